This is an optimization exercise on Yosys and OpenROAD, whose aim is small area, a short achievable clock period and few clock cycles, not a production implementation.
RTL that was checked went through simulation tests only; none was proved equivalent to the original.
The runs stand in the order in which they began. Some may have run side by side, so a run need not build on the results above it, and the first need not be the original design.
Some runs may be left out. An edit can pass the tests and still lose a function that they never use.
For run 1, only the layout was checked, not whether the RTL still works.
Power is estimated from default activity; no workload was simulated.

**flow/config.mk**
```make
export PLATFORM = sky130hd
export DESIGN_NAME = ysyx_24090012
export DESIGN_NICKNAME = ysyx_24090012
export VERILOG_FILES = /design/flow/design.v
export SDC_FILE = /design/flow/constraint.sdc
export NUM_CORES = 4
export LEC_CHECK = 0
export CAP_MARGIN = 20
export CORE_MARGIN = 2
export CORE_UTILIZATION = 30
export SLEW_MARGIN = 20
```
**flow/constraint.sdc**
```tcl
create_clock -name core_clock -period 16.0 [get_ports {clk}]
set_input_delay 3.2000 -clock core_clock [delete_from_list [all_inputs] [get_ports {clk}]]
set_output_delay 3.2000 -clock core_clock [all_outputs]
set_load 0.01 [all_outputs]
```
**flow/design.v**
```verilog
module ysyx_24090012(
    input         clk,          
    input         reset,          
    input         io_interrupt,   
    input         io_master_awready,
    output        io_master_awvalid,
    output [31:0] io_master_awaddr,
    output [3:0]  io_master_awid,
    output [7:0]  io_master_awlen,
    output [2:0]  io_master_awsize,
    output [1:0]  io_master_awburst,
    input         io_master_wready,
    output        io_master_wvalid,
    output [31:0] io_master_wdata,
    output [3:0]  io_master_wstrb,
    output        io_master_wlast,
    output        io_master_bready,
    input         io_master_bvalid,
    input  [1:0]  io_master_bresp,
    input  [3:0]  io_master_bid,
    input         io_master_arready,
    output        io_master_arvalid,
    output [31:0] io_master_araddr,
    output [3:0]  io_master_arid,
    output [7:0]  io_master_arlen,
    output [2:0]  io_master_arsize,
    output [1:0]  io_master_arburst,
    output        io_master_rready,
    input         io_master_rvalid,
    input  [1:0]  io_master_rresp,
    input  [31:0] io_master_rdata,
    input         io_master_rlast,
    input  [3:0]  io_master_rid
);
localparam NL = 4;               
localparam LB = 2;               
localparam NW = 4;               
localparam WB = 2;               
localparam TB = 32 - LB - WB - 2;
reg  [31:0] pcf;
reg  [31:0] cdata [0:NL*NW-1];
reg  [TB-1:0] ctag [0:NL-1];
reg  [NL-1:0] cval;
reg  [31:0] rf [1:15];
reg         x_valid;
reg  [31:0] x_pc, x_inst, x_a, x_b;
reg         x_pred, x_tz;
reg  [1:0]  bstate;              
localparam B_IDLE = 2'd0, B_WR = 2'd1, B_LD = 2'd2, B_IF = 2'd3;
reg         ar_v, aw_v, w_v;
reg  [31:0] ar_addr;
reg  [7:0]  ar_len;
reg  [2:0]  ar_size;
reg  [31:0] st_addr, st_data;
reg  [3:0]  st_strb;
reg  [2:0]  st_size;
reg         st_pend;
reg  [LB-1:0] fill_idx;
reg  [TB-1:0] fill_tag;
reg  [WB-1:0] fill_beat;
reg         ld_issued;
reg         ld_clint;
reg  [31:0] clint_q;
reg         r_v;
reg  [31:0] r_pc;
reg  [31:0] mstatus, mtvec, mepc, mcause;
reg         pend_v;
reg  [1:0]  pend_sel;
reg  [31:0] pend_data;
reg  [11:0] tpre;
reg  [57:0] tcnt;
wire [LB-1:0] f_idx = pcf[LB+WB+1:WB+2];
wire [TB-1:0] f_tag = pcf[31:LB+WB+2];
wire        f_hit = cval[f_idx] && (ctag[f_idx] == f_tag);
wire [31:0] f_inst = cdata[{f_idx, pcf[WB+1:2]}];
wire [6:0]  f_op  = f_inst[6:0];
wire [3:0]  f_rs1 = f_inst[18:15];
wire [3:0]  f_rs2 = f_inst[23:20];
wire        f_use1 = !(f_op == 7'b0110111 || f_op == 7'b0010111 || f_op == 7'b1101111);
wire        f_use2 = (f_op == 7'b0110011 || f_op == 7'b1100011 || f_op == 7'b0100011);
wire        f_is_br  = (f_op == 7'b1100011);
wire        f_is_jal = (f_op == 7'b1101111);
wire [31:0] f_bimm = {{20{f_inst[31]}}, f_inst[7], f_inst[30:25], f_inst[11:8], 1'b0};
wire [31:0] f_jimm = {{12{f_inst[31]}}, f_inst[19:12], f_inst[20], f_inst[30:21], 1'b0};
wire [31:0] f_tgt  = pcf + (f_is_jal ? f_jimm : f_bimm);
wire        f_tz   = (f_tgt == 32'h0);
wire        f_pred = (f_is_jal || (f_is_br && f_inst[31])) && !f_tz;
wire [31:0] f_pc4  = pcf + 32'd4;
wire [6:0]  op = x_inst[6:0];
wire [2:0]  f3 = x_inst[14:12];
wire [6:0]  f7 = x_inst[31:25];
wire [3:0]  x_rd = x_inst[10:7];
wire        is_lui   = (op == 7'b0110111);
wire        is_auipc = (op == 7'b0010111);
wire        is_jal   = (op == 7'b1101111);
wire        is_jalr  = (op == 7'b1100111);
wire        is_br    = (op == 7'b1100011);
wire        is_ld    = (op == 7'b0000011);
wire        is_st    = (op == 7'b0100011);
wire        is_opi   = (op == 7'b0010011);
wire        is_op    = (op == 7'b0110011);
wire        is_sys   = (op == 7'b1110011);
wire        x_wen_op = is_opi | is_lui | is_auipc | is_sys | is_jal | is_jalr | is_op | is_ld;
wire [11:0] x_csr = x_inst[31:20];
wire        is_ecall = is_sys && f3 == 3'b000 && x_csr == 12'h000;
wire        is_mret  = is_sys && f3 == 3'b000 && x_csr == 12'h302;
wire        is_ebrk  = is_sys && f3 == 3'b000 && x_csr == 12'h001;
wire [31:0] imm_i = {{20{x_inst[31]}}, x_inst[31:20]};
wire [31:0] imm_s = {{20{x_inst[31]}}, x_inst[31:25], x_inst[11:7]};
wire [31:0] imm_b = {{20{x_inst[31]}}, x_inst[7], x_inst[30:25], x_inst[11:8], 1'b0};
wire [31:0] imm_u = {x_inst[31:12], 12'b0};
wire        f7_0  = (f7 == 7'b0000000);
wire        f7_20 = (f7 == 7'b0100000);
wire        op_ok = f7_0 || (f7_20 && (f3 == 3'b000 || f3 == 3'b101));
wire        opi_ok = !((f3 == 3'b001 && !f7_0) || (f3 == 3'b101 && !f7_0 && !f7_20));
wire [31:0] opb = (is_op || is_br) ? x_b : (is_st ? imm_s : imm_i);
wire        do_sub = is_op && f7[5];
wire [31:0] sum = x_a + (do_sub ? ~opb : opb) + {31'b0, do_sub};
wire        ltu = (x_a < opb);
wire        lts = ($signed(x_a) < $signed(opb));
wire        eq  = (x_a == opb);
wire [4:0]  shamt = opb[4:0];
wire [31:0] sll = x_a << shamt;
wire [31:0] shr = $signed({f7[5] & x_a[31], x_a}) >>> shamt;
reg  [31:0] alu;
always @(*) begin
    case (f3)
        3'd0: alu = sum;
        3'd1: alu = sll;
        3'd2: alu = {31'b0, lts};
        3'd3: alu = is_op ? {31'b0, ltu} : {31'b0, (x_a == 32'h0)};
        3'd4: alu = x_a ^ opb;
        3'd5: alu = shr[31:0];
        3'd6: alu = x_a | opb;
        default: alu = x_a & opb;
    endcase
end
wire        c_mstatus = (x_csr == 12'h300);
wire        c_mtvec   = (x_csr == 12'h305);
wire        c_mepc    = (x_csr == 12'h341);
wire        c_mcause  = (x_csr == 12'h342);
wire [31:0] csr_rd = (c_mstatus ? mstatus : 32'h0) | (c_mtvec ? mtvec : 32'h0) |
                     (c_mepc ? mepc : 32'h0) | (c_mcause ? mcause : 32'h0) |
                     ((x_csr == 12'hF11) ? 32'h79737978 : 32'h0) |
                     ((x_csr == 12'hF12) ? 32'h016F959E : 32'h0);
wire        is_csrw = is_sys && (f3 == 3'b001 || f3 == 3'b010);
wire        csr_wr  = is_csrw && (c_mstatus || c_mtvec || c_mepc || c_mcause);
wire [31:0] pc4 = x_pc + 32'd4;
wire [31:0] zext8 = {24'b0, x_a[7:0]};
reg  [31:0] res;
always @(*) begin
    if (is_op)            res = op_ok ? alu : zext8;
    else if (is_opi)      res = opi_ok ? alu : zext8;
    else if (is_lui)      res = imm_u;
    else if (is_auipc)    res = x_pc + imm_u;
    else if (is_jal || is_jalr) res = pc4;
    else if (is_sys)      res = is_csrw ? csr_rd : ((f3 == 3'b000 && (is_ecall || is_mret || is_ebrk)) ? 32'h0 : zext8);
    else                  res = 32'h0;
end
reg br_cond;
always @(*) begin
    case (f3)
        3'b000: br_cond = eq;
        3'b001: br_cond = !eq;
        3'b100: br_cond = lts;
        3'b101: br_cond = !lts;
        3'b110: br_cond = ltu;
        3'b111: br_cond = !ltu;
        default: br_cond = 1'b0;
    endcase
end
wire        br_eff  = (is_jal || (is_br && br_cond)) && !x_tz;
wire        mispred = x_valid && (is_br || is_jal) && (br_eff != x_pred);
wire [31:0] br_pc   = br_eff ? (x_pc + imm_b) : pc4;
wire        x_redir_op = is_jalr || is_ecall || is_mret;
wire [31:0] redir_raw = is_jalr ? {sum[31:1], 1'b0} : (is_ecall ? mtvec : mepc);
wire [1:0]  lo = sum[1:0];
wire [2:0]  ld_size = (f3 == 3'b001 || f3 == 3'b101) ? 3'd1 : (f3 == 3'b010) ? 3'd2 : 3'd0;
wire [2:0]  sd_size = (f3 == 3'b001) ? 3'd1 : (f3 == 3'b010) ? 3'd2 : 3'd0;
reg  [3:0]  sd_strb;
always @(*) begin
    case (sd_size)
        3'd0: sd_strb = 4'b0001 << lo;
        3'd1: sd_strb = (lo == 2'b00) ? 4'b0011 : (lo == 2'b10) ? 4'b1100 : 4'b0000;
        default: sd_strb = (lo == 2'b00) ? 4'b1111 : 4'b0000;
    endcase
end
wire [31:0] sd_data = (sd_size == 3'd0) ? {4{x_b[7:0]}} : (sd_size == 3'd1) ? {2{x_b[15:0]}} : x_b;
wire        is_clint = (sum[31:16] == 16'h0200);
wire [31:0] tword = (sum[3:0] == 4'hC) ? {6'b0, tcnt[57:32]} : tcnt[31:0];
wire        bus_free = (bstate == B_IDLE) ||
                       (bstate == B_WR && io_master_bvalid) ||
                       ((bstate == B_LD || bstate == B_IF) && io_master_rvalid && io_master_rlast);
wire        st_can  = !st_pend || (w_v && io_master_wready);
wire        x_st_go = x_valid && is_st && st_can;
wire        ld_req  = x_valid && is_ld && !ld_issued && !st_pend && !x_st_go;
wire        ld_done_axi = ld_issued && !ld_clint && (bstate == B_LD) && io_master_rvalid;
wire        ld_done = ld_done_axi || (ld_issued && ld_clint);
wire [31:0] ld_word = ld_clint ? clint_q : io_master_rdata;
wire [1:0]  ld_lo = lo;
wire        ld_uns = (f3 == 3'b100 || f3 == 3'b101);
reg  [31:0] ld_val;
always @(*) begin
    case (ld_size)
        3'd0: begin
            case (ld_lo)
                2'd0: ld_val = {{24{!ld_uns & ld_word[7]}},  ld_word[7:0]};
                2'd1: ld_val = {{24{!ld_uns & ld_word[15]}}, ld_word[15:8]};
                2'd2: ld_val = {{24{!ld_uns & ld_word[23]}}, ld_word[23:16]};
                default: ld_val = {{24{!ld_uns & ld_word[31]}}, ld_word[31:24]};
            endcase
        end
        3'd1: ld_val = (ld_lo == 2'd0) ? {{16{!ld_uns & ld_word[15]}}, ld_word[15:0]} :
                       (ld_lo == 2'd2) ? {{16{!ld_uns & ld_word[31]}}, ld_word[31:16]} : 32'h0;
        default: ld_val = (ld_lo == 2'd0) ? ld_word : 32'h0;
    endcase
end
wire        x_done  = !x_valid || (is_st ? st_can : (is_ld ? ld_done : 1'b1));
wire        x_stall = !x_done;
wire        x_ret   = x_valid && x_done;
wire [31:0] wb_data = is_ld ? ld_val : res;
wire        x_wr    = x_ret && x_wen_op && (x_rd != 4'd0);
wire        fwd_ok = x_valid && x_wen_op && !is_ld && (x_rd != 4'd0);
wire [31:0] rf1 = (f_rs1 == 4'd0) ? 32'h0 : rf[f_rs1];
wire [31:0] rf2 = (f_rs2 == 4'd0) ? 32'h0 : rf[f_rs2];
wire [31:0] f_a = (fwd_ok && x_rd == f_rs1) ? res : rf1;
wire [31:0] f_b = (fwd_ok && x_rd == f_rs2) ? res : rf2;
wire        f_haz = x_valid && is_ld && (x_rd != 4'd0) &&
                    ((f_use1 && f_rs1 == x_rd) || (f_use2 && f_rs2 == x_rd));
wire        f_block = r_v || (x_valid && x_redir_op) || mispred;
wire        f_adv = f_hit && !x_stall && !f_haz && !f_block;
wire        if_req = !f_hit && !f_block && (bstate != B_IF);
integer i;
always @(posedge clk) begin
    if (reset) begin
        pcf <= 32'h3000_0000;
        cval <= {NL{1'b0}};
        x_valid <= 1'b0;
        bstate <= B_IDLE;
        ar_v <= 1'b0; aw_v <= 1'b0; w_v <= 1'b0;
        st_pend <= 1'b0;
        ld_issued <= 1'b0; ld_clint <= 1'b0;
        r_v <= 1'b0;
        mstatus <= 32'h0; mtvec <= 32'h0; mepc <= 32'h0; mcause <= 32'h0;
        pend_v <= 1'b0;
        tpre <= 12'h0; tcnt <= 58'h0;
    end else begin
        tpre <= tpre + 12'h1;
        if (tpre == 12'hFFF) tcnt <= tcnt + 58'h1;
        if (r_v) pcf <= r_pc;
        else if (mispred) pcf <= br_pc;
        else if (f_adv) pcf <= f_pred ? f_tgt : f_pc4;
        r_v <= 1'b0;
        if (x_ret && x_redir_op) begin
            r_v <= 1'b1;
            r_pc <= (redir_raw == 32'h0) ? pc4 : redir_raw;
        end
        if (!x_stall) begin
            x_valid <= f_adv;
            x_pc <= pcf; x_inst <= f_inst; x_a <= f_a; x_b <= f_b;
            x_pred <= f_pred; x_tz <= f_tz;
        end
        if (x_wr) rf[x_rd] <= wb_data;
        if (x_ret) begin
            if (pend_v) begin
                case (pend_sel)
                    2'd0: mstatus <= pend_data;
                    2'd1: mtvec <= pend_data;
                    2'd2: mepc <= pend_data;
                    default: mcause <= pend_data;
                endcase
            end
            pend_v <= csr_wr;
            pend_sel <= c_mstatus ? 2'd0 : c_mtvec ? 2'd1 : c_mepc ? 2'd2 : 2'd3;
            pend_data <= (f3 == 3'b001) ? x_a : (csr_rd | x_a);
            if (is_ecall) begin
                mepc <= x_pc;
                mcause <= 32'h0000000b;
            end
        end
        if (w_v && io_master_wready) st_pend <= 1'b0;
        if (x_st_go) begin
            st_pend <= 1'b1;
            st_addr <= sum; st_data <= sd_data; st_strb <= sd_strb; st_size <= sd_size;
        end
        if (ld_done) begin ld_issued <= 1'b0; ld_clint <= 1'b0; end
        if (ld_req && is_clint) begin
            ld_issued <= 1'b1; ld_clint <= 1'b1; clint_q <= tword;
        end
        if (ar_v && io_master_arready) ar_v <= 1'b0;
        if (aw_v && io_master_awready) aw_v <= 1'b0;
        if (w_v && io_master_wready) w_v <= 1'b0;
        if (bstate == B_IF && io_master_rvalid) begin
            cdata[{fill_idx, fill_beat}] <= io_master_rdata;
            fill_beat <= fill_beat + 1'b1;
            if (io_master_rlast) begin
                ctag[fill_idx] <= fill_tag;
                cval[fill_idx] <= 1'b1;
            end
        end
        if (bus_free) begin
            bstate <= B_IDLE;
            if (st_pend || x_st_go) begin
                bstate <= B_WR;
                aw_v <= 1'b1; w_v <= 1'b1;
            end else if (ld_req && !is_clint) begin
                bstate <= B_LD;
                ar_v <= 1'b1; ar_addr <= sum; ar_len <= 8'd0; ar_size <= ld_size;
                ld_issued <= 1'b1;
            end else if (if_req) begin
                bstate <= B_IF;
                ar_v <= 1'b1; ar_addr <= {pcf[31:WB+2], {(WB+2){1'b0}}};
                ar_len <= NW - 1; ar_size <= 3'd2;
                fill_idx <= f_idx; fill_tag <= f_tag; fill_beat <= {WB{1'b0}};
                cval[f_idx] <= 1'b0;
            end
        end
    end
end
assign io_master_awvalid = aw_v;
assign io_master_awaddr  = st_addr;
assign io_master_awid    = 4'h0;
assign io_master_awlen   = 8'd0;
assign io_master_awsize  = st_size;
assign io_master_awburst = 2'b01;
assign io_master_wvalid  = w_v;
assign io_master_wdata   = st_data;
assign io_master_wstrb   = st_strb;
assign io_master_wlast   = 1'b1;
assign io_master_bready  = 1'b1;
assign io_master_arvalid = ar_v;
assign io_master_araddr  = ar_addr;
assign io_master_arid    = 4'h0;
assign io_master_arlen   = ar_len;
assign io_master_arsize  = ar_size;
assign io_master_arburst = 2'b01;
assign io_master_rready  = 1'b1;
endmodule
```
**flow/run.sh**
```bash
#!/bin/bash
# synth_recipe.tcl (not shown) runs the flow's synth.tcl, then flattens the netlist and writes it again
# the make line also repeats each setting of config.mk as NAME=value (left out here)
make -C /OpenROAD-flow-scripts/flow DESIGN_CONFIG=/design/flow/config.mk WORK_HOME=/design/flow/orfs CLKGATE_MAP_FILE= SYNTH_SCRIPT=/design/flow/synth_recipe.tcl finish
```
==> run summary, run 1 <==
- The run finished with no timing, DRC or antenna violations.
- The worst setup path is launched from a flop.
- The max-slew violation count is 0.
- The cell sitting at the root of the clock tree is a sky130_fd_sc_hd__clkbuf_16.
- Setup slack on the worst reg-to-reg path comes out at 6460 ps.
- Headroom to the max-slew limit came out at 0.170.
- The post-synthesis cell area is 88600 um^2.
- In the final routed layout, each cell accounts on average for 29.2 um.
- 193 I/O pins were placed.
- The cell family contributing the most delay on the critical path is simple AND/OR/NAND/NOR gates.
- The number of optimization iterations in the first detailed-route pass is 24.
- The number of H-tree levels is 4.
- The count of yosys warnings during synthesis is 1.
- The total setup buffers inserted after CTS is 0.
- In the synthesized netlist, the cells that appear most often are sky130_fd_sc_hd__edfxtp_1, sky130_fd_sc_hd__nand2_1, sky130_fd_sc_hd__nor2_1, sky130_fd_sc_hd__a21oi_1, sky130_fd_sc_hd__mux4_2.
- The via count of the routed design is 65104.
- The count of port buffers added during placement is 148.
- The global router's overall resource usage is 0.213.
- The worst hold slack is 445 ps.
- In this run the static leakage power is 33.4 nW.
- The primary flip-flop cell chosen by synthesis mapping is sky130_fd_sc_hd__edfxtp_1.
- Setup violations remaining at the end of the flow were counted as 0.
- The global-route wire length before repair is 464000 um.
- The number of cell rows is 199.
- Adding up every negative setup slack in the final design gives 0 ps.
- Setup repair after global routing left no endpoint under its margin.
- The count of state elements after synthesis is 1708.
- After detailed placement, the total cell area comes to 95100 um^2.
- A synthesized cell averages 12.4 um^2.
- The count of endpoints failing hold in the final timing report is 0.
- The worst min-delay path class is reg -> reg.
- The most numerous cell in the Yosys netlist is sky130_fd_sc_hd__edfxtp_1.
- Measured on the finished design, the core utilization comes to 0.344.
- The sequential-to-total area share from yosys stat is 0.551.
- The post-route cell area is 101000 um^2.
- The count of flip-flops with a built-in enable after synthesis is 1459.
- The horizontal die dimension is 547 um.
- The die area is 300000 um^2.
- Using the TritonRoute via totals, the vias-per-cell ratio works out to 5.77.
- The startpoint-to-endpoint class of the critical path is reg -> reg.
- Clock skew on the completed layout was measured at 90.7 ps.
- The wire-length estimate of the detail-placed layout is 221000 um.
- The data required time of the critical path is 16430 ps.
- Measured along the y axis, the die boundary spans 547 um.
- The ratio of cells with drive above 1 in the final layout is 0.162.
- Of all flip-flops after synthesis, the portion carrying an async set or reset was 0.
- The area growth from synthesis to layout is 14.2%.
- The clock transition at the register clock pins on the worst setup and hold paths after CTS is 60 ps.
- The number of fillers in the final layout is 28597.
- The worst-case setup margin in the final layout is 6460 ps.
- The number of gates resized after CTS was 0.
- The tool flagged a number of max-cap violations equal to 0.
- For this run, the post-layout net count is 7461.
- The post-layout minimum cycle time is 9540 ps.
- Prior to clock tree synthesis, the placed netlist has a worst setup slack of 6750 ps.
- Among the stages of the critical path, the cell type that occurs most often is sky130_fd_sc_hd__buf_4.
- Sorting the synthesized cells by area gives the leading types as sky130_fd_sc_hd__edfxtp_1, sky130_fd_sc_hd__mux4_2, sky130_fd_sc_hd__dfxtp_1.
- VDD sags by at most 91.2 uV.
- The cell with the largest stage delay on the worst path is sky130_fd_sc_hd__and2_2.
- For this configuration, the core starts out at a cell density of 0.302.
- The period utilization is 0.596.
- In this run the worst path has a maximum fanout of 53.
- The total of hold buffers inserted after clock tree synthesis is 0.
- The region available for standard cell placement spans 294000 um^2.
- For this run, the slowest stage of the critical path takes 760 ps.
- The number of distinct standard cells referenced by the synthesized netlist is 116.
- After detailed routing, the total wire length is 330000 um.
- Global routing finished with a remaining overflow of 0.
- STA classifies the critical path endpoint as a flop.
- The actual slew at the worst max-slew pin is 1240 ps.
- The number of remaining DRC errors is 0.
- The number of nets with antenna violations after routing is 0.
- Traced cell by cell, the critical path runs through nand2b_1 > o41ai_1 > a211o_2 > buf_4 > inv_2 > buf_4 > xnor2_1 > inv_1 > fa_1 > nor2b_1 > o31a_1 > o211ai_1 > a21oi_1 > o22ai_1 > xnor2_1 > or4_1 > or3_1 > nor3_1 > a31oi_4 > buf_4 > inv_2 > buf_4 > and3_1 > and2_2.
- The final instance count without filler cells is 11291.
- Data on the critical path arrives at its endpoint at 9970 ps.
- The count of buffering cells on the critical path with inverters included is 7.
- After layout, the design draws a total of 9.75 mW.
- The number of buffers on the longest clock path is 4.
- Summed over all instances, the cell type with the most area after synthesis is sky130_fd_sc_hd__edfxtp_1.
- TritonCTS built the clock tree.
- The largest net degree at the start of global routing is 162.
- The initial antenna violation count is 27.
- In this run, CTS created clock tree buffers numbering 183.
- The DRC violation total after the first TritonRoute iteration is 8984.
- The share of the synthesized area in the top cell type is 0.494.
- The number of global-route vias before repair is 62576.
- The global placement routability congestion is 0.969.
- The clock latency at the later pin of the worst-skew pair is 890 ps.
- The total power density per cell area is 96.4 nW/um^2.
- Timing would allow up to 105 MHz.
- Once placement completed, the tool counted placed cells totaling 10941.
- The number of cells produced by synthesis is 7130.
- Clock tree synthesis found a total of 1708 sinks.
[where the power goes]
group	switching, mW	internal, mW
Clock	1.81	2.45
Sequential	0.0444	4.85
Combinational	0.419	0.181
[cell families after synthesis]
| family | Yosys count | synth area share |
|---|---|---|
| AND/OR/NAND/NOR | 1962 | 0.0979 |
| XOR/XNOR | 270 | 0.0271 |
| other | 2 | 0.0000848 |
| adder cells (fa/ha/maj) | 192 | 0.0274 |
| flip-flops | 1708 | 0.551 |
| multiplexers | 770 | 0.150 |
| AO/OA/AOI/OAI | 1574 | 0.116 |
| buffers and inverters | 652 | 0.0307 |
[cell usage in the layout, fill, tap and decap left out, types with 26 or more instances in the layout]
cell type,instances
sky130_fd_sc_hd__a211oi_1,52
sky130_fd_sc_hd__a311oi_1,44
sky130_fd_sc_hd__edfxtp_1,1459
sky130_fd_sc_hd__mux2_2,100
sky130_fd_sc_hd__and3_1,49
sky130_fd_sc_hd__o21ai_0,297
sky130_fd_sc_hd__o21a_1,38
sky130_fd_sc_hd__a21oi_1,460
sky130_fd_sc_hd__nor2b_1,34
sky130_fd_sc_hd__a22oi_1,81
sky130_fd_sc_hd__a21o_1,59
sky130_fd_sc_hd__a22o_1,27
sky130_fd_sc_hd__xnor2_1,167
sky130_fd_sc_hd__and2_1,31
sky130_fd_sc_hd__nand2_1,850
sky130_fd_sc_hd__nor2_1,491
sky130_fd_sc_hd__nor3_1,95
sky130_fd_sc_hd__ha_1,188
sky130_fd_sc_hd__o22ai_1,31
sky130_fd_sc_hd__mux4_2,435
sky130_fd_sc_hd__buf_4,222
sky130_fd_sc_hd__mux2i_1,219
sky130_fd_sc_hd__o21ai_1,29
sky130_fd_sc_hd__clkdlybuf4s50_1,147
sky130_fd_sc_hd__clkinv_1,39
sky130_fd_sc_hd__o211ai_1,61
sky130_fd_sc_hd__dfxtp_1,244
sky130_fd_sc_hd__clkbuf_1,35
sky130_fd_sc_hd__nor2_4,26
sky130_fd_sc_hd__nand3_1,139
sky130_fd_sc_hd__nand4_1,50
sky130_fd_sc_hd__or3_1,39
sky130_fd_sc_hd__clkinv_2,30
sky130_fd_sc_hd__inv_1,132
sky130_fd_sc_hd__nand2b_1,29
sky130_fd_sc_hd__o221ai_1,27
sky130_fd_sc_hd__a31oi_1,82
sky130_fd_sc_hd__xor2_1,96
sky130_fd_sc_hd__conb_1,31
sky130_fd_sc_hd__clkbuf_16,188
[metal layers]
| metal | track usage | routed length (um) | vias to the layer above |
|---|---|---|---|
| li1 | - | - | 27569 |
| met1 | 0.280 | 130000 | 32798 |
| met2 | 0.329 | 148000 | 3866 |
| met3 | 0.0442 | 32100 | 851 |
| met4 | 0.113 | 19500 | 20 |
| met5 | 0 | 115 | - |
[cell type report]
| type | instances | area [um^2] | share of cell area |
|---|---|---|---|
| timing repair buffer | 382 | 3310 | 0.0327 |
| clock buffer | 227 | 4890 | 0.0483 |
| tap | 3919 | 4900 | 0.0484 |
| inverter | 142 | 533 | 0.00527 |
| clock inverter | 103 | 990 | 0.00978 |
| sequential | 1708 | 48800 | 0.482 |
| multi-input combinational | 4799 | 37700 | 0.373 |
| antenna | 11 | 27.5 | 0.000272 |
[worst paths after layout]
kind | from | endpoint | cells after the start
setup / recovery | x_inst[2] | fill_tag[16] | 24
hold / removal | tpre[0] | tpre[0] | 1
setup reg to reg | x_inst[2] | fill_tag[16] | 24
hold reg to reg | tpre[0] | tpre[0] | 1
[state kept, by name, indices dropped and copies added, names as in the netlist, 12 cells and up, named ones only]
register / count
clint_q: 32
tcnt: 58
x_inst: 32
st_data: 32
x_pc: 32
st_addr: 32
tpre: 12
r_pc: 32
ar_addr: 32
mcause: 32
x_b: 32
pcf: 32
mepc: 32
mtvec: 32
pend_data: 32
fill_tag: 26
rf: 480
ctag: 104
x_a: 32
mstatus: 32
cdata: 512
==> inputs of run 2 (changes only) <==
==> flow/design.v (replaced) <==
module ysyx_24090012(
    input         clk,          
    input         reset,          
    input         io_interrupt,   
    input         io_master_awready,
    output        io_master_awvalid,
    output [31:0] io_master_awaddr,
    output [3:0]  io_master_awid,
    output [7:0]  io_master_awlen,
    output [2:0]  io_master_awsize,
    output [1:0]  io_master_awburst,
    input         io_master_wready,
    output        io_master_wvalid,
    output [31:0] io_master_wdata,
    output [3:0]  io_master_wstrb,
    output        io_master_wlast,
    output        io_master_bready,
    input         io_master_bvalid,
    input  [1:0]  io_master_bresp,
    input  [3:0]  io_master_bid,
    input         io_master_arready,
    output        io_master_arvalid,
    output [31:0] io_master_araddr,
    output [3:0]  io_master_arid,
    output [7:0]  io_master_arlen,
    output [2:0]  io_master_arsize,
    output [1:0]  io_master_arburst,
    output        io_master_rready,
    input         io_master_rvalid,
    input  [1:0]  io_master_rresp,
    input  [31:0] io_master_rdata,
    input         io_master_rlast,
    input  [3:0]  io_master_rid
);
localparam NL = 4;               
localparam LB = 2;               
localparam NW = 4;               
localparam WB = 2;               
localparam TB = 32 - LB - WB - 2;
reg  [31:0] pcf;
reg  [31:0] cdata [0:NL*NW-1];
reg  [TB-1:0] ctag [0:NL-1];
reg  [NL*NW-1:0] wv;             
reg  [31:0] rf [1:15];
reg         x_valid;
reg  [31:0] x_pc, x_inst, x_a, x_ob, x_b, x_tgt;
reg         x_pred;
reg         xk_op, xk_opi, xk_ld, xk_st, xk_br, xk_jal, xk_jalr, xk_sys, xk_redir, xk_ecall;
reg         xs_alu, xs_imm, xs_tgt, xs_pc4, xs_csr, xs_zext;    
reg         x_wen;               
reg  [1:0]  bstate;
localparam B_IDLE = 2'd0, B_WR = 2'd1, B_LD = 2'd2, B_IF = 2'd3;
reg         ar_v, aw_v, w_v;
reg  [31:0] ar_addr;
reg  [7:0]  ar_len;
reg  [2:0]  ar_size;
reg  [31:0] st_addr, st_data;
reg  [3:0]  st_strb;
reg  [2:0]  st_size;
reg         st_pend;
reg  [WB-1:0] fill_word;
reg         ld_issued;
reg         ld_clint;
reg         r_v, r_tz;
reg  [31:0] mstatus, mtvec, mepc, mcause;
reg         pend_v;
reg  [1:0]  pend_sel;
reg  [31:0] pend_data;
reg  [11:0] tpre;
reg  [57:0] tcnt;
wire [LB-1:0] f_idx  = pcf[LB+WB+1:WB+2];
wire [WB-1:0] f_word = pcf[WB+1:2];
wire [TB-1:0] f_tag  = pcf[31:LB+WB+2];
wire        f_hit  = wv[{f_idx, f_word}] && (ctag[f_idx] == f_tag);
wire [31:0] f_inst = cdata[{f_idx, f_word}];
wire [6:0]  f_op  = f_inst[6:0];
wire [2:0]  f_f3  = f_inst[14:12];
wire [6:0]  f_f7  = f_inst[31:25];
wire [3:0]  f_rs1 = f_inst[18:15];
wire [3:0]  f_rs2 = f_inst[23:20];
wire [3:0]  f_rd  = f_inst[10:7];
wire        k_lui   = (f_op == 7'b0110111);
wire        k_auipc = (f_op == 7'b0010111);
wire        k_jal   = (f_op == 7'b1101111);
wire        k_jalr  = (f_op == 7'b1100111);
wire        k_br    = (f_op == 7'b1100011);
wire        k_ld    = (f_op == 7'b0000011);
wire        k_st    = (f_op == 7'b0100011);
wire        k_opi   = (f_op == 7'b0010011);
wire        k_op    = (f_op == 7'b0110011);
wire        k_sys   = (f_op == 7'b1110011);
wire [11:0] f_csr   = f_inst[31:20];
wire        k_ecall = k_sys && f_f3 == 3'b000 && f_csr == 12'h000;
wire        k_mret  = k_sys && f_f3 == 3'b000 && f_csr == 12'h302;
wire        k_ebrk  = k_sys && f_f3 == 3'b000 && f_csr == 12'h001;
wire        k_csrw  = k_sys && (f_f3 == 3'b001 || f_f3 == 3'b010);
wire        f_use1 = !(k_lui || k_auipc || k_jal);
wire        f_use2 = k_op || k_br || k_st;
wire        f7_0  = (f_f7 == 7'b0000000);
wire        f7_20 = (f_f7 == 7'b0100000);
wire        op_ok  = f7_0 || (f7_20 && (f_f3 == 3'b000 || f_f3 == 3'b101));
wire        opi_ok = !((f_f3 == 3'b001 && !f7_0) || (f_f3 == 3'b101 && !f7_0 && !f7_20));
wire        s_alu  = (k_op && op_ok) || (k_opi && opi_ok);
wire        s_zext = (k_op && !op_ok) || (k_opi && !opi_ok) || (k_sys && !k_csrw && !k_ecall && !k_mret && !k_ebrk);
wire        f_wen  = (k_opi || k_lui || k_auipc || k_sys || k_jal || k_jalr || k_op || k_ld) && (f_rd != 4'd0);
wire [31:0] f_iimm = {{20{f_inst[31]}}, f_inst[31:20]};
wire [31:0] f_simm = {{20{f_inst[31]}}, f_inst[31:25], f_inst[11:7]};
wire [31:0] f_bimm = {{20{f_inst[31]}}, f_inst[7], f_inst[30:25], f_inst[11:8], 1'b0};
wire [31:0] f_jimm = {{12{f_inst[31]}}, f_inst[19:12], f_inst[20], f_inst[30:21], 1'b0};
wire [31:0] f_uimm = {f_inst[31:12], 12'b0};
wire [31:0] f_tgt  = pcf + (k_jal ? f_jimm : (k_auipc ? f_uimm : f_bimm));
wire        f_pred = k_jal || (k_br && f_inst[31]);
wire [31:0] f_pc4  = pcf + 32'd4;
wire [31:0] f_imm  = k_lui ? f_uimm : (k_st ? f_simm : f_iimm);
wire [2:0]  f3 = x_inst[14:12];
wire [3:0]  x_rd = x_inst[10:7];
wire [11:0] x_csr = x_inst[31:20];
wire        sub_op = xk_op && x_inst[30];
wire [31:0] sum = x_a + (sub_op ? ~x_ob : x_ob) + {31'b0, sub_op};
wire        ltu = (x_a < x_ob);
wire        lts = ($signed(x_a) < $signed(x_ob));
wire        eq  = (x_a == x_ob);
wire [4:0]  shamt = x_ob[4:0];
wire [31:0] sll = x_a << shamt;
wire [31:0] shr = $signed({x_inst[30] & x_a[31], x_a}) >>> shamt;
reg  [31:0] alu;
always @(*) begin
    case (f3)
        3'd0: alu = sum;
        3'd1: alu = sll;
        3'd2: alu = {31'b0, lts};
        3'd3: alu = xk_op ? {31'b0, ltu} : {31'b0, (x_a == 32'h0)};
        3'd4: alu = x_a ^ x_ob;
        3'd5: alu = shr[31:0];
        3'd6: alu = x_a | x_ob;
        default: alu = x_a & x_ob;
    endcase
end
wire        c_mstatus = (x_csr == 12'h300);
wire        c_mtvec   = (x_csr == 12'h305);
wire        c_mepc    = (x_csr == 12'h341);
wire        c_mcause  = (x_csr == 12'h342);
wire [31:0] csr_rd = (c_mstatus ? mstatus : 32'h0) | (c_mtvec ? mtvec : 32'h0) |
                     (c_mepc ? mepc : 32'h0) | (c_mcause ? mcause : 32'h0) |
                     ((x_csr == 12'hF11) ? 32'h79737978 : 32'h0) |
                     ((x_csr == 12'hF12) ? 32'h016F959E : 32'h0);
wire        csr_wr  = xs_csr && (c_mstatus || c_mtvec || c_mepc || c_mcause);
wire [31:0] pc4 = x_pc + 32'd4;
wire [31:0] res = ({32{xs_alu}} & alu) | ({32{xs_imm}} & x_ob) | ({32{xs_tgt}} & x_tgt) |
                  ({32{xs_pc4}} & pc4) | ({32{xs_csr}} & csr_rd) | ({32{xs_zext}} & {24'b0, x_a[7:0]});
reg br_cond;
always @(*) begin
    case (f3)
        3'b000: br_cond = eq;
        3'b001: br_cond = !eq;
        3'b100: br_cond = lts;
        3'b101: br_cond = !lts;
        3'b110: br_cond = ltu;
        3'b111: br_cond = !ltu;
        default: br_cond = 1'b0;
    endcase
end
wire        x_tz    = (x_tgt == 32'h0);
wire        br_eff  = (xk_jal || (xk_br && br_cond)) && !x_tz;
wire        mispred = x_valid && (xk_br || xk_jal) && (br_eff != x_pred);
wire [31:0] br_pc   = br_eff ? x_tgt : pc4;
wire [31:0] redir_raw = xk_jalr ? {sum[31:1], 1'b0} : (xk_ecall ? mtvec : mepc);
wire [1:0]  lo = sum[1:0];
wire [2:0]  ld_size = (f3 == 3'b001 || f3 == 3'b101) ? 3'd1 : (f3 == 3'b010) ? 3'd2 : 3'd0;
wire [2:0]  sd_size = (f3 == 3'b001) ? 3'd1 : (f3 == 3'b010) ? 3'd2 : 3'd0;
reg  [3:0]  sd_strb;
always @(*) begin
    case (sd_size)
        3'd0: sd_strb = 4'b0001 << lo;
        3'd1: sd_strb = (lo == 2'b00) ? 4'b0011 : (lo == 2'b10) ? 4'b1100 : 4'b0000;
        default: sd_strb = (lo == 2'b00) ? 4'b1111 : 4'b0000;
    endcase
end
wire [31:0] sd_data = (sd_size == 3'd0) ? {4{x_b[7:0]}} : (sd_size == 3'd1) ? {2{x_b[15:0]}} : x_b;
wire        is_clint = (sum[31:16] == 16'h0200);
wire [31:0] tword = (sum[3:0] == 4'hC) ? {6'b0, tcnt[57:32]} : tcnt[31:0];
wire [LB-1:0] fill_idx = ar_addr[LB+WB+1:WB+2];
wire        bus_free = (bstate == B_IDLE) ||
                       (bstate == B_WR && io_master_bvalid) ||
                       (bstate == B_LD && ld_clint) ||
                       ((bstate == B_LD || bstate == B_IF) && io_master_rvalid && io_master_rlast);
wire        x_st_go = x_valid && xk_st && !st_pend;
wire        ld_req  = x_valid && xk_ld && !ld_issued && !st_pend;
wire        ld_done = ld_issued && (ld_clint || ((bstate == B_LD) && io_master_rvalid));
wire [31:0] ld_word = ld_clint ? tword : io_master_rdata;
wire        ld_uns = (f3 == 3'b100 || f3 == 3'b101);
reg  [31:0] ld_val;
always @(*) begin
    case (ld_size)
        3'd0: begin
            case (lo)
                2'd0: ld_val = {{24{!ld_uns & ld_word[7]}},  ld_word[7:0]};
                2'd1: ld_val = {{24{!ld_uns & ld_word[15]}}, ld_word[15:8]};
                2'd2: ld_val = {{24{!ld_uns & ld_word[23]}}, ld_word[23:16]};
                default: ld_val = {{24{!ld_uns & ld_word[31]}}, ld_word[31:24]};
            endcase
        end
        3'd1: ld_val = (lo == 2'd0) ? {{16{!ld_uns & ld_word[15]}}, ld_word[15:0]} :
                       (lo == 2'd2) ? {{16{!ld_uns & ld_word[31]}}, ld_word[31:16]} : 32'h0;
        default: ld_val = (lo == 2'd0) ? ld_word : 32'h0;
    endcase
end
wire        x_done  = !x_valid || (xk_st ? !st_pend : (xk_ld ? ld_done : (xk_redir ? r_v : 1'b1)));
wire        x_stall = !x_done;
wire        x_ret   = x_valid && x_done;
wire        x_wr    = x_ret && x_wen;
wire        fwd_ok = x_valid && x_wen && !xk_ld;
wire [31:0] rf1 = (f_rs1 == 4'd0) ? 32'h0 : rf[f_rs1];
wire [31:0] rf2 = (f_rs2 == 4'd0) ? 32'h0 : rf[f_rs2];
wire [31:0] f_a = (fwd_ok && x_rd == f_rs1) ? res : rf1;
wire [31:0] f_b = (fwd_ok && x_rd == f_rs2) ? res : rf2;
wire        f_haz = x_valid && xk_ld && x_wen &&
                    ((f_use1 && f_rs1 == x_rd) || (f_use2 && f_rs2 == x_rd));
wire        f_block = (x_valid && xk_redir) || mispred;
wire        f_adv = f_hit && !x_stall && !f_haz && !f_block;
wire        if_req = !f_hit && !f_block && (bstate != B_IF) && !(x_valid && xk_ld && !ld_issued);
always @(posedge clk) begin
    if (reset) begin
        pcf <= 32'h3000_0000;
        wv <= {(NL*NW){1'b0}};
        x_valid <= 1'b0;
        bstate <= B_IDLE;
        ar_v <= 1'b0; aw_v <= 1'b0; w_v <= 1'b0;
        st_pend <= 1'b0;
        ld_issued <= 1'b0; ld_clint <= 1'b0;
        r_v <= 1'b0;
        mstatus <= 32'h0; mtvec <= 32'h0; mepc <= 32'h0; mcause <= 32'h0;
        pend_v <= 1'b0;
        tpre <= 12'h0; tcnt <= 58'h0;
    end else begin
        tpre <= tpre + 12'h1;
        if (tpre == 12'hFFF) tcnt <= tcnt + 58'h1;
        if (r_v) pcf <= r_tz ? pc4 : redir_raw;
        else if (mispred) pcf <= br_pc;
        else if (f_adv) pcf <= f_pred ? f_tgt : f_pc4;
        r_v <= x_valid && xk_redir && !r_v;
        r_tz <= (redir_raw == 32'h0);
        if (!x_stall) begin
            x_valid <= f_adv;
            x_pc <= pcf; x_inst <= f_inst; x_tgt <= f_tgt;
            x_a <= f_a; x_b <= f_b; x_ob <= (k_op || k_br) ? f_b : f_imm;
            x_pred <= f_pred;
            xk_op <= k_op; xk_opi <= k_opi; xk_ld <= k_ld; xk_st <= k_st; xk_br <= k_br;
            xk_jal <= k_jal; xk_jalr <= k_jalr; xk_sys <= k_sys;
            xk_redir <= k_jalr || k_ecall || k_mret; xk_ecall <= k_ecall;
            xs_alu <= s_alu; xs_imm <= k_lui; xs_tgt <= k_auipc; xs_pc4 <= k_jal || k_jalr;
            xs_csr <= k_csrw; xs_zext <= s_zext;
            x_wen <= f_wen;
        end
        if (x_wr) rf[x_rd] <= xk_ld ? ld_val : res;
        if (x_ret) begin
            if (pend_v) begin
                case (pend_sel)
                    2'd0: mstatus <= pend_data;
                    2'd1: mtvec <= pend_data;
                    2'd2: mepc <= pend_data;
                    default: mcause <= pend_data;
                endcase
            end
            pend_v <= csr_wr;
            pend_sel <= c_mstatus ? 2'd0 : c_mtvec ? 2'd1 : c_mepc ? 2'd2 : 2'd3;
            pend_data <= (f3 == 3'b001) ? x_a : (csr_rd | x_a);
            if (xk_ecall) begin
                mepc <= x_pc;
                mcause <= 32'h0000000b;
            end
        end
        if (w_v && io_master_wready) st_pend <= 1'b0;
        if (x_st_go) begin
            st_pend <= 1'b1;
            st_addr <= sum; st_data <= sd_data; st_strb <= sd_strb; st_size <= sd_size;
        end
        if (ld_done) begin ld_issued <= 1'b0; ld_clint <= 1'b0; end
        if (ar_v && io_master_arready) ar_v <= 1'b0;
        if (aw_v && io_master_awready) aw_v <= 1'b0;
        if (w_v && io_master_wready) w_v <= 1'b0;
        if (bstate == B_IF && io_master_rvalid) begin
            cdata[{fill_idx, fill_word}] <= io_master_rdata;
            wv[{fill_idx, fill_word}] <= 1'b1;
            fill_word <= fill_word + 1'b1;
        end
        if (bus_free) begin
            bstate <= B_IDLE;
            if (st_pend || x_st_go) begin
                bstate <= B_WR;
                aw_v <= 1'b1; w_v <= 1'b1;
            end else if (ld_req) begin
                bstate <= B_LD;
                ar_v <= !is_clint; ar_addr <= sum; ar_len <= 8'd0; ar_size <= ld_size;
                ld_issued <= 1'b1; ld_clint <= is_clint;
            end else if (if_req) begin
                bstate <= B_IF;
                ar_v <= 1'b1; ar_addr <= {pcf[31:2], 2'b00};
                ar_len <= {{(8-WB){1'b0}}, ~f_word}; ar_size <= 3'd2;
                fill_word <= f_word;
                ctag[f_idx] <= f_tag;
                if (ctag[f_idx] != f_tag) wv[f_idx*NW +: NW] <= {NW{1'b0}};
            end
        end
    end
end
assign io_master_awvalid = aw_v;
assign io_master_awaddr  = st_addr;
assign io_master_awid    = 4'h0;
assign io_master_awlen   = 8'd0;
assign io_master_awsize  = st_size;
assign io_master_awburst = 2'b01;
assign io_master_wvalid  = w_v;
assign io_master_wdata   = st_data;
assign io_master_wstrb   = st_strb;
assign io_master_wlast   = 1'b1;
assign io_master_bready  = 1'b1;
assign io_master_arvalid = ar_v;
assign io_master_araddr  = ar_addr;
assign io_master_arid    = 4'h0;
assign io_master_arlen   = ar_len;
assign io_master_arsize  = ar_size;
assign io_master_arburst = 2'b01;
assign io_master_rready  = 1'b1;
endmodule
==> flow/flow/run.sh (new file) <==
#!/bin/bash
# The standard layout (standard.sh), with the setup repair aimed at 10 ns of slack
# at the design's 16 ns clock, so that repair_timing keeps shortening the critical paths.
set -euo pipefail
bash standard.sh SETUP_SLACK_MARGIN=10 finish > standard_flow.log 2>&1
==> flow/standard.sh (new file) <==
#!/bin/bash
# synth_recipe.tcl (not shown) runs the flow's synth.tcl, then flattens the netlist and writes it again
# the make line also repeats each setting of config.mk as NAME=value (left out here)
make -C /OpenROAD-flow-scripts/flow DESIGN_CONFIG=/design/flow/config.mk WORK_HOME=/design/flow/orfs CLKGATE_MAP_FILE= SYNTH_SCRIPT=/design/flow/synth_recipe.tcl "${@:-finish}"
removed: flow/run.sh
==> run 2 against run 1 <==
Hold slack gained 8.3 ps. Clock-buffer cell count shrank 3. Cell area shrank 1.5%. Sequential power is essentially flat. Maximum frequency grew 57%. Still clean on timing, DRC and antenna. Clock power is essentially flat. Largest power group unchanged. Largest cell class unchanged. Global-route usage grew 0.23 points. Total power grew 0.52%. Clock skew grew 6.5 ps.
==> run summary, run 2 <==
- The leakage power summed over all cells was 33.1 nW (-0.83%).
- In this run the top signal layer used is met5.
- The clock tree root buffer cell is sky130_fd_sc_hd__clkbuf_16.
- The initial core utilization is 0.302 (about the same).
- The peak ir drop on the vdd network is 74.2 uV (-19%).
- The synthesized-area fraction occupied by xor and xnor cells came to 0.0224 (-0.00466).
- The sequential-to-total area share from yosys stat came to 0.561 (+0.0105).
- TritonCTS built the clock tree.
- The worst-case setup slack after placement came to 8050 ps (+1290 ps).
- The signal on the critical path passes through clkinvlp_4 > ha_1 > or4_1 > or4_1 > o41a_1 > a311o_1 > a22o_1 > o21ai_4 > a21oi_4 > buf_12 > nor4_4 > and2_1 > and3_4.
- The number of clock sinks is 1694 (-0.82%).
- The number of placed instances with taps included is 10317 (-5.7%).
- The final instance count without filler cells came to 10705 (-5.2%).
- The count of endpoints failing hold in the final timing report is 0 (unchanged).
- The initial antenna violation count is 32 (+19%).
- The number of global-route vias before repair came to 59768 (-4.5%).
- The core outline area is 285000 um^2 (-2.9%).
- The total power density per cell area came to 98.4 nW/um^2 (+2.1%).
- The final setup violation count came to 0 (unchanged).
- The count of yosys warnings during synthesis came to 1 (unchanged).
- The post-route cell area was 99700 um^2 (-1.5%).
- The number of nets in the layout was 7008 (-6.1%).
- The total wire length came to 324000 um (-1.8%).
- The most used flip-flop cell after synthesis is sky130_fd_sc_hd__edfxtp_1.
- The worst min-delay path class is reg -> reg.
- The worst-case headroom to the max-slew limit is 0.193 (+0.0230).
- The sequential cell area was 48300 um^2 (-1.1%).
- The die area is 291000 um^2 (-2.9%).
- The post-layout minimum cycle time was 6070 ps (-3470 ps).
- The setup clock skew after layout was 97.2 ps (+6.52 ps).
- The largest net degree at the start of global routing was 197 (+22%).
- The clock latency at the later pin of the worst-skew pair is 890 ps (about the same).
- The data arrival time at the worst-slack endpoint came to 6550 ps (-3420 ps).
- The actual slew at the worst max-slew pin is 1210 ps (-32.3 ps).
- The routed wire length per instance was 30.3 um (+3.6%).
- The number of flip-flops under the largest register name was 512 (unchanged).
- The global router's overall resource usage is 0.215 (+0.00231).
- The number of cells produced by synthesis was 6640 (-6.9%).
- The global placement routability congestion was 0.995 (+2.6%).
- The final core utilization was 0.349 (+0.00498).
- The ratio of cells with drive above 1 in the final layout is 0.177 (+0.0150).
- The HPWL reported at the end of detailed placement is 217000 um (-1.7%).
- STA classifies the critical path startpoint as a flop.
- The worst hold slack is 454 ps (+8.32 ps).
- The overall power after layout was 9.80 mW (+0.52%).
- The largest family of logic cells by synthesized area is multiplexers.
- The clock transition at the register clock pins on the worst setup and hold paths after CTS was 60 ps (about the same).
- The period utilization was 0.379 (-0.217).
- The share of the synthesized area in the top cell type is 0.500 (+0.00595).
- The library cell appearing most often on the critical path is sky130_fd_sc_hd__or4_1.
- The number of cell rows is 196 (-1.5%).
- The number of primary I/O pins is 193 (unchanged).
- The horizontal die dimension is 539 um (-1.5%).
- The multiplexer area fraction after synthesis is 0.156 (+0.00593).
- The count of port buffers added during placement is 148 (unchanged).
- The number of fillers in the final layout is 27461 (-4.0%).
- Setup repair after global routing could not meet its margin everywhere.
- The largest registers in the layout are cdata x512, rf x480, ctag x104.
- The layout-stage area growth over the synthesis result is 15.9%.
- The total negative slack for setup checks came to 0 ps (unchanged).
- The maximum clock frequency is 165 MHz (+57%).
- The largest register by flop count is cdata.
- The cell family contributing the most delay on the critical path is simple AND/OR/NAND/NOR gates.
- The total congestion overflow is 0 (unchanged).
- The worst-case setup margin in the final layout was 9930 ps (+3470 ps).
- The total met2 wirelength after detailed routing was 144000 um (-2.8%).
- The count of buffering cells on the critical path with inverters included is 2 (-5).
- The max-slew violation count was 0 (unchanged).
- The library cell with the largest summed area after synthesis is sky130_fd_sc_hd__edfxtp_1.
- The fraction of the mapped netlist area in compound gates is 0.108 (-0.00785).
- The startpoint-to-endpoint class of the critical path is reg -> reg.
- The most common cell after layout, fill and taps aside is sky130_fd_sc_hd__edfxtp_1.
- The data required time of the critical path was 16480 ps (+50 ps).
- The number of buffers created by CTS is 173 (-5.5%).
- The number of nets with antenna violations after routing is 0 (unchanged).
- The cell area after placement came to 92200 um^2 (-3.1%).
- The run finished with no timing, DRC or antenna violations.
- The simple-gate share of the synthesized area came to 0.0948 (-0.00306).
- The per-instance average area after synthesis came to 13.0 um^2 (+4.2%).
- The number of distinct standard cells referenced by the synthesized netlist came to 99 (-15%).
- The global-route wire length before repair was 452000 um (-2.7%).
- The fraction of registers with async set or reset after synthesis is 0 (unchanged).
- The number of remaining DRC errors is 0 (unchanged).
- The via count of the routed design is 62228 (-4.4%).
- Leaving out fill and tap cells, the most frequent cells in the layout are sky130_fd_sc_hd__edfxtp_1, sky130_fd_sc_hd__nand2_1, sky130_fd_sc_hd__nor2_1, sky130_fd_sc_hd__mux4_2, sky130_fd_sc_hd__a21oi_1.
- After synthesis, the most frequently instantiated cells are sky130_fd_sc_hd__edfxtp_1, sky130_fd_sc_hd__nand2_1, sky130_fd_sc_hd__nor2_1, sky130_fd_sc_hd__mux4_2, sky130_fd_sc_hd__a21oi_1.
- The count of state elements after synthesis is 1694 (-0.82%).
- The highest net fanout along the worst path is 26 (-51%).
- The number of buffers on the longest clock path came to 3 (-1).
- The detailed-routing wirelength on met1 is 125000 um (-3.5%).
- The number of H-tree levels came to 4 (unchanged).
- The DRC violation total after the first TritonRoute iteration was 8491 (-5.5%).
- The kind of end point of the critical path is a flop.
- The die span in y came to 539 um (-1.5%).
- The adder and majority cell fraction of the synthesized area is 0.0248 (-0.00269).
- The highest cell delay on the worst timing path is 660 ps (-100 ps).
- The cell with the largest stage delay on the worst path is sky130_fd_sc_hd__edfxtp_1.
- Ranked by total cell area, the synthesized netlist is headed by sky130_fd_sc_hd__edfxtp_1, sky130_fd_sc_hd__mux4_2, sky130_fd_sc_hd__dfxtp_1.
- The number of optimization iterations in the first detailed-route pass is 9 (-63%).
- The sum of met3 wire segment lengths after detailed routing is 33000 um (+2.5%).
- The area used by multi-input combinational logic came to 36100 um^2 (-4.4%).
- The max-capacitance violation count is 0 (unchanged).
- The post-detailed-route via-to-cell ratio is 5.81 (+0.81%).
- The most numerous cell in the Yosys netlist is sky130_fd_sc_hd__edfxtp_1.
- The count of flip-flops with a built-in enable after synthesis came to 1433 (-1.8%).
- The post-synthesis cell area is 86000 um^2 (-2.9%).
run 2: cell count changes after synthesis, sizes merged, moves of 46 or more:
cell   delta
nand2   -111
a21oi    -65
mux2     -62
mux2i    -46
o21ai    -47
mux4     +52
run 2: cells by family (layout without fill, tap and decap cells):
| family | count (synthesis) | count (layout) |
|---|---|---|
| AND/OR/NAND/NOR | 1815 | 1817 |
| flip-flops | 1694 | 1694 |
| AO/OA/AOI/OAI | 1392 | 1393 |
| multiplexers | 714 | 714 |
| buffers and inverters | 634 | 898 |
| XOR/XNOR | 220 | 220 |
| adder cells (fa/ha/maj) | 169 | 169 |
| other | 2 | 38 |
run 2: power by group:
| part | internal [mW] | leakage (nW) | switching, mW |
|---|---|---|---|
| clock network | 2.42 | 2.91 | 1.84 |
| registers | 4.83 | 15.2 | 0.0368 |
| logic | 0.192 | 15.0 | 0.484 |
run 2: timing repair:
action	in CTS	in global routing
pin swaps	5	17
setup endpoints to repair	1292	918
cloned	1	6
resized for setup	103	65
hold buffers	0	0
buffers inserted	19	30
run 2: worst paths after layout:
path / cells past startpoint / start / slack (ps) / end
max: 13 / x_ob[4] / 9930 / ctag[0][2]
min: 0 / pcf[0] / 450 / x_pc[0]
max reg2reg: 13 / x_ob[4] / 9930 / ctag[0][2]
min reg2reg: 0 / pcf[0] / 450 / x_pc[0]
run 2: layout make-up:
cell class                 count  area share
sequential                  1694       0.484
clock inverter               101      0.0132
clock buffer                 224      0.0474
timing repair buffer         401      0.0389
multi-input combinational   4344       0.362
tap                         3762      0.0472
inverter                     171     0.00672
timing repair inverter         1   0.0000502
antenna                        7    0.000176
run 2: worst reg2reg max path: stages, from the launching register on:
cell                         delay, ps
sky130_fd_sc_hd__edfxtp_1          660
sky130_fd_sc_hd__clkinvlp_4        450
sky130_fd_sc_hd__ha_1              410
sky130_fd_sc_hd__or4_1             540
sky130_fd_sc_hd__or4_1             550
sky130_fd_sc_hd__o41a_1            350
sky130_fd_sc_hd__a311o_1           370
sky130_fd_sc_hd__a22o_1            390
sky130_fd_sc_hd__o21ai_4           400
sky130_fd_sc_hd__a21oi_4           110
sky130_fd_sc_hd__buf_12            180
sky130_fd_sc_hd__nor4_4            350
sky130_fd_sc_hd__and2_1            390
sky130_fd_sc_hd__and3_4            550
run 2: metal layers:
layer  global-route usage  vias up
met5                    0        -
met4                0.122       34
met3               0.0517      817
met2                0.330     3668
met1                0.277    31694
li1                     -    26015
Testbench counts for the RTL of run 2, summed over its fixed seeds: cycles 1,376,372.
==> inputs of run 3 (changes only) <==
--- a/flow/design.v
+++ b/flow/design.v
@@ -37,5 +37,5 @@
 localparam NW = 4;               
 localparam WB = 2;               
-localparam TB = 32 - LB - WB - 2;
+localparam TB = 1 + 16 - LB - WB - 2;
 reg  [31:0] pcf;
 reg  [31:0] cdata [0:NL*NW-1];
@@ -43,17 +43,21 @@
 reg  [NL*NW-1:0] wv;             
 reg  [31:0] rf [1:15];
+reg         w_en;                
+reg  [3:0]  w_rd;
+reg  [31:0] w_data;
 reg         x_valid;
-reg  [31:0] x_pc, x_inst, x_a, x_ob, x_b, x_tgt;
+reg  [31:0] x_pc, x_inst, x_a, x_ob;
 reg         x_pred;
 reg         xk_op, xk_opi, xk_ld, xk_st, xk_br, xk_jal, xk_jalr, xk_sys, xk_redir, xk_ecall;
-reg         xs_alu, xs_imm, xs_tgt, xs_pc4, xs_csr, xs_zext;    
+reg         xs_alu, xs_imm, xs_auipc, xs_pc4, xs_csr, xs_zext;    
 reg         x_wen;               
 reg  [1:0]  bstate;
 localparam B_IDLE = 2'd0, B_WR = 2'd1, B_LD = 2'd2, B_IF = 2'd3;
 reg         ar_v, aw_v, w_v;
-reg  [31:0] ar_addr;
+reg  [31:0] addr_q;              
+reg  [LB-1:0] fill_idx;
 reg  [7:0]  ar_len;
 reg  [2:0]  ar_size;
-reg  [31:0] st_addr, st_data;
+reg  [31:0] st_data;
 reg  [3:0]  st_strb;
 reg  [2:0]  st_size;
@@ -71,5 +75,5 @@
 wire [LB-1:0] f_idx  = pcf[LB+WB+1:WB+2];
 wire [WB-1:0] f_word = pcf[WB+1:2];
-wire [TB-1:0] f_tag  = pcf[31:LB+WB+2];
+wire [TB-1:0] f_tag  = {pcf[28], pcf[15:LB+WB+2]};
 wire        f_hit  = wv[{f_idx, f_word}] && (ctag[f_idx] == f_tag);
 wire [31:0] f_inst = cdata[{f_idx, f_word}];
@@ -105,12 +109,13 @@
 wire        f_wen  = (k_opi || k_lui || k_auipc || k_sys || k_jal || k_jalr || k_op || k_ld) && (f_rd != 4'd0);
 wire [31:0] f_iimm = {{20{f_inst[31]}}, f_inst[31:20]};
-wire [31:0] f_simm = {{20{f_inst[31]}}, f_inst[31:25], f_inst[11:7]};
 wire [31:0] f_bimm = {{20{f_inst[31]}}, f_inst[7], f_inst[30:25], f_inst[11:8], 1'b0};
 wire [31:0] f_jimm = {{12{f_inst[31]}}, f_inst[19:12], f_inst[20], f_inst[30:21], 1'b0};
 wire [31:0] f_uimm = {f_inst[31:12], 12'b0};
-wire [31:0] f_tgt  = pcf + (k_jal ? f_jimm : (k_auipc ? f_uimm : f_bimm));
+wire [31:0] f_tgt_b = pcf + f_bimm;
+wire [31:0] f_tgt_j = pcf + f_jimm;
+wire [31:0] f_tgt  = k_jal ? f_tgt_j : f_tgt_b;
 wire        f_pred = k_jal || (k_br && f_inst[31]);
 wire [31:0] f_pc4  = pcf + 32'd4;
-wire [31:0] f_imm  = k_lui ? f_uimm : (k_st ? f_simm : f_iimm);
+wire [31:0] f_imm  = k_lui ? f_uimm : f_iimm;
 wire [2:0]  f3 = x_inst[14:12];
 wire [3:0]  x_rd = x_inst[10:7];
@@ -147,5 +152,5 @@
 wire        csr_wr  = xs_csr && (c_mstatus || c_mtvec || c_mepc || c_mcause);
 wire [31:0] pc4 = x_pc + 32'd4;
-wire [31:0] res = ({32{xs_alu}} & alu) | ({32{xs_imm}} & x_ob) | ({32{xs_tgt}} & x_tgt) |
+wire [31:0] res = ({32{xs_alu}} & alu) | ({32{xs_imm}} & x_ob) | ({32{xs_auipc}} & {x_pc[31:12] + x_inst[31:12], x_pc[11:0]}) |
                   ({32{xs_pc4}} & pc4) | ({32{xs_csr}} & csr_rd) | ({32{xs_zext}} & {24'b0, x_a[7:0]});
 reg br_cond;
@@ -161,10 +166,13 @@
     endcase
 end
-wire        x_tz    = (x_tgt == 32'h0);
-wire        br_eff  = (xk_jal || (xk_br && br_cond)) && !x_tz;
-wire        mispred = x_valid && (xk_br || xk_jal) && (br_eff != x_pred);
-wire [31:0] br_pc   = br_eff ? x_tgt : pc4;
+wire        br_eff  = xk_jal || (xk_br && br_cond);
+wire        mispred = (xk_br || xk_jal) && (br_eff != x_pred);
+wire [31:0] x_bimm  = {{20{x_inst[31]}}, x_inst[7], x_inst[30:25], x_inst[11:8], 1'b0};
+wire [31:0] br_pc   = br_eff ? (x_pc + x_bimm) : pc4;
 wire [31:0] redir_raw = xk_jalr ? {sum[31:1], 1'b0} : (xk_ecall ? mtvec : mepc);
 wire [1:0]  lo = sum[1:0];
+wire [31:0] x_simm = {{20{x_inst[31]}}, x_inst[31:25], x_inst[11:7]};
+wire [31:0] st_sum = x_a + x_simm;
+wire [1:0]  slo = st_sum[1:0];
 wire [2:0]  ld_size = (f3 == 3'b001 || f3 == 3'b101) ? 3'd1 : (f3 == 3'b010) ? 3'd2 : 3'd0;
 wire [2:0]  sd_size = (f3 == 3'b001) ? 3'd1 : (f3 == 3'b010) ? 3'd2 : 3'd0;
@@ -172,19 +180,18 @@
 always @(*) begin
     case (sd_size)
-        3'd0: sd_strb = 4'b0001 << lo;
-        3'd1: sd_strb = (lo == 2'b00) ? 4'b0011 : (lo == 2'b10) ? 4'b1100 : 4'b0000;
-        default: sd_strb = (lo == 2'b00) ? 4'b1111 : 4'b0000;
+        3'd0: sd_strb = 4'b0001 << slo;
+        3'd1: sd_strb = (slo == 2'b00) ? 4'b0011 : (slo == 2'b10) ? 4'b1100 : 4'b0000;
+        default: sd_strb = (slo == 2'b00) ? 4'b1111 : 4'b0000;
     endcase
 end
-wire [31:0] sd_data = (sd_size == 3'd0) ? {4{x_b[7:0]}} : (sd_size == 3'd1) ? {2{x_b[15:0]}} : x_b;
+wire [31:0] sd_data = (sd_size == 3'd0) ? {4{x_ob[7:0]}} : (sd_size == 3'd1) ? {2{x_ob[15:0]}} : x_ob;
 wire        is_clint = (sum[31:16] == 16'h0200);
 wire [31:0] tword = (sum[3:0] == 4'hC) ? {6'b0, tcnt[57:32]} : tcnt[31:0];
-wire [LB-1:0] fill_idx = ar_addr[LB+WB+1:WB+2];
 wire        bus_free = (bstate == B_IDLE) ||
                        (bstate == B_WR && io_master_bvalid) ||
                        (bstate == B_LD && ld_clint) ||
                        ((bstate == B_LD || bstate == B_IF) && io_master_rvalid && io_master_rlast);
-wire        x_st_go = x_valid && xk_st && !st_pend;
-wire        ld_req  = x_valid && xk_ld && !ld_issued && !st_pend;
+wire        x_st_go = xk_st && !st_pend && !ar_v;    
+wire        ld_req  = xk_ld && !ld_issued && !st_pend;
 wire        ld_done = ld_issued && (ld_clint || ((bstate == B_LD) && io_master_rvalid));
 wire [31:0] ld_word = ld_clint ? tword : io_master_rdata;
@@ -206,18 +213,26 @@
     endcase
 end
-wire        x_done  = !x_valid || (xk_st ? !st_pend : (xk_ld ? ld_done : (xk_redir ? r_v : 1'b1)));
+wire        x_done  = xk_st ? !st_pend : (xk_ld ? ld_done : (xk_redir ? r_v : 1'b1));
 wire        x_stall = !x_done;
 wire        x_ret   = x_valid && x_done;
-wire        x_wr    = x_ret && x_wen;
-wire        fwd_ok = x_valid && x_wen && !xk_ld;
+wire        x_wr    = x_wen && x_done;
+wire        fwd_ok = x_wen && !xk_ld;
 wire [31:0] rf1 = (f_rs1 == 4'd0) ? 32'h0 : rf[f_rs1];
 wire [31:0] rf2 = (f_rs2 == 4'd0) ? 32'h0 : rf[f_rs2];
-wire [31:0] f_a = (fwd_ok && x_rd == f_rs1) ? res : rf1;
-wire [31:0] f_b = (fwd_ok && x_rd == f_rs2) ? res : rf2;
-wire        f_haz = x_valid && xk_ld && x_wen &&
+wire [31:0] w1  = (w_en && w_rd == f_rs1) ? w_data : rf1;
+wire [31:0] w2  = (w_en && w_rd == f_rs2) ? w_data : rf2;
+wire [31:0] f_a = (fwd_ok && x_rd == f_rs1) ? res : w1;
+wire [31:0] f_b = (fwd_ok && x_rd == f_rs2) ? res : w2;
+wire        f_haz = xk_ld && x_wen &&
                     ((f_use1 && f_rs1 == x_rd) || (f_use2 && f_rs2 == x_rd));
-wire        f_block = (x_valid && xk_redir) || mispred;
+wire        f_block = xk_redir || mispred;
 wire        f_adv = f_hit && !x_stall && !f_haz && !f_block;
-wire        if_req = !f_hit && !f_block && (bstate != B_IF) && !(x_valid && xk_ld && !ld_issued);
+wire        if_req = !f_hit && !xk_redir && !r_v && (bstate != B_IF) && !(xk_ld && !ld_issued);
+wire        st_wr = st_pend || x_st_go;              
+wire        go_wr = bus_free && st_wr;
+wire        go_ld = bus_free && !st_wr && ld_req;
+wire        go_if = bus_free && !st_wr && !ld_req && if_req;
+wire        pc_take_tgt = f_adv && f_pred && !r_v && !mispred;
+wire [31:0] pc_other = r_v ? (r_tz ? pc4 : redir_raw) : mispred ? br_pc : f_adv ? f_pc4 : pcf;
 always @(posedge clk) begin
     if (reset) begin
@@ -225,4 +240,6 @@
         wv <= {(NL*NW){1'b0}};
         x_valid <= 1'b0;
+        xk_ld <= 1'b0; xk_st <= 1'b0; xk_br <= 1'b0; xk_jal <= 1'b0; xk_redir <= 1'b0; x_wen <= 1'b0;
+        w_en <= 1'b0;
         bstate <= B_IDLE;
         ar_v <= 1'b0; aw_v <= 1'b0; w_v <= 1'b0;
@@ -236,34 +253,24 @@
         tpre <= tpre + 12'h1;
         if (tpre == 12'hFFF) tcnt <= tcnt + 58'h1;
-        if (r_v) pcf <= r_tz ? pc4 : redir_raw;
-        else if (mispred) pcf <= br_pc;
-        else if (f_adv) pcf <= f_pred ? f_tgt : f_pc4;
-        r_v <= x_valid && xk_redir && !r_v;
-        r_tz <= (redir_raw == 32'h0);
+        pcf <= pc_take_tgt ? f_tgt : pc_other;
+        r_v <= xk_redir && !r_v;
         if (!x_stall) begin
             x_valid <= f_adv;
-            x_pc <= pcf; x_inst <= f_inst; x_tgt <= f_tgt;
-            x_a <= f_a; x_b <= f_b; x_ob <= (k_op || k_br) ? f_b : f_imm;
-            x_pred <= f_pred;
-            xk_op <= k_op; xk_opi <= k_opi; xk_ld <= k_ld; xk_st <= k_st; xk_br <= k_br;
-            xk_jal <= k_jal; xk_jalr <= k_jalr; xk_sys <= k_sys;
-            xk_redir <= k_jalr || k_ecall || k_mret; xk_ecall <= k_ecall;
-            xs_alu <= s_alu; xs_imm <= k_lui; xs_tgt <= k_auipc; xs_pc4 <= k_jal || k_jalr;
-            xs_csr <= k_csrw; xs_zext <= s_zext;
-            x_wen <= f_wen;
+            xk_ld <= f_adv && k_ld; xk_st <= f_adv && k_st; xk_br <= f_adv && k_br;
+            xk_jal <= f_adv && k_jal; xk_redir <= f_adv && (k_jalr || k_ecall || k_mret);
+            x_wen <= f_adv && f_wen;
+        end
+        w_en <= x_wr;
+        if (pend_v && (x_ret || !x_valid)) begin
+            pend_v <= 1'b0;
+            case (pend_sel)
+                2'd0: mstatus <= pend_data;
+                2'd1: mtvec <= pend_data;
+                2'd2: mepc <= pend_data;
+                default: mcause <= pend_data;
+            endcase
         end
-        if (x_wr) rf[x_rd] <= xk_ld ? ld_val : res;
         if (x_ret) begin
-            if (pend_v) begin
-                case (pend_sel)
-                    2'd0: mstatus <= pend_data;
-                    2'd1: mtvec <= pend_data;
-                    2'd2: mepc <= pend_data;
-                    default: mcause <= pend_data;
-                endcase
-            end
             pend_v <= csr_wr;
-            pend_sel <= c_mstatus ? 2'd0 : c_mtvec ? 2'd1 : c_mepc ? 2'd2 : 2'd3;
-            pend_data <= (f3 == 3'b001) ? x_a : (csr_rd | x_a);
             if (xk_ecall) begin
                 mepc <= x_pc;
@@ -272,39 +279,65 @@
         end
         if (w_v && io_master_wready) st_pend <= 1'b0;
-        if (x_st_go) begin
-            st_pend <= 1'b1;
-            st_addr <= sum; st_data <= sd_data; st_strb <= sd_strb; st_size <= sd_size;
-        end
+        if (x_st_go) st_pend <= 1'b1;
         if (ld_done) begin ld_issued <= 1'b0; ld_clint <= 1'b0; end
         if (ar_v && io_master_arready) ar_v <= 1'b0;
         if (aw_v && io_master_awready) aw_v <= 1'b0;
         if (w_v && io_master_wready) w_v <= 1'b0;
-        if (bstate == B_IF && io_master_rvalid) begin
-            cdata[{fill_idx, fill_word}] <= io_master_rdata;
-            wv[{fill_idx, fill_word}] <= 1'b1;
-            fill_word <= fill_word + 1'b1;
+        if (bstate == B_IF && io_master_rvalid) wv[{fill_idx, fill_word}] <= 1'b1;
+        if (bus_free) bstate <= B_IDLE;
+        if (go_wr) begin
+            bstate <= B_WR;
+            aw_v <= 1'b1; w_v <= 1'b1;
         end
-        if (bus_free) begin
-            bstate <= B_IDLE;
-            if (st_pend || x_st_go) begin
-                bstate <= B_WR;
-                aw_v <= 1'b1; w_v <= 1'b1;
-            end else if (ld_req) begin
-                bstate <= B_LD;
-                ar_v <= !is_clint; ar_addr <= sum; ar_len <= 8'd0; ar_size <= ld_size;
-                ld_issued <= 1'b1; ld_clint <= is_clint;
-            end else if (if_req) begin
-                bstate <= B_IF;
-                ar_v <= 1'b1; ar_addr <= {pcf[31:2], 2'b00};
-                ar_len <= {{(8-WB){1'b0}}, ~f_word}; ar_size <= 3'd2;
-                fill_word <= f_word;
-                ctag[f_idx] <= f_tag;
-                if (ctag[f_idx] != f_tag) wv[f_idx*NW +: NW] <= {NW{1'b0}};
-            end
+        if (go_ld) begin
+            bstate <= B_LD;
+            ar_v <= !is_clint;
+            ld_issued <= 1'b1; ld_clint <= is_clint;
+        end
+        if (go_if) begin
+            bstate <= B_IF;
+            ar_v <= 1'b1;
+            if (ctag[f_idx] != f_tag) wv[f_idx*NW +: NW] <= {NW{1'b0}};
         end
     end
 end
+always @(posedge clk) begin
+    r_tz <= (redir_raw == 32'h0);
+    if (!x_stall) begin
+        x_pc <= pcf; x_inst <= f_inst;
+        x_a <= f_a; x_ob <= (k_op || k_br || k_st) ? f_b : f_imm;
+        x_pred <= f_pred;
+        xk_op <= k_op; xk_opi <= k_opi;
+        xk_jalr <= k_jalr; xk_sys <= k_sys; xk_ecall <= k_ecall;
+        xs_alu <= s_alu; xs_imm <= k_lui; xs_auipc <= k_auipc; xs_pc4 <= k_jal || k_jalr;
+        xs_csr <= k_csrw; xs_zext <= s_zext;
+    end
+    if (w_en) rf[w_rd] <= w_data;
+    w_rd <= x_rd;
+    w_data <= xk_ld ? ld_val : res;
+    if (x_ret) begin
+        pend_sel <= c_mstatus ? 2'd0 : c_mtvec ? 2'd1 : c_mepc ? 2'd2 : 2'd3;
+        pend_data <= (f3 == 3'b001) ? x_a : (csr_rd | x_a);
+    end
+    if (x_st_go) begin
+        addr_q <= st_sum; st_data <= sd_data; st_strb <= sd_strb; st_size <= sd_size;
+    end
+    if (bstate == B_IF && io_master_rvalid) begin
+        cdata[{fill_idx, fill_word}] <= io_master_rdata;
+        fill_word <= fill_word + 1'b1;
+    end
+    if (go_ld) begin
+        addr_q <= sum; ar_len <= 8'd0; ar_size <= ld_size;
+    end
+    if (go_if) begin
+        addr_q <= {pcf[31:2], 2'b00};
+        fill_idx <= f_idx;
+        ar_len <= {{(8-WB){1'b0}}, ~f_word}; ar_size <= 3'd2;
+        fill_word <= f_word;
+        ctag[f_idx] <= f_tag;
+    end
+end
 assign io_master_awvalid = aw_v;
-assign io_master_awaddr  = st_addr;
+assign io_master_awaddr  = addr_q;
 assign io_master_awid    = 4'h0;
 assign io_master_awlen   = 8'd0;
@@ -317,5 +350,5 @@
 assign io_master_bready  = 1'b1;
 assign io_master_arvalid = ar_v;
-assign io_master_araddr  = ar_addr;
+assign io_master_araddr  = addr_q;
 assign io_master_arid    = 4'h0;
 assign io_master_arlen   = ar_len;
==> flow/flow/run.sh (replaced) <==
#!/bin/bash
# The standard layout (standard.sh), with the setup repair aimed at 11.5 ns of slack
# at the design's 16 ns clock, so that repair_timing keeps shortening the critical paths.
set -euo pipefail
bash standard.sh SETUP_SLACK_MARGIN=11.5 finish > standard_flow.log 2>&1
--- a/flow/config.mk
+++ b/flow/config.mk
@@ -6,6 +6,6 @@
 export NUM_CORES = 4
 export LEC_CHECK = 0
-export CAP_MARGIN = 20
+export CAP_MARGIN = 30
 export CORE_MARGIN = 2
 export CORE_UTILIZATION = 30
-export SLEW_MARGIN = 20
+export SLEW_MARGIN = 30
==> run 3 against run 2 <==
Synthesized area decreased by 0.79%. Largest power group unchanged. Hold slack got worse by 7.4 ps. Synthesized cell count increased by 6.3%. Via count is 11% higher. Routed wire length is 10% higher. Register-to-register slack better by 860 ps. Sequential power is 5.5% lower. Die area down 0.78%. Maximum frequency up 16%. Clock power decreased by 4%. Cell area grew 6.8%.
==> run summary, run 3 <==
- The run finished with no timing, DRC or antenna violations.
- The ratio of cells with drive above 1 in the final layout is 0.281 (+0.104).
- The worst min-delay path class is reg -> reg.
- The largest registers in the layout are cdata x512, rf x480, tcnt x58.
- The number of clock sinks was 1584 (-6.5%).
- The die span in y is 537 um (-0.39%).
- The total negative slack for setup checks is 0 ps (unchanged).
- The total of hold buffers inserted after clock tree synthesis is 0 (unchanged).
- The kind of end point of the critical path is a flop.
- The library cell with the largest summed area after synthesis is sky130_fd_sc_hd__edfxtp_1.
- The data arrival time at the worst-slack endpoint is 5930 ps (-620 ps).
- The highest net fanout along the worst path is 11 (-58%).
- The number of primary I/O pins is 193 (unchanged).
- Setup repair after global routing could not meet its margin everywhere.
- The count of state elements after synthesis is 1584 (-6.5%).
- The number of cells produced by synthesis was 7060 (+6.3%).
- The clock tree root buffer cell is sky130_fd_sc_hd__clkbuf_16.
- Sorting the synthesized cells by how often they occur yields sky130_fd_sc_hd__edfxtp_1, sky130_fd_sc_hd__nand2_1, sky130_fd_sc_hd__a21oi_1, sky130_fd_sc_hd__nor2_1, sky130_fd_sc_hd__mux4_2.
- The endpoint of the worst register-to-register path is pcf[31].
- The share of the synthesized area in the top cell type is 0.449 (-0.0516).
- The largest net degree at the start of global routing is 83 (-58%).
- The worst setup path is launched from a flop.
- The area growth from synthesis to layout is 24.7%.
- The die area came to 289000 um^2 (-0.78%).
- The max-slew violation count came to 0 (unchanged).
- The data required time of the critical path is 16720 ps (+240 ps).
- The number of global-route vias before repair was 63336 (+6.0%).
- The worst-case setup margin in the final layout is 10790 ps (+858 ps).
- The number of optimization iterations in the first detailed-route pass is 9 (unchanged).
- The final setup violation count is 0 (unchanged).
- The post-detailed-route via-to-cell ratio is 6.04 (+3.9%).
- The period utilization was 0.326 (-0.0536).
- The number of distinct standard cells referenced by the synthesized netlist is 94 (-5.1%).
- The HPWL reported at the end of detailed placement is 217000 um (+0.11%).
- The post-synthesis cell area is 85300 um^2 (-0.79%).
- The fraction of registers with async set or reset after synthesis was 0 (unchanged).
- The peak ir drop on the vdd network is 84.6 uV (+14%).
- The number of nets with antenna violations after routing is 0 (unchanged).
- The worst setup path endpoint is pcf[31].
- The library cells used most frequently in the layout, excluding fill and tap cells, are sky130_fd_sc_hd__edfxtp_1, sky130_fd_sc_hd__nand2_1, sky130_fd_sc_hd__nor2_1, sky130_fd_sc_hd__mux4_2, sky130_fd_sc_hd__a21oi_1.
- The worst-case setup slack after placement was 8410 ps (+359 ps).
- The DRC violation total after the first TritonRoute iteration is 10801 (+27%).
- The depth of the worst register-to-register path came to 23 (+10).
- The number of buffers on the longest clock path was 3 (unchanged).
- Sorting the synthesized cells by area gives the leading types as sky130_fd_sc_hd__edfxtp_1, sky130_fd_sc_hd__mux4_2, sky130_fd_sc_hd__dfxtp_1.
- The global router's overall resource usage is 0.231 (+0.0162).
- The number of remaining DRC errors was 0 (unchanged).
- The flop-to-flop setup slack is 10790 ps (+860 ps).
- The setup clock skew after layout is 86.0 ps (-11.2 ps).
- The critical path goes through buf_4 > buf_12 > buf_4 > mux4_2 > a22oi_2 > nand2_2 > nand3_4 > nor4_4 > buf_6 > mux2_4 > ha_4 > fa_2 > a21oi_4 > o21ai_4 > a31oi_4 > o211a_4 > o31ai_4 > a311o_1 > mux2i_1 > nor4_2 > nand2_1 > a21o_1 > o211a_1.
- The total congestion overflow was 0 (unchanged).
- The critical path is of the reg -> reg type.
- TritonCTS built the clock tree.
- The initial core utilization is 0.302 (+0.000463).
- The post-layout minimum cycle time is 5210 ps (-858 ps).
- The number of cell rows is 195 (-0.51%).
- The core outline area is 283000 um^2 (-0.94%).
- The highest cell delay on the worst timing path is 530 ps (-130 ps).
- The count of flip-flops with a built-in enable after synthesis is 1275 (-11%).
- The most numerous cell type found on the critical path is sky130_fd_sc_hd__buf_4.
- The number of H-tree levels was 4 (unchanged).
- The count of yosys warnings during synthesis is 1 (unchanged).
- The total wire length came to 358000 um (+10%).
- The actual slew at the worst max-slew pin is 1420 ps (+210 ps).
- The count of endpoints failing hold in the final timing report came to 0 (unchanged).
- The count of port buffers added during placement is 148 (unchanged).
- The number of flip-flops under the largest register name is 512 (unchanged).
- The most numerous cell in the Yosys netlist is sky130_fd_sc_hd__edfxtp_1.
- The global placement routability congestion is 1.00 (+1.0%).
- The sequential-to-total area share from yosys stat is 0.521 (-0.0399).
- The via count of the routed design is 68957 (+11%).
- The maximum clock frequency is 192 MHz (+16%).
- Leaving out fill and tap cells, the most frequent cell in the layout is sky130_fd_sc_hd__edfxtp_1.
- The per-instance average area after synthesis is 12.1 um^2 (-6.7%).
- The horizontal die dimension was 537 um (-0.39%).
- The number of nets in the layout came to 7827 (+12%).
- The clock transition at the register clock pins on the worst setup and hold paths after CTS was 70 ps (about the same).
- The worst-case headroom to the max-slew limit is 0.0560 (-0.137).
- The largest register by flop count is cdata.
- The total power density per cell area came to 94.2 nW/um^2 (-4.2%).
- The routed wire length per instance was 31.3 um (+3.5%).
- The leakage power summed over all cells was 37.1 nW (+12%).
- The clock latency at the later pin of the worst-skew pair is 880 ps (about the same).
- The number of buffers created by CTS came to 169 (-2.3%).
- The max-capacitance violation count is 0 (unchanged).
- For this design, the slowest cell found on the critical path is sky130_fd_sc_hd__mux4_2.
- The initial antenna violation count came to 31 (-3.1%).
- The global-route wire length before repair was 480000 um (+6.2%).
- The primary flip-flop cell chosen by synthesis mapping is sky130_fd_sc_hd__edfxtp_1.
-- run 3: kinds of logic (layout without fill, tap and decap cells) --
group                      after synthesis  count (layout)  synth area share
and+or+nand+nor                       1812            1843            0.0966
AOI/OAI and AO/OA                     1762            1762             0.134
DFF                                   1584            1584             0.521
muxes                                  688             689             0.146
buffers and inverters                  669            1212            0.0348
xor gates and xnor gates               292             292            0.0300
adders and majority gates              251             251            0.0372
other                                    2              44         0.0000880
-- run 3: stage by stage --
| stage | area [um^2] | hold slack [ps] | total power, mW | util | cells |
|---|---|---|---|---|---|
| after floorplan | 86200 | 409 | 5.21 | - | 7089 |
| after global placement | 91400 | 421 | 5.66 | 0.324 | 10641 |
| after detailed placement | 91500 | 426 | 5.67 | 0.324 | 10643 |
| after CTS | 101000 | 442 | 9.77 | 0.359 | 11186 |
| after global routing | 106000 | 451 | 10.3 | 0.377 | 11409 |
| final | 106000 | 446 | 10.0 | 0.377 | 11420 |
-- run 3: worst min path at each step --
stage	slack, ps	cells past startpoint	end	start
2_1_floorplan	410	0	x_pc[0]	pcf[0]
3_3_place_gp	420	0	x_pc[0]	pcf[0]
3_5_place_dp	430	0	x_pc[0]	pcf[0]
4_1_cts	440	0	x_pc[0]	pcf[0]
5_1_grt	450	0	x_pc[0]	pcf[0]
6_report	450	0	x_pc[0]	pcf[0]
-- run 3: worst max-delay path: cells and delay by family, from the launching register on --
kind	cells	cell delay, ps
AO/OA/AOI/OAI	9	1750
multiplexers	3	1010
AND/OR/NAND/NOR	5	770
buffers and inverters	4	600
adder cells (fa/ha/maj)	2	540
flip-flops	1	430
-- run 3: power by group --
part / leakage (nW) / internal (mW) / switching, mW
combinational: 19.6 / 0.524 / 0.815
clock: 2.76 / 2.32 / 1.77
sequential: 14.7 / 4.53 / 0.0652
total: 37.1 / 7.37 / 2.65
-- run 3: layer usage --
metal,track usage,part of all wire,routed length [um],vias to the layer above
li1,-,-,-,28289
met1,0.308,0.38,136000,34475
met2,0.343,0.42,152000,4983
met3,0.0613,0.13,45400,1172
met4,0.124,0.067,24000,38
met5,0,0.00068,243,-
-- run 3: area by class of cell --
| cell class | instances | area (um^2) |
|---|---|---|
| antenna | 13 | 32.5 |
| sequential | 1584 | 44500 |
| multi-input combinational | 4868 | 42400 |
| tap | 3743 | 4680 |
| fill | 26612 | 176000 |
| clock inverter | 93 | 1170 |
| clock buffer | 219 | 4570 |
| inverter | 151 | 606 |
| timing repair inverter | 1 | 5.00 |
| timing repair buffer | 748 | 8450 |
-- run 3: what timing repair did --
item,CTS,global route
gates cloned,54,41
endpoints found under the hold margin,0,0
endpoints found under the setup margin,1088,554
setup buffers,177,178
resized for setup,875,665
pin swaps,105,305
Testbench counts for the RTL of run 3, summed over its fixed seeds: cycles 1,379,051.
==> inputs of run 4 (changes only) <==
--- a/flow/design.v
+++ b/flow/design.v
@@ -110,10 +110,7 @@
 wire [31:0] f_iimm = {{20{f_inst[31]}}, f_inst[31:20]};
 wire [31:0] f_bimm = {{20{f_inst[31]}}, f_inst[7], f_inst[30:25], f_inst[11:8], 1'b0};
-wire [31:0] f_jimm = {{12{f_inst[31]}}, f_inst[19:12], f_inst[20], f_inst[30:21], 1'b0};
 wire [31:0] f_uimm = {f_inst[31:12], 12'b0};
-wire [31:0] f_tgt_b = pcf + f_bimm;
-wire [31:0] f_tgt_j = pcf + f_jimm;
-wire [31:0] f_tgt  = k_jal ? f_tgt_j : f_tgt_b;
-wire        f_pred = k_jal || (k_br && f_inst[31]);
+wire [31:0] f_tgt  = pcf + f_bimm;
+wire        f_pred = k_br && f_inst[31];
 wire [31:0] f_pc4  = pcf + 32'd4;
 wire [31:0] f_imm  = k_lui ? f_uimm : f_iimm;
@@ -169,5 +166,6 @@
 wire        mispred = (xk_br || xk_jal) && (br_eff != x_pred);
 wire [31:0] x_bimm  = {{20{x_inst[31]}}, x_inst[7], x_inst[30:25], x_inst[11:8], 1'b0};
-wire [31:0] br_pc   = br_eff ? (x_pc + x_bimm) : pc4;
+wire [31:0] x_jimm  = {{12{x_inst[31]}}, x_inst[19:12], x_inst[20], x_inst[30:21], 1'b0};
+wire [31:0] br_pc   = br_eff ? (x_pc + (xk_jal ? x_jimm : x_bimm)) : pc4;
 wire [31:0] redir_raw = xk_jalr ? {sum[31:1], 1'b0} : (xk_ecall ? mtvec : mepc);
 wire [1:0]  lo = sum[1:0];
==> run 4 against run 3 <==
Total power shrank 3.3%. Sequential power is essentially flat. Clock-buffer cell count grew 3. Cell count grew 8.6%. Synthesized area grew 1.5%. Non-clock buffer count shrank 147. Clock power shrank 3%. Cell area shrank 2.8%. Largest power group unchanged. Critical path depth shrank 22.
==> run summary, run 4 <==
- The maximum clock frequency came to 209 MHz (+9.1%).
- On the critical path the largest part of the delay comes from flip-flops.
- The switching part of the total power is 0.266 (+0.00197).
- The layout-stage area growth over the synthesis result is 19.4%.
- STA classifies the critical path startpoint as a flop.
- The highest cell delay on the worst timing path is 510 ps (-20 ps).
- The setup clock skew after layout is 109 ps (+23.0 ps).
- The number of placed instances with taps included is 11793 (+11%).
- The total congestion overflow is 0 (unchanged).
- The actual slew at the worst max-slew pin was 1180 ps (-234 ps).
- Setup repair after global routing could not meet its margin everywhere.
- The via count of the routed design came to 74026 (+7.4%).
- The flow ran to the end and the layout has no timing, DRC or antenna violations.
- The max-slew violation count is 0 (unchanged).
- The number of cells produced by synthesis is 8278 (+17%).
- The combinational share of power is 0.117 (-0.017).
- The post-synthesis cell area is 86600 um^2 (+1.5%).
- The leakage power summed over all cells is 36.6 nW (-1.3%).
- The number of cell rows is 197 (+1.0%).
- The number of flip-flops under the largest register name is 512 (unchanged).
- The core outline area is 288000 um^2 (+1.8%).
- The power spent charging and discharging nets is 2.58 mW (-2.5%).
- The fraction of registers with async set or reset after synthesis came to 0 (unchanged).
- The peak ir drop on the vdd network came to 121 uV (+42%).
- The die span in y was 541 um (+0.73%).
- The number of remaining DRC errors is 0 (unchanged).
- The number of nets with antenna violations after routing was 0 (unchanged).
- The HPWL reported at the end of detailed placement is 220000 um (+1.4%).
- The largest register by flop count is cdata.
- The clock latency at the later pin of the worst-skew pair came to 920 ps (+40 ps).
- The count of port buffers added during placement came to 148 (unchanged).
- The number of global-route vias before repair was 69028 (+9.0%).
- The number of distinct standard cells referenced by the synthesized netlist was 101 (+7.4%).
- The global placement routability congestion was 1.04 (+3.6%).
- The initial antenna violation count is 26 (-16%).
- The flop-to-flop setup slack came to 11360 ps (+570 ps).
- STA classifies the critical path endpoint as an output port.
- The DRC violation total after the first TritonRoute iteration is 10663 (-1.3%).
- The most common cell after layout, fill and taps aside is sky130_fd_sc_hd__nand2_1.
- The highest net fanout along the worst path came to 2 (-9).
- The total wire length came to 350000 um (-2.2%).
- The total power density per cell area is 93.8 nW/um^2 (-0.46%).
- The die area is 293000 um^2 (+1.5%).
- Walking the worst path, the cells encountered are buf_2.
- The overall power after layout is 9.70 mW (-3.3%).
- The clock transition at the register clock pins on the worst setup and hold paths after CTS came to 60 ps (about the same).
- The clock tree root buffer cell is sky130_fd_sc_hd__clkbuf_16.
- The data arrival time at the worst-slack endpoint is 1580 ps (-4350 ps).
- The internal power contribution came to 7.11 mW (-3.5%).
- The count of yosys warnings during synthesis came to 1 (unchanged).
- The number of buffers on the longest clock path is 3 (unchanged).
- The global router's overall resource usage is 0.223 (-0.00862).
- The final setup violation count was 0 (unchanged).
- The number of buffers created by CTS was 170 (+0.59%).
- The number of clock sinks is 1584 (unchanged).
- The count of flip-flops with a built-in enable after synthesis is 1275 (unchanged).
- The library cells used most frequently in the layout, excluding fill and tap cells, are sky130_fd_sc_hd__nand2_1, sky130_fd_sc_hd__edfxtp_1, sky130_fd_sc_hd__nor2_1, sky130_fd_sc_hd__a21oi_1, sky130_fd_sc_hd__nand3_1.
- The number of nets in the layout was 8779 (+12%).
- The post-detailed-route via-to-cell ratio is 5.97 (-1.2%).
- The sequential-to-total area share from yosys stat was 0.514 (-0.00761).
- The count of buffering cells on the critical path with inverters included was 1 (-3).
- The cell area after placement was 92200 um^2 (+0.70%).
- The critical path is of the reg -> out type.
- In the final layout, the registers with the most flip-flops are cdata x512, rf x480, tcnt x58.
- The worst-case setup margin in the final layout is 11220 ps (+435 ps).
- The clock network fraction of total power came to 0.408 (about the same).
- The number of primary I/O pins is 193 (unchanged).
- The total of hold buffers inserted after clock tree synthesis is 0 (unchanged).
- The min-delay analysis places its worst path in the category reg -> reg.
- The worst-case setup slack after placement came to 9000 ps (+590 ps).
- The period utilization was 0.299 (-0.0272).
- The per-instance average area after synthesis is 10.5 um^2 (-13%).
- The max-capacitance violation count is 0 (unchanged).
- The cell with the largest stage delay on the worst path is sky130_fd_sc_hd__edfxtp_1.
- The count of endpoints failing hold in the final timing report is 0 (unchanged).
- The data required time of the critical path is 12800 ps (-3920 ps).
- The routed wire length per instance is 28.2 um (-9.9%).
- The largest net degree at the start of global routing is 109 (+31%).
- The ratio of cells with drive above 1 in the final layout is 0.172 (-0.110).
- The count of state elements after synthesis was 1584 (unchanged).
- The register share of total power is 0.475 (+0.016).
- The worst hold slack came to 442 ps (-4.60 ps).
- The total negative slack for setup checks is 0 ps (unchanged).
- The number of H-tree levels was 4 (unchanged).
- The post-layout minimum cycle time came to 4780 ps (-435 ps).
- The final instance count without filler cells is 12404 (+8.6%).
- The clock tree from TritonCTS is yes.
- The horizontal die dimension was 541 um (+0.73%).
- Of all cell types, the one taking the most synthesized area is sky130_fd_sc_hd__edfxtp_1.
- Among all cell types in the netlist, the one instantiated most often is sky130_fd_sc_hd__nand2_1.
- The initial core utilization is 0.301 (-0.000978).
- The post-route cell area is 103000 um^2 (-2.8%).
- The share of the synthesized area in the top cell type was 0.442 (-0.00655).
- Among all flip-flop cells after synthesis, the most frequent one is sky130_fd_sc_hd__edfxtp_1.
- The global-route wire length before repair came to 484000 um (+0.90%).
- Yosys attributes the largest share of cell area to sky130_fd_sc_hd__edfxtp_1, sky130_fd_sc_hd__dfxtp_1, sky130_fd_sc_hd__nand2_1.
- In the synthesized netlist, the cells that appear most often are sky130_fd_sc_hd__nand2_1, sky130_fd_sc_hd__edfxtp_1, sky130_fd_sc_hd__nor2_1, sky130_fd_sc_hd__a21oi_1, sky130_fd_sc_hd__clkbuf_1.
- The final core utilization is 0.360 (-0.0171).
- The number of optimization iterations in the first detailed-route pass is 10 (+1).
- The worst-case headroom to the max-slew limit is 0.205 (+0.149).
[run 4: power groups by stage]
stage	Combinational (mW)	Sequential (mW)	Clock, mW
final	1.13	4.60	3.96
after global routing	1.17	4.61	4.14
after CTS	1.02	4.61	3.99
after detailed placement	0.949	4.70	0
after global placement	0.938	4.70	0
after floorplan	0.526	4.68	0
[run 4: cell type report]
cell class / count / area, um^2
Antenna cell: 11 / 27.5
Multi-Input combinational cell: 5939 / 41300
Tap cell: 3781 / 4730
Timing Repair Buffer: 601 / 6470
Clock buffer: 222 / 4640
Sequential cell: 1584 / 44500
Inverter: 178 / 753
Timing Repair inverter: 1 / 7.51
Clock inverter: 87 / 946
Fill cell: 27697 / 184000
[run 4: metal layers]
layer | vias up | global-route usage | part of all wire
li1 | 31288 | - | -
met1 | 36604 | 0.283 | 0.38
met2 | 5079 | 0.348 | 0.44
met3 | 1039 | 0.0540 | 0.12
met4 | 16 | 0.120 | 0.062
met5 | - | 0 | 0.00030
[run 4: repair_timing]
action                                  4_1_cts  5_1_grt
endpoints found under the setup margin      973      557
pin swaps                                    90      122
buffers inserted                            142       96
resized for setup                           864      287
gates cloned                                 20       33
[run 4: worst register-to-register path: stages, from the launching register on]
cell and delay [ps]:
sky130_fd_sc_hd__dfxtp_4 360, sky130_fd_sc_hd__buf_12 140, sky130_fd_sc_hd__buf_12 130, sky130_fd_sc_hd__buf_16 120, sky130_fd_sc_hd__buf_12 130, sky130_fd_sc_hd__mux4_1 620, sky130_fd_sc_hd__o22ai_4 150, sky130_fd_sc_hd__or2_4 180
sky130_fd_sc_hd__buf_12 130, sky130_fd_sc_hd__clkinv_16 140, sky130_fd_sc_hd__buf_16 580, sky130_fd_sc_hd__buf_4 190, sky130_fd_sc_hd__nand2_1 70, sky130_fd_sc_hd__and3_1 170, sky130_fd_sc_hd__a311oi_1 50, sky130_fd_sc_hd__a311oi_1 300
sky130_fd_sc_hd__a21oi_1 180, sky130_fd_sc_hd__a221o_1 430, sky130_fd_sc_hd__a31o_2 250
[run 4: path summary, 6_finish.rpt]
| kind | cells after the start | from | endpoint |
|---|---|---|---|
| setup / recovery | 1 | addr_q[6] | io_master_awaddr[6] |
| hold / removal | 0 | pcf[0] | x_pc[0] |
| setup reg to reg | 18 | flop | x_ob[30] |
| hold reg to reg | 0 | pcf[0] | x_pc[0] |
[run 4: cell families (layout without fill, tap and decap cells)]
| kind of cell | count (synthesis) | after routing | share of synthesized area |
|---|---|---|---|
| simple gates | 3067 | 3086 | 0.155 |
| compound gates | 1871 | 1872 | 0.146 |
| flops | 1584 | 1584 | 0.514 |
| buf+inv | 804 | 1089 | 0.0399 |
| mux | 413 | 413 | 0.0803 |
| xor+xnor | 286 | 286 | 0.0289 |
| fa+ha+maj | 251 | 251 | 0.0367 |
| other cells | 2 | 42 | 0.0000867 |
Testbench counts for the RTL of run 4, summed over its fixed seeds: cycles 1,380,453.
==> inputs of run 5 (changes only) <==
--- a/flow/design.v
+++ b/flow/design.v
@@ -213,5 +213,5 @@
 wire        x_done  = xk_st ? !st_pend : (xk_ld ? ld_done : (xk_redir ? r_v : 1'b1));
 wire        x_stall = !x_done;
-wire        x_ret   = x_valid && x_done;
+wire        csr_go  = x_valid && csr_wr;        
 wire        x_wr    = x_wen && x_done;
 wire        fwd_ok = x_wen && !xk_ld;
@@ -260,5 +260,5 @@
         end
         w_en <= x_wr;
-        if (pend_v && (x_ret || !x_valid)) begin
+        if (pend_v && (!x_valid || !xk_redir || r_v)) begin
             pend_v <= 1'b0;
             case (pend_sel)
@@ -269,10 +269,8 @@
             endcase
         end
-        if (x_ret) begin
-            pend_v <= csr_wr;
-            if (xk_ecall) begin
-                mepc <= x_pc;
-                mcause <= 32'h0000000b;
-            end
+        if (csr_go) pend_v <= 1'b1;
+        if (x_valid && xk_ecall && r_v) begin
+            mepc <= x_pc;
+            mcause <= 32'h0000000b;
         end
         if (w_v && io_master_wready) st_pend <= 1'b0;
@@ -314,10 +312,15 @@
     w_rd <= x_rd;
     w_data <= xk_ld ? ld_val : res;
-    if (x_ret) begin
+    if (csr_go) begin
         pend_sel <= c_mstatus ? 2'd0 : c_mtvec ? 2'd1 : c_mepc ? 2'd2 : 2'd3;
         pend_data <= (f3 == 3'b001) ? x_a : (csr_rd | x_a);
     end
     if (x_st_go) begin
-        addr_q <= st_sum; st_data <= sd_data; st_strb <= sd_strb; st_size <= sd_size;
+        st_data <= sd_data; st_strb <= sd_strb; st_size <= sd_size;
+    end
+    if (x_st_go || go_ld || go_if) addr_q <= x_st_go ? st_sum : (ld_req ? sum : {pcf[31:2], 2'b00});
+    if (go_ld || go_if) begin
+        ar_len <= ld_req ? 8'd0 : {{(8-WB){1'b0}}, ~f_word};
+        ar_size <= ld_req ? ld_size : 3'd2;
     end
     if (bstate == B_IF && io_master_rvalid) begin
@@ -325,11 +328,6 @@
         fill_word <= fill_word + 1'b1;
     end
-    if (go_ld) begin
-        addr_q <= sum; ar_len <= 8'd0; ar_size <= ld_size;
-    end
     if (go_if) begin
-        addr_q <= {pcf[31:2], 2'b00};
         fill_idx <= f_idx;
-        ar_len <= {{(8-WB){1'b0}}, ~f_word}; ar_size <= 3'd2;
         fill_word <= f_word;
         ctag[f_idx] <= f_tag;
==> run 5 against run 4 <==
Clock skew decreased by 32 ps. Routed wire length shrank 3.2%. First-iteration DRC count fell by 16%. Critical endpoint is now pcf[13].
==> run summary, run 5 <==
- The run finished with no timing, DRC or antenna violations.
- The number of clock sinks was 1584 (unchanged).
- The total congestion overflow is 0 (unchanged).
- The count of flip-flops with a built-in enable after synthesis is 1279 (+0.31%).
- The number of remaining DRC errors is 0 (unchanged).
- The number of primary I/O pins was 193 (unchanged).
- The data required time of the critical path came to 16710 ps (+3910 ps).
- The count of yosys warnings during synthesis is 1 (unchanged).
- The post-layout minimum cycle time came to 4970 ps (+190 ps).
- The routed wire length per instance is 29.3 um (+3.8%).
- The maximum clock frequency is 201 MHz (-3.8%).
- The die area is 292000 um^2 (-0.42%).
- The via count of the routed design is 68021 (-8.1%).
- TritonCTS built the clock tree.
- The share of the synthesized area in the top cell type was 0.445 (+0.00326).
- The max-slew violation count is 0 (unchanged).
- The layout-stage area growth over the synthesis result is 17.3%.
- The number of nets in the layout came to 7971 (-9.2%).
- The DRC violation total after the first TritonRoute iteration is 8957 (-16%).
- The clock transition at the register clock pins on the worst setup and hold paths after CTS was 60 ps (about the same).
- The primary flip-flop cell chosen by synthesis mapping is sky130_fd_sc_hd__edfxtp_1.
- In the final layout, the registers with the most flip-flops are cdata x512, rf x480, tcnt x58.
- The HPWL reported at the end of detailed placement came to 221000 um (+0.34%).
- The global-route wire length before repair is 474000 um (-2.0%).
- The number of fillers in the final layout is 27654 (-0.16%).
- The final instance count without filler cells is 11574 (-6.7%).
- The number of cells produced by synthesis is 7499 (-9.4%).
- The routing usage on met3 is 0.0451 (-0.00890).
- Setup repair after global routing could not meet its margin everywhere.
- The biggest area contributor in the post-synthesis netlist is sky130_fd_sc_hd__edfxtp_1.
- Sorting the synthesized cells by area gives the leading types as sky130_fd_sc_hd__edfxtp_1, sky130_fd_sc_hd__mux4_2, sky130_fd_sc_hd__dfxtp_1.
- The number of buffers on the longest clock path is 3 (unchanged).
- The total negative slack for setup checks was 0 ps (unchanged).
- The die span in y is 540 um (-0.21%).
- The count of buffering cells on the critical path with inverters included came to 5 (+4).
- The number of cell rows is 196 (-0.51%).
- STA classifies the critical path startpoint as a primary input.
- The number of optimization iterations in the first detailed-route pass is 9 (-1).
- The kind of end point of the critical path is a flop.
- The cell area after placement is 92000 um^2 (-0.20%).
- The post-route cell area is 101000 um^2 (-2.2%).
- The number of buffers created by CTS is 166 (-2.4%).
- The post-synthesis cell area is 86200 um^2 (-0.42%).
- The number of nets with antenna violations after routing was 0 (unchanged).
- The total of hold buffers inserted after clock tree synthesis is 0 (unchanged).
- The horizontal die dimension is 540 um (-0.21%).
- The data arrival time at the worst-slack endpoint was 5680 ps (+4100 ps).
- The peak ir drop on the vdd network came to 95.4 uV (-21%).
- The count of port buffers added during placement is 148 (unchanged).
- The per-instance average area after synthesis is 11.5 um^2 (+9.9%).
- The leakage power summed over all cells is 35.0 nW (-4.4%).
- The cell family contributing the most delay on the critical path is compound AO/OA/AOI/OAI gates.
- The number of placed instances with taps included came to 11057 (-6.2%).
- The total power density per cell area came to 92.5 nW/um^2 (-1.4%).
- The worst-case headroom to the max-slew limit was 0.266 (+0.0615).
- The number of global-route vias before repair is 63840 (-7.5%).
- The initial core utilization is 0.302 (+0.00104).
- The count of state elements after synthesis came to 1584 (unchanged).
- The global-route met2 utilization was 0.348 (about the same).
- Leaving out fill and tap cells, the most frequent cell in the layout is sky130_fd_sc_hd__edfxtp_1.
- The largest net degree at the start of global routing is 166 (+52%).
- After synthesis, the most frequently instantiated cells are sky130_fd_sc_hd__edfxtp_1, sky130_fd_sc_hd__nand2_1, sky130_fd_sc_hd__nor2_1, sky130_fd_sc_hd__a21oi_1, sky130_fd_sc_hd__mux4_2.
- The ratio of cells with drive above 1 in the final layout is 0.193 (+0.0210).
- The number of flip-flops under the largest register name was 512 (unchanged).
- Among all cell types in the netlist, the one instantiated most often is sky130_fd_sc_hd__edfxtp_1.
- The highest cell delay on the worst timing path came to 250 ps (-260 ps).
- The worst min-delay path class is reg -> reg.
- The core outline area is 285000 um^2 (-0.76%).
- The post-detailed-route via-to-cell ratio is 5.88 (-1.5%).
- Counting flops per register, the top entry is cdata.
- The count of endpoints failing hold in the final timing report came to 0 (unchanged).
- The period utilization is 0.310 (+0.0119).
- The highest net fanout along the worst path was 5 (+3).
- The actual slew at the worst max-slew pin came to 1100 ps (-81.3 ps).
- The number of distinct standard cells referenced by the synthesized netlist is 105 (+4.0%).
- The total wire length is 339000 um (-3.2%).
- The final setup violation count is 0 (unchanged).
- met2 is the most crowded layer.
- The clock latency at the later pin of the worst-skew pair is 840 ps (-80 ps).
- The setup clock skew after layout is 76.5 ps (-32.5 ps).
- The number of H-tree levels is 4 (unchanged).
- The worst setup path is of the in -> reg kind.
- The global placement routability congestion is 0.980 (-5.9%).
- The sequential-to-total area share from yosys stat is 0.516 (+0.00263).
- The initial antenna violation count came to 31 (+19%).
- The max-capacitance violation count was 0 (unchanged).
- The global-route track usage on met1 came to 0.297 (+0.0132).
- The fraction of registers with async set or reset after synthesis was 0 (unchanged).
- The critical path goes through buf_12 > and3b_2 > o211a_1 > o31ai_4 > nor2_1 > nor4b_4 > buf_4 > o31ai_4 > a41oi_4 > buf_12 > nand4_1 > buf_6 > buf_4 > a21oi_2 > a211o_1 > a311oi_1.
- The root buffer cell chosen for the clock tree is sky130_fd_sc_hd__clkbuf_16.
- The global router's overall resource usage came to 0.223 (+0.000335).
- In the layout the commonest cells are sky130_fd_sc_hd__edfxtp_1, sky130_fd_sc_hd__nand2_1, sky130_fd_sc_hd__nor2_1, sky130_fd_sc_hd__a21oi_1, sky130_fd_sc_hd__mux4_2.
- For this design, the slowest cell found on the critical path is sky130_fd_sc_hd__o211a_1.
## run 5: cell types whose count changed after synthesis, sizes merged, moves of 93 or more
cell | previous run | this run
a211oi | 74 | 198
a21oi | 571 | 478
a311oi | 202 | 12
nand2 | 1589 | 984
clkbuf | 438 | 345
nand3 | 352 | 106
mux4 | 213 | 364
## run 5: cells by family (layout without fill, tap and decap cells)
kind of cell	count (synthesis)	in the layout	synth area share
buffers and inverters	714	985	0.0366
multiplexers	596	601	0.122
AND/OR/NAND/NOR	2208	2213	0.115
XOR/XNOR	290	290	0.0295
AO/OA/AOI/OAI	1854	1854	0.144
adder cells (fa/ha/maj)	251	251	0.0369
flip-flops	1584	1584	0.516
other	2	34	0.0000871
## run 5: power by group
part | internal [mW] | switching [mW]
Combinational | 0.325 | 0.570
Clock | 2.20 | 1.71
Sequential | 4.51 | 0.0492
## run 5: repair_timing
item,in CTS,in global routing
gates resized for setup,763,159
cloned,18,5
buffers inserted,124,55
setup endpoints to repair,938,381
pin swaps,63,59
## run 5: layout make-up
type,instances,area [um^2],share of cell area
Tap cell,3762,4710,0.0465
Inverter,154,621,0.00613
Clock buffer,225,4590,0.0454
Antenna cell,3,7.51,0.0000742
Multi-Input combinational cell,5240,40900,0.404
Sequential cell,1584,44500,0.440
Timing Repair Buffer,521,4950,0.0489
Clock inverter,85,891,0.00881
## run 5: per-layer routing
| metal | vias up | part of all wire |
|---|---|---|
| met2 | 4095 | 0.45 |
| met4 | 26 | 0.054 |
| met3 | 816 | 0.10 |
| met5 | - | 0.00050 |
| met1 | 34208 | 0.39 |
| li1 | 28876 | - |
## run 5: through the flow
step | worst slack [ps] | power (mW) | hold WS, ps | util
floorplan | 9610 | 5.12 | 372 | -
finish | 11030 | 9.36 | 429 | 0.354
global route | 10950 | 9.59 | 446 | 0.354
detailed placement | 8270 | 5.46 | 435 | 0.322
CTS | 11060 | 9.36 | 420 | 0.350
global placement | 8330 | 5.45 | 422 | 0.322
## run 5: path summary, 6_finish.rpt
kind                    startpoint  depth (start not counted)  slack [ps]       to
setup / recovery  io_master_rvalid                         16       11030  pcf[13]
hold / removal              pcf[0]                          0         430  x_pc[0]
setup reg to reg            x_a[2]                         15       11250  pcf[23]
hold reg to reg             pcf[0]                          0         430  x_pc[0]
Testbench counts for the RTL of run 5, summed over its fixed seeds: cycles 1,380,453.
==> inputs of run 6 (changes only) <==
--- a/flow/design.v
+++ b/flow/design.v
@@ -111,5 +111,7 @@
 wire [31:0] f_bimm = {{20{f_inst[31]}}, f_inst[7], f_inst[30:25], f_inst[11:8], 1'b0};
 wire [31:0] f_uimm = {f_inst[31:12], 12'b0};
-wire [31:0] f_tgt  = pcf + f_bimm;
+wire [12:0] f_tlo  = {1'b0, pcf[11:0]} + {1'b0, f_bimm[11:0]};
+wire [19:0] f_hm1  = pcf[31:12] - 20'd1;
+wire [31:0] f_tgt  = {f_tlo[12] ? pcf[31:12] : f_hm1, f_tlo[11:0]};
 wire        f_pred = k_br && f_inst[31];
 wire [31:0] f_pc4  = pcf + 32'd4;
--- a/flow/config.mk
+++ b/flow/config.mk
@@ -8,4 +8,4 @@
 export CAP_MARGIN = 30
 export CORE_MARGIN = 2
-export CORE_UTILIZATION = 30
+export CORE_UTILIZATION = 55
 export SLEW_MARGIN = 30
==> run 6 against run 5 <==
Via count grew 1.7%. Die area shrank 46%. Still clean on timing, DRC and antenna. Sequential cell count is the same. Largest power group unchanged.
==> run summary, run 6 <==
- The flow ran to the end and the layout has no timing, DRC or antenna violations.
- The initial core utilization is 0.553 (+0.251).
- The combinational share of power is 0.091 (-0.005).
- The largest net degree at the start of global routing is 142 (-14%).
- The post-detailed-route via-to-cell ratio came to 6.94 (+18%).
- The count of buffering cells on the critical path with inverters included is 5 (unchanged).
- The worst hold slack is 445 ps (+15.9 ps).
- The core outline area is 154000 um^2 (-46%).
- The sum of met3 wire segment lengths after detailed routing is 41300 um (+18%).
- The number of primary I/O pins is 193 (unchanged).
- The slowest stage of the critical path belongs to the cell sky130_fd_sc_hd__or3_4.
- The worst-case headroom to the max-slew limit is 0.268 (+0.00156).
- The clock network fraction of total power was 0.422 (+0.005).
- The synthesized design spends more area on one cell type than any other, namely sky130_fd_sc_hd__edfxtp_1.
- The number of flip-flops under the largest register name is 512 (unchanged).
- The clock tree from TritonCTS is yes.
- The horizontal die dimension is 397 um (-26%).
- The HPWL reported at the end of detailed placement is 215000 um (-2.5%).
- In this design, the largest share of critical-path delay is due to compound AO/OA/AOI/OAI gates.
- The highest net fanout along the worst path came to 7 (+2).
- The worst setup path endpoint is pcf[29].
- The clock transition at the register clock pins on the worst setup and hold paths after CTS is 60 ps (about the same).
- The synthesized-area fraction occupied by xor and xnor cells is 0.0267 (-0.00275).
- The count of flip-flops with a built-in enable after synthesis was 1279 (unchanged).
- The number of buffers created by CTS is 168 (+1.2%).
- The logic depth of the worst path, buffers included came to 16 (unchanged).
- The data required time of the critical path is 16740 ps (+30 ps).
- The flop-to-flop setup slack was 11330 ps (+80 ps).
- The most numerous cell in the Yosys netlist is sky130_fd_sc_hd__edfxtp_1.
- The start point of the critical path is io_master_rvalid.
- The actual slew at the worst max-slew pin is 1090 ps (-10.2 ps).
- The largest registers in the layout are cdata x512, rf x480, tcnt x58.
- The number of nets in the layout came to 8058 (+1.1%).
- The multiplexer area fraction after synthesis was 0.113 (-0.00960).
- The number of global-route vias before repair is 64131 (+0.46%).
- The worst setup path is launched from a primary input.
- The count of port buffers added during placement was 148 (unchanged).
- The ratio of cells with drive above 1 in the final layout is 0.187 (-0.00615).
- The maximum clock frequency was 206 MHz (+2.6%).
- The final setup violation count came to 0 (unchanged).
- The fraction of the mapped netlist area in compound gates was 0.135 (-0.00905).
- The path class of the tightest hold or removal check is reg -> reg.
- The number of cells produced by synthesis is 7598 (+1.3%).
- Setup repair after global routing could not meet its margin everywhere.
- STA classifies the critical path endpoint as a flop.
- The internal power contribution is 6.98 mW (-0.65%).
- The cell sitting at the root of the clock tree is a sky130_fd_sc_hd__clkbuf_16.
- The count of yosys warnings during synthesis was 1 (unchanged).
- The number of cell rows is 144 (-27%).
- The number of H-tree levels is 4 (unchanged).
- The count of state elements after synthesis is 1584 (unchanged).
- The count of endpoints failing hold in the final timing report is 0 (unchanged).
- The peak ir drop on the vdd network was 121 uV (+27%).
- Yosys attributes the largest share of cell area to sky130_fd_sc_hd__edfxtp_1, sky130_fd_sc_hd__mux4_2, sky130_fd_sc_hd__dfxtp_1.
- The fraction of registers with async set or reset after synthesis is 0 (unchanged).
- The global-route wire length before repair is 470000 um (-1.0%).
- The worst register-to-register path ends at pcf[23].
- The startpoint-to-endpoint class of the critical path is in -> reg.
- By area, the combinational part of the netlist is dominated by compound AO/OA/AOI/OAI gates.
- The primary flip-flop cell chosen by synthesis mapping is sky130_fd_sc_hd__edfxtp_1.
- The number of fillers in the final layout is 11776 (-57%).
- Leaving out fill and tap cells, the most frequent cells in the layout are sky130_fd_sc_hd__edfxtp_1, sky130_fd_sc_hd__nand2_1, sky130_fd_sc_hd__a21oi_1, sky130_fd_sc_hd__nor2_1, sky130_fd_sc_hd__mux4_2.
- The post-layout minimum cycle time is 4840 ps (-124 ps).
- The overall power after layout is 9.34 mW (-0.16%).
- The total met2 wirelength after detailed routing is 149000 um (-2.1%).
- The total power density per cell area is 95.2 nW/um^2 (+2.9%).
- The number of optimization iterations in the first detailed-route pass came to 9 (unchanged).
- The commonest cells after synthesis are sky130_fd_sc_hd__edfxtp_1, sky130_fd_sc_hd__nand2_1, sky130_fd_sc_hd__a21oi_1, sky130_fd_sc_hd__nor2_1, sky130_fd_sc_hd__clkbuf_1.
- The cell area after placement is 88900 um^2 (-3.4%).
- The number of clock sinks is 1584 (unchanged).
- The number of remaining DRC errors is 0 (unchanged).
- The final core utilization is 0.639 (+0.284).
- The routed wire length per instance is 33.8 um (+16%).
- The detailed-routing wirelength on met1 came to 122000 um (-8.5%).
- The number of nets with antenna violations after routing is 0 (unchanged).
- The switching part of the total power is 0.253 (+0.00366).
- The per-instance average area after synthesis is 11.2 um^2 (-2.8%).
- The total wire length is 337000 um (-0.49%).
- The setup clock skew after layout is 109 ps (+32.2 ps).
- The number of buffers on the longest clock path is 3 (unchanged).
- The post-synthesis cell area is 84900 um^2 (-1.5%).
- The period utilization is 0.303 (-0.00776).
- The share of the synthesized area in the top cell type is 0.452 (+0.00670).
- The max-capacitance violation count is 0 (unchanged).
- The via count of the routed design was 69194 (+1.7%).
- The register share of total power is 0.487 (about the same).
- The total negative slack for setup checks is 0 ps (unchanged).
- The adder and majority cell fraction of the synthesized area is 0.0349 (-0.00195).
- The leakage power summed over all cells is 34.9 nW (-0.24%).
- The sequential-to-total area share from yosys stat came to 0.524 (+0.00776).
- The global router's overall resource usage came to 0.417 (+0.195).
- The depth of the worst register-to-register path is 18 (+3).
- The number of distinct standard cells referenced by the synthesized netlist is 95 (-9.5%).
- The clock latency at the later pin of the worst-skew pair was 880 ps (+40 ps).
- The DRC violation total after the first TritonRoute iteration is 10223 (+14%).
- The initial antenna violation count came to 19 (-39%).
- The uppermost layer routed is met5.
- The max-slew violation count is 0 (unchanged).
- The power spent charging and discharging nets is 2.36 mW (+1.3%).
- The data arrival time at the worst-slack endpoint is 5590 ps (-90 ps).
- Relative to the synthesized area, the layout overhead comes to 15.6%.
- The global placement routability congestion is 1.04 (+6.3%).
- The post-route cell area is 98200 um^2 (-3.0%).
- The simple-gate share of the synthesized area is 0.130 (+0.0155).
- Walking the worst path, the cells encountered are buf_12 > buf_4 > a31oi_4 > o22ai_4 > o21ai_4 > nor2_4 > buf_6 > nand3_4 > nor3_4 > a31oi_4 > buf_6 > nor2_4 > or3_4 > buf_12 > a2111oi_4 > a31oi_1.
- The largest register by flop count is cdata.
- The total of hold buffers inserted after clock tree synthesis is 0 (unchanged).
- The library cell used most frequently in the layout, excluding fill and tap cells, is sky130_fd_sc_hd__edfxtp_1.
- The die area is 158000 um^2 (-46%).
- The total congestion overflow came to 0 (unchanged).
- The die span in y was 397 um (-26%).
- The highest cell delay on the worst timing path is 410 ps (+160 ps).
[run 6: cell count changes after synthesis, sizes merged, moves of 30 or more]
| cell | delta |
|---|---|
| a221o | -39 |
| buf | -30 |
| nand3 | +158 |
| mux2i | -48 |
| a21oi | +89 |
| clkbuf | +41 |
| and2 | -102 |
| a311oi | +80 |
| a31oi | -56 |
| nand2 | +168 |
| a211oi | -89 |
[run 6: cells by family after synthesis]
kind of cell             after synthesis
adder cells (fa/ha/maj)              234
multiplexers                         529
buffers and inverters                746
AND/OR/NAND/NOR                     2490
XOR/XNOR                             259
other                                  2
flip-flops                          1584
AO/OA/AOI/OAI                       1754
[run 6: metrics by stage]
step	setup slack, ps	cells
detailed placement	9190	9432
finish	11160	9968
global route	11070	9958
floorplan	9940	7627
CTS	11350	9872
global placement	9210	9428
[run 6: power by group through the flow]
stage	Combinational [mW]	Sequential [mW]	Clock (mW)
global placement	0.758	4.64	0
detailed placement	0.771	4.64	0
floorplan	0.431	4.65	0
global route	0.881	4.55	4.12
finish	0.849	4.55	3.94
CTS	0.796	4.55	3.95
[run 6: layer usage]
| metal | track usage | vias up |
|---|---|---|
| met3 | 0.0997 | 1102 |
| met2 | 0.627 | 5049 |
| met5 | 0 | - |
| met4 | 0.255 | 10 |
| li1 | - | 29024 |
| met1 | 0.551 | 34009 |
[run 6: repair_timing]
item,CTS,global route
endpoints found under the setup margin,919,532
resized for setup,719,173
gates cloned,18,6
pin swaps,52,69
setup buffers,112,77
[run 6: layout make-up]
class                           count  area (um^2)  area share
Antenna cell                       13         32.5    0.000331
Clock inverter                     95         1130      0.0115
Tap cell                         2044         2560      0.0261
Multi-Input combinational cell   5307        39600       0.404
Timing Repair Buffer              535         5100      0.0520
Clock buffer                      215         4440      0.0452
Sequential cell                  1584        44500       0.454
Inverter                          175          712     0.00725
[run 6: worst min path at each step]
stage / from / end / depth (start not counted) / slack [ps]
floorplan: pcf[21] / x_pc[21] / 0 / 400
global placement: pcf[0] / x_pc[0] / 0 / 430
detailed placement: pcf[0] / x_pc[0] / 0 / 430
CTS: pcf[0] / x_pc[0] / 0 / 450
global route: pcf[0] / x_pc[0] / 0 / 470
finish: tpre[0] / tpre[0] / 1 / 440
Testbench counts for the RTL of run 6, summed over its fixed seeds: cycles 1,380,453.
==> inputs of run 7 (changes only) <==
--- a/flow/design.v
+++ b/flow/design.v
@@ -233,6 +233,7 @@
 wire        go_ld = bus_free && !st_wr && ld_req;
 wire        go_if = bus_free && !st_wr && !ld_req && if_req;
-wire        pc_take_tgt = f_adv && f_pred && !r_v && !mispred;
-wire [31:0] pc_other = r_v ? (r_tz ? pc4 : redir_raw) : mispred ? br_pc : f_adv ? f_pc4 : pcf;
+wire        pc_take_tgt = f_pred && !r_v && !mispred;
+wire [31:0] pc_other = r_v ? (r_tz ? pc4 : redir_raw) : mispred ? br_pc : f_pc4;
+wire        pc_en = r_v || mispred || f_adv;
 always @(posedge clk) begin
     if (reset) begin
@@ -253,5 +254,5 @@
         tpre <= tpre + 12'h1;
         if (tpre == 12'hFFF) tcnt <= tcnt + 58'h1;
-        pcf <= pc_take_tgt ? f_tgt : pc_other;
+        if (pc_en) pcf <= pc_take_tgt ? f_tgt : pc_other;
         r_v <= xk_redir && !r_v;
         if (!x_stall) begin
==> run 7 against run 6 <==
Critical path type is now reg -> reg. Sequential power about the same. Total power increased by 0.58%. Clock skew decreased by 27 ps. Via count decreased by 5.4%. Cell area decreased by 1.8%. Hold slack improved by 5.7 ps.
==> run summary, run 7 <==
- The max-capacitance violation count is 0 (unchanged).
- The worst min-delay path class is reg -> reg.
- The adder and majority cell fraction of the synthesized area is 0.0351 (+0.000146).
- The most common cell after layout, fill and taps aside is sky130_fd_sc_hd__edfxtp_1.
- The fraction of registers with async set or reset after synthesis came to 0 (unchanged).
- Counting instances in the post-synthesis netlist gives the leading cell types as sky130_fd_sc_hd__edfxtp_1, sky130_fd_sc_hd__nand2_1, sky130_fd_sc_hd__a21oi_1, sky130_fd_sc_hd__nor2_1, sky130_fd_sc_hd__mux4_2.
- STA classifies the critical path startpoint as a flop.
- sky130_fd_sc_hd__edfxtp_1 takes more of the synthesized area than any other cell.
- The clock tree root buffer cell is sky130_fd_sc_hd__clkbuf_16.
- Ranked by flip-flop count, first place goes to cdata.
- The worst-case setup slack after placement is 9520 ps (+326 ps).
- The data arrival time at the worst-slack endpoint was 5450 ps (-140 ps).
- The fraction of the mapped netlist area in compound gates is 0.125 (-0.00966).
- The share of the synthesized area in the top cell type is 0.454 (+0.00189).
- The ratio of cells with drive above 1 in the final layout came to 0.196 (+0.00987).
- The setup clock skew after layout is 82.2 ps (-26.6 ps).
- The routed wire length per instance is 34.4 um (+1.6%).
- The horizontal die dimension is 396 um (-0.21%).
- The multiplexer area fraction after synthesis is 0.144 (+0.0316).
- The synthesized-area fraction occupied by xor and xnor cells is 0.0274 (+0.000733).
- The number of cell rows came to 143 (-0.69%).
- The die area is 157000 um^2 (-0.41%).
- The number of clock sinks came to 1584 (unchanged).
- The most numerous cell in the Yosys netlist is sky130_fd_sc_hd__edfxtp_1.
- The initial antenna violation count came to 14 (-5).
- The number of remaining DRC errors was 0 (unchanged).
- The reg-to-reg startpoint is xk_op.
- The flow ran to the end and the layout has no timing, DRC or antenna violations.
- The depth of the worst register-to-register path is 15 (-3).
- The post-layout minimum cycle time is 4660 ps (-182 ps).
- The post-synthesis cell area came to 84600 um^2 (-0.42%).
- The worst setup path endpoint is r_tz.
- The post-detailed-route via-to-cell ratio was 6.99 (+0.76%).
- The global-route track usage on met1 is 0.529 (-0.0225).
- The total of hold buffers inserted after clock tree synthesis is 0 (unchanged).
- The worst register-to-register path ends at r_tz.
- The count of port buffers added during placement is 148 (unchanged).
- The simple-gate share of the synthesized area is 0.105 (-0.0252).
- The count of endpoints failing hold in the final timing report is 0 (unchanged).
- The total negative slack for setup checks was 0 ps (unchanged).
- The peak ir drop on the vdd network came to 104 uV (-14%).
- The number of cells produced by synthesis is 7014 (-7.7%).
- The primary flip-flop cell chosen by synthesis mapping is sky130_fd_sc_hd__edfxtp_1.
- The largest net degree at the start of global routing is 85 (-40%).
- The overall power after layout was 9.39 mW (+0.58%).
- The top cell types in the final layout, fill and taps aside, are sky130_fd_sc_hd__edfxtp_1, sky130_fd_sc_hd__nand2_1, sky130_fd_sc_hd__a21oi_1, sky130_fd_sc_hd__nor2_1, sky130_fd_sc_hd__mux4_2.
- The final setup violation count is 0 (unchanged).
- The actual slew at the worst max-slew pin is 1170 ps (+78.7 ps).
- The routing layer with the top usage in global route is met2.
- The global-route met2 utilization is 0.596 (-0.0310).
- The flop-to-flop setup slack is 11340 ps (about the same).
- The number of nets in the layout is 7462 (-7.4%).
- The count of state elements after synthesis was 1584 (unchanged).
- The number of buffers created by CTS is 168 (unchanged).
- The total wire length is 321000 um (-4.6%).
- The kind of end point of the critical path is a flop.
- The number of H-tree levels is 4 (unchanged).
- The worst hold slack came to 450 ps (+5.73 ps).
- The total congestion overflow is 0 (unchanged).
- The total power density per cell area was 97.4 nW/um^2 (+2.4%).
- The global-route wire length before repair is 446000 um (-5.0%).
- The number of distinct standard cells referenced by the synthesized netlist is 106 (+12%).
- The number of primary I/O pins came to 193 (unchanged).
- The core outline area came to 152000 um^2 (-0.93%).
- The max-slew violation count is 0 (unchanged).
- The maximum clock frequency is 215 MHz (+3.9%).
- By startpoint and endpoint, the worst setup path is classified as reg -> reg.
- The initial core utilization is 0.556 (+0.00286).
- The count of flip-flops with a built-in enable after synthesis came to 1279 (unchanged).
- The data required time of the critical path is 16790 ps (+50 ps).
- The highest net fanout along the worst path is 8 (+1).
- The number of buffers on the longest clock path is 3 (unchanged).
- The number of flip-flops under the largest register name is 512 (unchanged).
- The leakage power summed over all cells is 33.7 nW (-3.4%).
- The global router's overall resource usage is 0.399 (-0.0184).
- The period utilization is 0.291 (-0.0114).
- The DRC violation total after the first TritonRoute iteration is 9551 (-6.6%).
- The count of yosys warnings during synthesis is 1 (unchanged).
- The layout-stage area growth over the synthesis result is 14.0%.
- The clock tree from TritonCTS is yes.
- The largest registers in the layout are cdata x512, rf x480, tcnt x58.
- The global placement routability congestion was 1.04 (+0.34%).
- After synthesis, the largest family of logic cells by area is multiplexers.
- The per-instance average area after synthesis is 12.1 um^2 (+7.9%).
- The clock transition at the register clock pins on the worst setup and hold paths after CTS is 70 ps (about the same).
- The routing usage on met3 was 0.0973 (-0.00237).
- The via count of the routed design came to 65446 (-5.4%).
- The number of nets with antenna violations after routing was 0 (unchanged).
- Setup repair after global routing could not meet its margin everywhere.
- The worst-case headroom to the max-slew limit is 0.215 (-0.0528).
- The worst-case setup margin in the final layout came to 11340 ps (+182 ps).
- The HPWL reported at the end of detailed placement is 203000 um (-5.6%).
- The sequential-to-total area share from yosys stat is 0.526 (+0.00219).
- The number of optimization iterations in the first detailed-route pass is 9 (unchanged).
- Sorting the synthesized cells by area gives the leading types as sky130_fd_sc_hd__edfxtp_1, sky130_fd_sc_hd__mux4_2, sky130_fd_sc_hd__dfxtp_1.
- The clock latency at the later pin of the worst-skew pair came to 870 ps (about the same).
- The die span in y is 396 um (-0.21%).
- The start point of the critical path is xk_op.
- The number of global-route vias before repair is 61064 (-4.8%).
-- run 7: cell count changes in the layout (fill, tap and decap cells not counted), sizes merged, moves of 35 or more --
cell | before | now
nand2 | 1153 | 778
buf | 487 | 430
mux2i | 153 | 188
o21ai | 319 | 255
mux4 | 341 | 446
nand3 | 264 | 139
a311oi | 92 | 28
-- run 7: critical path, cell delays in order, from the launching register on --
cell	delay [ps]
sky130_fd_sc_hd__edfxtp_1	500
sky130_fd_sc_hd__nand2_8	120
sky130_fd_sc_hd__buf_12	170
sky130_fd_sc_hd__xnor2_1	120
sky130_fd_sc_hd__ha_1	370
sky130_fd_sc_hd__a21oi_1	220
sky130_fd_sc_hd__o21ai_0	170
sky130_fd_sc_hd__a311o_2	490
sky130_fd_sc_hd__a21o_1	210
sky130_fd_sc_hd__a21oi_1	280
sky130_fd_sc_hd__xor2_2	480
sky130_fd_sc_hd__o221ai_1	170
sky130_fd_sc_hd__nor4bb_1	460
sky130_fd_sc_hd__nand4_1	330
sky130_fd_sc_hd__nor4_1	350
sky130_fd_sc_hd__and3_1	190
-- run 7: worst min-delay path by stage --
stage	start	slack, ps	cells past startpoint	to
floorplan	pcf[17]	410	0	x_pc[17]
global placement	pcf[0]	420	0	x_pc[0]
detailed placement	pcf[0]	430	0	x_pc[0]
CTS	pcf[0]	450	0	x_pc[0]
global route	mstatus[30]	470	2	mstatus[30]
finish	tpre[0]	450	1	tpre[0]
-- run 7: area by class of cell --
cell class / count / area (um^2)
clock buffer: 210 / 4450
fill: 11836 / 55800
clock inverter: 105 / 1270
inverter: 166 / 666
antenna: 7 / 17.5
tap: 2030 / 2540
timing repair buffer: 476 / 4260
multi-input combinational: 4779 / 38700
sequential: 1584 / 44500
-- run 7: where the power goes --
group | internal [mW] | switching (mW) | total (mW)
logic | 0.285 | 0.527 | 0.812
registers | 4.51 | 0.0451 | 4.55
clock network | 2.28 | 1.75 | 4.03
total | 7.07 | 2.32 | 9.39
-- run 7: cells by family after synthesis --
kind of cell    after synthesis
compound gates             1620
fa+ha+maj                   234
flops                      1584
mux                         656
simple gates               1964
buf+inv                     689
xor+xnor                    265
other cells                   2
-- run 7: metrics by stage --
step / cells / area, um^2 / util
after global routing: 9350 / 96400 / 0.633
after CTS: 9282 / 95300 / 0.626
after floorplan: 7043 / 85000 / -
after detailed placement: 8861 / 88100 / 0.578
final: 9357 / 96400 / 0.633
after global placement: 8859 / 88000 / 0.578
-- run 7: timing repair --
item | CTS | global route
pin swaps | 29 | 29
endpoints found under the setup margin | 1009 | 495
buffers inserted | 95 | 60
resized for setup | 655 | 110
gates cloned | 11 | 8
-- run 7: per-layer routing --
layer	wire length [um]	vias up	part of all wire
li1	-	27282	-
met2	142000	4588	0.44
met1	119000	32518	0.37
met4	23600	14	0.073
met5	83	-	0.00026
met3	36500	1044	0.11
Testbench counts for the RTL of run 7, summed over its fixed seeds: cycles 1,380,453.
==> inputs of run 8 (changes only) <==
==> flow/flow/run.sh (replaced) <==
#!/bin/bash
# The standard layout (standard.sh), with the setup repair aimed at 12 ns of slack
# at the design's 16 ns clock, so that repair_timing keeps shortening the critical paths.
set -euo pipefail
bash standard.sh SETUP_SLACK_MARGIN=12 finish > standard_flow.log 2>&1
==> run 8 against run 7 <==
Setup slack gained 59 ps. Sequential power barely moved. Largest cell class unchanged. First-iteration DRC count up 8.7%. Sequential share of layout area fell by 4.1 points. Via count rose by 6.1%. Cell area increased by 9.8%. Largest power group unchanged. Still clean. Non-clock buffer count up 486. Routed wire length up 10%. Sequential cell count unchanged. Clock skew shrank 4.2 ps.
==> run summary, run 8 <==
- The sequential-to-total area share from yosys stat is 0.526 (unchanged).
- The global-route wire length before repair is 480000 um (+7.8%).
- The number of global-route vias before repair is 64504 (+5.6%).
- The DRC violation total after the first TritonRoute iteration was 10383 (+8.7%).
- The share of the synthesized area in the top cell type is 0.454 (unchanged).
- Leaving out fill and tap cells, the most frequent cell in the layout is sky130_fd_sc_hd__edfxtp_1.
- The total wire length came to 354000 um (+10%).
- The most used flip-flop cell after synthesis is sky130_fd_sc_hd__edfxtp_1.
- The maximum clock frequency is 217 MHz (+1.3%).
- The clock transition at the register clock pins on the worst setup and hold paths after CTS is 70 ps (about the same).
- The clock network fraction of total power came to 0.409 (-0.020).
- The number of buffers created by CTS was 168 (unchanged).
- The die span in y is 396 um (unchanged).
- The number of distinct standard cells referenced by the synthesized netlist was 106 (unchanged).
- Among all cell types in the netlist, the one instantiated most often is sky130_fd_sc_hd__edfxtp_1.
- The number of H-tree levels is 4 (unchanged).
- The worst setup path is launched from a flop.
- The actual slew at the worst max-slew pin is 1090 ps (-82.0 ps).
- The largest net degree at the start of global routing was 78 (-8.2%).
- The number of nets with antenna violations after routing is 0 (unchanged).
- The number of primary I/O pins is 193 (unchanged).
- The number of buffers on the longest clock path is 3 (unchanged).
- The combinational share of power is 0.112 (+0.026).
- The post-route cell area was 106000 um^2 (+9.8%).
- The power spent charging and discharging nets is 2.42 mW (+4.0%).
- Ranked by instance count, the synthesized netlist is headed by sky130_fd_sc_hd__edfxtp_1, sky130_fd_sc_hd__nand2_1, sky130_fd_sc_hd__a21oi_1, sky130_fd_sc_hd__nor2_1, sky130_fd_sc_hd__mux4_2.
- The number of fillers in the final layout is 10735 (-9.3%).
- The post-detailed-route via-to-cell ratio is 7.05 (+0.84%).
- The per-instance average area after synthesis is 12.1 um^2 (unchanged).
- The core outline area is 152000 um^2 (unchanged).
- The max-capacitance violation count is 0 (unchanged).
- The largest registers in the layout are cdata x512, rf x480, tcnt x58.
- The count of buffering cells on the critical path with inverters included is 1 (unchanged).
- The total congestion overflow came to 0 (unchanged).
- The leakage power summed over all cells is 37.5 nW (+11%).
- The sequential cell area is 44500 um^2 (about the same).
- In the post-synthesis netlist, the biggest area contributors are sky130_fd_sc_hd__edfxtp_1, sky130_fd_sc_hd__mux4_2, sky130_fd_sc_hd__dfxtp_1.
- The synthesized design spends more area on one cell type than any other, namely sky130_fd_sc_hd__edfxtp_1.
- The post-layout minimum cycle time is 4600 ps (-59.3 ps).
- The initial antenna violation count is 13 (-1).
- In the layout the commonest cells are sky130_fd_sc_hd__edfxtp_1, sky130_fd_sc_hd__nand2_1, sky130_fd_sc_hd__nor2_1, sky130_fd_sc_hd__a21oi_1, sky130_fd_sc_hd__buf_4.
- The number of optimization iterations in the first detailed-route pass came to 10 (+1).
- The data required time of the critical path is 12800 ps (-3990 ps).
- The ratio of cells with drive above 1 in the final layout came to 0.299 (+0.103).
- Traced cell by cell, the critical path runs through buf_2.
- The routing usage on met3 was 0.120 (+0.0223).
- The horizontal die dimension is 396 um (unchanged).
- The highest net fanout along the worst path is 2 (-6).
- The flow ran to the end and the layout has no timing, DRC or antenna violations.
- The worst setup path is captured at an output port.
- Ranked by flip-flop count, first place goes to cdata.
- The total negative slack for setup checks is 0 ps (unchanged).
- The global placement routability congestion is 1.06 (+1.8%).
- The peak ir drop on the vdd network is 127 uV (+22%).
- The count of state elements after synthesis came to 1584 (unchanged).
- The clock latency at the later pin of the worst-skew pair was 850 ps (-20 ps).
- The cell family contributing the most delay on the critical path is flip-flops.
- The routed wire length per instance is 35.9 um (+4.6%).
- The number of flip-flops under the largest register name is 512 (unchanged).
- The count of port buffers added during placement is 148 (unchanged).
- The post-synthesis cell area is 84600 um^2 (unchanged).
- The period utilization is 0.288 (-0.00371).
- The startpoint-to-endpoint class of the critical path is reg -> out.
- The global-route met2 utilization is 0.639 (+0.0426).
- The max-slew violation count is 0 (unchanged).
- The layout-stage area growth over the synthesis result is 25.2%.
- The via count of the routed design is 69454 (+6.1%).
- The die area came to 157000 um^2 (unchanged).
- The number of clock sinks is 1584 (unchanged).
- The highest cell delay on the worst timing path is 420 ps (-80 ps).
- The switching part of the total power is 0.254 (+0.00702).
- Clock tree synthesis selected as its root buffer the cell sky130_fd_sc_hd__clkbuf_16.
- The number of nets in the layout is 7971 (+6.8%).
- The count of endpoints failing hold in the final timing report is 0 (unchanged).
- The global router's overall resource usage is 0.433 (+0.0340).
- The data arrival time at the worst-slack endpoint came to 1400 ps (-4050 ps).
- The final setup violation count is 0 (unchanged).
- The count of flip-flops with a built-in enable after synthesis is 1279 (unchanged).
- Setup repair after global routing could not meet its margin everywhere.
- The area used by multi-input combinational logic was 41700 um^2 (+7.8%).
- The number of cell rows is 143 (unchanged).
- The total power density per cell area is 89.7 nW/um^2 (-7.9%).
- The worst-case headroom to the max-slew limit came to 0.272 (+0.0576).
- The count of yosys warnings during synthesis is 1 (unchanged).
- The number of remaining DRC errors is 0 (unchanged).
- In this run the worst hold path is classified as reg -> reg.
- The cell area after placement was 88200 um^2 (about the same).
- The global-route track usage on met1 was 0.559 (+0.0300).
- The cell with the largest stage delay on the worst path is sky130_fd_sc_hd__edfxtp_1.
- The fraction of registers with async set or reset after synthesis is 0 (unchanged).
- The internal power contribution is 7.09 mW (+0.20%).
- The clock tree from TritonCTS is yes.
- met2 is the most crowded layer.
- The HPWL reported at the end of detailed placement is 204000 um (about the same).
- The initial core utilization is 0.556 (unchanged).
- The register share of total power is 0.479 (-0.006).
- The setup clock skew after layout was 77.9 ps (-4.23 ps).
- The number of cells produced by synthesis came to 7014 (unchanged).
-- run 8: cell counts after synthesis --
Identical to the previous run, type by type.
-- run 8: area by class of cell --
cell class / instances / area share
flip-flops and latches: 1584 / 0.421
clock inverters: 94 / 0.00904
clock buffers: 203 / 0.0420
well taps: 2030 / 0.0240
repair buffers: 962 / 0.103
inverters: 166 / 0.00730
multi-input cells: 4799 / 0.394
diodes: 6 / 0.000142
repair inverters: 3 / 0.000295
-- run 8: layer usage --
layer	part of all wire	wire, um
met5	0.00017	60
met4	0.089	31300
met3	0.13	47400
met2	0.43	154000
met1	0.34	122000
-- run 8: through the flow --
stage	hold slack (ps)	setup slack [ps]	cells	power, mW	util
2_1_floorplan	406	9940	7043	5.10	-
3_3_place_gp	417	9130	8859	5.40	0.579
3_5_place_dp	425	9110	8860	5.41	0.579
4_1_cts	438	11340	9582	9.38	0.666
5_1_grt	453	11360	9841	9.72	0.695
6_report	442	11400	9847	9.50	0.695
-- run 8: path summary, 6_finish.rpt --
check | from | end | slack (ps) | cells after the start
hold / removal | pcf[0] | x_pc[0] | 440 | 0
setup reg to reg | x_ob[17] | pcf[7] | 11570 | 18
setup / recovery | addr_q[19] | io_master_araddr[19] | 11400 | 1
hold reg to reg | pcf[0] | x_pc[0] | 440 | 0
-- run 8: power groups by stage --
stage,logic [mW],clock network [mW],registers [mW]
after floorplan,0.445,0,4.65
after global placement,0.752,0,4.65
after detailed placement,0.759,0,4.65
after CTS,0.937,3.89,4.55
after global routing,1.09,4.06,4.56
final,1.06,3.88,4.55
-- run 8: kinds of logic (layout without fill, tap and decap cells) --
kind of cell             count (synthesis)  after routing  synth area share
AND/OR/NAND/NOR                       1964           1989             0.105
AO/OA/AOI/OAI                         1620           1621             0.125
flip-flops                            1584           1584             0.526
buffers and inverters                  689           1428            0.0369
multiplexers                           656            659             0.144
XOR/XNOR                               265            265            0.0274
adder cells (fa/ha/maj)                234            234            0.0351
other                                    2             37         0.0000888
-- run 8: timing repair --
action                                  4_1_cts  5_1_grt
resized for setup                          1290      413
cloned                                       68       33
hold buffers                                  0        0
pin swaps                                   212      183
endpoints found under the setup margin     1119      732
setup buffers                               357      224
==> inputs of run 9 (changes only) <==
--- a/flow/design.v
+++ b/flow/design.v
@@ -236,4 +236,5 @@
 wire [31:0] pc_other = r_v ? (r_tz ? pc4 : redir_raw) : mispred ? br_pc : f_pc4;
 wire        pc_en = r_v || mispred || f_adv;
+integer i;
 always @(posedge clk) begin
     if (reset) begin
@@ -297,5 +298,6 @@
             bstate <= B_IF;
             ar_v <= 1'b1;
-            if (ctag[f_idx] != f_tag) wv[f_idx*NW +: NW] <= {NW{1'b0}};
+            for (i = 0; i < NW; i = i + 1)
+                if (ctag[f_idx] != f_tag || i >= f_word) wv[f_idx*NW + i] <= 1'b0;
         end
     end
@@ -327,8 +329,6 @@
         ar_size <= ld_req ? ld_size : 3'd2;
     end
-    if (bstate == B_IF && io_master_rvalid) begin
-        cdata[{fill_idx, fill_word}] <= io_master_rdata;
-        fill_word <= fill_word + 1'b1;
-    end
+    if (bstate == B_IF) cdata[{fill_idx, fill_word}] <= io_master_rdata;
+    if (bstate == B_IF && io_master_rvalid) fill_word <= fill_word + 1'b1;
     if (go_if) begin
         fill_idx <= f_idx;
==> flow/flow/run.sh (replaced) <==
#!/bin/bash
# The standard layout (standard.sh), with the setup repair aimed at 11.5 ns of slack
# at the design's 16 ns clock, so that repair_timing keeps shortening the critical paths.
set -euo pipefail
bash standard.sh SETUP_SLACK_MARGIN=11.5 finish > standard_flow.log 2>&1
==> run 9 against run 8 <==
Setup slack gained 5.2 ps. Synthesized cell count is essentially flat. Largest power group unchanged. Sequential share of layout area grew 3.2 points. Register-to-register slack lost 170 ps. Hold slack lost 5.1 ps. Cell count shrank 3.8%. Largest cell class unchanged. Die area grew 0.23%. Global-route usage shrank 1.9 points.
==> run summary, run 9 <==
- The area used by multi-input combinational logic is 39500 um^2 (-5.4%).
- The count of endpoints failing hold in the final timing report is 0 (unchanged).
- In the synthesized netlist the dominant register cell turns out to be sky130_fd_sc_hd__edfxtp_1.
- The sequential-to-total area share from yosys stat came to 0.525 (-0.00124).
- The leakage power summed over all cells was 34.5 nW (-8.0%).
- The DRC violation total after the first TritonRoute iteration is 10481 (+0.94%).
- The highest cell delay on the worst timing path is 570 ps (+150 ps).
- The power spent charging and discharging nets is 2.50 mW (+3.5%).
- The number of buffers on the longest clock path was 3 (unchanged).
- The die span in y was 397 um (+0.12%).
- The HPWL reported at the end of detailed placement is 208000 um (+2.0%).
- The number of nets with antenna violations after routing is 0 (unchanged).
- The number of distinct standard cells referenced by the synthesized netlist was 100 (-5.7%).
- The count of buffering cells on the critical path with inverters included is 4 (+3).
- The internal power contribution is 7.07 mW (-0.20%).
- The number of optimization iterations in the first detailed-route pass is 9 (-1).
- The initial antenna violation count is 24 (+11).
- The total wire length is 333000 um (-5.8%).
- Counting flops per register, the top entry is cdata.
- The share of the synthesized area in the top cell type was 0.453 (-0.00107).
- The total negative slack for setup checks is 0 ps (unchanged).
- The number of clock sinks was 1584 (unchanged).
- The cell family contributing the most delay on the critical path is simple AND/OR/NAND/NOR gates.
- The flow ran to the end and the layout has no timing, DRC or antenna violations.
- The final instance count without filler cells is 9470 (-3.8%).
- The worst-case headroom to the max-slew limit is 0.245 (-0.0279).
- The data arrival time at the worst-slack endpoint came to 5340 ps (+3940 ps).
- The max-capacitance violation count is 0 (unchanged).
- In the post-synthesis netlist, the cell with the most instances is sky130_fd_sc_hd__edfxtp_1.
- The per-instance average area after synthesis is 12.1 um^2 (+0.21%).
- The routed wire length per instance came to 35.2 um (-2.1%).
- Leaving out fill and tap cells, the most frequent cell in the layout is sky130_fd_sc_hd__edfxtp_1.
- The commonest cells after synthesis are sky130_fd_sc_hd__edfxtp_1, sky130_fd_sc_hd__nand2_1, sky130_fd_sc_hd__nor2_1, sky130_fd_sc_hd__a21oi_1, sky130_fd_sc_hd__mux4_2.
- The startpoint-to-endpoint class of the critical path is reg -> reg.
- The clock latency at the later pin of the worst-skew pair is 850 ps (about the same).
- The kind of end point of the critical path is a flop.
- The largest registers in the layout are cdata x512, rf x480, tcnt x58.
- The peak ir drop on the vdd network is 113 uV (-11%).
- The combinational share of power was 0.117 (+0.005).
- The register share of total power was 0.474 (-0.005).
- The sequential cell area is 44500 um^2 (about the same).
- The global-route wire length before repair was 462000 um (-3.9%).
- The library cells used most frequently in the layout, excluding fill and tap cells, are sky130_fd_sc_hd__edfxtp_1, sky130_fd_sc_hd__nand2_1, sky130_fd_sc_hd__nor2_1, sky130_fd_sc_hd__mux4_2, sky130_fd_sc_hd__a21oi_1.
- The global router's overall resource usage is 0.414 (-0.0191).
- The count of flip-flops with a built-in enable after synthesis is 1279 (unchanged).
- The post-layout minimum cycle time is 4600 ps (-5.20 ps).
- The post-synthesis cell area is 84800 um^2 (+0.24%).
- The die area was 157000 um^2 (+0.23%).
- The count of port buffers added during placement is 148 (unchanged).
- The switching part of the total power is 0.261 (+0.00691).
- The worst-case setup margin in the final layout came to 11400 ps (+5.20 ps).
- The global placement routability congestion is 1.07 (+0.73%).
- The largest net degree at the start of global routing is 100 (+28%).
- The clock tree from TritonCTS is yes.
- The fraction of registers with async set or reset after synthesis is 0 (unchanged).
- The number of buffers created by CTS is 168 (unchanged).
- Setup repair after global routing could not meet its margin everywhere.
- In the post-synthesis netlist, the biggest area contributors are sky130_fd_sc_hd__edfxtp_1, sky130_fd_sc_hd__mux4_2, sky130_fd_sc_hd__dfxtp_1.
- The number of placed instances with taps included is 8902 (+0.47%).
- The actual slew at the worst max-slew pin is 1120 ps (+31.6 ps).
- The total power density per cell area was 97.3 nW/um^2 (+8.4%).
- The number of flip-flops under the largest register name was 512 (unchanged).
- The highest net fanout along the worst path is 17 (+15).
- The startpoint type of the worst setup path is a flop.
- The library cell with the largest summed area after synthesis is sky130_fd_sc_hd__edfxtp_1.
- The period utilization is 0.287 (-0.000325).
- The max-slew violation count is 0 (unchanged).
- The clock transition at the register clock pins on the worst setup and hold paths after CTS is 60 ps (about the same).
- The final setup violation count is 0 (unchanged).
- The maximum clock frequency is 218 MHz (+0.11%).
- The count of state elements after synthesis is 1584 (unchanged).
- The horizontal die dimension is 397 um (+0.12%).
- The number of cells produced by synthesis is 7016 (+0.029%).
- The clock tree root buffer cell is sky130_fd_sc_hd__clkbuf_16.
- The data required time of the critical path came to 16740 ps (+3940 ps).
- The number of fillers in the final layout is 11761 (+9.6%).
- The total congestion overflow was 0 (unchanged).
- The post-route cell area is 98400 um^2 (-7.1%).
- The number of nets in the layout is 7569 (-5.0%).
- The number of remaining DRC errors is 0 (unchanged).
- Relative to the synthesized area, the layout overhead comes to 16.1%.
- The worst-case setup slack after placement is 9310 ps (+196 ps).
- The cell area after placement is 88600 um^2 (+0.46%).
- The ratio of cells with drive above 1 in the final layout was 0.221 (-0.0782).
- The number of global-route vias before repair is 61657 (-4.4%).
- The number of H-tree levels was 4 (unchanged).
- The worst min-delay path class is reg -> reg.
- The setup clock skew after layout is 49.4 ps (-28.6 ps).
- The clock network fraction of total power came to 0.409 (about the same).
- The signal on the critical path passes through inv_1 > ha_4 > nor3_1 > nand4_1 > buf_4 > a21oi_2 > or3_1 > or3b_2 > mux2i_4 > nor4_1 > or4_4 > buf_4 > bufbuf_16 > o21ai_2 > a21oi_2 > nor3_2.
- The initial core utilization is 0.552 (-0.00320).
- The count of yosys warnings during synthesis came to 1 (unchanged).
- The core outline area is 154000 um^2 (+0.82%).
- Among all stages on the critical path, the largest delay is contributed by sky130_fd_sc_hd__edfxtp_1.
- The worst hold slack is 437 ps (-5.12 ps).
- The post-detailed-route via-to-cell ratio is 7.01 (-0.58%).
- The number of cell rows is 144 (+0.70%).
- The via count of the routed design was 66409 (-4.4%).
- The number of primary I/O pins is 193 (unchanged).
run 9: changes by cell type after synthesis, moves of 18 or more:
cell,delta
sky130_fd_sc_hd__mux4_2,+35
sky130_fd_sc_hd__nand2b_1,+25
sky130_fd_sc_hd__nand2_1,-22
sky130_fd_sc_hd__a222oi_1,-18
sky130_fd_sc_hd__inv_1,+21
sky130_fd_sc_hd__a311oi_1,-18
sky130_fd_sc_hd__clkbuf_1,+24
sky130_fd_sc_hd__a21oi_1,-64
sky130_fd_sc_hd__a22oi_1,+69
run 9: worst reg2reg max path, cell delays in order, from the launching register on:
cell	delay, ps
sky130_fd_sc_hd__edfxtp_1	570
sky130_fd_sc_hd__inv_1	310
sky130_fd_sc_hd__ha_4	370
sky130_fd_sc_hd__nor3_1	60
sky130_fd_sc_hd__nand4_1	80
sky130_fd_sc_hd__buf_4	180
sky130_fd_sc_hd__a21oi_2	70
sky130_fd_sc_hd__or3_1	440
sky130_fd_sc_hd__or3b_2	530
sky130_fd_sc_hd__mux2i_4	270
sky130_fd_sc_hd__nor4_1	130
sky130_fd_sc_hd__or4_4	520
sky130_fd_sc_hd__buf_4	180
sky130_fd_sc_hd__bufbuf_16	300
sky130_fd_sc_hd__o21ai_2	160
sky130_fd_sc_hd__a21oi_2	90
sky130_fd_sc_hd__nor3_2	270
run 9: worst paths after layout:
path              slack (ps)  cells after the start  endpoint     start
setup reg to reg       11400                     16    pcf[2]  x_ob[31]
hold reg to reg          440                      0   x_pc[0]    pcf[0]
setup / recovery       11400                     16    pcf[2]  x_ob[31]
hold / removal           440                      0   x_pc[0]    pcf[0]
run 9: stage by stage:
stage | power, mW | utilization
2_1_floorplan | 5.18 | -
3_3_place_gp | 5.58 | 0.577
3_5_place_dp | 5.59 | 0.577
4_1_cts | 9.50 | 0.630
5_1_grt | 9.80 | 0.641
6_report | 9.57 | 0.641
run 9: per-layer routing:
| metal | GRT usage | up-vias | wire, um |
|---|---|---|---|
| met5 | 0 | - | 168 |
| li1 | - | 27459 | - |
| met4 | 0.244 | 24 | 25400 |
| met1 | 0.557 | 32973 | 123000 |
| met3 | 0.108 | 1130 | 41300 |
| met2 | 0.608 | 4823 | 144000 |
run 9: logic make-up after synthesis:
group	synth area share
other cells	0.0000886
fa+ha+maj	0.0354
compound gates	0.122
simple gates	0.104
buf+inv	0.0360
mux	0.150
flops	0.525
xor+xnor	0.0281
run 9: cell type report:
cell class                      count  share of cell area
Multi-Input combinational cell   4755               0.401
Clock inverter                    100              0.0110
Tap cell                         2044              0.0260
Sequential cell                  1584               0.453
Inverter                          186             0.00783
Clock buffer                      211              0.0448
Antenna cell                        6            0.000153
Timing Repair Buffer              584              0.0566
run 9: power groups by stage:
stage / logic (mW) / clock network (mW) / registers, mW
2_1_floorplan: 0.544 / 0 / 4.63
3_3_place_gp: 0.947 / 0 / 4.63
3_5_place_dp: 0.954 / 0 / 4.64
4_1_cts: 1.01 / 3.94 / 4.54
5_1_grt: 1.15 / 4.11 / 4.55
6_report: 1.12 / 3.91 / 4.54
run 9: what timing repair did:
item                       4_1_cts  5_1_grt
gates cloned                    19        9
buffers inserted               138       83
setup endpoints to repair      504      267
hold buffers                     0        0
gates resized for setup        773      191
pin swaps                       63       79
Testbench counts for the RTL of run 9, summed over its fixed seeds: cycles 1,380,453.

afterwards: timing with drivers on the ports:
In the flow no input, the clock included, has a driving cell. The finished layouts below were timed again as built, in two steps. Step 1: set_driving_cell puts a clkbuf_16 on clk and a buf_2 on each other input, an assumption about the parent block. Step 2, shift: input delay + t, output delay - t, t = (earliest + latest rising clock arrival at the registers) / 2. This alone moves slack from input paths to output paths. Slacks: ideal ports / drivers / drivers and shift; pairs: ideal ports / drivers.
| run | t (ns) | slack for setup (ns) | slew at the worst register clock pin (ns) |
|---|---|---|---|
| run 1 | 0.947 | 6.462 / 6.462 / 6.462 | 0.07 / 0.07 |
| run 2 | 0.928 | 9.930 / 9.930 / 9.148 | 0.09 / 0.09 |
| run 3 | 0.926 | 10.788 / 10.788 / 10.013 | 0.07 / 0.07 |
| run 4 | 0.956 | 11.222 / 11.126 / 10.299 | 0.08 / 0.08 |
| run 5 | 0.900 | 11.033 / 11.088 / 10.188 | 0.07 / 0.07 |
| run 6 | 0.907 | 11.157 / 11.183 / 10.276 | 0.07 / 0.07 |
| run 7 | 0.915 | 11.339 / 11.269 / 10.641 | 0.07 / 0.07 |
| run 8 | 0.892 | 11.398 / 11.317 / 10.805 | 0.07 / 0.07 |
| run 9 | 0.904 | 11.403 / 11.328 / 10.611 | 0.07 / 0.07 |
After both steps every run listed still meets setup and hold. The setup slack of run 4, which loses most, moves by -0.096 ns with the drivers and by -0.923 ns with both steps.
